Source: an optimization exercise on an open RTL-to-GDS flow (aim: small area, a short achievable clock period and few clock cycles). Production flows keep margins and buffers that such runs may drop.
At most, simulation tests tie the RTL to the original design; equivalence was not proved.
The runs stand in the order in which they began. Some may have run side by side, so a run need not build on the results above it, and the first need not be the original design.
Not every run is shown, and edits may drop behaviour that the tests do not exercise.
No functional check of the RTL was part of runs 3, 4, 7, 10, 14, 15 and 22.

==> flow/design.v <==
module huffman(clk, reset, gray_valid, gray_data, CNT_valid, CNT1, CNT2, CNT3, CNT4, CNT5, CNT6,code_valid, HC1, HC2, HC3, HC4, HC5, HC6, M1, M2, M3, M4, M5, M6);
input clk;
input reset;
input gray_valid;
input [7:0] gray_data;
output reg CNT_valid;
output reg [7:0] CNT1, CNT2, CNT3, CNT4, CNT5, CNT6;
output reg code_valid;
output reg [7:0] HC1, HC2, HC3, HC4, HC5, HC6;
output reg [7:0] M1, M2, M3, M4, M5, M6;
reg			sort_index;
reg	[2:0]	comb_cnt;
reg	[2:0]	sort_cnt;
reg	[6:0]	num_cnt;
reg	[6:0]	A1_cnt;
reg	[6:0]	A2_cnt;
reg	[6:0]	A3_cnt;
reg	[6:0]	A4_cnt;
reg	[6:0]	A5_cnt;
reg	[6:0]	A6_cnt;
reg	[7:0]	Queue		[0:5];
reg	[5:0]	Member		[0:5];
reg	[7:0]	HC_Queue	[0:5];
reg	[7:0]	M_Queue		[0:5];
reg	[2:0]	current_state;
reg	[2:0]	next_state;
integer i;
parameter	IDLE	=	3'd0;
parameter	READ	=	3'd1;
parameter	SORT 	=	3'd2;
parameter	COMB 	=	3'd3;
parameter	SPLIT 	=	3'd4;
parameter	FINISH 	=	3'd5;
always @(posedge clk or posedge reset)
	begin
		if(reset)
			begin
				current_state <= IDLE;
			end
		else
			begin
				current_state <= next_state;
			end
	end
always @(*)
	begin
		case(current_state)
				IDLE:	next_state = (gray_valid) ? READ : IDLE;
				READ:	next_state = (num_cnt == 7'd100) ? SORT : READ;
				SORT:	next_state = (sort_cnt == 3'd6) ? COMB : SORT;
				COMB:	next_state = (comb_cnt == 3'd4) ? SPLIT : COMB;
				SPLIT:	next_state = FINISH;
				FINISH:	next_state = FINISH;
		default:
			begin
				next_state = IDLE;
			end
		endcase
	end
always @(posedge clk or posedge reset)
	begin
		if(reset)
			begin
				num_cnt <= 7'd0;
			end
		else
			begin
				case(current_state)
					IDLE:
						begin
							num_cnt <= (gray_valid) ? 7'd1 : 7'd0;
						end
					READ:
						begin
							num_cnt <= (num_cnt == 7'd100) ? num_cnt : num_cnt + 7'd1;
						end
				default:
					begin
						num_cnt <= num_cnt;
					end
				endcase
			end
	end
always @(posedge clk or posedge reset)
	begin
		if(reset)
			begin
				A1_cnt <= 7'd0;
				A2_cnt <= 7'd0;
				A3_cnt <= 7'd0;
				A4_cnt <= 7'd0;
				A5_cnt <= 7'd0;
				A6_cnt <= 7'd0;
			end
		else
			begin
				case(current_state)
					IDLE:
						begin
							A1_cnt <= ( (gray_data == 8'd1) && (gray_valid) )  ? 7'd1 : 7'd0;
							A2_cnt <= ( (gray_data == 8'd2) && (gray_valid) )  ? 7'd1 : 7'd0;
							A3_cnt <= ( (gray_data == 8'd3) && (gray_valid) )  ? 7'd1 : 7'd0;
							A4_cnt <= ( (gray_data == 8'd4) && (gray_valid) )  ? 7'd1 : 7'd0;
							A5_cnt <= ( (gray_data == 8'd5) && (gray_valid) )  ? 7'd1 : 7'd0;
							A6_cnt <= ( (gray_data == 8'd6) && (gray_valid) )  ? 7'd1 : 7'd0;
						end
					READ:
						if(num_cnt != 7'd100)
						begin
							A1_cnt <= (gray_data == 8'd1) ? A1_cnt + 7'd1 : A1_cnt;
							A2_cnt <= (gray_data == 8'd2) ?	A2_cnt + 7'd1 : A2_cnt;
							A3_cnt <= (gray_data == 8'd3) ?	A3_cnt + 7'd1 : A3_cnt;
							A4_cnt <= (gray_data == 8'd4) ?	A4_cnt + 7'd1 : A4_cnt;
							A5_cnt <= (gray_data == 8'd5) ?	A5_cnt + 7'd1 : A5_cnt;
							A6_cnt <= (gray_data == 8'd6) ?	A6_cnt + 7'd1 : A6_cnt;
						end
				default:
					begin
						A1_cnt <= A1_cnt;
						A2_cnt <= A2_cnt;
						A3_cnt <= A3_cnt;
						A4_cnt <= A4_cnt;
						A5_cnt <= A5_cnt;
						A6_cnt <= A6_cnt;
					end
				endcase
			end
	end
always @(posedge clk or posedge reset)
	begin
		if(reset)
			begin
				CNT1 <= 8'd0;
				CNT2 <= 8'd0;
				CNT3 <= 8'd0;
				CNT4 <= 8'd0;
				CNT5 <= 8'd0;
				CNT6 <= 8'd0;
			end
		else if((current_state == READ) && (num_cnt == 7'd100))
			begin
				CNT1 <= {1'b0, A1_cnt};
				CNT2 <= {1'b0, A2_cnt};
				CNT3 <= {1'b0, A3_cnt};
				CNT4 <= {1'b0, A4_cnt};
				CNT5 <= {1'b0, A5_cnt};
				CNT6 <= {1'b0, A6_cnt};
			end
	end
always@(posedge clk or posedge reset)
	begin
        if(reset)
        	begin
        		sort_index <= 1'd0;
        		sort_cnt <= 3'd0;
        		comb_cnt <= 3'd0;
        	end
        else
        	begin
        		case(current_state)
        			SORT:
        				begin
        					sort_index <= ~sort_index;
        					sort_cnt <= sort_cnt + 3'd1;
        				end
        			COMB:
        				begin
        					comb_cnt <= comb_cnt + 3'd1;
        				end
        		default:
        			begin
        				sort_index <= 1'd0;
        				sort_cnt <= 3'd0;
        				comb_cnt <= 3'd0;
        			end
        		endcase
        	end
     end
wire	[7:0]	new_node	=	Queue[0] + Queue[1];
wire	[5:0]	new_member	=	Member[0] | Member[1];
always @(posedge clk or posedge reset)
	begin
		if(reset)
			begin
				for(i=0 ; i<6 ; i=i+1)
					begin
						Queue[i] <= 8'd0;
						Member[i] <= 6'd0;
					end
			end
		else
			begin
				case(current_state)
					READ:
						begin
							Member[0] <= 6'b100000;
							Member[1] <= 6'b010000;
							Member[2] <= 6'b001000;
							Member[3] <= 6'b000100;
							Member[4] <= 6'b000010;
							Member[5] <= 6'b000001;
						end
					SORT:
						begin
							if( sort_cnt == 3'd0 )
								begin
									Queue[0] <= CNT6;
									Queue[1] <= CNT5;
									Queue[2] <= CNT4;
									Queue[3] <= CNT3;
									Queue[4] <= CNT2;
									Queue[5] <= CNT1;
								end
							else if( sort_index == 1'd1 )
								begin
    								for(i=0 ; i<6 ; i=i+2)
    									begin
    										if(Queue[i] > Queue[i+1])
    											begin
    												Queue[i] <= Queue[i+1];
    												Queue[i+1] <= Queue[i];
    												Member[i] <= Member[i+1];
    												Member[i+1] <= Member[i];
    											end
    									end
								end
							else
								begin
    								for(i=1 ; i<4 ; i=i+2)
    									begin
    										if(Queue[i] > Queue[i+1])
    											begin
    												Queue[i] <= Queue[i+1];
    												Queue[i+1] <= Queue[i];
    												Member[i] <= Member[i+1];
    												Member[i+1] <= Member[i];
    											end
    									end
 								end
						end
					COMB:
						begin
							for(i=0 ; i<4 ; i=i+1)
								begin
									if(Queue[i+2] < new_node)
										begin
											Queue[i] <= Queue[i+2];
											Member[i] <= Member[i+2];
										end
									else if( (i == 0) || (Queue[i+1] < new_node) )
										begin
											Queue[i] <= new_node;
											Member[i] <= new_member;
										end
									else
										begin
											Queue[i] <= Queue[i+1];
											Member[i] <= Member[i+1];
										end
								end
							Queue[4] <= (Queue[5] < new_node) ? new_node : Queue[5];
							Member[4] <= (Queue[5] < new_node) ? new_member : Member[5];
							Queue[5] <= 8'hff;
							Member[5] <= 6'd0;
						end
				default:
					begin
						for(i=0 ; i<6 ; i=i+1)
							begin
								Queue[i] <= Queue[i];
								Member[i] <= Member[i];
							end
					end
				endcase
			end
	end
always @(posedge clk or posedge reset)
	begin
		if(reset)
			begin
				for(i=0 ; i<6 ; i=i+1)
					begin
						HC_Queue[i] <= 8'd0;
						M_Queue[i] <= 8'd0;
					end
			end
		else
			begin
				case(current_state)
					READ:
						begin
							for(i=0 ; i<6 ; i=i+1)
								begin
									HC_Queue[i] <= 8'd0;
									M_Queue[i] <= 8'd0;
								end
						end
					COMB:
						begin
							for(i=0 ; i<6 ; i=i+1)
								begin
									if(Member[0][i])
										begin
											HC_Queue[i] <= HC_Queue[i] | (M_Queue[i] + 8'd1);
											M_Queue[i] <= {M_Queue[i][6:0], 1'b1};
										end
									else if(Member[1][i])
										begin
											M_Queue[i] <= {M_Queue[i][6:0], 1'b1};
										end
								end
						end
				default:
					begin
						for(i=0 ; i<6 ; i=i+1)
							begin
								HC_Queue[i] <= HC_Queue[i];
								M_Queue[i] <= M_Queue[i];
							end
					end
				endcase
			end
	end
always @(posedge clk or posedge reset)
	begin
		if(reset)
			begin
				HC1 <= 8'd0;	M1 <= 8'd0;
				HC2 <= 8'd0;	M2 <= 8'd0;
				HC3 <= 8'd0;	M3 <= 8'd0;
				HC4 <= 8'd0;	M4 <= 8'd0;
				HC5 <= 8'd0;	M5 <= 8'd0;
				HC6 <= 8'd0;	M6 <= 8'd0;
			end
		else if(current_state == SPLIT)
			begin
				HC1 <= HC_Queue[0];	M1 <= M_Queue[0];
				HC2 <= HC_Queue[1];	M2 <= M_Queue[1];
				HC3 <= HC_Queue[2];	M3 <= M_Queue[2];
				HC4 <= HC_Queue[3];	M4 <= M_Queue[3];
				HC5 <= HC_Queue[4];	M5 <= M_Queue[4];
				HC6 <= HC_Queue[5];	M6 <= M_Queue[5];
			end
	end
always @(posedge clk or posedge reset)
	begin
		if(reset)
			begin
				CNT_valid <= 1'd0;
				code_valid <= 1'd0;
			end
		else
			begin
				CNT_valid <= (current_state == READ) && (num_cnt == 7'd100);
				code_valid <= (current_state == SPLIT);
			end
	end
endmodule
==> flow/run.sh <==
#!/bin/bash
# synth_recipe.tcl (not shown) runs the flow's synth.tcl, then flattens the netlist and writes it again
# the make line also repeats each setting of config.mk as NAME=value (left out here)
make -C /OpenROAD-flow-scripts/flow DESIGN_CONFIG=/design/flow/config.mk WORK_HOME=/design/flow/orfs CLKGATE_MAP_FILE= SYNTH_SCRIPT=/design/flow/synth_recipe.tcl finish
==> flow/config.mk <==
export PLATFORM = sky130hd
export DESIGN_NAME = huffman
export DESIGN_NICKNAME = huffman
export VERILOG_FILES = /design/flow/design.v
export SDC_FILE = /design/flow/constraint.sdc
export NUM_CORES = 4
export LEC_CHECK = 0
export CAP_MARGIN = 20
export CORE_MARGIN = 2
export CORE_UTILIZATION = 40
export SLEW_MARGIN = 20
==> flow/constraint.sdc <==
create_clock -name core_clock -period 5.0 [get_ports {clk}]
set_input_delay 1.0000 -clock core_clock [delete_from_list [all_inputs] [get_ports {clk}]]
set_output_delay 1.0000 -clock core_clock [all_outputs]
set_load 0.01 [all_outputs]
==> flow_summary_export.csv, run 1 <==
group,metric,value,unit
synth,synth_ff_type,"dfrtp_1",
synth,ys_types,84,
drt,drt_pass1_iterations,7,
synth,async_reset_ff_frac,1.00,
floorplan,die_w,230,µm
synth,ys_ff_latch,379,
global_routing,grtUsageTotal,0.217,
sta,finalCritPeriodShare,0.912,
floorplan,initial_core_util,0.406,
synth,ys_seq_area_frac,0.464,
drt,vias,15900,
cts,cts_buffers,42,
setup_path,worstSetupPathType,"reg -> reg",
cts,cts_resized,0,
drt,avgRoutedWirePerCell,20.3,µm
sta,fin_tns_setup,0,ps
sta,max_slew_margin,0.407,
cells_and_area,layout_commonest_cell,"dfrtp_1",
synth,synth_cells,1996,
floorplan,coreArea,50300,µm²
drt,ant_nets,0,
cells_and_area,fillers,4652,
global_routing,grt_max_degree,96,
setup_path,rr_worst_depth,15,
setup_path,r2r_start,"Queue[1][2]",
synth,netlist_area,20400,µm²
cts,insertion_delay,580,ps
cells_and_area,final_cell_mix,"378 x dfrtp_1, 194 x nor2_1, 154 x nand2_1, 150 x clkdlybuf4s50_1, 146 x mux2_2",
sta,rsz0062_at_grt,"false",
place,dpl.hpwl,39400,µm
sta,setup_viol,0,
job,drv_cap,0,
cells_and_area,seq_area,9490,µm²
min_path,min-delay-path-class,"reg -> reg",
cells_and_area,antennaDiodeCount,0,
place,port_buffers,150,
floorplan,dieArea,52900,µm²
setup_path,worstReg2RegEnd,"Queue[2][6]",
setup_path,reg2reg_setup_slack,440,ps
synth,yosysWarnings,5,
cts,clkSinkCount,379,
cts,cts_tree,"built",
drt,via_per_inst,5.63,
cells_and_area,drive_above_1_share,0.143,
cts,clkTransAtPathRegs,60,ps
global_routing,grt_pass1_vias,16100,
cts,cts-root-buf,"clkbuf_16",
sta,min_period,4560,ps
setup_path,critPathCaptureType,"flop",
cells_and_area,areaGrowthSynthToFinish,18.6,%
sta,fmax,0.219,GHz
synth,synth_edf_count,0,
place,dp_slack,643,ps
global_routing,grt_pass1_wl,92400,µm
global_routing,grt-ovfl-total,0,
cts,hold_buffers,0,
place,place_congestion,0.905,
min_path,min_from,"HC_Queue[2][5]",
drt,drtIter0Drc,1218,
global_routing,antenna_found_initial,0,
sta,fin_skew,35.4,ps
setup_path,cp_max_fo,11,
cts,htreeDepth,2,
drt,drc_errors,0,
sta,fin_ws,439,ps
setup_path,required,5450,ps
cells_and_area,multi_input_area,10200,µm²
min_path,hold_path_end,"HC_Queue[2][5]",
setup_path,worstPathArrival,5010,ps
floorplan,die_h,230,µm
min_path,worstHoldPathCells,2,
drt,wl,57400,µm
outcome,status,"timing/DRC/antenna clean",
cells_and_area,nets,2225,
sta,worst_pin_slew,889,ps
sta,hold_violations,0,
cts,post_cts_buffers,0,
floorplan,io_pins,157,
floorplan,fp-row-count,82,
cts,clk_path_buf_depth,3,
synth,syn_area_per_cell,10.2,µm²
sta,slew_violations,0,
setup_path,crit_path_start_kind,"flop",
[worst max-delay path, cell delays in order (launching register included)]
cell	delay (ps)
dfrtp_1	400
inv_1	100
ha_1	370
nor3_1	270
o21a_1	300
nor3_1	110
o31ai_1	250
xnor2_1	330
inv_1	220
ha_1	400
o21ai_0	160
nor4_2	70
buf_4	160
nor2_2	670
nor2_2	310
a221oi_2	310
[Yosys cell counts (all sizes together) (11+ instances only)]
master | n | area, µm²
dfrtp | 379 | 9480
nor2 | 201 | 767
nand2 | 156 | 593
mux2 | 146 | 1640
a21oi | 130 | 651
mux2i | 115 | 1150
o21ai | 113 | 569
ha | 86 | 1080
inv | 81 | 304
clkbuf | 79 | 297
nand3 | 52 | 260
a22o | 46 | 403
xor2 | 43 | 377
buf | 36 | 205
o211ai | 34 | 255
xnor2 | 28 | 245
nand4 | 27 | 169
a211oi | 21 | 168
o221ai | 21 | 184
a31oi | 17 | 121
o21a | 16 | 121
nor2b | 12 | 75.1
nor3 | 12 | 60.1
and2 | 11 | 68.8
or2 | 11 | 68.8
[metal layers]
| layer | GRT usage | part of all wire | vias to the layer above |
|---|---|---|---|
| met2 | 0.339 | 0.45 | 503 |
| met1 | 0.309 | 0.46 | 7911 |
| met4 | 0.0704 | 0.028 | 0 |
| met3 | 0.0327 | 0.054 | 101 |
| met5 | 0 | 0 | - |
| li1 | - | - | 7424 |
[metrics by stage]
stage,util,area (µm²),std cells,hold WS [ps]
after floorplan,-,20400,2001,456
after global placement,0.452,22700,2754,471
after detailed placement,0.452,22700,2754,480
after CTS,0.481,24200,2829,495
after global routing,0.482,24200,2830,512
final,0.482,24200,2830,492
[worst max-delay path by stage]
stage,to,startpoint,depth (start not counted)
2_1_floorplan,A1_cnt[0],reset,1
3_3_place_gp,Queue[2][0],Queue[1][3],14
3_5_place_dp,Queue[2][6],Queue[1][2],15
4_1_cts,Queue[2][6],Queue[1][2],15
5_1_grt,Queue[2][6],Queue[1][3],15
6_report,Queue[2][6],Queue[1][2],15
[cell families after synthesis]
| kind of cell | Yosys count | share of synthesized area |
|---|---|---|
| AND/OR/NAND/NOR | 518 | 0.113 |
| AO/OA/AOI/OAI | 482 | 0.161 |
| flip-flops | 379 | 0.464 |
| multiplexers | 261 | 0.137 |
| buffers and inverters | 197 | 0.0396 |
| adder cells (fa/ha/maj) | 87 | 0.0537 |
| XOR/XNOR | 71 | 0.0305 |
| other | 1 | 0.000184 |
[state kept, by name, indices dropped and copies added, names as in the netlist, 8 cells and up]
name,flops
HC6,8
Member,36
M6,8
HC3,8
M5,8
M3,8
HC2,8
HC5,8
M1,8
HC4,8
Queue,48
HC1,8
M4,8
M2,8
HC_Queue,48
M_Queue,48
[layout make-up]
| class | count | share of cell area |
|---|---|---|
| clock buffers | 64 | 0.0514 |
| clock inverters | 11 | 0.00879 |
| multi-input cells | 1425 | 0.421 |
| repair buffers | 197 | 0.0792 |
| flip-flops and latches | 379 | 0.392 |
| well taps | 672 | 0.0347 |
| inverters | 82 | 0.0129 |
Testbench counts, summed over its fixed seeds: cycles 45,600.
Power of run 1 is not shown: the default activity estimate is doubtful for this run.
==> run 2, diff against run 1 <==
==> flow/design.v (replaced) <==
module huffman(clk, reset, gray_valid, gray_data, CNT_valid, CNT1, CNT2, CNT3, CNT4, CNT5, CNT6,code_valid, HC1, HC2, HC3, HC4, HC5, HC6, M1, M2, M3, M4, M5, M6);
input clk;
input reset;
input gray_valid;
input [7:0] gray_data;
output reg CNT_valid;
output [7:0] CNT1, CNT2, CNT3, CNT4, CNT5, CNT6;
output reg code_valid;
output [7:0] HC1, HC2, HC3, HC4, HC5, HC6;
output [7:0] M1, M2, M3, M4, M5, M6;
integer i;
reg [3:0] st;
wire sorting = (st == 4'd2) | (st == 4'd3) | (st == 4'd4);
wire merging = (st == 4'd5) | (st == 4'd6) | (st == 4'd7) | (st == 4'd8) | (st == 4'd9);
always @(posedge clk or posedge reset)
	if (reset) begin
		st <= 4'd0;
		CNT_valid <= 1'b0;
		code_valid <= 1'b0;
	end else begin
		CNT_valid <= (st == 4'd1) & ~gray_valid;
		code_valid <= (st == 4'd9);
		case (st)
			4'd0:	st <= gray_valid ? 4'd1 : 4'd0;
			4'd1:	st <= gray_valid ? 4'd1 : 4'd2;
			4'd10:	st <= 4'd10;
			default: st <= st + 4'd1;
		endcase
	end
reg [6:0] Q [0:5];
reg [5:0] Mem [0:5];
assign CNT6 = {1'b0, Q[0]};
assign CNT5 = {1'b0, Q[1]};
assign CNT4 = {1'b0, Q[2]};
assign CNT3 = {1'b0, Q[3]};
assign CNT2 = {1'b0, Q[4]};
assign CNT1 = {1'b0, Q[5]};
reg [6:0] ev [0:5];
reg [5:0] evm [0:5];
reg [6:0] od [0:5];
reg [5:0] odm [0:5];
always @(*) begin
	for (i = 0; i < 6; i = i + 2) begin
		if (Q[i] > Q[i+1]) begin
			ev[i] = Q[i+1]; ev[i+1] = Q[i];
			evm[i] = Mem[i+1]; evm[i+1] = Mem[i];
		end else begin
			ev[i] = Q[i]; ev[i+1] = Q[i+1];
			evm[i] = Mem[i]; evm[i+1] = Mem[i+1];
		end
	end
	od[0] = ev[0]; odm[0] = evm[0];
	od[5] = ev[5]; odm[5] = evm[5];
	for (i = 1; i < 5; i = i + 2) begin
		if (ev[i] > ev[i+1]) begin
			od[i] = ev[i+1]; od[i+1] = ev[i];
			odm[i] = evm[i+1]; odm[i+1] = evm[i];
		end else begin
			od[i] = ev[i]; od[i+1] = ev[i+1];
			odm[i] = evm[i]; odm[i+1] = evm[i+1];
		end
	end
end
wire [6:0] sum = Q[0] + Q[1];
wire [5:0] smem = Mem[0] | Mem[1];
reg [5:0] lt;
reg [6:0] mg [0:5];
reg [5:0] mgm [0:5];
always @(*) begin
	lt = 6'd0;
	for (i = 2; i < 6; i = i + 1)
		lt[i] = Q[i] < sum;
	for (i = 0; i < 4; i = i + 1) begin
		if (lt[i+2]) begin
			mg[i] = Q[i+2]; mgm[i] = Mem[i+2];
		end else if ((i == 0) || lt[i+1]) begin
			mg[i] = sum; mgm[i] = smem;
		end else begin
			mg[i] = Q[i+1]; mgm[i] = Mem[i+1];
		end
	end
	mg[4] = lt[5] ? sum : Q[5];
	mgm[4] = lt[5] ? smem : Mem[5];
	mg[5] = 7'h7f;
	mgm[5] = 6'd0;
end
always @(posedge clk or posedge reset)
	if (reset) begin
		for (i = 0; i < 6; i = i + 1) begin
			Q[i] <= 7'd0;
			Mem[i] <= 6'b100000 >> i;
		end
	end else if (sorting) begin
		for (i = 0; i < 6; i = i + 1) begin
			Q[i] <= od[i];
			Mem[i] <= odm[i];
		end
	end else if (merging) begin
		for (i = 0; i < 6; i = i + 1) begin
			Q[i] <= mg[i];
			Mem[i] <= mgm[i];
		end
	end else if (gray_valid) begin
		for (i = 0; i < 6; i = i + 1)
			if (gray_data[2:0] == 3'd6 - i)
				Q[i] <= Q[i] + 7'd1;
	end
reg [4:0] T [0:5];
reg [4:0] H [0:5];
always @(posedge clk or posedge reset)
	if (reset) begin
		for (i = 0; i < 6; i = i + 1) begin
			T[i] <= 5'd0;
			H[i] <= 5'd0;
		end
	end else if (merging) begin
		for (i = 0; i < 6; i = i + 1)
			if (Mem[0][i] | Mem[1][i]) begin
				T[i] <= {T[i][3:0], 1'b1};
				if (Mem[0][i])
					H[i] <= H[i] | (T[i] ^ {T[i][3:0], 1'b1});
			end
	end
assign HC1 = {3'b0, H[0]};	assign M1 = {3'b0, T[0]};
assign HC2 = {3'b0, H[1]};	assign M2 = {3'b0, T[1]};
assign HC3 = {3'b0, H[2]};	assign M3 = {3'b0, T[2]};
assign HC4 = {3'b0, H[3]};	assign M4 = {3'b0, T[3]};
assign HC5 = {3'b0, H[4]};	assign M5 = {3'b0, T[4]};
assign HC6 = {3'b0, H[5]};	assign M6 = {3'b0, T[5]};
endmodule
==> run 2 against run 1 <==
  * Clock skew is 18 ps lower
  * Final cell count shrank 37%
  * Sequential cell count shrank 235
  * Non-clock buffer count fell by 27
  * Maximum frequency increased by 0.82%
  * Setup slack gained 37 ps
  * Critical endpoint is now Q[3][4]
  * Global-route usage grew 2.2 points
  * Cell area down 45%
  * Hold slack worse by 17 ps
==> flow_summary_export.csv, run 2 <==
group,metric,value,unit
cells_and_area,largest_register_ffs,42,
cells_and_area,drive_above_1_share,0.123,
synth,synth_top_area_cell,"dfrtp_1",
cts,clk_path_buf_depth,2,
floorplan,dieArea,29300,µm²
sta,rsz0062_at_grt,"false",
synth,yosys-top-cells-count,"138 x dfrtp_1, 112 x nand2_1, 103 x a21oi_1",
cells_and_area,areaGrowthSynthToFinish,20.2,%
drt,wl,34400,µm
sta,fmax,0.221,GHz
cts,cts_resized,0,
global_routing,grt-ovfl-total,0,
place,dpl.hpwl,24100,µm
sta,max_slew_margin,0.253,
cts,hold_buffers,0,
place,port_buffers,109,
cells_and_area,nets,1483,
setup_path,crit_buf_inv,2,
sta,fin_tns_setup,0,ps
setup_path,cp_max_fo,13,
floorplan,fp-row-count,61,
cts,htreeDepth,4,
synth,ys_top_cells_by_area,"dfrtp_1 31%, ha_1 8.0%, mux2i_1 6.1%",
cells_and_area,top_regs,"Q: 42 flops, Mem: 36 flops",
floorplan,initial_core_util,0.404,
sta,hold_ws,475,ps
place,place_congestion,0.883,
sta,finalCritPeriodShare,0.905,
setup_path,path_common_cell,"a21oi_1",
synth,synth_ff_type,"dfrtp_1",
cts,cts_tree,"built",
setup_path,crit_path_start_kind,"flop",
sta,slew_violations,0,
synth,yosysWarnings,11,
synth,ys_types,73,
place,place_inst,1759,
synth,netlist.area_leader.share,0.309,
cts,cts_buffers,17,
drt,avgRoutedWirePerCell,19.2,µm
sta,min_period,4520,ps
cells_and_area,fillers,2656,
setup_path,worstPathArrival,4850,ps
setup_path,crit_slowest_cell,"dfrtp_1",
global_routing,grt_pass1_vias,10100,
drt,vias,10300,
global_routing,grtUsageTotal,0.239,
cells_and_area,regMostFlops,"Q",
setup_path,path_cells,"inv_1 -> ha_1 -> nor2b_1 -> o21ai_1 -> a21oi_1 -> o31ai_2 -> buf_4 -> mux2i_1 -> ha_1 -> nor2b_1 -> o21ai_0 -> a21oi_1 -> or2_2 -> a21oi_1 -> a221oi_1 -> o21ai_0 -> a21boi_0",
outcome,status,"timing/DRC/antenna clean",
setup_path,worstSetupPathType,"reg -> reg",
global_routing,antenna_found_initial,0,
cells_and_area,fin_cells,1791,
synth,synth_edf_count,0,
min_path,min-delay-path-class,"reg -> reg",
drt,ant_nets,0,
sta,fin_skew,17.2,ps
floorplan,die_h,171,µm
floorplan,io_pins,157,
sta,hold_violations,0,
synth,async_reset_ff_frac,1.00,
floorplan,die_w,171,µm
setup_path,required,5320,ps
synth,synth_cells,1287,
floorplan,coreArea,27600,µm²
synth,syn_area_per_cell,8.68,µm²
cells_and_area,final_cell_mix,"138 x dfrtp_1, 112 x nand2_1, 109 x clkdlybuf4s50_1, 102 x a21oi_1, 95 x nor2_1",
synth,ys_seq_area_frac,0.323,
cts,insertion_delay,440,ps
cts,clkTransAtPathRegs,80,ps
global_routing,grt_pass1_wl,55000,µm
drt,drc_errors,0,
synth,yosysMostFrequentCell,"dfrtp_1",
setup_path,critPathCaptureType,"flop",
cts,clkSinkCount,144,
cts,cts-root-buf,"clkbuf_16",
synth,netlist_area,11200,µm²
cells_and_area,antennaDiodeCount,0,
cells_and_area,layout_commonest_cell,"dfrtp_1",
drt,drt_pass1_iterations,5,
synth,ys_ff_latch,144,
drt,drtIter0Drc,919,
global_routing,grt_max_degree,113,
setup_path,cpLargestDelayFamily,"compound AO/OA/AOI/OAI gates",
sta,worst_pin_slew,1100,ps
job,drv_cap,0,
cts,post_cts_buffers,0,
drt,via_per_inst,5.76,
sta,setup_viol,0,
setup_path,cpPeakStageDelay,530,ps
-- run 2: cell types whose count changed after synthesis, moves of 31 or more --
cell	change
buf_4	+36
a22o_1	-40
o21bai_1	+35
inv_1	-31
dfrtp_1	-241
mux2i_1	-47
xor2_1	-34
mux2_2	-106
nand2_1	-43
nor2_1	-102
-- run 2: worst paths after layout --
| check | start | end | slack (ps) | cells after the start |
|---|---|---|---|---|
| min reg2reg | H[2][3] | H[2][3] | 480 | 1 |
| max in group asynchronous | reset | Mem[2][3] | 3040 | 3 |
| min | H[2][3] | H[2][3] | 480 | 1 |
| max reg2reg | Q[5][1] | Q[3][4] | 480 | 17 |
| max | Q[5][1] | Q[3][4] | 480 | 17 |
| min in group asynchronous | reset | H[4][3] | 1130 | 2 |
-- run 2: metal layers --
metal | share of wire | track usage | up-vias | routed length [µm]
met4 | 0.029 | 0.0932 | 0 | 995
met2 | 0.46 | 0.382 | 413 | 15800
li1 | - | - | 4852 | -
met3 | 0.065 | 0.0354 | 75 | 2240
met1 | 0.45 | 0.325 | 4980 | 15400
met5 | 0 | 0 | - | 0
-- run 2: stage by stage --
step	utilization	setup slack, ps	area [µm²]
finish	0.486	476	13400
global route	0.486	152	13400
CTS	0.486	548	13400
detailed placement	0.463	645	12800
global placement	0.463	688	12800
floorplan	-	144	11300
-- run 2: layout make-up --
cell class,instances,area (µm²),share of cell area
repair buffers,170,1590,0.118
multi-input cells,1017,6940,0.517
well taps,378,473,0.0352
clock buffers,17,425,0.0317
flip-flops and latches,144,3610,0.269
clock inverters,15,195,0.0145
inverters,50,195,0.0145
-- run 2: logic make-up (layout without fill, tap and decap cells) --
group	count (synthesis)	in the layout	synth area share
fa+ha+maj	73	73	0.0824
buf+inv	167	252	0.0736
mux	108	108	0.101
flops	144	144	0.323
xor+xnor	53	53	0.0416
compound gates	408	408	0.242
other cells	1	42	0.000336
simple gates	333	333	0.135
-- run 2: worst register-to-register path: stages (launching register included) --
cell	delay, ps
dfrtp_1	530
inv_1	110
ha_1	310
nor2b_1	130
o21ai_1	250
a21oi_1	160
o31ai_2	220
buf_4	300
mux2i_1	310
ha_1	290
nor2b_1	140
o21ai_0	180
a21oi_1	150
or2_2	360
a21oi_1	350
a221oi_1	150
o21ai_0	180
a21boi_0	290
Testbench counts for the RTL of run 2, summed over its fixed seeds: cycles 43,600.
Power of run 2 is not shown: the default activity estimate is doubtful for this run.
==> run 3, diff against run 2 <==
==> flow/design.v (replaced) <==
module huffman(clk, reset, gray_valid, gray_data, CNT_valid, CNT1, CNT2, CNT3, CNT4, CNT5, CNT6,code_valid, HC1, HC2, HC3, HC4, HC5, HC6, M1, M2, M3, M4, M5, M6);
input clk;
input reset;
input gray_valid;
input [7:0] gray_data;
output reg CNT_valid;
output [7:0] CNT1, CNT2, CNT3, CNT4, CNT5, CNT6;
output reg code_valid;
output [7:0] HC1, HC2, HC3, HC4, HC5, HC6;
output [7:0] M1, M2, M3, M4, M5, M6;
integer i;
reg [3:0] st;
wire sort_ev = (st == 4'd2) | (st == 4'd4) | (st == 4'd6);
wire sort_od = (st == 4'd3) | (st == 4'd5) | (st == 4'd7);
wire sort_last = (st == 4'd7);
wire merging = (st >= 4'd8) & (st <= 4'd12);
always @(posedge clk or posedge reset)
	if (reset) begin
		st <= 4'd0;
		CNT_valid <= 1'b0;
		code_valid <= 1'b0;
	end else begin
		CNT_valid <= (st == 4'd1) & ~gray_valid;
		code_valid <= (st == 4'd12);
		case (st)
			4'd0:	st <= gray_valid ? 4'd1 : 4'd0;
			4'd1:	st <= gray_valid ? 4'd1 : 4'd2;
			4'd13:	st <= 4'd13;
			default: st <= st + 4'd1;
		endcase
	end
reg [6:0] Q [0:5];
assign CNT6 = {1'b0, Q[0]};
assign CNT5 = {1'b0, Q[1]};
assign CNT4 = {1'b0, Q[2]};
assign CNT3 = {1'b0, Q[3]};
assign CNT2 = {1'b0, Q[4]};
assign CNT1 = {1'b0, Q[5]};
wire [2:0] ef = {Q[4] > Q[5], Q[2] > Q[3], Q[0] > Q[1]};
wire [1:0] of = {Q[3] > Q[4], Q[1] > Q[2]};
wire [6:0] S = Q[0];
wire [5:2] lt = {Q[5] < S, Q[4] < S, Q[3] < S, Q[2] < S};
wire [2:0] ins = {2'b00, lt[2]} + {2'b00, lt[3]} + {2'b00, lt[4]} + {2'b00, lt[5]};
wire [6:0] addA = Q[0] + Q[2];
wire [6:0] addB = sort_last ? (Q[0] + Q[1]) : (Q[2] + Q[3]);
always @(posedge clk or posedge reset)
	if (reset) begin
		for (i = 0; i < 6; i = i + 1)
			Q[i] <= 7'd0;
	end else if (sort_ev) begin
		for (i = 0; i < 6; i = i + 2)
			if (ef[i/2]) begin
				Q[i] <= Q[i+1];
				Q[i+1] <= Q[i];
			end
	end else if (sort_od) begin
		for (i = 1; i < 5; i = i + 2)
			if (of[i/2]) begin
				Q[i] <= Q[i+1];
				Q[i+1] <= Q[i];
			end
		if (sort_last)
			Q[0] <= of[0] ? addA : addB;
	end else if (merging) begin
		Q[0] <= lt[3] ? addB : addA;
		Q[2] <= lt[4] ? Q[4] : (lt[3] ? S : Q[3]);
		Q[3] <= lt[5] ? Q[5] : (lt[4] ? S : Q[4]);
		Q[4] <= lt[5] ? S : Q[5];
		Q[5] <= 7'h7f;
	end else if (gray_valid) begin
		for (i = 0; i < 6; i = i + 1)
			if (gray_data[2:0] == 3'd6 - i)
				Q[i] <= Q[i] + 7'd1;
	end
reg [2:0] P [0:5];
reg [4:0] T [0:5];
reg [4:0] H [0:5];
reg [2:0] np;
always @(posedge clk or posedge reset)
	if (reset) begin
		for (i = 0; i < 6; i = i + 1) begin
			P[i] <= 3'd5 - i;
			T[i] <= 5'd0;
			H[i] <= 5'd0;
		end
	end else begin
		for (i = 0; i < 6; i = i + 1) begin
			np = P[i];
			if (sort_ev) begin
				np[0] = P[i][0] ^ ef[P[i][2:1]];
			end else if (sort_od) begin
				case (P[i])
					3'd1: if (of[0]) np = 3'd2;
					3'd2: if (of[0]) np = 3'd1;
					3'd3: if (of[1]) np = 3'd4;
					3'd4: if (of[1]) np = 3'd3;
					default: ;
				endcase
			end else if (merging) begin
				if (P[i] <= 3'd1) begin
					np = ins;
					T[i] <= {T[i][3:0], 1'b1};
					if (P[i] == 3'd0)
						H[i] <= H[i] | (T[i] ^ {T[i][3:0], 1'b1});
				end else if (lt[P[i]])
					np = P[i] - 3'd2;
				else
					np = P[i] - 3'd1;
			end
			P[i] <= np;
		end
	end
assign HC1 = {3'b0, H[0]};	assign M1 = {3'b0, T[0]};
assign HC2 = {3'b0, H[1]};	assign M2 = {3'b0, T[1]};
assign HC3 = {3'b0, H[2]};	assign M3 = {3'b0, T[2]};
assign HC4 = {3'b0, H[3]};	assign M4 = {3'b0, T[3]};
assign HC5 = {3'b0, H[4]};	assign M5 = {3'b0, T[4]};
assign HC6 = {3'b0, H[5]};	assign M6 = {3'b0, T[5]};
endmodule
--- a/flow/config.mk
+++ b/flow/config.mk
@@ -7,2 +7,3 @@
 export LEC_CHECK = 0
+export ABC_CLOCK_PERIOD_IN_PS = 2000
 export CAP_MARGIN = 20
@@ -10,2 +11,3 @@
 export CORE_UTILIZATION = 40
+export SETUP_SLACK_MARGIN = 2.8
 export SLEW_MARGIN = 20
==> run 3 against run 2 <==
  * Final cell count increased by 18%
  * Critical path depth decreased by 4
  * Sequential cell count is 18 lower
  * Highest routed layer unchanged
==> flow_summary_export.csv, run 3 <==
group,metric,value,unit
outcome,status,"timing/DRC/antenna clean",
synth,synth_ff_type,"dfrtp_1",
cells_and_area,regMostFlops,"Q",
synth,synth_top_area_cell,"dfrtp_1",
global_routing,antenna_found_initial,0,
global_routing,grt_pass1_wl,68800,µm
synth,yosysWarnings,5,
drt,ant_nets,0,
floorplan,die_w,177,µm
synth,ys_ff_latch,126,
cells_and_area,areaGrowthSynthToFinish,44.4,%
cts,htreeDepth,4,
setup_path,critPathCaptureType,"flop",
cells_and_area,layout_commonest_cell,"buf_4",
setup_path,worstPathArrival,3530,ps
floorplan,die_h,177,µm
sta,fin_tns_setup,0,ps
sta,max_slew_margin,0.406,
synth,synth_cells,1401,
min_path,worstHoldPathCells,1,
setup_path,path_common_cell,"inv_2",
global_routing,grt-ovfl-total,0,
drt,wl,45700,µm
cells_and_area,nets,1864,
setup_path,worstReg2RegEnd,"P[1][0]",
place,port_buffers,109,
synth,ys_seq_area_frac,0.263,
setup_path,required,5320,ps
setup_path,worstSetupPathType,"reg -> reg",
setup_path,path_cells,"clkinv_4 -> buf_4 -> ha_1 -> and4_1 -> a21oi_2 -> inv_2 -> fa_1 -> inv_2 -> ha_4 -> a32oi_2 -> o21ai_1 -> o41a_1 -> a31o_1",
drt,drtIter0Drc,1358,
drt,drc_errors,0,
sta,setup_viol,0,
drt,avgRoutedWirePerCell,21.6,µm
sta,rsz0062_at_grt,"true",
drt,via_per_inst,6.02,
synth,synth_edf_count,0,
floorplan,io_pins,157,
setup_path,cp_max_fo,5,
cells_and_area,top_regs,"Q: 42 flops, H: 30 flops, T: 30 flops",
setup_path,crit_path_start_kind,"flop",
floorplan,coreArea,29600,µm²
global_routing,grt_pass1_vias,12200,
synth,ys_top_cells_by_area,"dfrtp_1 25%, ha_1 14%, mux2i_1 4.2%",
setup_path,cpPeakStageDelay,570,ps
job,drv_cap,0,
global_routing,grt_max_degree,59,
synth,netlist.area_leader.share,0.247,
cts,clkTransAtPathRegs,70,ps
cells_and_area,fin_area,17400,µm²
sta,fmax,0.311,GHz
setup_path,reg2reg_setup_slack,1790,ps
cells_and_area,final_cell_mix,"155 x buf_4, 107 x ha_1, 89 x nand2_1, 86 x buf_6, 69 x inv_1",
cts,clkSinkCount,126,
sta,fin_skew,17.0,ps
synth,yosys-top-cells-count,"138 x ha_1, 119 x dfrtp_1, 104 x nand2_1",
setup_path,crit_slowest_cell,"fa_1",
synth,netlist_area,12000,µm²
cts,insertion_delay,440,ps
global_routing,grtUsageTotal,0.281,
cts,cts-root-buf,"clkbuf_16",
min_path,min_from,"H[4][2]",
drt,vias,12700,
setup_path,r2r_start,"Q[0][4]",
sta,slew_violations,0,
cts,cts_tree,"built",
floorplan,fp-row-count,63,
synth,async_reset_ff_frac,1.00,
min_path,min-delay-path-class,"reg -> reg",
place,place_congestion,0.908,
drt,drt_pass1_iterations,7,
cts,cts_buffers,17,
synth,ys_types,92,
setup_path,rr_worst_depth,13,
sta,hold_violations,0,
floorplan,dieArea,31500,µm²
cells_and_area,largest_register_ffs,42,
synth,yosysMostFrequentCell,"ha_1",
floorplan,initial_core_util,0.406,
cells_and_area,drive_above_1_share,0.358,
synth,syn_area_per_cell,8.59,µm²
sta,min_period,3210,ps
place,dpl-instance-area,13500,µm²
cts,clk_path_buf_depth,2,
place,dpl.hpwl,27200,µm
min_path,hold_path_end,"H[4][2]",
sta,worst_pin_slew,887,ps
sta,finalCritPeriodShare,0.643,
-- run 3: cell count changes after synthesis, sizes merged, moves of 20 or more --
cell	delta
a211oi	-20
a21oi	-22
ha	+67
inv	+42
nor2	-25
o21ai	+30
-- run 3: cell type report --
| type | instances | area [µm²] |
|---|---|---|
| Multi-Input combinational cell | 1110 | 9280 |
| Fill cell | 2579 | 12300 |
| Clock buffer | 20 | 447 |
| Tap cell | 390 | 488 |
| Timing Repair Buffer | 363 | 3450 |
| Sequential cell | 126 | 3230 |
| Antenna cell | 2 | 5.00 |
| Inverter | 92 | 394 |
| Timing Repair inverter | 1 | 5.00 |
| Clock inverter | 12 | 88.8 |
-- run 3: cells by family after synthesis --
group,Yosys count,synth area share
AND/OR/NAND/NOR,370,0.155
AO/OA/AOI/OAI,428,0.246
XOR/XNOR,45,0.0327
flip-flops,126,0.263
adder cells (fa/ha/maj),142,0.150
other,1,0.000312
multiplexers,82,0.0714
buffers and inverters,207,0.0819
-- run 3: metal layers --
layer	up-vias	wire length (µm)	GRT usage
met5	-	0	0
met4	0	1610	0.120
met3	123	4050	0.0636
met2	680	20900	0.442
met1	6194	19200	0.371
li1	5745	-	-
-- run 3: worst max-delay path by stage --
| stage | from | end | slack [ps] | cells after the start |
|---|---|---|---|---|
| 2_1_floorplan | Q[0][2] | P[1][0] | 1610 | 15 |
| 3_3_place_gp | Q[0][2] | P[1][0] | 1240 | 13 |
| 3_5_place_dp | Q[0][2] | P[1][0] | 1190 | 13 |
| 4_1_cts | Q[0][2] | P[1][0] | 1890 | 13 |
| 5_1_grt | Q[0][4] | P[1][0] | 1750 | 13 |
| 6_report | Q[0][4] | P[1][0] | 1790 | 13 |
-- run 3: critical path: cells and delay by family (launching register included) --
family                   cells  cell delay [ps]
flip-flops                   1              390
AO/OA/AOI/OAI                5             1000
adder cells (fa/ha/maj)      3             1100
buffers and inverters        4              390
AND/OR/NAND/NOR              1              190
-- run 3: metrics by stage --
stage	instances	utilization	setup WS, ps	hold WS, ps
floorplan	1442	-	1610	513
detailed placement	1850	0.454	1190	461
global placement	1850	0.454	1240	458
CTS	2065	0.554	1890	473
global route	2114	0.586	1750	483
finish	2116	0.586	1790	466
-- run 3: repair_timing --
action                     CTS  global route
setup buffers              178            47
setup endpoints to repair  175           146
gates cloned                 5             2
gates resized for setup    484           173
hold buffers                 0             0
pin swaps                   43            77
Power of run 3 is not shown: default switching activity piles up to over one toggle a cycle in this logic, so the estimate is an artifact.
==> run 4, diff against run 3 <==
--- a/flow/config.mk
+++ b/flow/config.mk
@@ -7,3 +7,2 @@
 export LEC_CHECK = 0
-export ABC_CLOCK_PERIOD_IN_PS = 2000
 export CAP_MARGIN = 20
@@ -11,3 +10,2 @@
 export CORE_UTILIZATION = 40
-export SETUP_SLACK_MARGIN = 2.8
 export SLEW_MARGIN = 20
==> run 4 against run 3 <==
  * Still clean
  * Synthesized area did not move
  * Count of clock-buffer cells in the layout decreased by 1
  * Sequential cell count is the same
  * Cell area shrank 19%
  * Maximum frequency is 20% lower
==> flow_summary_export.csv, run 4 <==
group,metric,value,unit
cts,cts_buffers,17,
synth,yosysWarnings,5,
synth,synth_top_family_by_area,"compound AO/OA/AOI/OAI gates",
synth,yosysMostFrequentCell,"ha_1",
global_routing,grt_max_degree,70,
cells_and_area,fillers,2914,
min_path,min-delay-path-class,"reg -> reg",
floorplan,dieArea,31500,µm²
job,drv_cap,0,
sta,fmax,0.249,GHz
sta,hold_violations,0,
cells_and_area,drive_above_1_share,0.0921,
cells_and_area,seq_area,3160,µm²
drt,drtIter0Drc,1035,
synth,netlist.area_leader.share,0.247,
cts,post_cts_buffers,0,
cells_and_area,final_cell_mix,"138 x ha_1, 119 x dfrtp_1, 109 x clkdlybuf4s50_1, 104 x nand2_1",
place,dpl.hpwl,27100,µm
outcome,status,"timing/DRC/antenna clean",
setup_path,worstSetupPathType,"reg -> reg",
sta,hold_ws,472,ps
sta,worst_pin_slew,1050,ps
setup_path,crit_path_start_kind,"flop",
floorplan,initial_core_util,0.406,
setup_path,path_cells,"inv_1 -> ha_1 -> a21oi_1 -> a21oi_1 -> nor3_4 -> inv_1 -> fa_1 -> inv_1 -> ha_1 -> a32oi_1 -> o21ai_0 -> o41a_1 -> a31o_1",
cells_and_area,utilization,0.473,
global_routing,grt-ovfl-total,0,
cells_and_area,largest_register_ffs,42,
synth,synth_edf_count,0,
sta,fin_skew,14.1,ps
cells_and_area,areaGrowthSynthToFinish,16.5,%
drt,drt_pass1_iterations,6,
setup_path,cpLargestDelayFamily,"adder cells",
synth,syn_area_per_cell,8.59,µm²
floorplan,fp-row-count,63,
synth,synth_top_area_cell,"dfrtp_1",
synth,ys_types,92,
synth,ys_seq_area_frac,0.263,
synth,synth_cells,1401,
setup_path,cpPeakStageDelay,560,ps
setup_path,crit_buf_inv,3,
synth,synth-xor-area-share,0.0327,
floorplan,coreArea,29600,µm²
synth,async_reset_ff_frac,1.00,
cts,hold_buffers,0,
drt,via_per_inst,5.95,
floorplan,die_w,177,µm
synth,ys_ff_latch,126,
cells_and_area,layout_commonest_cell,"ha_1",
synth,netlist_area,12000,µm²
setup_path,crit_slowest_cell,"fa_1",
synth,synth-simple-area-share,0.155,
setup_path,cp_max_fo,9,
cells_and_area,regMostFlops,"Q",
sta,rsz0062_at_grt,"false",
cts,clk_path_buf_depth,2,
drt,wl,38400,µm
cts,clkTransAtPathRegs,70,ps
cts,clkSinkCount,126,
drt,ant_nets,0,
floorplan,io_pins,157,
synth,muxShareOfSynthArea,0.0714,
sta,min_period,4010,ps
synth,synth_ff_type,"dfrtp_1",
global_routing,grt_pass1_wl,60000,µm
cts,insertion_delay,440,ps
synth,ys_top_cells_by_area,"dfrtp_1 25%, ha_1 14%, mux2i_1 4.2%",
drt,vias,11200,
sta,fin_tns_setup,0,ps
cells_and_area,top_regs,"Q: 42 flops, H: 30 flops, T: 30 flops",
synth,synth_compound_area_frac,0.246,
cts,cts_tree,"built",
sta,slew_violations,0,
cts,cts_resized,0,
synth,yosys-top-cells-count,"138 x ha_1, 119 x dfrtp_1, 104 x nand2_1",
cells_and_area,nets,1639,
drt,avgRoutedWirePerCell,20.3,µm
setup_path,worstPathArrival,4350,ps
setup_path,path_common_cell,"inv_1",
cells_and_area,multi_input_area,8070,µm²
place,port_buffers,109,
sta,finalCritPeriodShare,0.802,
cts,htreeDepth,4,
sta,setup_viol,0,
cts,cts-root-buf,"clkbuf_16",
place,place_congestion,0.894,
setup_path,required,5330,ps
setup_path,critPathCaptureType,"flop",
sta,max_slew_margin,0.299,
global_routing,antenna_found_initial,0,
global_routing,grtUsageTotal,0.245,
synth,synth_adder_area_share,0.150,
global_routing,grt_pass1_vias,10600,
floorplan,die_h,177,µm
cells_and_area,antennaDiodeCount,0,
drt,drc_errors,0,
## run 4: cell counts after synthesis
Identical to the previous run, type by type.
## run 4: cells by family after synthesis
kind of cell | count (synthesis)
AO/OA/AOI/OAI | 428
other | 1
AND/OR/NAND/NOR | 370
flip-flops | 126
multiplexers | 82
XOR/XNOR | 45
buffers and inverters | 207
adder cells (fa/ha/maj) | 142
## run 4: stage by stage
step	instance area (µm²)	setup WS, ps	cells
floorplan	12200	656	1442
CTS	14000	1060	1889
finish	14000	988	1889
detailed placement	13400	1050	1857
global route	14000	773	1889
global placement	13400	1140	1857
## run 4: final timing paths
path | cells after the start | to | slack [ps] | from
setup reg to reg | 13 | P[1][0] | 990 | Q[0][2]
setup / recovery | 13 | P[1][0] | 990 | Q[0][2]
min in group asynchronous | 2 | H[2][4] | 1050 | reset
hold reg to reg | 1 | H[2][2] | 470 | H[2][2]
max in group asynchronous | 3 | H[5][0] | 3000 | reset
hold / removal | 1 | H[2][2] | 470 | H[2][2]
## run 4: layout make-up
type	instances	share of cell area
timing repair buffer	140	0.0944
sequential	126	0.226
inverter	92	0.0250
multi-input combinational	1109	0.576
clock buffer	19	0.0323
tap	390	0.0348
clock inverter	13	0.0124
## run 4: metal layers
metal | routed length (µm) | global-route usage | vias up | part of all wire
met5 | 0 | 0 | - | 0
met4 | 1210 | 0.0997 | 0 | 0.032
met3 | 3080 | 0.0388 | 80 | 0.080
met2 | 17100 | 0.380 | 485 | 0.45
met1 | 17000 | 0.341 | 5417 | 0.44
li1 | - | - | 5261 | -
Power of run 4 is not shown: the default activity estimate is doubtful for this run.
==> run 5, diff against run 4 <==
==> flow/design.v (replaced) <==
module huffman(clk, reset, gray_valid, gray_data, CNT_valid, CNT1, CNT2, CNT3, CNT4, CNT5, CNT6,code_valid, HC1, HC2, HC3, HC4, HC5, HC6, M1, M2, M3, M4, M5, M6);
input clk;
input reset;
input gray_valid;
input [7:0] gray_data;
output reg CNT_valid;
output [7:0] CNT1, CNT2, CNT3, CNT4, CNT5, CNT6;
output reg code_valid;
output [7:0] HC1, HC2, HC3, HC4, HC5, HC6;
output [7:0] M1, M2, M3, M4, M5, M6;
integer i;
function lt7;
	input [6:0] a, b;
	integer k;
	reg c;
	begin
		c = 1'b0;
		for (k = 0; k < 7; k = k + 1)
			c = (~a[k] & b[k]) | (~(a[k] & ~b[k]) & c);
		lt7 = c;
	end
endfunction
reg [3:0] st;
reg srt, slast, mrg;
wire [3:0] st_n = (st == 4'd0) ? {3'd0, gray_valid} :
		(st == 4'd1) ? (gray_valid ? 4'd1 : 4'd2) :
		(st == 4'd12) ? 4'd12 : st + 4'd1;
always @(posedge clk or posedge reset)
	if (reset) begin
		st <= 4'd0;
		srt <= 1'b0;
		slast <= 1'b0;
		mrg <= 1'b0;
		CNT_valid <= 1'b0;
		code_valid <= 1'b0;
	end else begin
		st <= st_n;
		srt <= (st_n >= 4'd2) & (st_n <= 4'd6);
		slast <= (st_n == 4'd6);
		mrg <= (st_n >= 4'd7) & (st_n <= 4'd11);
		CNT_valid <= (st == 4'd1) & ~gray_valid;
		code_valid <= (st == 4'd11);
	end
reg [6:0] Q [0:5];
assign CNT1 = {1'b0, Q[5]};
assign CNT2 = {1'b0, Q[0]};
assign CNT3 = {1'b0, Q[1]};
assign CNT4 = {1'b0, Q[2]};
assign CNT5 = {1'b0, Q[3]};
assign CNT6 = {1'b0, Q[4]};
wire [5:1] unsorted = {1'b0, st == 4'd2, st <= 4'd3, st <= 4'd4, st <= 4'd5};
wire [7:0] lt;
assign lt[0] = 1'b1;
assign lt[6] = 1'b0;
assign lt[7] = 1'b0;
genvar g;
generate
	for (g = 1; g < 6; g = g + 1) begin : cmp
		assign lt[g] = (srt & unsorted[g]) | lt7(Q[g], Q[0]);
	end
endgenerate
wire [6:0] R1 = slast ? Q[1] : Q[2];
wire [6:0] R2 = slast ? Q[2] : Q[3];
wire [6:0] addA = Q[0] + R1;
wire [6:0] addB = R1 + R2;
wire sumB = slast ? lt[2] : lt[3];
wire [6:0] S = (addA & {7{~sumB}}) | (addB & {7{sumB}});
wire [5:0] inc;
assign inc[0] = gray_valid & (gray_data[2:0] == 3'd2);
assign inc[1] = gray_valid & (gray_data[2:0] == 3'd3);
assign inc[2] = gray_valid & (gray_data[2:0] == 3'd4);
assign inc[3] = gray_valid & (gray_data[2:0] == 3'd5);
assign inc[4] = gray_valid & (gray_data[2:0] == 3'd6);
assign inc[5] = gray_valid & (gray_data[2:0] == 3'd1);
always @(posedge clk or posedge reset)
	if (reset) begin
		for (i = 0; i < 6; i = i + 1)
			Q[i] <= 7'd0;
	end else if (srt) begin
		Q[0] <= slast ? S : (lt[1] ? Q[1] : Q[0]);
		for (i = 1; i < 6; i = i + 1)
			Q[i] <= lt[i+1] ? Q[(i+1)%6] : (lt[i] ? Q[0] : Q[i]);
	end else if (mrg) begin
		Q[0] <= S;
		for (i = 2; i < 6; i = i + 1)
			Q[i] <= lt[i+2] ? Q[(i+2)%6] : (lt[i+1] ? Q[0] : ((i == 5) ? 7'h7f : Q[(i+1)%6]));
	end else begin
		for (i = 0; i < 6; i = i + 1)
			Q[i] <= Q[i] + {6'd0, inc[i]};
	end
wire [2:0] ins_s = {lt[4], lt[2] & ~lt[4], (lt[1] & ~lt[2]) | (lt[3] & ~lt[4]) | lt[5]};
wire [2:0] ins_m = {lt[5], lt[3] & ~lt[5], (lt[2] & ~lt[3]) | (lt[4] & ~lt[5])};
reg [2:0] nv [0:7];
always @(*) begin
	if (mrg) begin
		nv[0] = ins_m;
		nv[1] = ins_m;
		for (i = 2; i < 6; i = i + 1)
			nv[i] = lt[i] ? i - 2 : i - 1;
	end else begin
		nv[0] = ins_s;
		for (i = 1; i < 6; i = i + 1)
			nv[i] = lt[i] ? i - 1 : i;
	end
	nv[6] = 3'd0;
	nv[7] = 3'd0;
end
reg [2:0] P [0:5];
reg [4:0] T [0:5];
reg [4:0] H [0:5];
always @(posedge clk or posedge reset)
	if (reset) begin
		P[0] <= 3'd5;
		for (i = 1; i < 6; i = i + 1)
			P[i] <= i - 1;
		for (i = 0; i < 6; i = i + 1) begin
			T[i] <= 5'd0;
			H[i] <= 5'd0;
		end
	end else begin
		for (i = 0; i < 6; i = i + 1) begin
			if (srt | mrg)
				P[i] <= nv[P[i]];
			if (mrg & (P[i] <= 3'd1)) begin
				T[i] <= {T[i][3:0], 1'b1};
				if (P[i] == 3'd0)
					H[i] <= H[i] | ({T[i][3:0], 1'b1} & ~T[i]);
			end
		end
	end
assign HC1 = {3'b0, H[0]};	assign M1 = {3'b0, T[0][4:1], 1'b1};
assign HC2 = {3'b0, H[1]};	assign M2 = {3'b0, T[1][4:1], 1'b1};
assign HC3 = {3'b0, H[2]};	assign M3 = {3'b0, T[2][4:1], 1'b1};
assign HC4 = {3'b0, H[3]};	assign M4 = {3'b0, T[3][4:1], 1'b1};
assign HC5 = {3'b0, H[4]};	assign M5 = {3'b0, T[4][4:1], 1'b1};
assign HC6 = {3'b0, H[5]};	assign M6 = {3'b0, T[5][4:1], 1'b1};
endmodule
==> run 5 against run 4 <==
  * Still clean on timing, DRC and antenna
  * Synthesized cell count down 20%
  * Setup slack better by 250 ps
  * Core utilization is 0.30 points higher
  * Non-clock buffer count fell by 20
  * Global-route usage decreased by 2.7 points
  * Synthesized area is 22% lower
  * First-iteration DRC count shrank 21%
  * Register-to-register slack improved by 250 ps
  * Final cell count decreased by 21%
  * Clock skew decreased by 6.7 ps
  * Critical path type unchanged
  * Critical endpoint is now P[4][0]
  * Largest cell class unchanged
==> flow_summary_export.csv, run 5 <==
group,metric,value,unit
outcome,status,"timing/DRC/antenna clean",
synth,synth-simple-area-share,0.164,
sta,setup_viol,0,
sta,fin_skew,7.44,ps
setup_path,cpPeakStageDelay,750,ps
floorplan,coreArea,22800,µm²
synth,muxShareOfSynthArea,0.0425,
cells_and_area,antennaDiodeCount,0,
sta,fmax,0.266,GHz
floorplan,die_w,157,µm
sta,slew_violations,0,
synth,yosysWarnings,6,
sta,fin_tns_setup,0,ps
synth,synth_compound_area_frac,0.242,
cells_and_area,final_cell_mix,"121 x dfrtp_1, 106 x nand2_1, 103 x clkdlybuf4s50_1, 90 x o21ai_0, 86 x a21oi_1",
cts,htreeDepth,4,
floorplan,fp-row-count,55,
synth,synth-xor-area-share,0.0291,
synth,netlist_area,9330,µm²
setup_path,required,5350,ps
place,port_buffers,103,
floorplan,dieArea,24600,µm²
drt,ant_nets,0,
job,drv_cap,0,
global_routing,antenna_found_initial,0,
setup_path,crit_slowest_cell,"dfrtp_1",
global_routing,grt-ovfl-total,0,
place,dpl.hpwl,18500,µm
drt,via_per_inst,5.52,
synth,yosysMostFrequentCell,"dfrtp_1",
place,place_congestion,0.865,
setup_path,worstSetupPathType,"reg -> reg",
synth,synth_ff_type,"dfrtp_1",
cts,post_cts_buffers,0,
cts,clkSinkCount,129,
drt,drc_errors,0,
synth,ys_top_cells_by_area,"dfrtp_1 33%, buf_4 6.0%, o21ai_0 4.8%",
cts,cts-root-buf,"clkbuf_16",
cts,cts_resized,0,
min_path,min-delay-path-class,"reg -> reg",
setup_path,path_cells,"clkinv_1 -> o22ai_1 -> a22oi_1 -> a22oi_2 -> o21a_1 -> a21oi_2 -> ha_1 -> nor4bb_1 -> a2111o_1 -> o21a_1 -> a41oi_1 -> o21ai_1",
synth,async_reset_ff_frac,1.00,
cells_and_area,top_regs,"Q: 42 flops, H: 30 flops, T: 30 flops",
global_routing,grt_max_degree,82,
cts,cts_tree,"built",
cts,clk_path_buf_depth,2,
synth,ys_seq_area_frac,0.347,
cts,clkTransAtPathRegs,60,ps
floorplan,initial_core_util,0.410,
synth,synth_top_area_cell,"dfrtp_1",
synth,ys_ff_latch,129,
synth,synth_adder_area_share,0.0591,
cells_and_area,regMostFlops,"Q",
cells_and_area,layout_commonest_cell,"dfrtp_1",
drt,vias,8247,
setup_path,critPathCaptureType,"flop",
synth,synth_top_family_by_area,"compound AO/OA/AOI/OAI gates",
setup_path,worstPathArrival,4110,ps
synth,netlist.area_leader.share,0.327,
global_routing,grt_pass1_wl,42300,µm
sta,worst_pin_slew,1090,ps
sta,hold_violations,0,
floorplan,die_h,157,µm
sta,rsz0062_at_grt,"false",
synth,synth_edf_count,0,
cts,hold_buffers,0,
setup_path,crit_path_start_kind,"flop",
setup_path,path_common_cell,"o21a_1",
sta,finalCritPeriodShare,0.753,
drt,drtIter0Drc,820,
cells_and_area,largest_register_ffs,42,
synth,yosys-top-cells-count,"122 x dfrtp_1, 106 x nand2_1, 90 x o21ai_0",
synth,syn_area_per_cell,8.35,µm²
cells_and_area,nets,1215,
cts,cts_buffers,17,
drt,wl,26400,µm
sta,max_slew_margin,0.273,
sta,min_period,3770,ps
synth,ys_types,82,
drt,drt_pass1_iterations,5,
synth,synth_cells,1118,
drt,avgRoutedWirePerCell,17.7,µm
cells_and_area,drive_above_1_share,0.103,
floorplan,io_pins,157,
cells_and_area,areaGrowthSynthToFinish,16.2,%
global_routing,grtUsageTotal,0.218,
global_routing,grt_pass1_vias,7586,
setup_path,reg2reg_setup_slack,1230,ps
cts,insertion_delay,430,ps
setup_path,cp_max_fo,12,
## run 5: area by class of cell
type	count	area (µm²)
multi-input cells	830	5210
well taps	313	392
inverters	69	267
repair buffers	120	1160
flip-flops and latches	129	3240
clock buffers	18	439
clock inverters	14	143
fillers	2243	11900
## run 5: cell families after synthesis
kind of cell | after synthesis
and+or+nand+nor | 329
buffers and inverters | 205
other | 2
xor gates and xnor gates | 31
DFF | 129
muxes | 38
AOI/OAI and AO/OA | 340
adders and majority gates | 44
## run 5: path summary, 6_finish.rpt
kind | startpoint | endpoint | cells after the start
hold / removal | H[3][0] | H[3][0] | 1
hold reg to reg | H[3][0] | H[3][0] | 1
setup reg to reg | Q[0][4] | P[4][0] | 12
setup / recovery | Q[0][4] | P[4][0] | 12
min in group asynchronous | reset | T[5][4] | 2
max in group asynchronous | reset | H[5][0] | 3
## run 5: routing by layer
metal | up-vias | routed length, µm | GRT usage
li1 | 3971 | - | -
met1 | 3925 | 11600 | 0.292
met2 | 304 | 12600 | 0.361
met3 | 47 | 1670 | 0.0393
met4 | 0 | 572 | 0.0642
met5 | - | 0 | 0
## run 5: per-stage QoR
stage,setup WS (ps),instance area (µm²),util,hold slack [ps],cells
detailed placement,1370,10300,0.450,448,1461
global route,993,10800,0.476,475,1493
floorplan,571,9510,-,456,1164
global placement,1400,10300,0.450,438,1461
CTS,1350,10800,0.476,462,1493
finish,1230,10800,0.476,455,1493
## run 5: worst max-delay path, delay by kind of cell (launching register included)
family	cells	cell delay, ps
AOI/OAI and AO/OA	9	1800
DFF	1	750
buffers and inverters	1	530
adders and majority gates	1	440
and+or+nand+nor	1	160
Testbench counts for the RTL of run 5, summed over its fixed seeds: cycles 44,400.
Power of run 5 is not shown: the default activity estimate is doubtful for this run.
==> run 6, diff against run 5 <==
--- a/flow/config.mk
+++ b/flow/config.mk
@@ -10,2 +10,3 @@
 export CORE_UTILIZATION = 40
+export SETUP_SLACK_MARGIN = 2.0
 export SLEW_MARGIN = 20
==> run 6 against run 5 <==
  * Die area unchanged
  * Routed wire length up 1.9%
  * Hold slack better by 3.9 ps
  * Non-clock buffer count up 20
  * Count of clock-buffer cells in the layout unchanged
  * Sequential share of layout area down 0.78 points
  * Synthesized area unchanged
  * First-iteration DRC count down 23%
  * Clock skew up 3.8 ps
  * Critical path type unchanged
==> flow_summary_export.csv, run 6 <==
group,metric,value,unit
cells_and_area,antennaDiodeCount,0,
global_routing,grt-ovfl-total,0,
sta,fin_tns_setup,0,ps
drt,vias,8368,
min_path,min-delay-path-class,"reg -> reg",
synth,netlist.area_leader.share,0.327,
cts,insertion_delay,430,ps
sta,slew_violations,0,
global_routing,grt_max_degree,103,
cells_and_area,areaGrowthSynthToFinish,20.2,%
synth,ys_ff_latch,129,
floorplan,dieArea,24600,µm²
drt,avgRoutedWirePerCell,17.8,µm
sta,fmax,0.341,GHz
setup_path,cp-endpoint,"Q[2][3]",
setup_path,reg2reg_setup_slack,2060,ps
drt,ant_nets,0,
min_path,worstHoldPathCells,2,
synth,ys_types,82,
cts,cts_buffers,17,
cells_and_area,regMostFlops,"Q",
synth,ys_top_cells_by_area,"dfrtp_1 33%, buf_4 6.0%, o21ai_0 4.8%",
cts,hold_buffers,0,
sta,hold_violations,0,
setup_path,r2r_start,"Q[0][3]",
sta,setup_viol,0,
setup_path,rr_worst_depth,10,
sta,min_period,2940,ps
floorplan,die_h,157,µm
synth,synth_top_area_cell,"dfrtp_1",
cells_and_area,layout_commonest_cell,"dfrtp_1",
floorplan,io_pins,157,
cts,clk_path_buf_depth,2,
global_routing,grt_pass1_wl,43000,µm
setup_path,critPathCaptureType,"flop",
drt,drt_pass1_iterations,6,
floorplan,coreArea,22800,µm²
drt,via_per_inst,5.53,
floorplan,die_w,157,µm
setup_path,worstSetupPathType,"reg -> reg",
cts,cts_tree,"built",
synth,netlist_area,9330,µm²
cells_and_area,nets,1235,
synth,synth_edf_count,0,
global_routing,antenna_found_initial,0,
setup_path,required,5290,ps
cts,clkSinkCount,129,
setup_path,worstReg2RegEnd,"Q[2][3]",
cells_and_area,utilization,0.492,
synth,async_reset_ff_frac,1.00,
floorplan,initial_core_util,0.410,
cells_and_area,final_cell_mix,"110 x dfrtp_1, 106 x nand2_1, 103 x clkdlybuf4s50_1, 88 x o21ai_0, 85 x a21oi_1",
cts,clkTransAtPathRegs,60,ps
synth,yosysWarnings,6,
place,place_congestion,0.870,
drt,drc_errors,0,
place,dpl.hpwl,18200,µm
cells_and_area,fillers,2174,
sta,worst_pin_slew,1020,ps
drt,wl,26900,µm
cts,cts-root-buf,"clkbuf_16",
synth,syn_area_per_cell,8.35,µm²
synth,synth_ff_type,"dfrtp_1",
synth,ys_seq_area_frac,0.347,
floorplan,fp-row-count,55,
sta,max_slew_margin,0.314,
sta,rsz0062_at_grt,"true",
outcome,status,"timing/DRC/antenna clean",
synth,yosysMostFrequentCell,"dfrtp_1",
sta,finalCritPeriodShare,0.587,
sta,fin_skew,11.2,ps
cells_and_area,drive_above_1_share,0.145,
synth,yosys-top-cells-count,"122 x dfrtp_1, 106 x nand2_1, 90 x o21ai_0",
setup_path,crit_path_start_kind,"flop",
place,port_buffers,103,
setup_path,cp_max_fo,10,
cells_and_area,largest_register_ffs,42,
global_routing,grt_pass1_vias,7859,
cts,htreeDepth,4,
synth,synth_cells,1118,
setup_path,worstPathArrival,3220,ps
job,drv_cap,0,
setup_path,worstSetupStartpoint,"Q[0][3]",
global_routing,grtUsageTotal,0.223,
drt,drtIter0Drc,634,
cells_and_area,top_regs,"Q: 42 flops, H: 30 flops, T: 30 flops",
run 6: timing repair:
item | 4_1_cts | 5_1_grt
endpoints found under the setup margin | 38 | 19
pin swaps | 5 | 7
hold endpoints to repair | 0 | 0
setup buffers | 12 | 14
gates resized for setup | 19 | 21
run 6: layout make-up:
cell class                 count  area (µm²)  share of cell area
timing repair buffer         140        1330               0.119
clock buffer                  18         429              0.0383
sequential                   129        3260               0.291
inverter                      69         270              0.0241
multi-input combinational    830        5350               0.477
tap                          313         392              0.0349
clock inverter                14         181              0.0162
run 6: kinds of logic (layout without fill, tap and decap cells):
group                      count (synthesis)  after routing  synth area share
AOI/OAI and AO/OA                        340            340             0.242
and+or+nand+nor                          329            329             0.165
buffers and inverters                    205            241             0.115
DFF                                      129            129             0.347
adders and majority gates                 44             44            0.0591
muxes                                     38             38            0.0425
xor gates and xnor gates                  31             31            0.0291
other                                      2             48          0.000805
run 6: per-stage QoR:
| stage | hold WS (ps) | cell area, µm² | cells | setup WS [ps] |
|---|---|---|---|---|
| after floorplan | 456 | 9580 | 1164 | 1990 |
| after global placement | 439 | 10300 | 1455 | 1230 |
| after detailed placement | 448 | 10300 | 1455 | 1170 |
| after CTS | 462 | 11000 | 1499 | 2010 |
| after global routing | 477 | 11200 | 1513 | 1930 |
| final | 459 | 11200 | 1513 | 2060 |
run 6: how the worst min path moves through the flow:
stage	from	endpoint	slack, ps
floorplan	T[0][4]	H[0][4]	460
global placement	H[3][0]	H[3][0]	440
detailed placement	H[2][3]	H[2][3]	450
CTS	H[2][3]	H[2][3]	460
global route	H[2][4]	H[2][4]	480
finish	H[2][3]	H[2][3]	460
run 6: metal layers:
metal | global-route usage | up-vias | routed length [µm]
met3 | 0.0501 | 58 | 1880
met2 | 0.349 | 315 | 12400
met5 | 0 | - | 0
met4 | 0.0725 | 0 | 602
li1 | - | 3996 | -
met1 | 0.306 | 3999 | 12100
run 6: worst max-delay path, cell delays in order, from the launching register on:
cell and delay, ps:
dfrtp_4 500, inv_2 180, maj3_2 350, maj3_2 340, o21ai_4 240, buf_4 220
mux2_2 340, mux2i_1 200, nor2_1 80, a221oi_1 220, o21ai_0 140
Power of run 6 is not shown: the default activity estimate is doubtful for this run.
==> run 7, diff against run 6 <==
--- a/flow/design.v
+++ b/flow/design.v
@@ -13,9 +13,13 @@
 	input [6:0] a, b;
-	integer k;
-	reg c;
+	reg [6:0] l, g;
+	reg l10, g10, l32, g32, l54, g54, l30, g30, l64, g64;
 	begin
-		c = 1'b0;
-		for (k = 0; k < 7; k = k + 1)
-			c = (~a[k] & b[k]) | (~(a[k] & ~b[k]) & c);
-		lt7 = c;
+		l = ~a & b;
+		g = a & ~b;
+		l10 = l[1] | (~g[1] & l[0]);	g10 = g[1] | (~l[1] & g[0]);
+		l32 = l[3] | (~g[3] & l[2]);	g32 = g[3] | (~l[3] & g[2]);
+		l54 = l[5] | (~g[5] & l[4]);	g54 = g[5] | (~l[5] & g[4]);
+		l30 = l32 | (~g32 & l10);	g30 = g32 | (~l32 & g10);
+		l64 = l[6] | (~g[6] & l54);	g64 = g[6] | (~l[6] & g54);
+		lt7 = l64 | (~g64 & l30);
 	end
@@ -74,2 +78,21 @@
 assign inc[5] = gray_valid & (gray_data[2:0] == 3'd1);
+reg [6:0] Qn [0:5];
+reg [6:0] Qc [0:5];
+reg selB, selC, selD;
+always @(*) begin
+	for (i = 0; i < 6; i = i + 1)
+		Qc[i] = Q[i] + {6'd0, inc[i]};
+	selB = srt & ~slast & lt[1];
+	selD = slast | mrg;
+	Qn[0] = (Qc[0] & {7{~(selB | selD)}}) | (Q[1] & {7{selB}}) | (S & {7{selD}});
+	for (i = 1; i < 5; i = i + 1) begin
+		selB = (srt & lt[i+1]) | (mrg & (i > 1) & ~lt[i+2] & ~lt[i+1]);
+		selC = mrg & (i > 1) & lt[i+2];
+		selD = (srt & ~lt[i+1] & lt[i]) | (mrg & (i > 1) & ~lt[i+2] & lt[i+1]);
+		Qn[i] = (Qc[i] & {7{~(selB | selC | selD)}}) | (Q[(i+1)%6] & {7{selB}})
+			| (Q[(i+2)%6] & {7{selC}}) | (Q[0] & {7{selD}});
+	end
+	selD = srt & lt[5];
+	Qn[5] = (Qc[5] & {7{~(selD | mrg)}}) | (Q[0] & {7{selD}}) | {7{mrg}};
+end
 always @(posedge clk or posedge reset)
@@ -78,13 +101,5 @@
 			Q[i] <= 7'd0;
-	end else if (srt) begin
-		Q[0] <= slast ? S : (lt[1] ? Q[1] : Q[0]);
-		for (i = 1; i < 6; i = i + 1)
-			Q[i] <= lt[i+1] ? Q[(i+1)%6] : (lt[i] ? Q[0] : Q[i]);
-	end else if (mrg) begin
-		Q[0] <= S;
-		for (i = 2; i < 6; i = i + 1)
-			Q[i] <= lt[i+2] ? Q[(i+2)%6] : (lt[i+1] ? Q[0] : ((i == 5) ? 7'h7f : Q[(i+1)%6]));
 	end else begin
 		for (i = 0; i < 6; i = i + 1)
-			Q[i] <= Q[i] + {6'd0, inc[i]};
+			Q[i] <= Qn[i];
 	end
--- a/flow/config.mk
+++ b/flow/config.mk
@@ -10,3 +10,3 @@
 export CORE_UTILIZATION = 40
-export SETUP_SLACK_MARGIN = 2.0
+export SETUP_SLACK_MARGIN = 2.5
 export SLEW_MARGIN = 20
==> run 7 against run 6 <==
  * Still clean on timing, DRC and antenna
  * Global-route usage fell by 1.0 points
  * Sequential cell count did not move
  * Sequential share of layout area fell by 1.4 points
  * Critical path depth rose by 5
  * Count of clock-buffer cells in the layout did not move
  * Core utilization rose by 5.5 points
  * First-iteration DRC count rose by 19%
  * Synthesized cell count fell by 12%
  * Final cell count fell by 5.3%
  * Setup slack got worse by 39 ps
  * Critical path type unchanged
  * Critical endpoint is now P[5][0]
  * Highest routed layer unchanged
==> flow_summary_export.csv, run 7 <==
group,metric,value,unit
outcome,status,"timing/DRC/antenna clean",
cts,cts_tree,"built",
synth,ys_ff_latch,129,
floorplan,die_w,152,µm
cts,hold_buffers,0,
sta,setup_viol,0,
global_routing,grt-ovfl-total,0,
sta,hold_violations,0,
sta,finalCritPeriodShare,0.595,
floorplan,io_pins,157,
drt,drtIter0Drc,754,
global_routing,grt_pass1_wl,40300,µm
sta,slew_violations,0,
cts,clk_path_buf_depth,2,
cts,insertion_delay,420,ps
cts,clkTransAtPathRegs,60,ps
drt,via_per_inst,5.59,
sta,max_slew_margin,0.397,
synth,yosysMostFrequentCell,"dfrtp_1",
setup_path,critPathCaptureType,"flop",
synth,async_reset_ff_frac,1.00,
sta,min_period,2970,ps
cells_and_area,top_regs,"Q: 42 flops, H: 30 flops, T: 30 flops",
cells_and_area,fillers,1972,
drt,vias,8005,
place,place_congestion,0.842,
synth,syn_area_per_cell,8.93,µm²
cts,clkSinkCount,129,
setup_path,crit_path_start_kind,"flop",
cells_and_area,final_cell_mix,"86 x clkdlybuf4s50_1, 78 x dfrtp_1, 78 x buf_4, 65 x inv_1, 64 x nand2_1",
setup_path,cp_max_fo,5,
synth,netlist.area_leader.share,0.346,
global_routing,grtUsageTotal,0.213,
cells_and_area,drive_above_1_share,0.302,
cells_and_area,multi_input_area,5350,µm²
floorplan,coreArea,21800,µm²
setup_path,worstSetupPathType,"reg -> reg",
cts,cts-root-buf,"clkbuf_16",
synth,yosys-top-cells-count,"122 x dfrtp_1, 86 x o21ai_0, 78 x inv_1",
cells_and_area,regMostFlops,"Q",
synth,ys_types,80,
job,drv_cap,0,
drt,ant_nets,0,
cts,cts_buffers,17,
global_routing,grt_max_degree,62,
sta,fin_skew,12.5,ps
floorplan,fp-row-count,54,
global_routing,antenna_found_initial,0,
place,port_buffers,103,
setup_path,required,5310,ps
floorplan,dieArea,23200,µm²
sta,worst_pin_slew,902,ps
synth,synth_cells,987,
synth,netlist_area,8810,µm²
cells_and_area,areaGrowthSynthToFinish,35.2,%
min_path,min-delay-path-class,"reg -> reg",
sta,fin_tns_setup,0,ps
cells_and_area,largest_register_ffs,42,
synth,synth_edf_count,0,
drt,wl,26400,µm
drt,drt_pass1_iterations,7,
setup_path,worstPathArrival,3280,ps
cells_and_area,nets,1193,
drt,avgRoutedWirePerCell,18.4,µm
cts,htreeDepth,4,
place,dpl-instance-area,9800,µm²
cells_and_area,fin_area,11900,µm²
floorplan,die_h,152,µm
cells_and_area,layout_commonest_cell,"clkdlybuf4s50_1",
synth,ys_seq_area_frac,0.367,
sta,fmax,0.336,GHz
sta,rsz0062_at_grt,"true",
floorplan,initial_core_util,0.405,
synth,yosysWarnings,8,
synth,ys_top_cells_by_area,"dfrtp_1 35%, buf_4 6.2%, ha_1 5.7%",
drt,drc_errors,0,
global_routing,grt_pass1_vias,7477,
cells_and_area,seq_area,3300,µm²
place,dpl.hpwl,17000,µm
cells_and_area,antennaDiodeCount,0,
synth,synth_top_area_cell,"dfrtp_1",
synth,synth_ff_type,"dfrtp_1",
run 7: cell count changes in the layout (fill, tap and decap cells not counted), moves of 11 or more:
cell | before | now
buf_4 | 34 | 78
a21oi_1 | 85 | 32
dfrtp_2 | 8 | 42
nor2_1 | 82 | 34
nand2_1 | 106 | 64
nand2b_1 | 30 | 15
a222oi_1 | 3 | 14
buf_6 | 1 | 15
nand3_1 | 35 | 24
clkdlybuf4s50_1 | 103 | 86
o21ai_0 | 88 | 55
dfrtp_1 | 110 | 78
nor3_1 | 28 | 11
o21ai_1 | 4 | 27
run 7: metal layers:
layer / share of wire / GRT usage / wire, µm
met5: 0 / 0 / 0
met2: 0.49 / 0.349 / 12800
met4: 0.022 / 0.0705 / 569
met1: 0.44 / 0.286 / 11500
met3: 0.056 / 0.0404 / 1470
run 7: timing repair:
item                                    in CTS  in global routing
buffers inserted                            50                 42
gates cloned                                 1                  3
endpoints found under the setup margin     130                 76
pin swaps                                   31                 61
gates resized for setup                    109                110
run 7: final cells by class:
type,count,share of cell area
clock buffer,18,0.0369
clock inverter,14,0.0170
inverter,80,0.0272
multi-input combinational,706,0.449
sequential,129,0.277
tap,280,0.0294
timing repair buffer,205,0.163
timing repair inverter,1,0.000420
run 7: path summary, 6_finish.rpt:
| check | slack, ps | end | depth (start not counted) | start |
|---|---|---|---|---|
| setup / recovery | 2030 | P[5][0] | 15 | Q[0][1] |
| hold / removal | 460 | H[2][0] | 1 | H[2][0] |
| setup reg to reg | 2030 | P[5][0] | 15 | Q[0][1] |
| hold reg to reg | 460 | H[2][0] | 1 | H[2][0] |
| max in group asynchronous | 2910 | Q[1][6] | 3 | reset |
| min in group asynchronous | 1110 | H[1][2] | 2 | reset |
run 7: stage by stage:
stage / util / instances / hold slack [ps] / setup slack (ps)
2_1_floorplan: - / 1033 / 472 / 2220
4_1_cts: 0.512 / 1388 / 464 / 2080
6_report: 0.548 / 1433 / 461 / 2030
3_3_place_gp: 0.450 / 1305 / 442 / 1530
3_5_place_dp: 0.450 / 1305 / 450 / 1470
5_1_grt: 0.548 / 1433 / 476 / 1950
run 7: cell families after synthesis:
logic type / Yosys count / share of synthesized area
multiplexers: 27 / 0.0325
AO/OA/AOI/OAI: 314 / 0.245
buffers and inverters: 198 / 0.117
flip-flops: 129 / 0.367
adder cells (fa/ha/maj): 52 / 0.0730
other: 2 / 0.000852
AND/OR/NAND/NOR: 223 / 0.123
XOR/XNOR: 42 / 0.0417
run 7: critical path: stages, from the launching register on:
cell and delay, ps:
dfrtp_2 420, buf_6 110, nand3b_1 70, a22o_1 200
maj3_2 310, maj3_2 350, o21ai_4 170, buf_4 140
buf_6 100, buf_6 90, ha_4 210, inv_6 80
nand3_1 70, o311ai_0 120, o311ai_1 160, o32ai_1 250
Power of run 7 is not shown: the default activity estimate is doubtful for this run.
==> run 8, diff against run 7 <==
--- a/flow/design.v
+++ b/flow/design.v
@@ -27,2 +27,3 @@
 reg [3:0] st;
+reg mv;
 reg srt, slast, mrg;
@@ -30,3 +31,3 @@
 		(st == 4'd1) ? (gray_valid ? 4'd1 : 4'd2) :
-		(st == 4'd12) ? 4'd12 : st + 4'd1;
+		(st == 4'd12) ? 4'd12 : (mv ? st + 4'd1 : st);
 always @(posedge clk or posedge reset)
@@ -34,2 +35,3 @@
 		st <= 4'd0;
+		mv <= 1'b0;
 		srt <= 1'b0;
@@ -41,2 +43,3 @@
 		st <= st_n;
+		mv <= (srt | mrg) & ~mv;
 		srt <= (st_n >= 4'd2) & (st_n <= 4'd6);
@@ -45,3 +48,3 @@
 		CNT_valid <= (st == 4'd1) & ~gray_valid;
-		code_valid <= (st == 4'd11);
+		code_valid <= (st == 4'd11) & mv;
 	end
@@ -55,6 +58,3 @@
 wire [5:1] unsorted = {1'b0, st == 4'd2, st <= 4'd3, st <= 4'd4, st <= 4'd5};
-wire [7:0] lt;
-assign lt[0] = 1'b1;
-assign lt[6] = 1'b0;
-assign lt[7] = 1'b0;
+wire [5:1] lt_c;
 genvar g;
@@ -62,5 +62,12 @@
 	for (g = 1; g < 6; g = g + 1) begin : cmp
-		assign lt[g] = (srt & unsorted[g]) | lt7(Q[g], Q[0]);
+		assign lt_c[g] = (srt & unsorted[g]) | lt7(Q[g], Q[0]);
 	end
 endgenerate
+reg [5:1] lt_r;
+always @(posedge clk or posedge reset)
+	if (reset)
+		lt_r <= 5'd0;
+	else
+		lt_r <= lt_c;
+wire [7:0] lt = {2'b00, lt_r, 1'b1};
 wire [6:0] R1 = slast ? Q[1] : Q[2];
@@ -84,9 +91,9 @@
 		Qc[i] = Q[i] + {6'd0, inc[i]};
-	selB = srt & ~slast & lt[1];
-	selD = slast | mrg;
+	selB = mv & srt & ~slast & lt[1];
+	selD = mv & (slast | mrg);
 	Qn[0] = (Qc[0] & {7{~(selB | selD)}}) | (Q[1] & {7{selB}}) | (S & {7{selD}});
 	for (i = 1; i < 5; i = i + 1) begin
-		selB = (srt & lt[i+1]) | (mrg & (i > 1) & ~lt[i+2] & ~lt[i+1]);
-		selC = mrg & (i > 1) & lt[i+2];
-		selD = (srt & ~lt[i+1] & lt[i]) | (mrg & (i > 1) & ~lt[i+2] & lt[i+1]);
+		selB = mv & ((srt & lt[i+1]) | (mrg & (i > 1) & ~lt[i+2] & ~lt[i+1]));
+		selC = mv & mrg & (i > 1) & lt[i+2];
+		selD = mv & ((srt & ~lt[i+1] & lt[i]) | (mrg & (i > 1) & ~lt[i+2] & lt[i+1]));
 		Qn[i] = (Qc[i] & {7{~(selB | selC | selD)}}) | (Q[(i+1)%6] & {7{selB}})
@@ -94,4 +101,4 @@
 	end
-	selD = srt & lt[5];
-	Qn[5] = (Qc[5] & {7{~(selD | mrg)}}) | (Q[0] & {7{selD}}) | {7{mrg}};
+	selD = mv & srt & lt[5];
+	Qn[5] = (Qc[5] & {7{~(selD | (mv & mrg))}}) | (Q[0] & {7{selD}}) | {7{mv & mrg}};
 end
@@ -136,5 +143,5 @@
 		for (i = 0; i < 6; i = i + 1) begin
-			if (srt | mrg)
+			if (mv)
 				P[i] <= nv[P[i]];
-			if (mrg & (P[i] <= 3'd1)) begin
+			if (mv & mrg & (P[i] <= 3'd1)) begin
 				T[i] <= {T[i][3:0], 1'b1};
--- a/flow/config.mk
+++ b/flow/config.mk
@@ -10,3 +10,3 @@
 export CORE_UTILIZATION = 40
-export SETUP_SLACK_MARGIN = 2.5
+export SETUP_SLACK_MARGIN = 3.0
 export SLEW_MARGIN = 20
==> run 8 against run 7 <==
  * Still clean
  * Register-to-register slack better by 690 ps
  * Clock skew is 4.9 ps higher
  * First-iteration DRC count decreased by 2.9%
  * Sequential share of layout area up 1.6 points
  * Routed wire length fell by 4.2%
  * Via count shrank 0.55%
  * Die area is 0.57% higher
  * Setup slack better by 690 ps
  * Final cell count grew 2.0%
  * Global-route usage increased by 0.17 points
  * Critical path depth decreased by 5
  * Sequential cell count grew 6
  * Largest cell class unchanged
  * Highest routed layer unchanged
==> flow_summary_export.csv, run 8 <==
group,metric,value,unit
outcome,status,"timing/DRC/antenna clean",
floorplan,coreArea,21800,µm²
cells_and_area,nets,1217,
place,dpl.hpwl,15800,µm
cts,htreeDepth,4,
synth,ys_types,68,
cts,clkSinkCount,135,
global_routing,grt_max_degree,136,
setup_path,cp_max_fo,6,
global_routing,grt.met1_usage,0.281,
setup_path,crit_slowest_cell,"dfrtp_4",
drt,wl,25300,µm
synth,synth_top_area_cell,"dfrtp_1",
synth,synth_edf_count,0,
global_routing,grt_util_met3,0.0346,
synth,synth_compound_area_frac,0.216,
synth,syn_area_per_cell,8.73,µm²
global_routing,grt_pass1_wl,40900,µm
synth,synth_adder_area_share,0.0769,
setup_path,worstSetupPathType,"reg -> reg",
setup_path,rr_worst_depth,10,
min_path,min-delay-path-class,"reg -> reg",
min_path,min_from,"H[0][0]",
floorplan,io_pins,157,
global_routing,globalRoute.busiestLayer,"met2",
place,port_buffers,103,
drt,drc_errors,0,
cts,cts_buffers,17,
sta,worst_pin_slew,775,ps
floorplan,die_h,153,µm
cells_and_area,top_regs,"Q: 42 flops, H: 30 flops, T: 30 flops",
drt,via_per_inst,5.45,
synth,synth-xor-area-share,0.0435,
cells_and_area,final_cell_mix,"100 x buf_4, 98 x o21ai_0, 89 x nand2_1, 83 x dfrtp_1, 68 x buf_2",
synth,async_reset_ff_frac,1.00,
sta,hold_violations,0,
sta,setup_viol,0,
setup_path,path_cells,"buf_8 -> buf_4 -> mux2_4 -> ha_1 -> o21ai_0 -> a21oi_2 -> o22ai_1 -> xnor2_1 -> nand2b_1 -> o211ai_1",
sta,rsz0062_at_grt,"true",
sta,slew_violations,0,
synth,synth_ff_type,"dfrtp_1",
cells_and_area,layout_commonest_cell,"buf_4",
place,place_congestion,0.830,
cells_and_area,drive_above_1_share,0.405,
cts,insertion_delay,430,ps
setup_path,required,5300,ps
synth,yosysWarnings,8,
synth,netlist.area_leader.share,0.361,
synth,muxShareOfSynthArea,0.0230,
drt,drtIter0Drc,732,
setup_path,worstPathArrival,2580,ps
cts,cts-root-buf,"clkbuf_16",
setup_path,r2r_start,"slast",
synth,ys_ff_latch,135,
cells_and_area,areaGrowthSynthToFinish,32.9,%
floorplan,initial_core_util,0.407,
global_routing,antenna_found_initial,0,
cts,clk_path_buf_depth,2,
min_path,worstHoldPathCells,1,
drt,ant_nets,0,
cts,clkTransAtPathRegs,60,ps
setup_path,reg2reg_setup_slack,2720,ps
global_routing,grtUsageTotal,0.215,
sta,fin_tns_setup,0,ps
synth,netlist_area,8860,µm²
setup_path,critPathCaptureType,"flop",
synth,synth_top_family_by_area,"compound AO/OA/AOI/OAI gates",
global_routing,grt-ovfl-total,0,
job,drv_cap,0,
setup_path,crit_path_start_kind,"flop",
sta,fin_skew,17.4,ps
synth,ys_top_cells_by_area,"dfrtp_1 36%, o21ai_0 6.8%, buf_4 6.1%",
drt,drt_pass1_iterations,7,
global_routing,gr-usage-met2,0.363,
drt,vias,7961,
cells_and_area,antennaDiodeCount,0,
setup_path,cpLargestDelayFamily,"flip-flops",
sta,finalCritPeriodShare,0.456,
setup_path,worstReg2RegEnd,"Q[0][6]",
drt,avgRoutedWirePerCell,17.3,µm
cells_and_area,regMostFlops,"Q",
synth,ys_seq_area_frac,0.382,
synth,yosysMostFrequentCell,"dfrtp_1",
floorplan,dieArea,23400,µm²
cells_and_area,fillers,2001,
setup_path,crit_buf_inv,2,
cts,cts_tree,"built",
sta,min_period,2280,ps
floorplan,die_w,153,µm
global_routing,grt_pass1_vias,7713,
sta,max_slew_margin,0.479,
synth,synth_cells,1015,
setup_path,cpPeakStageDelay,550,ps
sta,fmax,0.438,GHz
floorplan,fp-row-count,54,
synth,yosys-top-cells-count,"128 x dfrtp_1, 120 x o21ai_0, 93 x nand2_1",
synth,synth-simple-area-share,0.140,
cells_and_area,largest_register_ffs,42,
min_path,hold_path_end,"H[0][0]",
-- run 8: cells by family after synthesis --
| kind of cell | count (synthesis) |
|---|---|
| muxes | 19 |
| buffers and inverters | 203 |
| xor gates and xnor gates | 44 |
| and+or+nand+nor | 264 |
| other | 2 |
| AOI/OAI and AO/OA | 292 |
| DFF | 135 |
| adders and majority gates | 56 |
-- run 8: how the worst max path moves through the flow --
stage / startpoint / to / slack [ps] / cells past startpoint
floorplan: reset / CNT_valid / 2330 / 1
global placement: gray_valid / Q[1][4] / 1680 / 11
detailed placement: gray_valid / Q[1][4] / 1630 / 11
CTS: slast / Q[0][6] / 2690 / 10
global route: slast / Q[0][6] / 2610 / 10
finish: slast / Q[0][6] / 2720 / 10
-- run 8: repair_timing --
action                                  CTS  global route
buffers inserted                         97            16
resized for setup                       564            61
hold buffers                              0             0
pin swaps                                44            36
endpoints found under the setup margin  223           103
-- run 8: layout make-up --
type | count | area (µm²) | share of cell area
Sequential cell | 135 | 3450 | 0.293
Inverter | 74 | 298 | 0.0253
Clock inverter | 15 | 144 | 0.0122
Multi-Input combinational cell | 723 | 5430 | 0.461
Tap cell | 280 | 350 | 0.0297
Timing Repair Buffer | 218 | 1680 | 0.143
Clock buffer | 17 | 425 | 0.0361
-- run 8: metal layers --
layer	up-vias	part of all wire
li1	3756	-
met1	3909	0.43
met2	245	0.49
met3	51	0.047
met4	0	0.030
met5	-	0
-- run 8: stage by stage --
| step | hold slack (ps) | utilization | setup WS, ps | cell area [µm²] | instances |
|---|---|---|---|---|---|
| finish | 447 | 0.542 | 2720 | 11800 | 1462 |
| global route | 478 | 0.542 | 2610 | 11800 | 1462 |
| CTS | 452 | 0.523 | 2690 | 11400 | 1446 |
| detailed placement | 442 | 0.460 | 1630 | 10000 | 1317 |
| global placement | 441 | 0.460 | 1680 | 10000 | 1317 |
| floorplan | 484 | - | 2330 | 9400 | 1061 |
Testbench counts for the RTL of run 8, summed over its fixed seeds: cycles 48,400.
Power of run 8 is not shown: the default activity estimate is doubtful for this run.
==> run 9, diff against run 8 <==
--- a/flow/config.mk
+++ b/flow/config.mk
@@ -10,3 +10,3 @@
 export CORE_UTILIZATION = 40
-export SETUP_SLACK_MARGIN = 3.0
+export SETUP_SLACK_MARGIN = 3.5
 export SLEW_MARGIN = 20
==> run 9 against run 8 <==
  * Critical path depth is 1 higher
  * Die area stayed put
  * Sequential share of layout area is 4.8 points lower
  * Cell area is 20% higher
  * Synthesized cell count stayed put
  * Routed wire length is 17% higher
==> flow_summary_export.csv, run 9 <==
group,metric,value,unit
outcome,status,"timing/DRC/antenna clean",
floorplan,die_h,153,µm
setup_path,worstSetupPathType,"reg -> reg",
floorplan,initial_core_util,0.407,
cells_and_area,multi_input_area,6370,µm²
floorplan,coreArea,21800,µm²
place,port_buffers,103,
global_routing,grt_pass1_wl,44400,µm
floorplan,io_pins,157,
synth,netlist_area,8860,µm²
cells_and_area,areaGrowthSynthToFinish,59.1,%
min_path,min_from,"H[4][0]",
cells_and_area,nets,1332,
synth,synth_ff_type,"dfrtp_1",
cells_and_area,fillers,1694,
sta,fin_skew,11.8,ps
drt,avgRoutedWirePerCell,18.7,µm
setup_path,required,5350,ps
job,drv_cap,0,
sta,worst_pin_slew,747,ps
floorplan,fp-row-count,54,
sta,finalCritPeriodShare,0.444,
cells_and_area,regMostFlops,"Q",
cells_and_area,final_cell_mix,"151 x buf_4, 83 x dfrtp_1, 82 x buf_6, 80 x nand2_1, 77 x o21ai_1",
synth,ys_ff_latch,135,
cts,cts_tree,"built",
cts,insertion_delay,430,ps
setup_path,cp_max_fo,10,
cells_and_area,utilization,0.648,
setup_path,r2r_start,"slast",
drt,vias,8632,
synth,synth_cells,1015,
drt,drt_pass1_iterations,13,
cts,hold_buffers,0,
synth,netlist.area_leader.share,0.361,
cts,clkTransAtPathRegs,70,ps
place,dpl.hpwl,15900,µm
synth,ys_top_cells_by_area,"dfrtp_1 36%, o21ai_0 6.8%, buf_4 6.1%",
cells_and_area,top_regs,"Q: 42 flops, H: 30 flops, T: 30 flops",
synth,ys_seq_area_frac,0.382,
setup_path,worstReg2RegEnd,"Q[0][6]",
synth,yosysWarnings,8,
cells_and_area,largest_register_ffs,42,
drt,ant_nets,0,
cells_and_area,antennaDiodeCount,0,
synth,synth_top_area_cell,"dfrtp_1",
place,place_congestion,0.832,
drt,via_per_inst,5.47,
sta,slew_violations,0,
synth,yosys-top-cells-count,"128 x dfrtp_1, 120 x o21ai_0, 93 x nand2_1",
global_routing,grtUsageTotal,0.237,
sta,rsz0062_at_grt,"true",
synth,ys_types,68,
setup_path,worstPathArrival,2560,ps
sta,max_slew_margin,0.502,
drt,drc_errors,0,
sta,fin_tns_setup,0,ps
cells_and_area,layout_commonest_cell,"buf_4",
cells_and_area,drive_above_1_share,0.524,
setup_path,rr_worst_depth,11,
global_routing,antenna_found_initial,0,
sta,setup_viol,0,
synth,async_reset_ff_frac,1.00,
cts,cts-root-buf,"clkbuf_16",
global_routing,grt_max_degree,69,
cts,htreeDepth,4,
synth,syn_area_per_cell,8.73,µm²
synth,yosysMostFrequentCell,"dfrtp_1",
floorplan,dieArea,23400,µm²
min_path,min-delay-path-class,"reg -> reg",
drt,drtIter0Drc,772,
floorplan,die_w,153,µm
sta,min_period,2220,ps
setup_path,critPathCaptureType,"flop",
global_routing,grt_pass1_vias,8263,
cts,clkSinkCount,135,
synth,synth_edf_count,0,
drt,wl,29500,µm
sta,hold_violations,0,
cts,cts_buffers,17,
place,place_inst,1319,
setup_path,cp-endpoint,"Q[0][6]",
global_routing,grt-ovfl-total,0,
setup_path,worstSetupStartpoint,"slast",
setup_path,reg2reg_setup_slack,2780,ps
cts,clk_path_buf_depth,2,
cells_and_area,fin_cells,1577,
setup_path,crit_path_start_kind,"flop",
sta,fmax,0.451,GHz
cells_and_area,seq_area,3450,µm²
-- run 9: cell types whose count changed in the layout (fill, tap and decap cells not counted), moves of 9 or more --
| cell | change |
|---|---|
| nand2_1 | -9 |
| buf_12 | +13 |
| buf_6 | +41 |
| o21ai_1 | +55 |
| o21ai_0 | -70 |
| a31o_4 | +18 |
| buf_4 | +51 |
| o21ai_2 | +15 |
| nor3_4 | +13 |
| a31o_2 | -18 |
-- run 9: cells by family after synthesis --
| logic type | share of synthesized area |
|---|---|
| xor gates and xnor gates | 0.0435 |
| AOI/OAI and AO/OA | 0.216 |
| buffers and inverters | 0.118 |
| DFF | 0.382 |
| other | 0.000847 |
| adders and majority gates | 0.0769 |
| muxes | 0.0230 |
| and+or+nand+nor | 0.140 |
-- run 9: cell type report --
cell class,instances,share of cell area
inverter,74,0.0212
multi-input combinational,729,0.452
timing repair buffer,327,0.215
sequential,135,0.245
clock inverter,15,0.0125
tap,280,0.0248
clock buffer,17,0.0302
-- run 9: how the worst min path moves through the flow --
stage,endpoint,slack [ps],cells past startpoint
after floorplan,T[1][1],490,2
after global placement,H[2][0],440,1
after detailed placement,H[2][0],450,1
after CTS,H[2][0],450,1
after global routing,H[1][0],480,1
final,H[4][0],450,1
-- run 9: worst max-delay path: stages (launching register included) --
cell and delay, ps:
dfrtp_1 410, buf_12 160, mux2_4 230, ha_4 140, inv_2 40, fa_2 380
nor2b_4 170, nor3_4 60, o21bai_1 160, a21oi_2 80, xor2_1 140, o211ai_1 160
-- run 9: timing repair --
item                                    in CTS  in global routing
gates cloned                                11                  3
endpoints found under the setup margin     364                270
pin swaps                                  156                110
gates resized for setup                    728                130
setup buffers                              160                 52
-- run 9: per-stage QoR --
step / hold WS (ps) / setup slack, ps / cell area, µm²
after floorplan: 486 / 2330 / 9700
after global placement: 440 / 1640 / 10200
after detailed placement: 446 / 1610 / 10200
after CTS: 453 / 2760 / 13100
final: 452 / 2780 / 14100
after global routing: 483 / 2610 / 14100
-- run 9: layer usage --
layer,vias to the layer above,global-route usage,wire (µm)
met5,-,0,0
met4,0,0.0877,809
met3,66,0.0403,1530
met2,321,0.410,15200
met1,4223,0.296,12000
li1,4022,-,-
Power of run 9 is not shown: the default activity estimate is doubtful for this run.
==> run 10, diff against run 9 <==
--- a/flow/design.v
+++ b/flow/design.v
@@ -72,8 +72,5 @@
 wire [7:0] lt = {2'b00, lt_r, 1'b1};
-wire [6:0] R1 = slast ? Q[1] : Q[2];
-wire [6:0] R2 = slast ? Q[2] : Q[3];
-wire [6:0] addA = Q[0] + R1;
-wire [6:0] addB = R1 + R2;
-wire sumB = slast ? lt[2] : lt[3];
-wire [6:0] S = (addA & {7{~sumB}}) | (addB & {7{sumB}});
+wire [6:0] addA = Q[0] + Q[1];
+wire [6:0] addB = Q[1] + Q[2];
+wire [6:0] S = (addA & {7{~lt[2]}}) | (addB & {7{lt[2]}});
 wire [5:0] inc;
@@ -85,2 +82,4 @@
 assign inc[5] = gray_valid & (gray_data[2:0] == 3'd1);
+wire sm = mv & srt & ~slast;
+wire mm = mv & (slast | mrg);
 reg [6:0] Qn [0:5];
@@ -91,9 +90,8 @@
 		Qc[i] = Q[i] + {6'd0, inc[i]};
-	selB = mv & srt & ~slast & lt[1];
-	selD = mv & (slast | mrg);
-	Qn[0] = (Qc[0] & {7{~(selB | selD)}}) | (Q[1] & {7{selB}}) | (S & {7{selD}});
+	selB = sm & lt[1];
+	Qn[0] = (Qc[0] & {7{~(selB | mm)}}) | (Q[1] & {7{selB}}) | (S & {7{mm}});
 	for (i = 1; i < 5; i = i + 1) begin
-		selB = mv & ((srt & lt[i+1]) | (mrg & (i > 1) & ~lt[i+2] & ~lt[i+1]));
-		selC = mv & mrg & (i > 1) & lt[i+2];
-		selD = mv & ((srt & ~lt[i+1] & lt[i]) | (mrg & (i > 1) & ~lt[i+2] & lt[i+1]));
+		selB = (sm & lt[i+1]) | (mm & ~lt[i+2] & ~lt[i+1]);
+		selC = mm & lt[i+2];
+		selD = (sm & ~lt[i+1] & lt[i]) | (mm & ~lt[i+2] & lt[i+1]);
 		Qn[i] = (Qc[i] & {7{~(selB | selC | selD)}}) | (Q[(i+1)%6] & {7{selB}})
@@ -101,4 +99,4 @@
 	end
-	selD = mv & srt & lt[5];
-	Qn[5] = (Qc[5] & {7{~(selD | (mv & mrg))}}) | (Q[0] & {7{selD}}) | {7{mv & mrg}};
+	selD = sm & lt[5];
+	Qn[5] = (Qc[5] & {7{~(selD | mm)}}) | (Q[0] & {7{selD}}) | {7{mm}};
 end
@@ -112,13 +110,16 @@
 	end
-wire [2:0] ins_s = {lt[4], lt[2] & ~lt[4], (lt[1] & ~lt[2]) | (lt[3] & ~lt[4]) | lt[5]};
-wire [2:0] ins_m = {lt[5], lt[3] & ~lt[5], (lt[2] & ~lt[3]) | (lt[4] & ~lt[5])};
+wire [2:0] ins = {lt[4], lt[2] & ~lt[4], (lt[1] & ~lt[2]) | (lt[3] & ~lt[4]) | lt[5]};
+function [2:0] place;
+	input [2:0] m;
+	place = (m == 3'd0) ? 3'd0 : (m == 3'd1) ? 3'd5 : m - 3'd1;
+endfunction
 reg [2:0] nv [0:7];
 always @(*) begin
-	if (mrg) begin
-		nv[0] = ins_m;
-		nv[1] = ins_m;
-		for (i = 2; i < 6; i = i + 1)
-			nv[i] = lt[i] ? i - 2 : i - 1;
+	if (mm) begin
+		nv[0] = place(ins);
+		for (i = 1; i < 5; i = i + 1)
+			nv[i] = lt[i] ? place(i - 1) : place(i);
+		nv[5] = slast ? (lt[5] ? place(4) : place(5)) : place(ins);
 	end else begin
-		nv[0] = ins_s;
+		nv[0] = ins;
 		for (i = 1; i < 6; i = i + 1)
@@ -145,3 +146,3 @@
 				P[i] <= nv[P[i]];
-			if (mv & mrg & (P[i] <= 3'd1)) begin
+			if (mv & mrg & ((P[i] == 3'd0) | (P[i] == 3'd5))) begin
 				T[i] <= {T[i][3:0], 1'b1};
--- a/flow/config.mk
+++ b/flow/config.mk
@@ -9,4 +9,4 @@
 export CORE_MARGIN = 2
-export CORE_UTILIZATION = 40
-export SETUP_SLACK_MARGIN = 3.5
+export CORE_UTILIZATION = 60
+export SETUP_SLACK_MARGIN = 3.0
 export SLEW_MARGIN = 20
==> run 10 against run 9 <==
  * Clock skew down 2.2 ps
  * Critical path depth down 2
  * Via count down 3.3%
  * Global-route usage up 8.6 points
  * Hold slack worse by 0.79 ps
  * Maximum frequency up 0.11%
  * Critical endpoint unchanged
==> flow_summary_export.csv, run 10 <==
group,metric,value,unit
cts,clk_path_buf_depth,2,
floorplan,io_pins,157,
cells_and_area,antennaDiodeCount,0,
cells_and_area,final_cell_mix,"90 x buf_4, 82 x dfrtp_1, 77 x buf_2, 74 x inv_1, 49 x nand2_1",
synth,ys_top_cells_by_area,"dfrtp_1 36%, ha_1 7.0%, buf_4 6.2%",
synth,ys_ff_latch,135,
synth,yosysWarnings,8,
cells_and_area,fillers,943,
cells_and_area,top_regs,"Q: 42 flops, H: 30 flops, T: 30 flops",
global_routing,antenna_found_initial,0,
cells_and_area,largest_register_ffs,42,
synth,ys_seq_area_frac,0.378,
setup_path,worstPathArrival,2560,ps
synth,synth_top_area_cell,"dfrtp_1",
cts,cts_tree,"built",
floorplan,die_h,126,µm
synth,netlist_area,8950,µm²
global_routing,grt-ovfl-total,0,
cells_and_area,nets,1197,
drt,ant_nets,0,
sta,slew_violations,0,
min_path,min-delay-path-class,"reg -> reg",
setup_path,crit_path_start_kind,"flop",
global_routing,grt_pass1_wl,40800,µm
synth,yosysMostFrequentCell,"dfrtp_1",
cts,clkTransAtPathRegs,60,ps
drt,vias,8346,
drt,avgRoutedWirePerCell,20.6,µm
cts,cts_buffers,17,
setup_path,required,5340,ps
cells_and_area,multi_input_area,5520,µm²
drt,via_per_inst,6.27,
synth,synth_cells,972,
place,place_congestion,0.849,
floorplan,fp-row-count,44,
drt,wl,27400,µm
synth,synth_ff_type,"dfrtp_1",
synth,ys_types,69,
cells_and_area,layout_commonest_cell,"buf_4",
sta,rsz0062_at_grt,"true",
setup_path,worstSetupPathType,"reg -> reg",
sta,fin_tns_setup,0,ps
cells_and_area,areaGrowthSynthToFinish,31.4,%
sta,min_period,2220,ps
floorplan,die_w,126,µm
cts,clkSinkCount,135,
sta,finalCritPeriodShare,0.443,
cts,hold_buffers,0,
floorplan,dieArea,15900,µm²
global_routing,grtUsageTotal,0.322,
outcome,status,"timing/DRC/antenna clean",
drt,drc_errors,0,
cells_and_area,seq_area,3450,µm²
setup_path,cp_max_fo,9,
synth,synth_edf_count,0,
cells_and_area,regMostFlops,"Q",
floorplan,coreArea,14500,µm²
sta,fmax,0.451,GHz
drt,drt_pass1_iterations,8,
sta,fin_skew,9.57,ps
cells_and_area,drive_above_1_share,0.421,
cts,htreeDepth,4,
cts,insertion_delay,440,ps
synth,async_reset_ff_frac,1.00,
place,port_buffers,103,
sta,hold_violations,0,
place,dpl.hpwl,14700,µm
global_routing,grt_max_degree,136,
job,drv_cap,0,
synth,yosys-top-cells-count,"128 x dfrtp_1, 83 x inv_1, 74 x buf_4",
global_routing,grt_pass1_vias,7831,
setup_path,critPathCaptureType,"flop",
synth,netlist.area_leader.share,0.358,
synth,syn_area_per_cell,9.21,µm²
sta,setup_viol,0,
drt,drtIter0Drc,1104,
floorplan,initial_core_util,0.616,
cts,cts-root-buf,"clkbuf_16",
sta,max_slew_margin,0.497,
sta,worst_pin_slew,754,ps
-- run 10: cell types whose count changed after synthesis, moves of 13 or more --
cell      before  now
a22oi_1       23    3
a222oi_1      14   28
o41ai_1        0   15
a21oi_1       30   57
a22o_1         1   16
o21ai_0      120   49
ha_1          35   50
o221ai_1       2   15
nand2_1       93   55
-- run 10: cell type report --
cell class,count,area share
multi-input combinational,678,0.469
clock buffer,21,0.0392
inverter,86,0.0295
clock inverter,11,0.0105
tap,184,0.0196
timing repair buffer,215,0.138
timing repair inverter,1,0.000426
sequential,135,0.293
-- run 10: worst paths after layout --
kind | from | end | slack (ps) | cells after the start
worst max-delay path | Q[0][5] | Q[0][6] | 2780 | 9
worst min-delay path | H[4][3] | H[4][3] | 450 | 2
worst max register to register | Q[0][5] | Q[0][6] | 2780 | 9
worst min register to register | H[4][3] | H[4][3] | 450 | 2
max in group asynchronous | reset | Q[5][6] | 3260 | 3
min in group asynchronous | reset | Q[0][0] | 1110 | 3
-- run 10: timing repair --
item / in CTS / in global routing
gates resized for setup: 543 / 119
gates cloned: 2 / 0
pin swaps: 35 / 43
buffers inserted: 94 / 11
setup endpoints to repair: 177 / 90
-- run 10: logic make-up (layout without fill, tap and decap cells) --
logic type / Yosys count / count (layout) / synth area share
mux: 18 / 18 / 0.0222
buf+inv: 205 / 334 / 0.118
other cells: 2 / 48 / 0.000839
fa+ha+maj: 61 / 61 / 0.0855
compound gates: 280 / 280 / 0.222
xor+xnor: 39 / 39 / 0.0382
flops: 135 / 135 / 0.378
simple gates: 232 / 232 / 0.135
-- run 10: worst max-delay path: stages, from the launching register on --
cell      delay (ps)
dfrtp_2          440
buf_4            180
clkinv_2         170
ha_4             350
inv_1             80
a21oi_2          190
o31ai_4          110
xor2_1           170
or3_1            330
o211ai_1         100
-- run 10: through the flow --
step                instance area, µm²  utilization  cells  setup slack, ps  hold slack, ps
detailed placement                9920        0.682   1192             1820             447
global placement                  9920        0.682   1192             1870             441
CTS                              11200        0.767   1320             2870             456
floorplan                         9340            -   1018             2330             452
global route                     11800        0.809   1331             2720             472
finish                           11800        0.809   1331             2780             451
-- run 10: routing by layer --
layer | track usage | routed length (µm)
met5 | 0 | 0
met1 | 0.394 | 10400
met4 | 0.179 | 1410
met3 | 0.0599 | 2000
met2 | 0.538 | 13600
Power of run 10 is not shown: the default activity estimate is doubtful for this run.
==> run 11, diff against run 10 <==
--- a/flow/design.v
+++ b/flow/design.v
@@ -29,2 +29,3 @@
 reg srt, slast, mrg;
+wire img_end = (st == 4'd1) & ~gray_valid;
 wire [3:0] st_n = (st == 4'd0) ? {3'd0, gray_valid} :
@@ -43,3 +44,3 @@
 		st <= st_n;
-		mv <= (srt | mrg) & ~mv;
+		mv <= img_end | ((srt | mrg) & (~mv | (st_n == 4'd11)));
 		srt <= (st_n >= 4'd2) & (st_n <= 4'd6);
@@ -47,3 +48,3 @@
 		mrg <= (st_n >= 4'd7) & (st_n <= 4'd11);
-		CNT_valid <= (st == 4'd1) & ~gray_valid;
+		CNT_valid <= img_end;
 		code_valid <= (st == 4'd11) & mv;
@@ -57,3 +58,3 @@
 assign CNT6 = {1'b0, Q[4]};
-wire [5:1] unsorted = {1'b0, st == 4'd2, st <= 4'd3, st <= 4'd4, st <= 4'd5};
+wire [5:1] unsorted = {1'b0, st <= 4'd2, st <= 4'd3, st <= 4'd4, st <= 4'd5};
 wire [5:1] lt_c;
@@ -62,3 +63,3 @@
 	for (g = 1; g < 6; g = g + 1) begin : cmp
-		assign lt_c[g] = (srt & unsorted[g]) | lt7(Q[g], Q[0]);
+		assign lt_c[g] = unsorted[g] | lt7(Q[g], Q[0]);
 	end
--- a/flow/config.mk
+++ b/flow/config.mk
@@ -9,3 +9,3 @@
 export CORE_MARGIN = 2
-export CORE_UTILIZATION = 60
+export CORE_UTILIZATION = 40
 export SETUP_SLACK_MARGIN = 3.0
==> run 11 against run 10 <==
  * Non-clock buffer count up 22
  * Critical endpoint is now P[3][0]
  * Maximum frequency is 6.2% higher
  * Sequential cell count unchanged
  * Highest routed layer unchanged
  * Final cell count rose by 8.7%
  * Routed wire length is 1.8% lower
  * Still clean
==> flow_summary_export.csv, run 11 <==
group,metric,value,unit
setup_path,cp_max_fo,6,
setup_path,crit_slowest_cell,"dfrtp_2",
cts,insertion_delay,430,ps
synth,yosysWarnings,8,
sta,fin_tns_setup,0,ps
sta,fin_skew,20.6,ps
drt,drt_pass1_iterations,8,
cts,hold_buffers,0,
global_routing,grtUsageTotal,0.225,
cells_and_area,layout_commonest_cell,"buf_4",
sta,min_period,2090,ps
synth,netlist_area,8950,µm²
global_routing,grt_max_degree,64,
global_routing,grt-ovfl-total,0,
global_routing,grt_pass1_vias,7596,
synth,yosysMostFrequentCell,"dfrtp_1",
sta,worst_pin_slew,985,ps
setup_path,crit_buf_inv,2,
cts,htreeDepth,4,
place,port_buffers,103,
cts,clkSinkCount,135,
synth,synth_ff_type,"dfrtp_1",
drt,vias,8059,
synth,ys_seq_area_frac,0.378,
floorplan,dieArea,23600,µm²
synth,ys_ff_latch,135,
synth,synth_edf_count,0,
job,drv_cap,0,
cells_and_area,regMostFlops,"Q",
place,place_inst,1283,
cells_and_area,antennaDiodeCount,0,
drt,wl,26900,µm
synth,netlist.area_leader.share,0.358,
sta,max_slew_margin,0.338,
setup_path,cpLargestDelayFamily,"compound AO/OA/AOI/OAI gates",
place,dpl.hpwl,16300,µm
setup_path,worstSetupPathType,"reg -> reg",
drt,via_per_inst,5.57,
sta,rsz0062_at_grt,"true",
synth,syn_area_per_cell,9.25,µm²
cts,clk_path_buf_depth,2,
floorplan,die_w,154,µm
sta,slew_violations,0,
cells_and_area,nets,1215,
drt,ant_nets,0,
setup_path,required,5320,ps
cells_and_area,top_regs,"Q: 42 flops, H: 30 flops, T: 30 flops",
synth,yosys-top-cells-count,"128 x dfrtp_1, 87 x inv_1, 73 x buf_4",
setup_path,cpPeakStageDelay,410,ps
cells_and_area,final_cell_mix,"117 x buf_4, 79 x dfrtp_1, 78 x inv_1, 61 x buf_2, 48 x conb_1",
drt,drtIter0Drc,762,
cts,cts_tree,"built",
floorplan,coreArea,21900,µm²
floorplan,io_pins,157,
outcome,status,"timing/DRC/antenna clean",
synth,async_reset_ff_frac,1.00,
setup_path,critPathCaptureType,"flop",
sta,hold_violations,0,
global_routing,grt_pass1_wl,42700,µm
place,dpl-instance-area,10000,µm²
place,place_congestion,0.862,
synth,synth_cells,967,
cells_and_area,areaGrowthSynthToFinish,36.0,%
cells_and_area,fin_cells,1447,
drt,avgRoutedWirePerCell,18.6,µm
setup_path,worstPathArrival,2410,ps
cells_and_area,largest_register_ffs,42,
global_routing,antenna_found_initial,0,
min_path,min-delay-path-class,"reg -> reg",
cts,clkTransAtPathRegs,70,ps
sta,fmax,0.479,GHz
sta,finalCritPeriodShare,0.417,
cts,cts-root-buf,"clkbuf_16",
cells_and_area,fin_area,12200,µm²
synth,synth_top_area_cell,"dfrtp_1",
synth,ys_types,74,
sta,setup_viol,0,
cells_and_area,drive_above_1_share,0.434,
cts,cts_buffers,17,
floorplan,fp-row-count,54,
setup_path,path_cells,"and2b_2 -> nor3_4 -> inv_2 -> ha_4 -> nand2_2 -> a22oi_2 -> o31ai_4 -> buf_12 -> o221ai_2 -> a22o_1",
drt,drc_errors,0,
synth,ys_top_cells_by_area,"dfrtp_1 36%, ha_1 6.7%, buf_4 6.1%",
setup_path,crit_path_start_kind,"flop",
floorplan,die_h,154,µm
floorplan,initial_core_util,0.409,
-- run 11: cell types whose count changed after synthesis, sizes merged, moves of 4 or more --
cell	previous run	this run
nand3b	9	5
a22oi	3	7
o221ai	15	11
or3	14	9
nor2b	17	8
nand3	21	25
inv	84	89
and3b	5	1
nor2	45	40
maj3	9	5
o21ai	57	65
-- run 11: worst paths after layout --
kind | startpoint | to | slack (ps) | depth (start not counted)
max | lt_r[4] | P[3][0] | 2910 | 10
min | H[0][4] | H[0][4] | 450 | 2
max reg2reg | lt_r[4] | P[3][0] | 2910 | 10
min reg2reg | H[0][4] | H[0][4] | 450 | 2
max in group asynchronous | reset | Q[0][1] | 3200 | 3
min in group asynchronous | reset | code_valid | 970 | 2
-- run 11: metrics by stage --
stage | utilization | hold slack, ps | setup slack (ps)
finish | 0.556 | 453 | 2910
detailed placement | 0.457 | 448 | 1700
global route | 0.556 | 481 | 2800
CTS | 0.530 | 459 | 2880
floorplan | - | 453 | 2330
global placement | 0.457 | 445 | 1730
-- run 11: kinds of logic after synthesis --
logic type                 count (synthesis)  synth area share
AOI/OAI and AO/OA                        295             0.236
and+or+nand+nor                          207             0.119
adders and majority gates                 55            0.0775
buffers and inverters                    210             0.121
other                                      2          0.000839
DFF                                      135             0.378
muxes                                     23            0.0285
xor gates and xnor gates                  40            0.0391
-- run 11: per-layer routing --
layer	GRT usage	vias up	share of wire
li1	-	3788	-
met1	0.309	3944	0.43
met2	0.371	303	0.49
met3	0.0443	24	0.067
met4	0.0481	0	0.012
met5	0	-	0
-- run 11: tightest hold or removal path: cells and delay by family (launching register included) --
| kind | cells | cell delay [ps] |
|---|---|---|
| flip-flops | 1 | 330 |
| AO/OA/AOI/OAI | 1 | 40 |
| buffers and inverters | 1 | 40 |
-- run 11: final cells by class --
class | instances | area, µm²
Tap cell | 280 | 350
Clock buffer | 18 | 439
Clock inverter | 14 | 158
Timing Repair inverter | 2 | 17.5
Multi-Input combinational cell | 669 | 5420
Timing Repair Buffer | 237 | 1940
Fill cell | 1968 | 9720
Sequential cell | 135 | 3450
Inverter | 92 | 392
-- run 11: repair_timing --
item	CTS	global route
pin swaps	46	52
endpoints found under the hold margin	0	0
setup buffers	108	20
resized for setup	589	87
endpoints found under the setup margin	294	191
gates cloned	2	2
Testbench counts for the RTL of run 11, summed over its fixed seeds: cycles 47,600.
Power of run 11 is not shown: the default activity estimate is doubtful for this run.
==> run 12, diff against run 11 <==
--- a/flow/config.mk
+++ b/flow/config.mk
@@ -9,3 +9,4 @@
 export CORE_MARGIN = 2
-export CORE_UTILIZATION = 40
+export CORE_UTILIZATION = 55
+export CTS_CLUSTER_SIZE = 30
 export SETUP_SLACK_MARGIN = 3.0
==> run 12 against run 11 <==
  * Die area fell by 27%
  * Core utilization increased by 20 points
  * Cell area decreased by 1.1%
  * Synthesized cell count unchanged
  * Count of clock-buffer cells in the layout up 2
  * Via count increased by 5.2%
  * Critical path type unchanged
  * Highest routed layer unchanged
==> flow_summary_export.csv, run 12 <==
group,metric,value,unit
drt,top_layer_used,"met4",
sta,setup_viol,0,
setup_path,crit_path_start_kind,"flop",
sta,rsz0062_at_grt,"true",
cts,insertion_delay,430,ps
synth,netlist.area_leader.share,0.358,
floorplan,die_w,132,µm
floorplan,coreArea,15900,µm²
setup_path,critPathCaptureType,"flop",
sta,slew_violations,0,
sta,fin_skew,12.8,ps
job,drv_cap,0,
setup_path,required,5310,ps
setup_path,worstPathArrival,2510,ps
sta,worst_pin_slew,807,ps
synth,async_reset_ff_frac,1.00,
place,dpl.hpwl,16200,µm
outcome,status,"timing/DRC/antenna clean",
cts,cts_tree,"built",
cells_and_area,regMostFlops,"Q",
synth,yosys-top-cells-count,"128 x dfrtp_1, 87 x inv_1, 73 x buf_4",
global_routing,grt-ovfl-total,0,
floorplan,io_pins,157,
drt,ant_nets,0,
cells_and_area,largest_register_ffs,42,
floorplan,initial_core_util,0.563,
floorplan,dieArea,17300,µm²
cts,clkTransAtPathRegs,60,ps
cts,cts_buffers,17,
global_routing,grt_pass1_wl,43700,µm
global_routing,antenna_found_initial,0,
sta,fmax,0.456,GHz
drt,drt_pass1_iterations,9,
setup_path,cp_max_fo,7,
cells_and_area,areaGrowthSynthToFinish,34.4,%
min_path,min-delay-path-class,"reg -> reg",
synth,yosysMostFrequentCell,"dfrtp_1",
drt,avgRoutedWirePerCell,20.3,µm
drt,drtIter0Drc,1052,
sta,fin_tns_setup,0,ps
cells_and_area,drive_above_1_share,0.427,
drt,via_per_inst,6.10,
cells_and_area,nets,1222,
global_routing,grt_max_degree,136,
drt,wl,28200,µm
cts,cts-root-buf,"clkbuf_16",
synth,ys_seq_area_frac,0.378,
synth,synth_edf_count,0,
floorplan,die_h,132,µm
cells_and_area,top_regs,"Q: 42 flops, H: 30 flops, T: 30 flops",
synth,synth_top_area_cell,"dfrtp_1",
synth,synth_cells,967,
cts,htreeDepth,4,
synth,synth_ff_type,"dfrtp_1",
sta,hold_violations,0,
cells_and_area,antennaDiodeCount,0,
drt,dr_wl_met3,1920,µm
cts,clkSinkCount,135,
synth,ys_types,74,
drt,met1_length,10700,µm
cells_and_area,fillers,1120,
sta,min_period,2190,ps
synth,ys_ff_latch,135,
cells_and_area,final_cell_mix,"122 x buf_4, 80 x dfrtp_1, 79 x inv_1, 71 x buf_2",
synth,syn_area_per_cell,9.25,µm²
global_routing,grt_pass1_vias,8253,
setup_path,worstSetupPathType,"reg -> reg",
synth,ys_top_cells_by_area,"dfrtp_1 36%, ha_1 6.7%, buf_4 6.1%",
cts,clk_path_buf_depth,2,
drt,vias,8480,
drt,wl_met2,14200,µm
sta,finalCritPeriodShare,0.438,
global_routing,grtUsageTotal,0.313,
drt,drc_errors,0,
sta,max_slew_margin,0.462,
synth,yosysWarnings,8,
floorplan,fp-row-count,46,
cells_and_area,layout_commonest_cell,"buf_4",
place,place_congestion,0.868,
place,port_buffers,103,
synth,netlist_area,8950,µm²
[run 12: cell counts after synthesis]
Identical to the previous run, type by type.
[run 12: logic make-up (layout without fill, tap and decap cells)]
logic type                 Yosys count  count (layout)  synth area share
muxes                               23              23            0.0285
other                                2              48          0.000839
xor gates and xnor gates            40              40            0.0391
buffers and inverters              210             370             0.121
AOI/OAI and AO/OA                  295             296             0.236
DFF                                135             135             0.378
adders and majority gates           55              55            0.0775
and+or+nand+nor                    207             207             0.119
[run 12: what timing repair did]
item | 4_1_cts | 5_1_grt
buffers inserted | 108 | 29
hold endpoints to repair | 0 | 0
hold buffers | 0 | 0
endpoints found under the setup margin | 176 | 93
resized for setup | 555 | 88
cloned | 2 | 1
pin swaps | 45 | 58
[run 12: area by class of cell]
| type | count | area [µm²] | area share |
|---|---|---|---|
| repair inverters | 2 | 17.5 | 0.00146 |
| repair buffers | 244 | 1920 | 0.159 |
| multi-input cells | 669 | 5360 | 0.445 |
| flip-flops and latches | 135 | 3450 | 0.287 |
| clock inverters | 12 | 166 | 0.0138 |
| inverters | 92 | 395 | 0.0329 |
| well taps | 216 | 270 | 0.0225 |
| clock buffers | 20 | 457 | 0.0380 |
[run 12: final timing paths]
kind	startpoint	to	slack [ps]	depth (start not counted)
setup / recovery	lt_r[4]	P[5][1]	2810	11
hold / removal	H[5][0]	H[5][0]	450	1
setup reg to reg	lt_r[4]	P[5][1]	2810	11
hold reg to reg	H[5][0]	H[5][0]	450	1
max in group asynchronous	reset	Q[1][5]	3220	3
min in group asynchronous	reset	H[5][4]	1080	3
[run 12: per-stage QoR]
step	util	setup WS (ps)	cell area [µm²]	std cells	hold slack, ps
finish	0.757	2810	12000	1390	454
floorplan	-	2330	9340	1013	453
detailed placement	0.625	1720	9930	1218	452
global route	0.757	2590	12000	1390	470
CTS	0.718	2830	11400	1360	462
global placement	0.625	1760	9930	1218	442
[run 12: worst max-delay path: stages, from the launching register on]
cell	delay [ps]
dfrtp_2	400
clkinvlp_4	240
nand2_2	240
ha_4	190
nor2_2	50
nor2_1	100
nor2_2	70
o211ai_1	250
buf_4	220
buf_4	120
o21ai_2	40
a22o_1	170
[run 12: routing by layer]
layer | vias to the layer above | track usage
met5 | - | 0
met4 | 0 | 0.153
li1 | 3794 | -
met1 | 4102 | 0.379
met2 | 464 | 0.540
met3 | 120 | 0.0532
Power of run 12 is not shown: the default activity estimate is doubtful for this run.
==> run 13, diff against run 12 <==
--- a/flow/config.mk
+++ b/flow/config.mk
@@ -9,5 +9,4 @@
 export CORE_MARGIN = 2
-export CORE_UTILIZATION = 55
-export CTS_CLUSTER_SIZE = 30
-export SETUP_SLACK_MARGIN = 3.0
+export CORE_UTILIZATION = 40
+export SETUP_SLACK_MARGIN = 2.6
 export SLEW_MARGIN = 20
==> run 13 against run 12 <==
  * Still clean
  * Final cell count is 1.2% lower
  * Via count decreased by 9.8%
  * Synthesized cell count unchanged
  * Register-to-register slack worse by 140 ps
  * Maximum frequency shrank 7.2%
  * First-iteration DRC count shrank 30%
  * Critical path depth down 10
  * Setup slack got worse by 170 ps
  * Synthesized area unchanged
  * Critical endpoint is now CNT5[5]
  * Highest routed layer unchanged
==> flow_summary_export.csv, run 13 <==
group,metric,value,unit
synth,async_reset_ff_frac,1.00,
synth,synth_adder_area_share,0.0775,
synth,synth_compound_area_frac,0.236,
sta,slew_violations,0,
floorplan,initial_core_util,0.409,
setup_path,rr_worst_depth,6,
synth,muxShareOfSynthArea,0.0285,
synth,netlist.area_leader.share,0.358,
synth,netlist_area,8950,µm²
floorplan,coreArea,21900,µm²
synth,synth_ff_type,"dfrtp_1",
floorplan,die_h,154,µm
synth,synth_top_area_cell,"dfrtp_1",
synth,ys_seq_area_frac,0.378,
drt,via_per_inst,5.57,
setup_path,cpPeakStageDelay,550,ps
cells_and_area,largest_register_ffs,42,
synth,synth_cells,967,
sta,hold_violations,0,
drt,drc_errors,0,
setup_path,cp_max_fo,2,
cts,insertion_delay,430,ps
cells_and_area,fin_area,11100,µm²
cts,clkTransAtPathRegs,60,ps
drt,avgRoutedWirePerCell,17.9,µm
global_routing,grt_pass1_vias,7282,
synth,synth_edf_count,0,
cells_and_area,top_regs,"Q: 42 flops, H: 30 flops, T: 30 flops",
place,dpl.hpwl,16000,µm
global_routing,grt-ovfl-total,0,
floorplan,fp-row-count,54,
job,drv_cap,0,
synth,synth-simple-area-share,0.119,
synth,yosysMostFrequentCell,"dfrtp_1",
drt,wl,24600,µm
synth,yosys-top-cells-count,"128 x dfrtp_1, 87 x inv_1, 73 x buf_4",
min_path,min_from,"H[2][2]",
cells_and_area,final_cell_mix,"85 x inv_1, 83 x dfrtp_1, 79 x clkdlybuf4s50_1, 61 x buf_4, 56 x a21oi_1",
setup_path,reg2reg_setup_slack,2670,ps
floorplan,io_pins,157,
place,place_congestion,0.876,
synth,syn_area_per_cell,9.25,µm²
cts,clk_path_buf_depth,2,
global_routing,antenna_found_initial,0,
cts,cts_buffers,17,
cells_and_area,nets,1142,
synth,ys_top_cells_by_area,"dfrtp_1 36%, ha_1 6.7%, buf_4 6.1%",
cells_and_area,drive_above_1_share,0.217,
cells_and_area,layout_commonest_cell,"inv_1",
setup_path,required,4000,ps
min_path,min-delay-path-class,"reg -> reg",
min_path,hold_path_end,"H[2][2]",
cells_and_area,regMostFlops,"Q",
sta,fin_ws,2640,ps
cts,hold_buffers,0,
sta,worst_pin_slew,863,ps
cells_and_area,fillers,2099,
sta,finalCritPeriodShare,0.472,
synth,yosysWarnings,8,
floorplan,dieArea,23600,µm²
sta,fin_skew,9.96,ps
setup_path,worstSetupPathType,"reg -> out",
cts,cts-root-buf,"clkbuf_16",
sta,min_period,2360,ps
sta,setup_viol,0,
place,dp_slack,1710,ps
global_routing,grtUsageTotal,0.207,
synth,synth_top_family_by_area,"compound AO/OA/AOI/OAI gates",
place,port_buffers,103,
outcome,status,"timing/DRC/antenna clean",
cts,htreeDepth,4,
cts,clkSinkCount,135,
cts,cts_tree,"built",
synth,ys_ff_latch,135,
sta,fmax,0.424,GHz
setup_path,critPathCaptureType,"primary output",
cells_and_area,areaGrowthSynthToFinish,24.0,%
setup_path,path_cells,"clkdlybuf4s50_1",
global_routing,grt_pass1_wl,39500,µm
synth,ys_types,74,
setup_path,cpLargestDelayFamily,"buffers and inverters",
setup_path,r2r_start,"mv",
sta,rsz0062_at_grt,"false",
synth,synth-xor-area-share,0.0391,
setup_path,crit_buf_inv,1,
drt,drtIter0Drc,736,
setup_path,crit_slowest_cell,"clkdlybuf4s50_1",
floorplan,die_w,154,µm
sta,hold_ws,458,ps
sta,fin_tns_setup,0,ps
global_routing,grt_max_degree,136,
setup_path,worstReg2RegEnd,"Q[1][1]",
setup_path,worstPathArrival,1360,ps
drt,ant_nets,0,
drt,vias,7652,
place,dpl-instance-area,9820,µm²
setup_path,crit_path_start_kind,"flop",
sta,max_slew_margin,0.419,
drt,drt_pass1_iterations,8,
min_path,worstHoldPathCells,2,
run 13: cell types whose count changed in the layout (fill, tap and decap cells not counted), sizes merged:
cell / change
dlymetal6s2s: +8
inv: +2
o21ai: -1
dlygate4sd2: +15
diode: +1
clkbuf: -1
buf: -179
clkinvlp: -5
clkinv: +2
clkdlybuf4s50: +78
run 13: stage by stage:
step,utilization,std cells
after floorplan,-,1013
after global placement,0.449,1283
after detailed placement,0.449,1283
after CTS,0.499,1363
after global routing,0.507,1373
final,0.507,1374
run 13: worst max path at each step:
stage | from | to | slack (ps) | depth (start not counted)
5_1_grt | lt_r[4] | P[4][1] | 2570 | 11
3_5_place_dp | gray_valid | Q[0][6] | 1710 | 10
3_3_place_gp | gray_valid | Q[0][6] | 1740 | 10
2_1_floorplan | reset | CNT_valid | 2330 | 1
4_1_cts | Q[0][3] | CNT2[3] | 2410 | 1
6_report | Q[3][5] | CNT5[5] | 2640 | 1
run 13: repair_timing:
item                                   4_1_cts  5_1_grt
setup endpoints to repair                   97       45
endpoints found under the hold margin        0        0
buffers inserted                            49       10
pin swaps                                    6       10
gates resized for setup                     80       31
run 13: metal layers:
metal | up-vias | GRT usage | share of wire
li1 | 3611 | - | -
met1 | 3699 | 0.283 | 0.43
met2 | 309 | 0.331 | 0.48
met3 | 33 | 0.0403 | 0.066
met4 | 0 | 0.0682 | 0.019
met5 | - | 0 | 0
run 13: logic make-up (layout without fill, tap and decap cells):
group | after synthesis | after routing
compound gates | 295 | 295
xor+xnor | 40 | 40
fa+ha+maj | 55 | 55
buf+inv | 210 | 290
flops | 135 | 135
mux | 23 | 23
other cells | 2 | 49
simple gates | 207 | 207
run 13: final cells by class:
type | count | area (µm²) | share of cell area
Multi-Input combinational cell | 668 | 4800 | 0.433
Sequential cell | 135 | 3450 | 0.310
Tap cell | 280 | 350 | 0.0316
Clock inverter | 13 | 173 | 0.0156
Antenna cell | 1 | 2.50 | 0.000225
Inverter | 92 | 358 | 0.0322
Clock buffer | 18 | 429 | 0.0387
Timing Repair Buffer | 167 | 1540 | 0.138
Power of run 13 is not shown: the default activity estimate is doubtful for this run.
==> run 14, diff against run 13 <==
--- a/flow/design.v
+++ b/flow/design.v
@@ -123,3 +123,3 @@
 		nv[5] = slast ? (lt[5] ? place(4) : place(5)) : place(ins);
-	end else begin
+	end else if (sm) begin
 		nv[0] = ins;
@@ -127,5 +127,8 @@
 			nv[i] = lt[i] ? i - 1 : i;
+	end else begin
+		for (i = 0; i < 6; i = i + 1)
+			nv[i] = i;
 	end
-	nv[6] = 3'd0;
-	nv[7] = 3'd0;
+	nv[6] = 3'd6;
+	nv[7] = 3'd7;
 end
@@ -134,2 +137,3 @@
 reg [4:0] H [0:5];
+reg lo, hi;
 always @(posedge clk or posedge reset)
@@ -145,9 +149,7 @@
 		for (i = 0; i < 6; i = i + 1) begin
-			if (mv)
-				P[i] <= nv[P[i]];
-			if (mv & mrg & ((P[i] == 3'd0) | (P[i] == 3'd5))) begin
-				T[i] <= {T[i][3:0], 1'b1};
-				if (P[i] == 3'd0)
-					H[i] <= H[i] | ({T[i][3:0], 1'b1} & ~T[i]);
-			end
+			P[i] <= nv[P[i]];
+			lo = mv & mrg & (P[i] == 3'd0);
+			hi = mv & mrg & (P[i] == 3'd5);
+			T[i] <= T[i] | ({5{lo | hi}} & {T[i][3:0], 1'b1});
+			H[i] <= H[i] | ({5{lo}} & {T[i][3:0], 1'b1} & ~T[i]);
 		end
==> flow/flow/run.sh (new file) <==
#!/bin/bash
# Own flow: the standard synthesis and layout (standard.sh), with the
# port buffers made of the smallest plain buffer cell. The make output goes
# to layout.log here.
set -euo pipefail
bash standard.sh BUFFER_PORTS_ARGS="-buffer_cell sky130_fd_sc_hd__buf_1" finish > "$PWD/layout.log" 2>&1
==> flow/standard.sh (new file) <==
#!/bin/bash
# synth_recipe.tcl (not shown) runs the flow's synth.tcl, then flattens the netlist and writes it again
# the make line also repeats each setting of config.mk as NAME=value (left out here)
make -C /OpenROAD-flow-scripts/flow DESIGN_CONFIG=/design/flow/config.mk WORK_HOME=/design/flow/orfs CLKGATE_MAP_FILE= SYNTH_SCRIPT=/design/flow/synth_recipe.tcl "${@:-finish}"
--- a/flow/config.mk
+++ b/flow/config.mk
@@ -10,3 +10,3 @@
 export CORE_UTILIZATION = 40
-export SETUP_SLACK_MARGIN = 2.6
+export SETUP_SLACK_MARGIN = 3.0
 export SLEW_MARGIN = 20
removed: flow/run.sh
==> run 14 against run 13 <==
  * Setup slack improved by 11 ps
  * Critical path type is now reg -> reg
  * Sequential cell count unchanged
  * Via count increased by 9.8%
  * Still clean on timing, DRC and antenna
  * Critical endpoint is now P[1][0]
==> flow_summary_export.csv, run 14 <==
group,metric,value,unit
cells_and_area,drive_above_1_share,0.340,
cells_and_area,fillers,2016,
drt,drc_errors,0,
cells_and_area,top_regs,"Q: 42 flops, H: 30 flops, T: 30 flops",
drt,dr_wl_met3,1800,µm
floorplan,dieArea,23800,µm²
place,place_congestion,0.828,
place,port_buffers,103,
synth,async_reset_ff_frac,1.00,
min_path,min-delay-path-class,"reg -> reg",
synth,synth_ff_type,"dfrtp_1",
setup_path,crit_slowest_cell,"dfrtp_2",
global_routing,grt-ovfl-total,0,
drt,drt_pass1_iterations,9,
synth,netlist.area_leader.share,0.354,
setup_path,critPathCaptureType,"flop",
sta,slew_violations,0,
cts,clkSinkCount,135,
sta,hold_violations,0,
drt,top_layer_used,"met4",
floorplan,io_pins,157,
job,drv_cap,0,
sta,fin_skew,13.5,ps
drt,vias,8402,
global_routing,grt_pass1_wl,42400,µm
setup_path,cp_max_fo,5,
setup_path,required,5310,ps
setup_path,path_cells,"and2b_2 -> nor3_4 -> inv_1 -> ha_2 -> nor2b_4 -> or3_4 -> a21oi_4 -> buf_12 -> o221ai_2 -> o22a_1",
cells_and_area,largest_register_ffs,42,
global_routing,grt_pass1_vias,7773,
cells_and_area,regMostFlops,"Q",
synth,ys_seq_area_frac,0.375,
setup_path,reg2reg_setup_slack,2650,ps
sta,rsz0062_at_grt,"true",
place,dpl.hpwl,16500,µm
cts,clkTransAtPathRegs,60,ps
global_routing,antenna_found_initial,0,
floorplan,die_h,154,µm
synth,syn_area_per_cell,8.86,µm²
cts,cts_buffers,17,
global_routing,grtUsageTotal,0.226,
synth,synth_cells,1021,
synth,yosysWarnings,8,
sta,min_period,2350,ps
drt,drtIter0Drc,711,
drt,wl,27800,µm
min_path,min_from,"H[4][0]",
setup_path,cpPeakStageDelay,400,ps
sta,setup_viol,0,
setup_path,worstSetupPathType,"reg -> reg",
drt,met1_length,11800,µm
cts,insertion_delay,440,ps
synth,ys_top_cells_by_area,"dfrtp_1 35%, buf_4 6.3%, ha_1 5.8%",
floorplan,die_w,154,µm
cts,cts_tree,"built",
sta,finalCritPeriodShare,0.470,
cells_and_area,layout_commonest_cell,"buf_4",
cts,cts-root-buf,"clkbuf_16",
min_path,hold_path_end,"H[4][0]",
cells_and_area,areaGrowthSynthToFinish,31.5,%
drt,wl_met2,13100,µm
drt,via_per_inst,5.63,
cells_and_area,final_cell_mix,"112 x buf_4, 106 x nand2_1, 76 x dfrtp_1, 72 x inv_1, 53 x nor2_1",
synth,ys_ff_latch,135,
floorplan,fp-row-count,55,
setup_path,r2r_start,"lt_r[3]",
cells_and_area,antennaDiodeCount,0,
outcome,status,"timing/DRC/antenna clean",
global_routing,grt_max_degree,90,
synth,synth_edf_count,0,
sta,fin_tns_setup,0,ps
synth,synth_top_area_cell,"dfrtp_1",
cts,hold_buffers,0,
floorplan,coreArea,22400,µm²
cts,clk_path_buf_depth,2,
synth,yosysMostFrequentCell,"dfrtp_1",
drt,ant_nets,0,
setup_path,rr_worst_depth,10,
setup_path,worstReg2RegEnd,"P[1][0]",
min_path,worstHoldPathCells,1,
synth,yosys-top-cells-count,"128 x dfrtp_1, 113 x nand2_1, 78 x inv_1",
cts,htreeDepth,4,
drt,avgRoutedWirePerCell,18.6,µm
floorplan,initial_core_util,0.403,
synth,netlist_area,9040,µm²
sta,worst_pin_slew,780,ps
cells_and_area,nets,1250,
setup_path,crit_path_start_kind,"flop",
sta,fmax,0.426,GHz
sta,max_slew_margin,0.480,
setup_path,worstPathArrival,2660,ps
synth,ys_types,73,
==> run 14: cells by family after synthesis <==
family	count (synthesis)	synth area share
other	2	0.000830
AOI/OAI and AO/OA	272	0.228
adders and majority gates	52	0.0718
and+or+nand+nor	307	0.160
DFF	135	0.375
buffers and inverters	204	0.118
muxes	4	0.00457
xor gates and xnor gates	45	0.0436
==> run 14: area by class of cell <==
class                           count  area (µm²)  share of cell area
Tap cell                          285         357              0.0300
Timing Repair Buffer              234        1720               0.145
Clock buffer                       17         425              0.0358
Clock inverter                     15         178              0.0149
Multi-Input combinational cell    728        5440               0.457
Sequential cell                   135        3460               0.291
Inverter                           79         315              0.0265
==> run 14: worst max-delay path: cells and delay by family, from the launching register on <==
family	cells	cell delay [ps]
simple gates	4	930
compound gates	3	500
flops	1	400
buf+inv	2	220
fa+ha+maj	1	180
==> run 14: worst max path at each step <==
stage	from	to	cells past startpoint	slack [ps]
after detailed placement	lt_r[2]	P[4][0]	9	2050
after global routing	lt_r[3]	P[1][0]	10	2600
after floorplan	reset	CNT_valid	1	2330
after CTS	lt_r[3]	P[1][0]	10	2760
after global placement	lt_r[2]	P[4][0]	9	2050
final	lt_r[3]	P[1][0]	10	2650
==> run 14: per-stage QoR <==
| stage | worst slack [ps] | instance area (µm²) | cells | utilization | hold slack, ps |
|---|---|---|---|---|---|
| 4_1_cts | 2760 | 11400 | 1470 | 0.507 | 458 |
| 2_1_floorplan | 2330 | 9420 | 1067 | - | 441 |
| 6_report | 2650 | 11900 | 1493 | 0.530 | 453 |
| 5_1_grt | 2600 | 11900 | 1493 | 0.530 | 468 |
| 3_5_place_dp | 2050 | 9430 | 1334 | 0.420 | 444 |
| 3_3_place_gp | 2050 | 9430 | 1334 | 0.420 | 439 |
==> run 14: repair_timing <==
item                       4_1_cts  5_1_grt
pin swaps                       48       33
gates resized for setup        177       96
setup buffers                  104       22
setup endpoints to repair      116      112
==> run 14: layer usage <==
metal	vias up	GRT usage
met5	-	0
met4	0	0.111
met3	79	0.0437
met2	355	0.362
met1	4083	0.295
li1	3885	-
Power of run 14 is not shown: the default activity estimate is doubtful for this run.
==> run 15, diff against run 14 <==
--- a/flow/config.mk
+++ b/flow/config.mk
@@ -10,3 +10,3 @@
 export CORE_UTILIZATION = 40
-export SETUP_SLACK_MARGIN = 3.0
+export SETUP_SLACK_MARGIN = 2.8
 export SLEW_MARGIN = 20
==> run 15 against run 14 <==
  * Non-clock buffer count decreased by 88
  * Critical endpoint unchanged
  * Synthesized area is the same
  * Routed wire length decreased by 8.7%
  * Clock skew down 4.1 ps
  * Cell area decreased by 11%
  * Register-to-register slack better by 50 ps
  * Sequential cell count unchanged
  * Critical path depth is 1 lower
  * Hold slack better by 5.7 ps
  * Die area unchanged
  * Count of clock-buffer cells in the layout unchanged
  * Critical path type unchanged
  * Largest cell class unchanged
==> flow_summary_export.csv, run 15 <==
group,metric,value,unit
cells_and_area,largest_register_ffs,42,
cts,insertion_delay,430,ps
setup_path,worstReg2RegEnd,"P[1][0]",
synth,netlist.area_leader.share,0.354,
sta,min_period,2300,ps
setup_path,reg2reg_setup_slack,2700,ps
drt,drc_errors,0,
sta,rsz0062_at_grt,"true",
place,place_congestion,0.833,
global_routing,antenna_found_initial,0,
cts,cts-root-buf,"clkbuf_16",
drt,wl,25400,µm
floorplan,die_h,154,µm
synth,synth_ff_type,"dfrtp_1",
floorplan,dieArea,23800,µm²
drt,ant_nets,0,
floorplan,io_pins,157,
cells_and_area,drive_above_1_share,0.183,
sta,fin_tns_setup,0,ps
synth,yosysWarnings,8,
cts,htreeDepth,4,
sta,worst_pin_slew,756,ps
setup_path,path_cells,"buf_4 -> nand2b_1 -> ha_2 -> nor2b_4 -> or3_4 -> a21oi_4 -> buf_12 -> o221ai_4 -> o22a_1",
setup_path,worstSetupStartpoint,"lt_r[4]",
cts,cts_buffers,17,
place,dp_slack,1910,ps
place,dpl.hpwl,16400,µm
synth,muxShareOfSynthArea,0.00457,
setup_path,required,5310,ps
synth,synth_top_area_cell,"dfrtp_1",
sta,hold_ws,459,ps
sta,finalCritPeriodShare,0.459,
setup_path,worstPathArrival,2610,ps
synth,synth_top_family_by_area,"compound AO/OA/AOI/OAI gates",
place,place_inst,1334,
sta,max_slew_margin,0.492,
sta,fin_skew,9.40,ps
setup_path,cp_max_fo,11,
synth,yosysMostFrequentCell,"dfrtp_1",
synth,yosys-top-cells-count,"128 x dfrtp_1, 113 x nand2_1, 78 x inv_1",
synth,synth-simple-area-share,0.160,
synth,ys_seq_area_frac,0.375,
min_path,min-delay-path-class,"reg -> reg",
job,drv_cap,0,
setup_path,cp_num_cells,9,
cells_and_area,top_regs,"Q: 42 flops, H: 30 flops, T: 30 flops",
cells_and_area,fin_cells,1405,
synth,synth_compound_area_frac,0.228,
global_routing,grt_max_degree,136,
floorplan,fp-row-count,55,
cells_and_area,nets,1162,
drt,drtIter0Drc,646,
setup_path,rr_worst_depth,9,
sta,fin_ws,2700,ps
synth,netlist_area,9040,µm²
synth,ys_types,73,
setup_path,worstSetupPathType,"reg -> reg",
setup_path,crit_path_start_kind,"flop",
sta,hold_violations,0,
setup_path,crit_buf_inv,2,
global_routing,grt_pass1_vias,7323,
global_routing,grtUsageTotal,0.210,
outcome,status,"timing/DRC/antenna clean",
sta,setup_viol,0,
synth,ys_ff_latch,135,
synth,async_reset_ff_frac,1.00,
setup_path,cpPeakStageDelay,410,ps
global_routing,grt-ovfl-total,0,
sta,fmax,0.436,GHz
synth,synth_cells,1021,
cells_and_area,antennaDiodeCount,0,
synth,synth-xor-area-share,0.0436,
sta,slew_violations,0,
setup_path,crit_slowest_cell,"dfrtp_2",
cts,cts_tree,"built",
cells_and_area,areaGrowthSynthToFinish,16.5,%
drt,vias,7802,
cts,clkTransAtPathRegs,70,ps
cts,hold_buffers,0,
cells_and_area,regMostFlops,"Q",
drt,drt_pass1_iterations,8,
floorplan,die_w,154,µm
synth,syn_area_per_cell,8.86,µm²
synth,ys_top_cells_by_area,"dfrtp_1 35%, buf_4 6.3%, ha_1 5.8%",
synth,synth_edf_count,0,
setup_path,cpLargestDelayFamily,"simple AND/OR/NAND/NOR gates",
setup_path,r2r_start,"lt_r[4]",
cts,clkSinkCount,135,
synth,synth_adder_area_share,0.0718,
cts,clk_path_buf_depth,2,
cells_and_area,final_cell_mix,"111 x nand2_1, 103 x dfrtp_1, 98 x buf_1, 72 x inv_1, 56 x nor2_1",
setup_path,cp-endpoint,"P[1][0]",
place,port_buffers,103,
floorplan,coreArea,22400,µm²
drt,avgRoutedWirePerCell,18.1,µm
drt,via_per_inst,5.55,
floorplan,initial_core_util,0.403,
global_routing,grt_pass1_wl,39600,µm
setup_path,critPathCaptureType,"flop",
cells_and_area,layout_commonest_cell,"nand2_1",
==> run 15: changes by cell type in the layout (fill, tap and decap cells not counted), moves of 5 or more <==
| cell | delta |
|---|---|
| nand3_1 | +7 |
| buf_1 | +48 |
| dfrtp_1 | +27 |
| ha_1 | +10 |
| nand2_1 | +5 |
| buf_2 | -5 |
| nand3_2 | -7 |
| buf_6 | -36 |
| buf_4 | -73 |
| clkbuf_2 | -18 |
| dfrtp_2 | -27 |
| ha_4 | -11 |
==> run 15: repair_timing <==
| item | 4_1_cts | 5_1_grt |
|---|---|---|
| hold endpoints to repair | 0 | 0 |
| pin swaps | 11 | 17 |
| buffers inserted | 32 | 7 |
| endpoints found under the setup margin | 60 | 50 |
| gates resized for setup | 55 | 46 |
==> run 15: worst min-delay path by stage <==
stage	depth (start not counted)	startpoint	slack, ps	end
global placement	2	H[2][4]	440	H[2][4]
finish	2	H[1][4]	460	H[1][4]
global route	2	H[0][4]	470	H[0][4]
floorplan	2	T[4][4]	440	T[4][4]
CTS	2	H[1][4]	460	H[1][4]
detailed placement	2	H[1][4]	450	H[1][4]
==> run 15: kinds of logic (layout without fill, tap and decap cells) <==
group / after synthesis / count (layout)
other: 2 / 48
buffers and inverters: 204 / 257
DFF: 135 / 135
AOI/OAI and AO/OA: 272 / 272
and+or+nand+nor: 307 / 307
adders and majority gates: 52 / 52
xor gates and xnor gates: 45 / 45
muxes: 4 / 4
==> run 15: tightest hold or removal path, cell delays in order, from the launching register on <==
cell and delay (ps):
dfrtp_1 340, inv_1 40, o41ai_1 50
==> run 15: stage by stage <==
step	instance area (µm²)	utilization
final	10500	0.470
after floorplan	9340	-
after CTS	10300	0.460
after global routing	10500	0.470
after detailed placement	9350	0.417
after global placement	9350	0.417
==> run 15: cell type report <==
type / instances / area [µm²]
multi-input cells: 728 / 5120
fillers: 2176 / 11900
repair buffers: 146 / 761
clock inverters: 15 / 130
well taps: 285 / 357
inverters: 79 / 315
flip-flops and latches: 135 / 3430
clock buffers: 17 / 425
==> run 15: per-layer routing <==
metal | global-route usage | routed length (µm)
met5 | 0 | 0
met4 | 0.0767 | 678
met3 | 0.0429 | 1710
met2 | 0.345 | 12100
met1 | 0.276 | 10900
Power of run 15 is not shown: the default activity estimate is doubtful for this run.
==> run 16, diff against run 15 <==
--- a/flow/design.v
+++ b/flow/design.v
@@ -123,3 +123,3 @@
 		nv[5] = slast ? (lt[5] ? place(4) : place(5)) : place(ins);
-	end else if (sm) begin
+	end else begin
 		nv[0] = ins;
@@ -127,8 +127,5 @@
 			nv[i] = lt[i] ? i - 1 : i;
-	end else begin
-		for (i = 0; i < 6; i = i + 1)
-			nv[i] = i;
 	end
-	nv[6] = 3'd6;
-	nv[7] = 3'd7;
+	nv[6] = 3'd0;
+	nv[7] = 3'd0;
 end
@@ -137,3 +134,2 @@
 reg [4:0] H [0:5];
-reg lo, hi;
 always @(posedge clk or posedge reset)
@@ -149,7 +145,9 @@
 		for (i = 0; i < 6; i = i + 1) begin
-			P[i] <= nv[P[i]];
-			lo = mv & mrg & (P[i] == 3'd0);
-			hi = mv & mrg & (P[i] == 3'd5);
-			T[i] <= T[i] | ({5{lo | hi}} & {T[i][3:0], 1'b1});
-			H[i] <= H[i] | ({5{lo}} & {T[i][3:0], 1'b1} & ~T[i]);
+			if (mv)
+				P[i] <= nv[P[i]];
+			if (mv & mrg & ((P[i] == 3'd0) | (P[i] == 3'd5))) begin
+				T[i] <= {T[i][3:0], 1'b1};
+				if (P[i] == 3'd0)
+					H[i] <= H[i] | ({T[i][3:0], 1'b1} & ~T[i]);
+			end
 		end
--- a/flow/config.mk
+++ b/flow/config.mk
@@ -10,3 +10,3 @@
 export CORE_UTILIZATION = 40
-export SETUP_SLACK_MARGIN = 2.8
+export SETUP_SLACK_MARGIN = 3.0
 export SLEW_MARGIN = 20
==> run 16 against run 15 <==
  * Still clean on timing, DRC and antenna
  * Setup slack gained 190 ps
  * Count of clock-buffer cells in the layout rose by 1
  * Synthesized cell count fell by 5.3%
  * Synthesized area down 1.1%
  * First-iteration DRC count rose by 22%
  * Maximum frequency grew 9.1%
  * Hold slack hardly changed
  * Non-clock buffer count rose by 86
  * Global-route usage up 1.0 points
  * Clock skew increased by 5.4 ps
  * Routed wire length rose by 6.6%
  * Final cell count rose by 2.6%
  * Critical endpoint is now Q[0][6]
==> flow_summary_export.csv, run 16 <==
group,metric,value,unit
outcome,status,"timing/DRC/antenna clean",
setup_path,r2r_start,"Q[0][2]",
setup_path,reg2reg_setup_slack,2900,ps
sta,hold_violations,0,
floorplan,initial_core_util,0.409,
setup_path,crit_slowest_cell,"dfrtp_1",
setup_path,worstPathArrival,2390,ps
floorplan,dieArea,23600,µm²
drt,drtIter0Drc,785,
setup_path,rr_worst_depth,10,
synth,synth_top_family_by_area,"compound AO/OA/AOI/OAI gates",
place,place_congestion,0.817,
synth,synth-xor-area-share,0.0391,
synth,ys_ff_latch,135,
drt,drt_pass1_iterations,8,
synth,ys_top_cells_by_area,"dfrtp_1 36%, ha_1 6.7%, buf_4 6.1%",
setup_path,cp-endpoint,"Q[0][6]",
cts,cts_buffers,17,
cells_and_area,layout_commonest_cell,"buf_4",
sta,setup_viol,0,
cells_and_area,largest_register_ffs,42,
sta,max_slew_margin,0.481,
cts,clkSinkCount,135,
sta,fmax,0.475,GHz
cts,clkTransAtPathRegs,70,ps
synth,syn_area_per_cell,9.25,µm²
setup_path,cpLargestDelayFamily,"compound AO/OA/AOI/OAI gates",
synth,synth_top_area_cell,"dfrtp_1",
job,drv_cap,0,
global_routing,grt_pass1_vias,7610,
drt,wl_met2,13400,µm
synth,synth_ff_type,"dfrtp_1",
cts,htreeDepth,4,
floorplan,coreArea,21900,µm²
place,port_buffers,103,
cts,cts_tree,"built",
global_routing,grtUsageTotal,0.220,
synth,synth_cells,967,
cells_and_area,final_cell_mix,"108 x buf_4, 81 x dfrtp_1, 79 x inv_1, 65 x buf_1",
sta,finalCritPeriodShare,0.421,
synth,yosys-top-cells-count,"128 x dfrtp_1, 87 x inv_1, 73 x buf_4",
drt,met1_length,11300,µm
drt,drc_errors,0,
drt,avgRoutedWirePerCell,18.8,µm
synth,synth_edf_count,0,
synth,netlist.area_leader.share,0.358,
setup_path,worstReg2RegEnd,"Q[0][6]",
sta,worst_pin_slew,779,ps
drt,wl,27000,µm
floorplan,die_w,154,µm
setup_path,crit_buf_inv,3,
drt,top_layer_used,"met4",
setup_path,cp_num_cells,10,
cts,hold_buffers,0,
global_routing,grt_pass1_wl,41600,µm
sta,slew_violations,0,
setup_path,cpPeakStageDelay,370,ps
setup_path,path_common_cell,"buf_12",
cells_and_area,seq_area,3450,µm²
synth,ys_types,74,
sta,min_period,2100,ps
cells_and_area,antennaDiodeCount,0,
synth,netlist_area,8950,µm²
synth,synth_compound_area_frac,0.236,
setup_path,worstSetupStartpoint,"Q[0][2]",
synth,muxShareOfSynthArea,0.0285,
cells_and_area,fillers,1971,
drt,vias,8131,
sta,rsz0062_at_grt,"true",
min_path,min-delay-path-class,"reg -> reg",
cells_and_area,regMostFlops,"Q",
global_routing,grt_max_degree,136,
drt,via_per_inst,5.64,
cells_and_area,utilization,0.545,
synth,async_reset_ff_frac,1.00,
cells_and_area,top_regs,"Q: 42 flops, H: 30 flops, T: 30 flops",
sta,fin_skew,14.8,ps
drt,ant_nets,0,
synth,synth-simple-area-share,0.119,
floorplan,die_h,154,µm
cts,clk_path_buf_depth,2,
setup_path,path_cells,"buf_12 -> buf_12 -> clkinvlp_4 -> ha_4 -> o21bai_4 -> a21oi_4 -> nor2_2 -> mux2_4 -> o21ai_2 -> o211ai_1",
cells_and_area,nets,1210,
cells_and_area,drive_above_1_share,0.361,
cells_and_area,areaGrowthSynthToFinish,33.3,%
cts,insertion_delay,420,ps
synth,yosysMostFrequentCell,"dfrtp_1",
setup_path,required,5290,ps
sta,fin_tns_setup,0,ps
setup_path,cp_max_fo,5,
floorplan,fp-row-count,54,
setup_path,crit_path_start_kind,"flop",
synth,ys_seq_area_frac,0.378,
cts,cts-root-buf,"clkbuf_16",
place,dpl.hpwl,15700,µm
global_routing,grt-ovfl-total,0,
setup_path,critPathCaptureType,"flop",
global_routing,antenna_found_initial,0,
setup_path,worstSetupPathType,"reg -> reg",
synth,synth_adder_area_share,0.0775,
cells_and_area,multi_input_area,5360,µm²
floorplan,io_pins,157,
synth,yosysWarnings,8,
drt,dr_wl_met3,1650,µm
run 16: kinds of logic after synthesis:
kind of cell | after synthesis
other cells | 2
buf+inv | 210
mux | 23
xor+xnor | 40
fa+ha+maj | 55
compound gates | 295
flops | 135
simple gates | 207
run 16: area by class of cell:
type / count / area share
clock buffers: 18 / 0.0368
clock inverters: 14 / 0.0157
inverters: 92 / 0.0324
multi-input cells: 669 / 0.449
flip-flops and latches: 135 / 0.289
well taps: 280 / 0.0294
repair buffers: 232 / 0.146
repair inverters: 2 / 0.00147
run 16: timing repair:
action / 4_1_cts / 5_1_grt
pin swaps: 40 / 46
gates cloned: 2 / 1
setup endpoints to repair: 120 / 106
gates resized for setup: 161 / 119
setup buffers: 102 / 22
endpoints found under the hold margin: 0 / 0
run 16: worst min-delay path by stage:
stage                  from      end  slack, ps  cells after the start
CTS                 H[2][2]  H[2][2]        460                      2
finish              H[2][2]  H[2][2]        460                      2
detailed placement  H[2][4]  H[2][4]        450                      2
floorplan           T[2][4]  H[2][4]        450                      1
global placement    H[2][2]  H[2][2]        440                      2
global route        H[1][3]  H[1][3]        480                      1
run 16: metrics by stage:
stage / worst slack (ps) / hold slack (ps) / area, µm² / std cells
after floorplan: 2330 / 453 / 9340 / 1013
after global placement: 2100 / 442 / 9380 / 1283
after detailed placement: 2080 / 446 / 9380 / 1283
after CTS: 2890 / 462 / 11300 / 1419
after global routing: 2860 / 477 / 11900 / 1442
final: 2900 / 459 / 11900 / 1442
run 16: worst reg2reg max path, stage by stage (launching register included):
cell	delay [ps]
dfrtp_1	370
buf_12	120
buf_12	120
clkinvlp_4	140
ha_4	270
o21bai_4	190
a21oi_4	90
nor2_2	130
mux2_4	310
o21ai_2	130
o211ai_1	120
run 16: metal layers:
layer	vias to the layer above	global-route usage
met5	-	0
met4	0	0.0699
met3	49	0.0355
met2	350	0.372
met1	3978	0.291
li1	3754	-
Testbench counts for the RTL of run 16, summed over its fixed seeds: cycles 47,600.
Power of run 16 is not shown: the default activity estimate is doubtful for this run.
==> run 17, diff against run 16 <==
--- a/flow/design.v
+++ b/flow/design.v
@@ -90,3 +90,3 @@
 	for (i = 0; i < 6; i = i + 1)
-		Qc[i] = Q[i] + {6'd0, inc[i]};
+		Qc[i] = inc[i] ? Q[i] + 7'd1 : Q[i];
 	selB = sm & lt[1];
==> run 17 against run 16 <==
  * Critical path depth is the same
  * Sequential share of layout area grew 0.81 points
  * Core utilization shrank 2.8 points
  * Synthesized area grew 2.1%
  * Die area grew 2.0%
==> flow_summary_export.csv, run 17 <==
group,metric,value,unit
setup_path,critPathCaptureType,"flop",
synth,yosysMostFrequentCell,"dfrtp_1",
synth,synth_edf_count,0,
min_path,min-delay-path-class,"reg -> reg",
setup_path,path_cells,"nor2b_4 -> nor3_4 -> inv_2 -> ha_4 -> nor2_4 -> o21bai_4 -> o31ai_4 -> nand2b_1 -> a31oi_1 -> mux2_4",
sta,fmax,0.465,GHz
sta,rsz0062_at_grt,"true",
cells_and_area,drive_above_1_share,0.305,
synth,ys_top_cells_by_area,"dfrtp_1 35%, buf_4 5.9%, ha_1 5.8%",
cts,clk_path_buf_depth,2,
synth,synth_top_area_cell,"dfrtp_1",
synth,synth_cells,1032,
place,port_buffers,103,
job,drv_cap,0,
global_routing,grt-ovfl-total,0,
sta,hold_violations,0,
drt,via_per_inst,5.53,
floorplan,die_h,155,µm
setup_path,rr_worst_depth,10,
global_routing,antenna_found_initial,0,
sta,max_slew_margin,0.485,
synth,yosysWarnings,8,
synth,ys_ff_latch,135,
synth,netlist_area,9140,µm²
cts,htreeDepth,4,
cts,cts_buffers,17,
drt,drc_errors,0,
sta,worst_pin_slew,772,ps
min_path,min_from,"H[1][0]",
synth,async_reset_ff_frac,1.00,
setup_path,worstPathArrival,2530,ps
cts,clkTransAtPathRegs,70,ps
cts,cts_tree,"built",
global_routing,grt_pass1_vias,7613,
sta,finalCritPeriodShare,0.430,
floorplan,dieArea,24100,µm²
synth,ys_types,74,
global_routing,grtUsageTotal,0.217,
cells_and_area,largest_register_ffs,42,
cts,clkSinkCount,135,
global_routing,grt_pass1_wl,41500,µm
setup_path,worstSetupPathType,"reg -> reg",
global_routing,grt_max_degree,136,
drt,avgRoutedWirePerCell,18.0,µm
sta,fin_tns_setup,0,ps
floorplan,io_pins,157,
cells_and_area,regMostFlops,"Q",
cells_and_area,nets,1246,
floorplan,initial_core_util,0.406,
setup_path,reg2reg_setup_slack,2850,ps
setup_path,cp_max_fo,5,
cells_and_area,antennaDiodeCount,0,
sta,fin_ws,2850,ps
setup_path,required,5380,ps
outcome,status,"timing/DRC/antenna clean",
setup_path,r2r_start,"lt_r[3]",
cells_and_area,final_cell_mix,"109 x buf_4, 88 x nand2_1, 77 x dfrtp_1, 67 x inv_1, 59 x buf_1",
place,dpl.hpwl,16100,µm
drt,vias,8232,
synth,yosys-top-cells-count,"128 x dfrtp_1, 88 x nand2_1, 72 x buf_4",
place,dp_slack,1980,ps
floorplan,fp-row-count,55,
floorplan,die_w,155,µm
cts,insertion_delay,430,ps
setup_path,worstReg2RegEnd,"P[4][1]",
floorplan,coreArea,22500,µm²
sta,setup_viol,0,
drt,drtIter0Drc,764,
synth,syn_area_per_cell,8.85,µm²
min_path,hold_path_end,"H[1][0]",
setup_path,crit_slowest_cell,"dfrtp_2",
setup_path,cpPeakStageDelay,440,ps
drt,drt_pass1_iterations,8,
sta,fin_skew,14.1,ps
drt,ant_nets,0,
synth,ys_seq_area_frac,0.371,
cells_and_area,top_regs,"Q: 42 flops, H: 30 flops, T: 30 flops",
sta,slew_violations,0,
cts,cts-root-buf,"clkbuf_16",
setup_path,crit_path_start_kind,"flop",
synth,synth_ff_type,"dfrtp_1",
cells_and_area,layout_commonest_cell,"buf_4",
place,place_congestion,0.841,
min_path,worstHoldPathCells,2,
synth,netlist.area_leader.share,0.351,
sta,hold_ws,458,ps
drt,wl,26800,µm
cells_and_area,areaGrowthSynthToFinish,27.3,%
sta,min_period,2150,ps
==> run 17: changes by cell type after synthesis, moves of 9 or more <==
| cell | before | now |
|---|---|---|
| a21oi_1 | 59 | 44 |
| a22o_1 | 18 | 0 |
| a31o_1 | 0 | 9 |
| clkbuf_1 | 35 | 47 |
| inv_1 | 87 | 70 |
| nand2_1 | 52 | 88 |
| nand3_1 | 25 | 10 |
| nand4_1 | 1 | 10 |
| nor2_1 | 40 | 58 |
| nor2b_1 | 8 | 22 |
| o21ai_1 | 4 | 37 |
| o21bai_1 | 4 | 14 |
==> run 17: stage by stage <==
stage	utilization	cell area, µm²	cells
floorplan	-	9410	1078
global placement	0.417	9390	1342
detailed placement	0.417	9390	1342
CTS	0.495	11100	1461
global route	0.517	11600	1489
finish	0.517	11600	1489
==> run 17: cell families after synthesis <==
logic type,count (synthesis),share of synthesized area
AND/OR/NAND/NOR,274,0.149
buffers and inverters,204,0.115
other,2,0.000822
adder cells (fa/ha/maj),50,0.0690
AO/OA/AOI/OAI,299,0.225
XOR/XNOR,45,0.0431
flip-flops,135,0.371
multiplexers,23,0.0274
==> run 17: per-layer routing <==
metal | vias up | global-route usage | part of all wire
met2 | 324 | 0.354 | 0.49
met1 | 3963 | 0.291 | 0.43
met4 | 0 | 0.0772 | 0.023
met5 | - | 0 | 0
li1 | 3897 | - | -
met3 | 48 | 0.0362 | 0.058
==> run 17: layout make-up <==
| cell class | count | area (µm²) |
|---|---|---|
| Clock buffer | 17 | 425 |
| Clock inverter | 15 | 215 |
| Fill cell | 2077 | 10900 |
| Inverter | 76 | 300 |
| Multi-Input combinational cell | 740 | 5320 |
| Sequential cell | 135 | 3460 |
| Tap cell | 285 | 357 |
| Timing Repair Buffer | 221 | 1560 |
==> run 17: timing repair <==
action,CTS,global route
setup buffers,84,28
setup endpoints to repair,132,88
hold buffers,0,0
gates resized for setup,141,86
cloned,3,0
pin swaps,17,41
==> run 17: how the worst max path moves through the flow <==
stage | to | slack, ps | cells after the start | start
after floorplan | CNT_valid | 2330 | 1 | reset
after global placement | P[3][0] | 1990 | 7 | slast
after detailed placement | P[1][0] | 1980 | 7 | slast
after CTS | CNT2[0] | 2910 | 1 | Q[0][0]
after global routing | P[4][1] | 2770 | 10 | lt_r[3]
final | P[4][1] | 2850 | 10 | lt_r[3]
==> run 17: worst max-delay path: cells and delay by family, from the launching register on <==
family                   cells  cell delay, ps
AO/OA/AOI/OAI                3             620
adder cells (fa/ha/maj)      1             170
buffers and inverters        1              80
flip-flops                   1             440
multiplexers                 1             170
AND/OR/NAND/NOR              4             600
Testbench counts for the RTL of run 17, summed over its fixed seeds: cycles 47,600.
Power of run 17 is not shown: the default activity estimate is doubtful for this run.
==> run 18, diff against run 17 <==
--- a/flow/design.v
+++ b/flow/design.v
@@ -90,3 +90,3 @@
 	for (i = 0; i < 6; i = i + 1)
-		Qc[i] = inc[i] ? Q[i] + 7'd1 : Q[i];
+		Qc[i] = Q[i] + {6'd0, inc[i]};
 	selB = sm & lt[1];
--- a/flow/config.mk
+++ b/flow/config.mk
@@ -10,3 +10,3 @@
 export CORE_UTILIZATION = 40
-export SETUP_SLACK_MARGIN = 3.0
+export SETUP_SLACK_MARGIN = 2.8
 export SLEW_MARGIN = 20
==> run 18 against run 17 <==
  * Via count down 8.9%
  * Core utilization down 4.2 points
  * Clock skew up 3.4 ps
  * Count of clock-buffer cells in the layout up 1
  * Die area down 2.0%
  * Critical path type is now reg -> out
  * Final cell count down 9.3%
  * Critical path depth down 9
  * Largest cell class unchanged
  * Hold slack worse by 0.77 ps
  * Register-to-register slack better by 40 ps
  * Maximum frequency down 0.38%
  * Synthesized area down 2.0%
==> flow_summary_export.csv, run 18 <==
group,metric,value,unit
drt,ant_nets,0,
global_routing,grt_pass1_vias,6928,
global_routing,grt-ovfl-total,0,
cells_and_area,largest_register_ffs,42,
setup_path,crit_buf_inv,1,
setup_path,cpPeakStageDelay,530,ps
job,drv_cap,0,
setup_path,path_cells,"buf_1",
floorplan,die_h,154,µm
cts,cts_tree,"built",
global_routing,grt_pass1_wl,37800,µm
cells_and_area,areaGrowthSynthToFinish,16.2,%
sta,rsz0062_at_grt,"true",
setup_path,cp_max_fo,7,
synth,async_reset_ff_frac,1.00,
place,place_congestion,0.852,
drt,vias,7502,
setup_path,critPathCaptureType,"primary output",
synth,yosys-top-cells-count,"128 x dfrtp_1, 87 x inv_1, 73 x buf_4",
sta,worst_pin_slew,957,ps
sta,finalCritPeriodShare,0.432,
cts,clkTransAtPathRegs,60,ps
setup_path,worstSetupPathType,"reg -> out",
synth,yosysWarnings,8,
sta,fin_skew,17.6,ps
setup_path,worstPathArrival,1160,ps
synth,ys_seq_area_frac,0.378,
synth,synth_ff_type,"dfrtp_1",
drt,wl_met2,10900,µm
floorplan,fp-row-count,54,
cells_and_area,drive_above_1_share,0.197,
global_routing,grt_max_degree,136,
cells_and_area,top_regs,"Q: 42 flops, H: 30 flops, T: 30 flops",
drt,met1_length,10900,µm
floorplan,coreArea,21900,µm²
floorplan,initial_core_util,0.409,
sta,hold_ws,458,ps
synth,synth_top_area_cell,"dfrtp_1",
drt,top_layer_used,"met4",
cts,clk_path_buf_depth,2,
sta,fmax,0.463,GHz
synth,netlist.area_leader.share,0.358,
drt,drt_pass1_iterations,7,
sta,slew_violations,0,
cells_and_area,regMostFlops,"Q",
cts,clkSinkCount,135,
floorplan,io_pins,157,
drt,drc_errors,0,
place,port_buffers,103,
outcome,status,"timing/DRC/antenna clean",
sta,max_slew_margin,0.356,
cells_and_area,nets,1120,
floorplan,dieArea,23600,µm²
synth,syn_area_per_cell,9.25,µm²
cts,insertion_delay,420,ps
cells_and_area,antennaDiodeCount,0,
global_routing,grtUsageTotal,0.195,
synth,synth_cells,967,
place,dpl.hpwl,15900,µm
sta,setup_viol,0,
cells_and_area,final_cell_mix,"108 x dfrtp_1, 98 x buf_1, 81 x inv_1, 56 x a21oi_1, 51 x o21ai_0",
synth,ys_types,74,
cts,cts-root-buf,"clkbuf_16",
cells_and_area,fillers,2136,
drt,avgRoutedWirePerCell,17.3,µm
cts,htreeDepth,4,
sta,fin_ws,2840,ps
setup_path,crit_slowest_cell,"dfrtp_1",
synth,yosysMostFrequentCell,"dfrtp_1",
cts,cts_buffers,17,
cts,hold_buffers,0,
sta,fin_tns_setup,0,ps
global_routing,antenna_found_initial,0,
min_path,min-delay-path-class,"reg -> reg",
synth,ys_top_cells_by_area,"dfrtp_1 36%, ha_1 6.7%, buf_4 6.1%",
drt,drtIter0Drc,599,
cells_and_area,layout_commonest_cell,"dfrtp_1",
synth,ys_ff_latch,135,
drt,via_per_inst,5.56,
setup_path,cpLargestDelayFamily,"flip-flops",
floorplan,die_w,154,µm
synth,synth_edf_count,0,
drt,dr_wl_met3,1230,µm
sta,hold_violations,0,
synth,netlist_area,8950,µm²
setup_path,crit_path_start_kind,"flop",
sta,min_period,2160,ps
place,dp_slack,2100,ps
drt,wl,23400,µm
setup_path,required,4000,ps
==> run 18: cell types whose count changed after synthesis, sizes merged, moves of 8 or more <==
cell | previous run | this run
nor2 | 58 | 40
a31o | 22 | 14
o21bai | 14 | 4
nand2 | 88 | 52
nand4 | 10 | 1
nand3 | 10 | 25
o21ai | 84 | 65
nor2b | 22 | 8
a22o | 0 | 18
a21oi | 45 | 60
inv | 75 | 89
clkbuf | 47 | 35
==> run 18: kinds of logic after synthesis <==
family	after synthesis	synth area share
AOI/OAI and AO/OA	295	0.236
xor gates and xnor gates	40	0.0391
adders and majority gates	55	0.0775
buffers and inverters	210	0.121
DFF	135	0.378
muxes	23	0.0285
other	2	0.000839
and+or+nand+nor	207	0.119
==> run 18: worst paths after layout <==
check	startpoint	to	slack, ps	cells past startpoint
worst max-delay path	Q[4][5]	CNT6[5]	2840	1
worst min-delay path	H[2][4]	H[2][4]	460	2
worst max register to register	lt_r[2]	P[5][1]	2890	11
worst min register to register	H[2][4]	H[2][4]	460	2
max in group asynchronous	reset	lt_r[5]	3590	3
min in group asynchronous	reset	H[5][3]	780	3
==> run 18: routing by layer <==
| layer | vias to the layer above | track usage |
|---|---|---|
| met1 | 3638 | 0.278 |
| met5 | - | 0 |
| li1 | 3587 | - |
| met4 | 0 | 0.0476 |
| met3 | 24 | 0.0355 |
| met2 | 253 | 0.310 |
==> run 18: metrics by stage <==
step                      utilization  area, µm²  cells
after floorplan                     -       9220   1013
after global placement          0.423       9260   1282
after detailed placement        0.423       9260   1282
after CTS                       0.462      10100   1331
after global routing            0.475      10400   1350
final                           0.475      10400   1350
==> run 18: final cells by class <==
class                      instances  area (µm²)  area share
clock buffer                      18         439      0.0422
clock inverter                    12         178      0.0171
inverter                          92         365      0.0351
multi-input combinational        668        4910       0.472
sequential                       135        3410       0.328
tap                              280         350      0.0337
timing repair buffer             145         742      0.0714
==> run 18: repair_timing <==
| action | 4_1_cts | 5_1_grt |
|---|---|---|
| resized for setup | 38 | 42 |
| pin swaps | 5 | 12 |
| buffers inserted | 19 | 19 |
| setup endpoints to repair | 66 | 55 |
Testbench counts for the RTL of run 18, summed over its fixed seeds: cycles 47,600.
Power of run 18 is not shown: the default activity estimate is doubtful for this run.
==> run 19, diff against run 18 <==
--- a/flow/design.v
+++ b/flow/design.v
@@ -90,3 +90,3 @@
 	for (i = 0; i < 6; i = i + 1)
-		Qc[i] = Q[i] + {6'd0, inc[i]};
+		Qc[i] = inc[i] ? Q[i] + 7'd1 : Q[i];
 	selB = sm & lt[1];
==> run 19 against run 18 <==
  * Final cell count is 3.6% higher
  * Synthesized area rose by 2.1%
  * Setup slack got worse by 6.7 ps
  * Core utilization shrank 1.4 points
  * Highest routed layer unchanged
  * Clock skew decreased by 1.8 ps
  * Still clean on timing, DRC and antenna
  * Cell area decreased by 0.22%
  * Global-route usage increased by 0.25 points
  * Maximum frequency down 0.31%
  * Hold slack got worse by 4.5 ps
  * Die area grew 2.0%
  * Register-to-register slack about the same
  * Routed wire length grew 2.5%
==> flow_summary_export.csv, run 19 <==
group,metric,value,unit
outcome,status,"timing/DRC/antenna clean",
cells_and_area,drive_above_1_share,0.142,
cts,insertion_delay,430,ps
synth,synth_edf_count,0,
place,place_congestion,0.824,
cells_and_area,antennaDiodeCount,0,
sta,fin_skew,15.8,ps
drt,via_per_inst,5.49,
min_path,min-delay-path-class,"reg -> reg",
setup_path,worstPathArrival,1160,ps
cts,cts-root-buf,"clkbuf_16",
cts,clk_path_buf_depth,2,
drt,drc_errors,0,
synth,synth_ff_type,"dfrtp_1",
place,dpl.hpwl,16200,µm
setup_path,cpLargestDelayFamily,"flip-flops",
global_routing,grt_pass1_wl,38200,µm
cts,clkSinkCount,135,
setup_path,cpPeakStageDelay,460,ps
setup_path,reg2reg_setup_slack,2890,ps
synth,netlist.area_leader.share,0.351,
synth,ys_top_cells_by_area,"dfrtp_1 35%, buf_4 5.9%, ha_1 5.8%",
drt,wl,24000,µm
cts,hold_buffers,0,
floorplan,coreArea,22500,µm²
floorplan,io_pins,157,
min_path,hold_path_end,"H[4][0]",
synth,ys_ff_latch,135,
setup_path,path_cells,"buf_4 -> buf_1",
cells_and_area,fillers,2222,
cells_and_area,areaGrowthSynthToFinish,13.6,%
sta,hold_violations,0,
drt,vias,7674,
synth,ys_types,74,
cells_and_area,largest_register_ffs,42,
global_routing,grt_max_degree,116,
cts,htreeDepth,4,
floorplan,die_h,155,µm
setup_path,worstReg2RegEnd,"Q[0][4]",
drt,drtIter0Drc,640,
synth,netlist_area,9140,µm²
min_path,worstHoldPathCells,1,
setup_path,crit_path_start_kind,"flop",
sta,setup_viol,0,
floorplan,dieArea,24100,µm²
drt,ant_nets,0,
global_routing,grt_pass1_vias,6998,
setup_path,rr_worst_depth,8,
cts,cts_buffers,17,
cells_and_area,layout_commonest_cell,"dfrtp_1",
place,dp_slack,2110,ps
global_routing,grtUsageTotal,0.198,
global_routing,antenna_found_initial,0,
sta,max_slew_margin,0.345,
setup_path,crit_slowest_cell,"dfrtp_2",
cts,clkTransAtPathRegs,70,ps
sta,finalCritPeriodShare,0.433,
sta,hold_ws,453,ps
sta,min_period,2160,ps
cells_and_area,nets,1156,
floorplan,die_w,155,µm
synth,syn_area_per_cell,8.85,µm²
setup_path,critPathCaptureType,"primary output",
sta,fin_ws,2840,ps
setup_path,r2r_start,"Q[2][0]",
synth,synth_cells,1032,
synth,yosysWarnings,8,
cts,cts_tree,"built",
job,drv_cap,0,
synth,async_reset_ff_frac,1.00,
sta,fmax,0.462,GHz
setup_path,required,4000,ps
min_path,min_from,"H[4][0]",
setup_path,worstSetupPathType,"reg -> out",
floorplan,initial_core_util,0.406,
cells_and_area,final_cell_mix,"108 x dfrtp_1, 100 x buf_1, 87 x nand2_1, 69 x inv_1, 57 x nor2_1",
place,port_buffers,103,
drt,drt_pass1_iterations,6,
cells_and_area,top_regs,"Q: 42 flops, H: 30 flops, T: 30 flops",
sta,worst_pin_slew,975,ps
synth,yosysMostFrequentCell,"dfrtp_1",
synth,ys_seq_area_frac,0.371,
setup_path,crit_buf_inv,2,
sta,fin_tns_setup,0,ps
cells_and_area,regMostFlops,"Q",
synth,yosys-top-cells-count,"128 x dfrtp_1, 88 x nand2_1, 72 x buf_4",
setup_path,cp_max_fo,7,
synth,synth_top_area_cell,"dfrtp_1",
drt,avgRoutedWirePerCell,17.1,µm
sta,rsz0062_at_grt,"true",
floorplan,fp-row-count,55,
global_routing,grt-ovfl-total,0,
sta,slew_violations,0,
run 19: logic make-up (layout without fill, tap and decap cells):
logic type,after synthesis,count (layout),share of synthesized area
XOR/XNOR,45,45,0.0431
adder cells (fa/ha/maj),50,50,0.0690
flip-flops,135,135,0.371
AND/OR/NAND/NOR,274,274,0.149
multiplexers,23,23,0.0274
buffers and inverters,204,240,0.115
other,2,48,0.000822
AO/OA/AOI/OAI,299,299,0.225
run 19: worst reg2reg max path, stage by stage, from the launching register on:
cell and delay (ps):
dfrtp_2 440, ha_1 240, inv_1 70, fa_1 430, nor2b_2 170, nor3_1 80
o21ai_0 170, o22ai_1 90, a221o_1 310
run 19: how the worst max path moves through the flow:
| stage | cells after the start | to | start | slack (ps) |
|---|---|---|---|---|
| 2_1_floorplan | 1 | CNT_valid | reset | 2330 |
| 6_report | 2 | CNT3[1] | Q[1][1] | 2840 |
| 5_1_grt | 9 | Q[0][6] | Q[0][0] | 2760 |
| 4_1_cts | 10 | P[4][1] | lt_r[3] | 2780 |
| 3_3_place_gp | 4 | T[5][3] | mv | 2160 |
| 3_5_place_dp | 8 | P[4][1] | lt_r[2] | 2110 |
run 19: layer usage:
metal / GRT usage / vias up / wire length, µm / part of all wire
met5: 0 / - / 0 / 0
met2: 0.322 / 223 / 11600 / 0.49
met3: 0.0401 / 21 / 1140 / 0.048
met4: 0.0472 / 0 / 191 / 0.0080
met1: 0.271 / 3721 / 11000 / 0.46
li1: - / 3709 / - / -
run 19: cell type report:
cell class	instances	area, µm²	area share
clock buffers	18	429	0.0414
clock inverters	14	186	0.0180
inverters	76	294	0.0283
multi-input cells	739	5060	0.488
flip-flops and latches	135	3420	0.330
well taps	285	357	0.0344
repair buffers	132	624	0.0602
run 19: what timing repair did:
| action | in CTS | in global routing |
|---|---|---|
| gates resized for setup | 37 | 32 |
| setup endpoints to repair | 107 | 35 |
| pin swaps | 3 | 8 |
| hold endpoints to repair | 0 | 0 |
| buffers inserted | 14 | 10 |
run 19: through the flow:
step / instances / util / area [µm²]
after floorplan: 1078 / - / 9320
after global placement: 1343 / 0.415 / 9340
after detailed placement: 1343 / 0.415 / 9340
after CTS: 1389 / 0.452 / 10200
after global routing: 1399 / 0.461 / 10400
final: 1399 / 0.461 / 10400
Testbench counts for the RTL of run 19, summed over its fixed seeds: cycles 47,600.
Power of run 19 is not shown: the default activity estimate is doubtful for this run.
==> run 20, diff against run 19 <==
--- a/flow/config.mk
+++ b/flow/config.mk
@@ -10,3 +10,3 @@
 export CORE_UTILIZATION = 40
-export SETUP_SLACK_MARGIN = 2.8
+export SETUP_SLACK_MARGIN = 2.6
 export SLEW_MARGIN = 20
==> run 20 against run 19 <==
  * Via count fell by 0.85%
  * Register-to-register slack worse by 240 ps
  * Count of clock-buffer cells in the layout shrank 1
==> flow_summary_export.csv, run 20 <==
group,metric,value,unit
cells_and_area,layout_commonest_cell,"dfrtp_1",
synth,ys_seq_area_frac,0.371,
setup_path,worstSetupPathType,"reg -> reg",
floorplan,dieArea,24100,µm²
cells_and_area,regMostFlops,"Q",
drt,ant_nets,0,
setup_path,crit_slowest_cell,"dfrtp_4",
setup_path,crit_path_start_kind,"flop",
sta,fmax,0.426,GHz
sta,slew_violations,0,
cts,clkSinkCount,135,
synth,yosysWarnings,8,
global_routing,grt-ovfl-total,0,
floorplan,initial_core_util,0.406,
place,place_congestion,0.840,
outcome,status,"timing/DRC/antenna clean",
sta,rsz0062_at_grt,"true",
cells_and_area,fin_cells,1375,
global_routing,grt_pass1_wl,38200,µm
drt,via_per_inst,5.53,
cts,insertion_delay,430,ps
drt,drt_pass1_iterations,6,
floorplan,io_pins,157,
sta,hold_violations,0,
sta,max_slew_margin,0.383,
synth,synth_ff_type,"dfrtp_1",
global_routing,antenna_found_initial,0,
global_routing,grt_pass1_vias,7028,
sta,fin_skew,17.5,ps
setup_path,worstPathArrival,2700,ps
synth,synth-xor-area-share,0.0431,
cts,htreeDepth,4,
place,place_inst,1343,
drt,drtIter0Drc,578,
synth,synth_compound_area_frac,0.225,
drt,drc_errors,0,
cts,clkTransAtPathRegs,60,ps
place,dpl.hpwl,16400,µm
cells_and_area,top_regs,"Q: 42 flops, H: 30 flops, T: 30 flops",
cells_and_area,final_cell_mix,"119 x dfrtp_1, 102 x buf_1, 87 x nand2_1, 69 x inv_1, 58 x nor2_1",
drt,avgRoutedWirePerCell,17.0,µm
setup_path,cpPeakStageDelay,590,ps
place,port_buffers,103,
sta,setup_viol,0,
synth,synth_cells,1032,
drt,vias,7609,
global_routing,grtUsageTotal,0.197,
cts,cts-root-buf,"clkbuf_16",
synth,ys_ff_latch,135,
floorplan,fp-row-count,55,
synth,synth_edf_count,0,
cells_and_area,areaGrowthSynthToFinish,9.55,%
floorplan,coreArea,22500,µm²
cells_and_area,drive_above_1_share,0.100,
cells_and_area,antennaDiodeCount,0,
synth,syn_area_per_cell,8.85,µm²
sta,worst_pin_slew,917,ps
synth,async_reset_ff_frac,1.00,
synth,synth_top_family_by_area,"compound AO/OA/AOI/OAI gates",
setup_path,path_cells,"nor2b_1 -> nor3_2 -> inv_2 -> ha_1 -> nor2_1 -> o21bai_2 -> mux2i_4 -> nor2_1 -> a31oi_1 -> mux2_2",
cts,cts_buffers,17,
synth,synth_top_area_cell,"dfrtp_1",
cts,post_cts_buffers,0,
cts,cts_tree,"built",
synth,netlist_area,9140,µm²
floorplan,die_h,155,µm
drt,wl,23300,µm
sta,min_period,2350,ps
setup_path,critPathCaptureType,"flop",
synth,ys_types,74,
job,drv_cap,0,
setup_path,cp_max_fo,17,
setup_path,required,5350,ps
synth,netlist.area_leader.share,0.351,
global_routing,grt_max_degree,122,
synth,ys_top_cells_by_area,"dfrtp_1 35%, buf_4 5.9%, ha_1 5.8%",
sta,finalCritPeriodShare,0.470,
synth,synth-simple-area-share,0.149,
cells_and_area,largest_register_ffs,42,
cells_and_area,nets,1132,
synth,yosys-top-cells-count,"128 x dfrtp_1, 88 x nand2_1, 72 x buf_4",
synth,synth_adder_area_share,0.0690,
synth,muxShareOfSynthArea,0.0274,
synth,yosysMostFrequentCell,"dfrtp_1",
setup_path,path_common_cell,"nor2_1",
min_path,min-delay-path-class,"reg -> reg",
sta,fin_tns_setup,0,ps
floorplan,die_w,155,µm
cts,clk_path_buf_depth,2,
==> run 20: cell counts after synthesis <==
No cell type changed its count.
==> run 20: layout make-up <==
cell class / instances / area (µm²)
fill: 2269 / 12500
multi-input combinational: 739 / 4950
sequential: 135 / 3410
timing repair buffer: 108 / 438
clock buffer: 17 / 425
tap: 285 / 357
inverter: 76 / 292
clock inverter: 15 / 136
==> run 20: worst paths after layout <==
kind                            startpoint        end  slack, ps  cells after the start
worst max-delay path               lt_r[1]    P[5][1]       2650                     10
worst min-delay path               H[4][0]    H[4][0]        460                      1
worst max register to register     lt_r[1]    P[5][1]       2650                     10
worst min register to register     H[4][0]    H[4][0]        460                      1
min in group asynchronous            reset  CNT_valid        550                      2
max in group asynchronous            reset    Q[0][0]       3450                      3
==> run 20: metal layers <==
metal  share of wire  track usage  routed length, µm
met1            0.45        0.273              10600
met2            0.48        0.318              11100
met3           0.059       0.0368               1380
met4           0.012       0.0511                277
met5               0            0                  0
==> run 20: critical path, delay by kind of cell (launching register included) <==
kind                     cells  cell delay [ps]
AO/OA/AOI/OAI                2              290
adder cells (fa/ha/maj)      1              210
flip-flops                   1              590
AND/OR/NAND/NOR              4              640
multiplexers                 2              490
buffers and inverters        1               70
==> run 20: metrics by stage <==
stage	setup slack, ps	instance area (µm²)	util	hold slack (ps)
6_report	2650	10000	0.445	458
5_1_grt	2530	10000	0.445	480
4_1_cts	2600	9950	0.442	459
3_5_place_dp	2040	9340	0.415	445
3_3_place_gp	2070	9340	0.415	442
2_1_floorplan	2330	9310	-	453
==> run 20: kinds of logic (layout without fill, tap and decap cells) <==
| logic type | after synthesis | after routing |
|---|---|---|
| buffers and inverters | 204 | 216 |
| multiplexers | 23 | 23 |
| flip-flops | 135 | 135 |
| adder cells (fa/ha/maj) | 50 | 50 |
| other | 2 | 48 |
| AND/OR/NAND/NOR | 274 | 274 |
| AO/OA/AOI/OAI | 299 | 299 |
| XOR/XNOR | 45 | 45 |
==> run 20: timing repair <==
action | in CTS | in global routing
hold buffers | 0 | 0
resized for setup | 14 | 15
endpoints found under the setup margin | 72 | 38
pin swaps | 2 | 0
Power of run 20 is not shown: the default activity estimate is doubtful for this run.
==> run 21, diff against run 20 <==
--- a/flow/config.mk
+++ b/flow/config.mk
@@ -10,3 +10,3 @@
 export CORE_UTILIZATION = 40
-export SETUP_SLACK_MARGIN = 2.6
+export SETUP_SLACK_MARGIN = 2.4
 export SLEW_MARGIN = 20
==> run 21 against run 20 <==
  * Non-clock buffer count unchanged
  * Register-to-register slack lost 100 ps
  * Via count is 0.34% lower
  * Highest routed layer unchanged
  * Clock skew fell by 3.1 ps
  * Sequential share of layout area about the same
  * Still clean
  * Die area did not move
  * Setup slack lost 100 ps
  * Synthesized area did not move
  * Final cell count unchanged
  * Global-route usage down 0.65 points
  * Maximum frequency is 4.2% lower
  * Critical path depth fell by 1
==> flow_summary_export.csv, run 21 <==
group,metric,value,unit
synth,ys_types,74,
global_routing,grt-ovfl-total,0,
synth,synth_top_family_by_area,"compound AO/OA/AOI/OAI gates",
sta,fin_skew,14.3,ps
place,dpl.hpwl,16300,µm
cells_and_area,final_cell_mix,"123 x dfrtp_1, 103 x buf_1, 87 x nand2_1, 69 x inv_1, 58 x nor2_1",
cells_and_area,layout_commonest_cell,"dfrtp_1",
sta,fin_ws,2550,ps
synth,netlist.area_leader.share,0.351,
cells_and_area,nets,1132,
synth,ys_ff_latch,135,
cts,cts_tree,"built",
cts,clk_path_buf_depth,2,
floorplan,io_pins,157,
setup_path,cpPeakStageDelay,560,ps
drt,drc_errors,0,
sta,fmax,0.408,GHz
cells_and_area,seq_area,3390,µm²
synth,syn_area_per_cell,8.85,µm²
synth,synth_edf_count,0,
global_routing,grtUsageTotal,0.191,
floorplan,coreArea,22500,µm²
synth,synth_adder_area_share,0.0690,
synth,synth_cells,1032,
cells_and_area,areaGrowthSynthToFinish,9.12,%
setup_path,path_cells,"nor2b_1 -> nor3_2 -> inv_2 -> ha_1 -> nor2_1 -> o21bai_1 -> o31ai_1 -> a21oi_1 -> a21oi_1",
cts,cts_buffers,17,
cts,clkTransAtPathRegs,70,ps
synth,synth_compound_area_frac,0.225,
setup_path,critPathCaptureType,"flop",
sta,setup_viol,0,
drt,ant_nets,0,
floorplan,dieArea,24100,µm²
setup_path,path_common_cell,"a21oi_1",
synth,yosys-top-cells-count,"128 x dfrtp_1, 88 x nand2_1, 72 x buf_4",
setup_path,worstPathArrival,2800,ps
sta,hold_violations,0,
min_path,min-delay-path-class,"reg -> reg",
sta,max_slew_margin,0.337,
drt,avgRoutedWirePerCell,16.9,µm
cells_and_area,regMostFlops,"Q",
synth,synth_top_area_cell,"dfrtp_1",
floorplan,die_w,155,µm
synth,synth-xor-area-share,0.0431,
sta,finalCritPeriodShare,0.491,
cells_and_area,drive_above_1_share,0.0890,
setup_path,cpLargestDelayFamily,"compound AO/OA/AOI/OAI gates",
cells_and_area,multi_input_area,4910,µm²
global_routing,grt_max_degree,112,
global_routing,grt_pass1_wl,36900,µm
cells_and_area,fillers,2208,
sta,worst_pin_slew,986,ps
synth,yosysWarnings,8,
cts,insertion_delay,420,ps
setup_path,worstSetupPathType,"reg -> reg",
sta,rsz0062_at_grt,"true",
sta,fin_tns_setup,0,ps
drt,wl,23200,µm
floorplan,initial_core_util,0.406,
floorplan,fp-row-count,55,
synth,synth_ff_type,"dfrtp_1",
outcome,status,"timing/DRC/antenna clean",
place,port_buffers,103,
synth,async_reset_ff_frac,1.00,
place,dp_slack,2040,ps
cts,cts-root-buf,"clkbuf_16",
floorplan,die_h,155,µm
cts,clkSinkCount,135,
drt,vias,7583,
synth,netlist_area,9140,µm²
sta,min_period,2450,ps
synth,ys_top_cells_by_area,"dfrtp_1 35%, buf_4 5.9%, ha_1 5.8%",
place,place_congestion,0.846,
global_routing,grt_pass1_vias,6889,
setup_path,required,5350,ps
drt,drt_pass1_iterations,7,
cells_and_area,top_regs,"Q: 42 flops, H: 30 flops, T: 30 flops",
cts,hold_buffers,0,
cts,htreeDepth,4,
synth,synth-simple-area-share,0.149,
job,drv_cap,0,
setup_path,cp_max_fo,17,
cells_and_area,antennaDiodeCount,0,
synth,ys_seq_area_frac,0.371,
setup_path,crit_path_start_kind,"flop",
synth,yosysMostFrequentCell,"dfrtp_1",
sta,slew_violations,0,
setup_path,crit_buf_inv,1,
drt,via_per_inst,5.51,
cells_and_area,largest_register_ffs,42,
drt,drtIter0Drc,635,
synth,muxShareOfSynthArea,0.0274,
setup_path,crit_slowest_cell,"o31ai_1",
global_routing,antenna_found_initial,0,
-- run 21: logic make-up after synthesis --
family | Yosys count
xor gates and xnor gates | 45
adders and majority gates | 50
DFF | 135
AOI/OAI and AO/OA | 299
and+or+nand+nor | 274
muxes | 23
other | 2
buffers and inverters | 204
-- run 21: tightest hold or removal path, delay by kind of cell, from the launching register on --
kind                   cells  cell delay (ps)
buffers and inverters      1               40
flip-flops                 1              340
AO/OA/AOI/OAI              1               50
-- run 21: what timing repair did --
action / 4_1_cts / 5_1_grt
endpoints found under the setup margin: 36 / 14
cloned: 0 / 0
setup buffers: 0 / 0
resized for setup: 8 / 5
-- run 21: cell type report --
type | instances | area share
multi-input combinational | 739 | 0.493
sequential | 135 | 0.340
timing repair buffer | 108 | 0.0438
clock buffer | 19 | 0.0434
tap | 285 | 0.0358
inverter | 76 | 0.0292
clock inverter | 13 | 0.0148
-- run 21: worst paths after layout --
check,start,end,slack [ps],cells after the start
setup / recovery,lt_r[1],P[3][1],2550,9
setup reg to reg,lt_r[1],P[3][1],2550,9
hold reg to reg,H[4][3],H[4][3],460,2
max in group asynchronous,reset,H[1][1],3330,3
hold / removal,H[4][3],H[4][3],460,2
min in group asynchronous,reset,Q[1][6],630,2
-- run 21: layer usage --
metal  vias up  global-route usage  part of all wire
met4         0              0.0591             0.017
met2       236               0.309              0.48
met1      3652               0.259              0.46
met3        25              0.0348             0.047
met5         -                   0                 0
li1       3670                   -                 -
-- run 21: metrics by stage --
step	utilization	std cells	cell area (µm²)	hold slack (ps)
after floorplan	-	1078	9310	453
after global placement	0.415	1343	9340	439
after detailed placement	0.415	1343	9340	446
after CTS	0.442	1375	9950	461
after global routing	0.443	1375	9970	486
final	0.443	1375	9970	461
Power of run 21 is not shown: the default activity estimate is doubtful for this run.
==> run 22, diff against run 21 <==
--- a/flow/design.v
+++ b/flow/design.v
@@ -73,5 +73,3 @@
 wire [7:0] lt = {2'b00, lt_r, 1'b1};
-wire [6:0] addA = Q[0] + Q[1];
-wire [6:0] addB = Q[1] + Q[2];
-wire [6:0] S = (addA & {7{~lt[2]}}) | (addB & {7{lt[2]}});
+wire [6:0] S = Q[1] + (lt[2] ? Q[2] : Q[0]);
 wire [5:0] inc;
--- a/flow/config.mk
+++ b/flow/config.mk
@@ -10,3 +10,3 @@
 export CORE_UTILIZATION = 40
-export SETUP_SLACK_MARGIN = 2.4
+export SETUP_SLACK_MARGIN = 2.8
 export SLEW_MARGIN = 20
==> run 22 against run 21 <==
  * Still clean on timing, DRC and antenna
  * Routed wire length is 2.0% higher
  * Via count hardly changed
  * Die area is 5.2% lower
  * Critical path depth is 2 higher
  * Count of clock-buffer cells in the layout is 1 lower
  * First-iteration DRC count is 9.9% higher
  * Clock skew is 1.5 ps lower
  * Maximum frequency is 10% higher
  * Cell area is 1.9% higher
  * Sequential cell count stayed put
  * Sequential share of layout area is 0.49 points lower
  * Non-clock buffer count is 45 higher
  * Largest cell class unchanged
  * Highest routed layer unchanged
==> flow_summary_export.csv, run 22 <==
group,metric,value,unit
sta,setup_viol,0,
synth,synth_top_area_cell,"dfrtp_1",
sta,hold_ws,455,ps
drt,drc_errors,0,
cts,insertion_delay,430,ps
job,drv_cap,0,
floorplan,die_h,151,µm
cells_and_area,top_regs,"Q: 42 flops, H: 30 flops, T: 30 flops",
setup_path,worstPathArrival,2490,ps
cells_and_area,areaGrowthSynthToFinish,17.4,%
setup_path,path_cells,"buf_12 -> mux2_4 -> ha_4 -> inv_2 -> fa_2 -> nand2b_4 -> a21oi_4 -> o32a_1 -> a31oi_1 -> o21ai_1 -> o221ai_1",
setup_path,cp_max_fo,4,
global_routing,grt_max_degree,95,
setup_path,critPathCaptureType,"flop",
cts,clkTransAtPathRegs,60,ps
cts,clk_path_buf_depth,2,
floorplan,dieArea,22800,µm²
synth,syn_area_per_cell,8.92,µm²
floorplan,io_pins,157,
synth,netlist_area,8650,µm²
drt,wl,23700,µm
floorplan,fp-row-count,53,
sta,rsz0062_at_grt,"true",
synth,ys_seq_area_frac,0.392,
drt,avgRoutedWirePerCell,17.5,µm
global_routing,grt-ovfl-total,0,
synth,async_reset_ff_frac,1.00,
global_routing,antenna_found_initial,0,
cts,clkSinkCount,135,
cells_and_area,layout_commonest_cell,"dfrtp_1",
cells_and_area,fillers,2028,
drt,drt_pass1_iterations,8,
setup_path,crit_slowest_cell,"dfrtp_2",
cells_and_area,drive_above_1_share,0.185,
drt,vias,7588,
global_routing,grtUsageTotal,0.203,
cts,cts_tree,"built",
drt,via_per_inst,5.59,
drt,drtIter0Drc,698,
synth,synth_cells,970,
floorplan,coreArea,21200,µm²
place,port_buffers,103,
cells_and_area,utilization,0.480,
place,place_inst,1285,
sta,worst_pin_slew,943,ps
cells_and_area,regMostFlops,"Q",
cells_and_area,nets,1105,
sta,max_slew_margin,0.366,
sta,min_period,2220,ps
setup_path,cpPeakStageDelay,430,ps
cts,cts_buffers,17,
global_routing,grt_pass1_vias,6829,
cells_and_area,final_cell_mix,"112 x dfrtp_1, 101 x buf_1, 80 x o21ai_0, 75 x inv_1, 67 x nand2_1",
floorplan,initial_core_util,0.409,
min_path,min-delay-path-class,"reg -> reg",
setup_path,required,5260,ps
synth,synth_ff_type,"dfrtp_1",
outcome,status,"timing/DRC/antenna clean",
floorplan,die_w,151,µm
sta,finalCritPeriodShare,0.445,
sta,fmax,0.450,GHz
sta,fin_skew,12.8,ps
sta,slew_violations,0,
synth,ys_ff_latch,135,
cells_and_area,antennaDiodeCount,0,
synth,synth_edf_count,0,
global_routing,grt_pass1_wl,36300,µm
synth,ys_types,70,
cells_and_area,fin_cells,1358,
place,place_congestion,0.808,
cts,htreeDepth,4,
synth,yosysWarnings,8,
synth,yosys-top-cells-count,"128 x dfrtp_1, 92 x o21ai_0, 79 x inv_1",
cts,cts-root-buf,"clkbuf_16",
cells_and_area,largest_register_ffs,42,
drt,ant_nets,0,
synth,netlist.area_leader.share,0.370,
sta,hold_violations,0,
setup_path,crit_path_start_kind,"flop",
synth,yosysMostFrequentCell,"dfrtp_1",
place,dpl.hpwl,15800,µm
synth,ys_top_cells_by_area,"dfrtp_1 37%, buf_4 6.3%, o21ai_0 5.3%",
sta,fin_tns_setup,0,ps
setup_path,worstSetupPathType,"reg -> reg",
==> run 22: cell types whose count changed after synthesis, moves of 10 or more <==
cell | before | now
ha_1 | 42 | 22
nand2_1 | 88 | 70
nor2b_1 | 22 | 12
o21bai_1 | 14 | 2
o21ai_1 | 37 | 5
clkbuf_1 | 47 | 37
o21ai_0 | 46 | 92
==> run 22: worst max-delay path, delay by kind of cell, from the launching register on <==
| kind | cells | cell delay, ps |
|---|---|---|
| multiplexers | 1 | 200 |
| adder cells (fa/ha/maj) | 2 | 460 |
| AO/OA/AOI/OAI | 5 | 650 |
| AND/OR/NAND/NOR | 1 | 160 |
| flip-flops | 1 | 430 |
| buffers and inverters | 2 | 170 |
==> run 22: path summary, 6_finish.rpt <==
path	from	endpoint	slack, ps	depth (start not counted)
setup / recovery	lt_r[2]	Q[0][6]	2780	11
hold / removal	H[5][0]	H[5][0]	460	1
setup reg to reg	lt_r[2]	Q[0][6]	2780	11
hold reg to reg	H[5][0]	H[5][0]	460	1
max in group asynchronous	reset	P[4][0]	3570	3
min in group asynchronous	reset	Q[0][4]	590	2
==> run 22: metal layers <==
metal | GRT usage | share of wire
met1 | 0.270 | 0.44
met2 | 0.338 | 0.49
met3 | 0.0334 | 0.055
met4 | 0.0682 | 0.016
met5 | 0 | 0
==> run 22: timing repair <==
action / CTS / global route
gates cloned: 0 / 1
hold buffers: 0 / 0
pin swaps: 5 / 14
setup buffers: 19 / 21
setup endpoints to repair: 73 / 44
resized for setup: 42 / 47
==> run 22: metrics by stage <==
stage / cell area [µm²] / worst slack [ps]
finish: 10200 / 2780
global route: 10200 / 2670
CTS: 9800 / 2770
detailed placement: 8950 / 1970
global placement: 8950 / 2000
floorplan: 8910 / 2330
==> run 22: cell families (layout without fill, tap and decap cells) <==
logic type                 Yosys count  count (layout)  share of synthesized area
other                                2              48                   0.000868
DFF                                135             135                      0.392
xor gates and xnor gates            38              38                     0.0385
AOI/OAI and AO/OA                  293             293                      0.229
buffers and inverters              199             266                      0.120
muxes                               26              26                     0.0327
and+or+nand+nor                    249             249                      0.147
adders and majority gates           28              28                     0.0399
==> run 22: final cells by class <==
| cell class | count | area [µm²] | share of cell area |
|---|---|---|---|
| Inverter | 82 | 322 | 0.0317 |
| Timing Repair Buffer | 153 | 872 | 0.0859 |
| Tap cell | 275 | 344 | 0.0339 |
| Sequential cell | 135 | 3410 | 0.336 |
| Clock buffer | 18 | 439 | 0.0432 |
| Clock inverter | 13 | 121 | 0.0120 |
| Multi-Input combinational cell | 682 | 4650 | 0.458 |
Power of run 22 is not shown: the default activity estimate is doubtful for this run.
==> run 23, diff against run 22 <==
--- a/flow/design.v
+++ b/flow/design.v
@@ -73,3 +73,5 @@
 wire [7:0] lt = {2'b00, lt_r, 1'b1};
-wire [6:0] S = Q[1] + (lt[2] ? Q[2] : Q[0]);
+wire [6:0] addA = Q[0] + Q[1];
+wire [6:0] addB = Q[1] + Q[2];
+wire [6:0] S = (addA & {7{~lt[2]}}) | (addB & {7{lt[2]}});
 wire [5:0] inc;
--- a/flow/config.mk
+++ b/flow/config.mk
@@ -10,2 +10,3 @@
 export CORE_UTILIZATION = 40
+export CTS_BUF_LIST = sky130_fd_sc_hd__clkbuf_4 sky130_fd_sc_hd__clkbuf_8
 export SETUP_SLACK_MARGIN = 2.8
==> run 23 against run 22 <==
  * First-iteration DRC count decreased by 1.9%
  * Final cell count increased by 3.8%
  * Synthesized cell count increased by 6.4%
  * Routed wire length increased by 1.4%
  * Via count increased by 1.6%
  * Core utilization decreased by 2.3 points
  * Critical endpoint is now CNT3[1]
  * Largest cell class unchanged
==> flow_summary_export.csv, run 23 <==
group,metric,value,unit
floorplan,dieArea,24100,µm²
synth,ys_seq_area_frac,0.371,
synth,synth_edf_count,0,
cells_and_area,top_regs,"Q: 42 flops, H: 30 flops, T: 30 flops",
global_routing,grtUsageTotal,0.198,
drt,ant_nets,0,
synth,yosys-top-cells-count,"128 x dfrtp_1, 88 x nand2_1, 72 x buf_4",
cts,clk_path_buf_depth,2,
synth,synth_adder_area_share,0.0690,
sta,finalCritPeriodShare,0.441,
drt,avgRoutedWirePerCell,17.1,µm
sta,fin_skew,18.4,ps
sta,min_period,2200,ps
sta,fin_tns_setup,0,ps
sta,rsz0062_at_grt,"true",
setup_path,worstReg2RegEnd,"P[5][0]",
cells_and_area,fillers,2241,
synth,netlist_area,9140,µm²
synth,syn_area_per_cell,8.85,µm²
setup_path,crit_buf_inv,2,
setup_path,cpPeakStageDelay,470,ps
synth,synth_cells,1032,
setup_path,required,4000,ps
global_routing,grt_pass1_wl,38100,µm
min_path,hold_path_end,"H[4][0]",
global_routing,grt_max_degree,116,
synth,yosysMostFrequentCell,"dfrtp_1",
sta,fmax,0.454,GHz
synth,muxShareOfSynthArea,0.0274,
setup_path,r2r_start,"mrg",
setup_path,worstSetupPathType,"reg -> out",
cts,insertion_delay,460,ps
floorplan,initial_core_util,0.406,
cells_and_area,regMostFlops,"Q",
synth,synth-simple-area-share,0.149,
floorplan,die_w,155,µm
drt,via_per_inst,5.47,
global_routing,antenna_found_initial,0,
cells_and_area,nets,1166,
cts,clkTransAtPathRegs,90,ps
cells_and_area,layout_commonest_cell,"buf_1",
cts,cts_tree,"built",
cts,cts_buffers,17,
cells_and_area,drive_above_1_share,0.169,
sta,worst_pin_slew,756,ps
job,drv_cap,0,
floorplan,coreArea,22500,µm²
min_path,min-delay-path-class,"reg -> reg",
place,place_congestion,0.824,
cts,htreeDepth,4,
drt,drc_errors,0,
cells_and_area,antennaDiodeCount,0,
min_path,min_from,"H[4][0]",
setup_path,crit_path_start_kind,"flop",
global_routing,grt-ovfl-total,0,
setup_path,path_cells,"buf_4 -> buf_1",
cells_and_area,areaGrowthSynthToFinish,12.6,%
drt,wl,24100,µm
synth,ys_ff_latch,135,
cells_and_area,final_cell_mix,"99 x buf_1, 92 x dfrtp_1, 87 x nand2_1, 69 x inv_1, 57 x nor2_1",
synth,synth_top_area_cell,"dfrtp_1",
global_routing,grt_pass1_vias,6952,
synth,synth_compound_area_frac,0.225,
sta,slew_violations,0,
sta,max_slew_margin,0.495,
synth,ys_types,74,
place,dpl.hpwl,16200,µm
cells_and_area,largest_register_ffs,42,
setup_path,reg2reg_setup_slack,2880,ps
synth,netlist.area_leader.share,0.351,
synth,yosysWarnings,8,
setup_path,cp_max_fo,8,
place,port_buffers,103,
setup_path,cpLargestDelayFamily,"flip-flops",
synth,ys_top_cells_by_area,"dfrtp_1 35%, buf_4 5.9%, ha_1 5.8%",
setup_path,rr_worst_depth,6,
drt,drtIter0Drc,685,
synth,synth_ff_type,"dfrtp_1",
outcome,status,"timing/DRC/antenna clean",
sta,hold_violations,0,
drt,vias,7711,
floorplan,die_h,155,µm
setup_path,worstPathArrival,1200,ps
synth,synth-xor-area-share,0.0431,
drt,drt_pass1_iterations,6,
sta,setup_viol,0,
setup_path,critPathCaptureType,"primary output",
cts,hold_buffers,0,
min_path,worstHoldPathCells,1,
cts,cts-root-buf,"clkbuf_8",
setup_path,crit_slowest_cell,"dfrtp_2",
synth,async_reset_ff_frac,1.00,
synth,synth_top_family_by_area,"compound AO/OA/AOI/OAI gates",
cts,clkSinkCount,135,
floorplan,io_pins,157,
floorplan,fp-row-count,55,
[run 23: cell types whose count changed after synthesis, moves of 9 or more]
| cell | change |
|---|---|
| o21ai_0 | -46 |
| inv_1 | -9 |
| nand2_1 | +18 |
| o21bai_1 | +12 |
| a31o_1 | +9 |
| clkbuf_1 | +10 |
| a22o_1 | -9 |
| nor2b_1 | +10 |
| o21ai_1 | +32 |
| ha_1 | +20 |
[run 23: logic make-up (layout without fill, tap and decap cells)]
kind of cell / Yosys count / count (layout)
other: 2 / 48
XOR/XNOR: 45 / 45
flip-flops: 135 / 135
AND/OR/NAND/NOR: 274 / 274
adder cells (fa/ha/maj): 50 / 50
buffers and inverters: 204 / 250
multiplexers: 23 / 23
AO/OA/AOI/OAI: 299 / 299
[run 23: worst max path at each step]
stage	depth (start not counted)	from	slack, ps	endpoint
2_1_floorplan	1	reset	2330	CNT_valid
3_3_place_gp	4	mv	2160	T[5][3]
3_5_place_dp	8	lt_r[2]	2110	P[4][1]
4_1_cts	10	lt_r[3]	2700	P[4][1]
5_1_grt	2	Q[1][1]	2740	CNT3[1]
6_report	2	Q[1][1]	2800	CNT3[1]
[run 23: final cells by class]
cell class / instances / area [µm²] / area share
repair buffers: 142 / 697 / 0.0678
multi-input cells: 739 / 5070 / 0.493
flip-flops and latches: 135 / 3440 / 0.334
clock inverters: 14 / 186 / 0.0181
well taps: 285 / 357 / 0.0347
clock buffers: 18 / 241 / 0.0235
inverters: 76 / 294 / 0.0286
[run 23: timing repair]
item                                    4_1_cts  5_1_grt
buffers inserted                             14       20
cloned                                        0        0
hold endpoints to repair                      0        0
gates resized for setup                      38       50
pin swaps                                     2       10
endpoints found under the setup margin      113       53
[run 23: routing by layer]
metal  vias to the layer above  part of all wire  global-route usage
met1                      3715              0.45               0.273
met3                        20             0.053              0.0373
met2                       242              0.48               0.320
met4                         0             0.012              0.0503
li1                       3734                 -                   -
met5                         -                 0                   0
[run 23: stage by stage]
step                      instance area [µm²]   util  instances  hold WS (ps)  setup slack, ps
after floorplan                          9320      -       1078           453             2330
after global placement                   9340  0.415       1343           444             2160
after detailed placement                 9340  0.415       1343           443             2110
after CTS                                9980  0.443       1389           464             2700
after global routing                    10300  0.457       1409           494             2740
final                                   10300  0.457       1409           459             2800
Testbench counts for the RTL of run 23, summed over its fixed seeds: cycles 47,600.
Power of run 23 is not shown: the default activity estimate is doubtful for this run.
==> run 24, diff against run 23 <==
--- a/flow/config.mk
+++ b/flow/config.mk
@@ -9,4 +9,3 @@
 export CORE_MARGIN = 2
-export CORE_UTILIZATION = 40
-export CTS_BUF_LIST = sky130_fd_sc_hd__clkbuf_4 sky130_fd_sc_hd__clkbuf_8
+export CORE_UTILIZATION = 60
 export SETUP_SLACK_MARGIN = 2.8
==> run 24 against run 23 <==
  * Via count up 0.92%
  * First-iteration DRC count up 8.6%
  * Synthesized cell count did not move
  * Clock skew down 7.9 ps
  * Synthesized area stayed put
  * Core utilization up 23 points
  * Final cell count fell by 6.7%
  * Still clean
  * Global-route usage up 8.7 points
  * Count of clock-buffer cells in the layout rose by 1
==> flow_summary_export.csv, run 24 <==
group,metric,value,unit
cells_and_area,layout_commonest_cell,"dfrtp_1",
cells_and_area,regMostFlops,"Q",
synth,synth_ff_type,"dfrtp_1",
synth,ys_seq_area_frac,0.371,
cts,cts_tree,"built",
floorplan,initial_core_util,0.608,
global_routing,antenna_found_initial,0,
sta,fin_tns_setup,0,ps
sta,fin_skew,10.5,ps
cts,cts-root-buf,"clkbuf_16",
global_routing,grt-ovfl-total,0,
synth,syn_area_per_cell,8.85,µm²
synth,async_reset_ff_frac,1.00,
sta,fin_ws,2800,ps
cells_and_area,largest_register_ffs,42,
place,place_congestion,0.850,
synth,yosysMostFrequentCell,"dfrtp_1",
sta,worst_pin_slew,867,ps
synth,netlist.area_leader.share,0.351,
sta,hold_violations,0,
global_routing,grt_pass1_wl,37100,µm
drt,vias,7782,
place,dpl.hpwl,15400,µm
cells_and_area,drive_above_1_share,0.151,
synth,netlist_area,9140,µm²
cells_and_area,top_regs,"Q: 42 flops, H: 30 flops, T: 30 flops",
setup_path,worstPathArrival,2560,ps
cells_and_area,final_cell_mix,"110 x dfrtp_1, 100 x buf_1, 87 x nand2_1, 69 x inv_1, 57 x nor2_1",
synth,yosys-top-cells-count,"128 x dfrtp_1, 88 x nand2_1, 72 x buf_4",
cts,hold_buffers,0,
synth,synth_top_area_cell,"dfrtp_1",
cts,clkSinkCount,135,
global_routing,grtUsageTotal,0.284,
place,port_buffers,103,
sta,min_period,2200,ps
sta,slew_violations,0,
cells_and_area,antennaDiodeCount,0,
floorplan,die_h,127,µm
floorplan,die_w,127,µm
sta,hold_ws,458,ps
cts,htreeDepth,4,
cells_and_area,areaGrowthSynthToFinish,13.0,%
setup_path,cp_max_fo,4,
drt,avgRoutedWirePerCell,17.4,µm
setup_path,critPathCaptureType,"flop",
synth,synth_edf_count,0,
sta,finalCritPeriodShare,0.439,
floorplan,coreArea,15000,µm²
setup_path,worstSetupPathType,"reg -> reg",
cells_and_area,fillers,1263,
floorplan,io_pins,157,
setup_path,crit_path_start_kind,"flop",
floorplan,dieArea,16200,µm²
synth,synth_cells,1032,
global_routing,grt_max_degree,136,
outcome,status,"timing/DRC/antenna clean",
drt,via_per_inst,5.92,
drt,wl,22900,µm
synth,ys_types,74,
drt,drt_pass1_iterations,9,
setup_path,required,5370,ps
drt,drc_errors,0,
min_path,min-delay-path-class,"reg -> reg",
cts,insertion_delay,420,ps
cells_and_area,nets,1169,
sta,setup_viol,0,
cells_and_area,utilization,0.687,
job,drv_cap,0,
global_routing,grt_pass1_vias,7216,
drt,ant_nets,0,
sta,max_slew_margin,0.417,
sta,fmax,0.455,GHz
cts,clk_path_buf_depth,2,
floorplan,fp-row-count,45,
synth,yosysWarnings,8,
cts,cts_buffers,17,
sta,rsz0062_at_grt,"true",
drt,drtIter0Drc,744,
synth,ys_ff_latch,135,
cts,clkTransAtPathRegs,60,ps
place,dp_slack,2150,ps
synth,ys_top_cells_by_area,"dfrtp_1 35%, buf_4 5.9%, ha_1 5.8%",
run 24: cell count changes in the layout (fill, tap and decap cells not counted), sizes merged:
| cell | change |
|---|---|
| buf | +2 |
| bufbuf | +1 |
| bufinv | -2 |
| clkbuf | +1 |
| clkinv | +3 |
| inv | -2 |
run 24: per-stage QoR:
stage	cells	cell area [µm²]
2_1_floorplan	1078	9320
3_3_place_gp	1246	9220
3_5_place_dp	1246	9220
4_1_cts	1289	10000
5_1_grt	1315	10300
6_report	1315	10300
run 24: critical path: stages, from the launching register on:
cell,delay (ps)
dfrtp_2,430
nor2b_4,150
nor3_4,240
inv_2,70
ha_1,230
nor2_2,170
o21bai_4,100
o31ai_2,180
buf_4,160
nand2b_1,50
a31oi_1,180
mux2_2,170
run 24: path summary, 6_finish.rpt:
check | startpoint | slack (ps) | endpoint | depth (start not counted)
min reg2reg | H[0][4] | 460 | H[0][4] | 2
max | lt_r[3] | 2800 | P[4][1] | 11
max in group asynchronous | reset | 3550 | lt_r[5] | 3
min | H[0][4] | 460 | H[0][4] | 2
min in group asynchronous | reset | 720 | Q[1][5] | 3
max reg2reg | lt_r[3] | 2800 | P[4][1] | 11
run 24: kinds of logic (layout without fill, tap and decap cells):
family,count (synthesis),after routing,synth area share
buf+inv,204,253,0.115
xor+xnor,45,45,0.0431
simple gates,274,274,0.149
other cells,2,48,0.000822
compound gates,299,299,0.225
fa+ha+maj,50,50,0.0690
flops,135,135,0.371
mux,23,23,0.0274
run 24: area by class of cell:
class | count | area [µm²] | share of cell area
Tap cell | 188 | 235 | 0.0228
Clock inverter | 13 | 135 | 0.0131
Timing Repair Buffer | 145 | 768 | 0.0744
Inverter | 76 | 294 | 0.0285
Clock buffer | 19 | 453 | 0.0439
Multi-Input combinational cell | 739 | 5020 | 0.486
Sequential cell | 135 | 3420 | 0.331
run 24: repair_timing:
item                                    4_1_cts  5_1_grt
gates cloned                                  1        0
setup buffers                                10       26
gates resized for setup                      43       24
endpoints found under the setup margin       85       40
pin swaps                                     3        4
endpoints found under the hold margin         0        0
run 24: layer usage:
layer / vias up / part of all wire / wire [µm] / track usage
met5: - / 0 / 0 / 0
met4: 0 / 0.019 / 430 / 0.0892
met3: 32 / 0.057 / 1310 / 0.0444
met2: 280 / 0.50 / 11400 / 0.480
met1: 3728 / 0.43 / 9760 / 0.379
li1: 3742 / - / - / -
Power of run 24 is not shown: the default activity estimate is doubtful for this run.
==> run 25, diff against run 24 <==
--- a/flow/config.mk
+++ b/flow/config.mk
@@ -9,4 +9,4 @@
 export CORE_MARGIN = 2
-export CORE_UTILIZATION = 60
-export SETUP_SLACK_MARGIN = 2.8
+export CORE_UTILIZATION = 40
+export SETUP_SLACK_MARGIN = 2.7
 export SLEW_MARGIN = 20
==> run 25 against run 24 <==
  * Core utilization shrank 23 points
  * Critical path type is now reg -> out
  * Highest routed layer unchanged
  * Clock skew is 6.3 ps higher
  * Synthesized cell count stayed put
  * Hold slack gained 3.9 ps
==> flow_summary_export.csv, run 25 <==
group,metric,value,unit
cells_and_area,top_regs,"Q: 42 flops, H: 30 flops, T: 30 flops",
place,dpl.hpwl,16300,µm
synth,yosysMostFrequentCell,"dfrtp_1",
synth,synth_cells,1032,
setup_path,worstSetupPathType,"reg -> out",
synth,ys_types,74,
synth,ys_seq_area_frac,0.371,
sta,worst_pin_slew,916,ps
global_routing,grt_pass1_wl,37400,µm
sta,fmax,0.450,GHz
cells_and_area,seq_area,3420,µm²
cells_and_area,final_cell_mix,"113 x dfrtp_1, 102 x buf_1, 87 x nand2_1, 69 x inv_1, 58 x nor2_1",
setup_path,worstPathArrival,1220,ps
sta,hold_violations,0,
cells_and_area,regMostFlops,"Q",
sta,min_period,2220,ps
cts,cts_tree,"built",
floorplan,io_pins,157,
cells_and_area,largest_register_ffs,42,
setup_path,cpPeakStageDelay,510,ps
setup_path,crit_slowest_cell,"dfrtp_4",
synth,ys_ff_latch,135,
synth,synth_top_area_cell,"dfrtp_1",
cells_and_area,antennaDiodeCount,0,
floorplan,initial_core_util,0.406,
setup_path,crit_path_start_kind,"flop",
cells_and_area,areaGrowthSynthToFinish,12.5,%
sta,slew_violations,0,
synth,synth_edf_count,0,
place,port_buffers,103,
place,place_congestion,0.831,
sta,fin_tns_setup,0,ps
cells_and_area,fillers,2181,
drt,avgRoutedWirePerCell,16.8,µm
cells_and_area,utilization,0.457,
outcome,status,"timing/DRC/antenna clean",
cts,htreeDepth,4,
floorplan,die_h,155,µm
global_routing,grt_max_degree,119,
setup_path,cp-endpoint,"CNT2[0]",
sta,setup_viol,0,
sta,finalCritPeriodShare,0.444,
synth,synth_compound_area_frac,0.225,
synth,netlist_area,9140,µm²
synth,synth-xor-area-share,0.0431,
sta,rsz0062_at_grt,"false",
floorplan,die_w,155,µm
cts,clkTransAtPathRegs,70,ps
global_routing,grtUsageTotal,0.193,
cts,cts-root-buf,"clkbuf_16",
setup_path,critPathCaptureType,"primary output",
cts,clk_path_buf_depth,2,
cts,insertion_delay,430,ps
setup_path,required,4000,ps
synth,synth_top_family_by_area,"compound AO/OA/AOI/OAI gates",
synth,netlist.area_leader.share,0.351,
setup_path,path_cells,"buf_12 -> buf_1",
setup_path,r2r_start,"lt_r[1]",
floorplan,fp-row-count,55,
sta,fin_skew,16.8,ps
cells_and_area,drive_above_1_share,0.128,
drt,drc_errors,0,
synth,async_reset_ff_frac,1.00,
cells_and_area,nets,1155,
cts,hold_buffers,0,
synth,ys_top_cells_by_area,"dfrtp_1 35%, buf_4 5.9%, ha_1 5.8%",
cts,clkSinkCount,135,
sta,max_slew_margin,0.384,
drt,ant_nets,0,
setup_path,reg2reg_setup_slack,2840,ps
min_path,min-delay-path-class,"reg -> reg",
global_routing,antenna_found_initial,0,
synth,synth_adder_area_share,0.0690,
cts,cts_buffers,17,
floorplan,coreArea,22500,µm²
drt,vias,7634,
cells_and_area,fin_area,10300,µm²
setup_path,worstSetupStartpoint,"Q[0][0]",
setup_path,worstReg2RegEnd,"P[4][1]",
synth,synth-simple-area-share,0.149,
synth,muxShareOfSynthArea,0.0274,
setup_path,cp_max_fo,13,
cells_and_area,layout_commonest_cell,"dfrtp_1",
synth,synth_ff_type,"dfrtp_1",
place,dpl-instance-area,9340,µm²
synth,yosysWarnings,8,
global_routing,grt-ovfl-total,0,
job,drv_cap,0,
synth,syn_area_per_cell,8.85,µm²
setup_path,rr_worst_depth,10,
drt,drt_pass1_iterations,6,
synth,yosys-top-cells-count,"128 x dfrtp_1, 88 x nand2_1, 72 x buf_4",
drt,drtIter0Drc,638,
floorplan,dieArea,24100,µm²
cells_and_area,multi_input_area,4960,µm²
global_routing,grt_pass1_vias,6956,
drt,wl,23400,µm
drt,via_per_inst,5.46,
==> run 25: layout make-up <==
type                            instances  area share
Clock buffer                           18      0.0427
Clock inverter                         14      0.0180
Inverter                               76      0.0286
Multi-Input combinational cell        739       0.483
Sequential cell                       135       0.333
Tap cell                              285      0.0347
Timing Repair Buffer                  131      0.0606
==> run 25: timing repair <==
item	CTS	global route
resized for setup	21	21
setup buffers	2	21
endpoints found under the setup margin	84	48
pin swaps	2	2
==> run 25: kinds of logic after synthesis <==
| family | count (synthesis) |
|---|---|
| other cells | 2 |
| buf+inv | 204 |
| simple gates | 274 |
| xor+xnor | 45 |
| mux | 23 |
| fa+ha+maj | 50 |
| flops | 135 |
| compound gates | 299 |
==> run 25: metrics by stage <==
step	hold slack (ps)	setup slack, ps	cells
2_1_floorplan	453	2330	1078
3_5_place_dp	449	2150	1343
6_report	462	2780	1398
5_1_grt	478	2680	1398
3_3_place_gp	440	2130	1343
4_1_cts	466	2670	1377
==> run 25: critical path: cells and delay by family (launching register included) <==
kind	cells	cell delay [ps]
buffers and inverters	2	280
DFF	1	510
==> run 25: worst min-delay path by stage <==
stage / startpoint / to / slack, ps / cells after the start
CTS: H[5][0] / H[5][0] / 470 / 1
global route: H[4][2] / H[4][2] / 480 / 1
finish: H[1][0] / H[1][0] / 460 / 2
detailed placement: H[5][0] / H[5][0] / 450 / 1
global placement: H[5][0] / H[5][0] / 440 / 1
floorplan: T[0][4] / H[0][4] / 450 / 1
==> run 25: metal layers <==
layer,up-vias,track usage,share of wire
li1,3714,-,-
met1,3679,0.262,0.46
met2,225,0.313,0.47
met3,16,0.0376,0.052
met4,0,0.0556,0.012
met5,-,0,0
Power of run 25 is not shown: the default activity estimate is doubtful for this run.
==> run 26, diff against run 25 <==
--- a/flow/config.mk
+++ b/flow/config.mk
@@ -10,3 +10,3 @@
 export CORE_UTILIZATION = 40
-export SETUP_SLACK_MARGIN = 2.7
+export SETUP_SLACK_MARGIN = 2.9
 export SLEW_MARGIN = 20
==> run 26 against run 25 <==
  * Core utilization up 2.4 points
  * Final cell count up 3.3%
  * Non-clock buffer count up 45
  * Die area unchanged
  * Sequential share of layout area down 1.3 points
  * Setup slack better by 68 ps
  * Cell area up 5.2%
  * Sequential cell count unchanged
  * Synthesized area unchanged
  * Hold slack worse by 7.9 ps
  * Largest cell class unchanged
==> flow_summary_export.csv, run 26 <==
group,metric,value,unit
cts,clk_path_buf_depth,2,
synth,yosys-top-cells-count,"128 x dfrtp_1, 88 x nand2_1, 72 x buf_4",
place,place_congestion,0.843,
cts,hold_buffers,0,
drt,vias,8018,
cells_and_area,utilization,0.480,
cells_and_area,top_regs,"Q: 42 flops, H: 30 flops, T: 30 flops",
floorplan,coreArea,22500,µm²
floorplan,dieArea,24100,µm²
synth,yosysWarnings,8,
synth,netlist_area,9140,µm²
floorplan,initial_core_util,0.406,
floorplan,fp-row-count,55,
setup_path,reg2reg_setup_slack,2920,ps
place,port_buffers,103,
global_routing,grt_pass1_wl,39300,µm
place,dpl.hpwl,16200,µm
setup_path,crit_path_start_kind,"flop",
place,dp_slack,1920,ps
synth,synth_cells,1032,
cells_and_area,nets,1201,
setup_path,rr_worst_depth,7,
setup_path,cp_max_fo,7,
floorplan,die_w,155,µm
global_routing,grt-ovfl-total,0,
synth,ys_types,74,
synth,async_reset_ff_frac,1.00,
sta,fin_ws,2850,ps
global_routing,antenna_found_initial,0,
synth,synth_edf_count,0,
sta,max_slew_margin,0.366,
sta,worst_pin_slew,943,ps
setup_path,path_common_cell,"buf_6",
synth,ys_seq_area_frac,0.371,
setup_path,path_cells,"buf_6 -> buf_6",
cells_and_area,drive_above_1_share,0.228,
cts,cts-root-buf,"clkbuf_16",
cells_and_area,areaGrowthSynthToFinish,18.4,%
cells_and_area,final_cell_mix,"92 x buf_1, 87 x nand2_1, 77 x dfrtp_1, 69 x buf_4, 68 x inv_1",
drt,drc_errors,0,
outcome,status,"timing/DRC/antenna clean",
cells_and_area,regMostFlops,"Q",
setup_path,worstPathArrival,1150,ps
sta,setup_viol,0,
sta,rsz0062_at_grt,"true",
cells_and_area,fillers,2174,
cells_and_area,largest_register_ffs,42,
sta,fin_skew,12.4,ps
synth,yosysMostFrequentCell,"dfrtp_1",
sta,min_period,2150,ps
cts,clkTransAtPathRegs,70,ps
setup_path,crit_slowest_cell,"dfrtp_2",
cts,cts_tree,"built",
drt,ant_nets,0,
setup_path,worstSetupPathType,"reg -> out",
sta,hold_violations,0,
setup_path,critPathCaptureType,"primary output",
sta,slew_violations,0,
drt,avgRoutedWirePerCell,17.5,µm
cts,htreeDepth,4,
drt,via_per_inst,5.55,
synth,netlist.area_leader.share,0.351,
synth,synth_top_area_cell,"dfrtp_1",
floorplan,io_pins,157,
synth,syn_area_per_cell,8.85,µm²
sta,fin_tns_setup,0,ps
global_routing,grt_max_degree,125,
job,drv_cap,0,
sta,finalCritPeriodShare,0.431,
cts,clkSinkCount,135,
synth,ys_top_cells_by_area,"dfrtp_1 35%, buf_4 5.9%, ha_1 5.8%",
cells_and_area,antennaDiodeCount,0,
global_routing,grt_pass1_vias,7221,
cts,cts_buffers,17,
setup_path,required,4000,ps
setup_path,cp-endpoint,"CNT3[1]",
cts,insertion_delay,430,ps
drt,drtIter0Drc,725,
setup_path,worstSetupStartpoint,"Q[1][1]",
global_routing,grtUsageTotal,0.205,
floorplan,die_h,155,µm
drt,wl,25300,µm
setup_path,worstReg2RegEnd,"Q[0][4]",
sta,fmax,0.464,GHz
drt,drt_pass1_iterations,6,
synth,synth_ff_type,"dfrtp_1",
setup_path,r2r_start,"Q[0][2]",
cells_and_area,layout_commonest_cell,"buf_1",
synth,ys_ff_latch,135,
setup_path,cpPeakStageDelay,470,ps
min_path,min-delay-path-class,"reg -> reg",
-- run 26: worst min-delay path by stage --
stage               endpoint    start  depth (start not counted)  slack, ps
CTS                  H[5][0]  H[5][0]                          1        460
global placement     H[4][0]  H[4][0]                          1        440
detailed placement   H[5][0]  H[5][0]                          1        440
finish               H[4][0]  H[4][0]                          1        450
floorplan            H[0][4]  T[0][4]                          1        450
global route         H[0][0]  H[0][0]                          2        490
-- run 26: layout make-up --
class	instances	area [µm²]	share of cell area
Clock inverter	15	136	0.0126
Tap cell	285	357	0.0330
Clock buffer	17	425	0.0393
Inverter	76	298	0.0275
Sequential cell	135	3460	0.320
Multi-Input combinational cell	740	5160	0.477
Timing Repair Buffer	176	983	0.0910
-- run 26: metrics by stage --
stage                     instance area (µm²)  hold WS, ps  std cells
after floorplan                          9350          453       1078
after global placement                   9350          439       1342
after detailed placement                 9350          443       1342
after CTS                               10400          458       1416
after global routing                    10800          487       1444
final                                   10800          454       1444
-- run 26: worst max-delay path, delay by kind of cell, from the launching register on --
family | cells | cell delay [ps]
DFF | 1 | 470
buffers and inverters | 2 | 250
-- run 26: cells by family after synthesis --
family                     Yosys count  synth area share
DFF                                135             0.371
AOI/OAI and AO/OA                  299             0.225
and+or+nand+nor                    274             0.149
adders and majority gates           50            0.0690
muxes                               23            0.0274
buffers and inverters              204             0.115
other                                2          0.000822
xor gates and xnor gates            45            0.0431
-- run 26: timing repair --
| action | 4_1_cts | 5_1_grt |
|---|---|---|
| cloned | 1 | 0 |
| hold endpoints to repair | 0 | 0 |
| gates resized for setup | 77 | 55 |
| endpoints found under the setup margin | 114 | 61 |
| pin swaps | 8 | 16 |
| buffers inserted | 41 | 28 |
-- run 26: per-layer routing --
layer,share of wire,up-vias,global-route usage
met4,0.025,0,0.0701
met2,0.48,266,0.330
li1,-,3811,-
met1,0.45,3896,0.276
met5,0,-,0
met3,0.053,45,0.0407
Power of run 26 is not shown: the default activity estimate is doubtful for this run.

==> afterwards: timing with drivers on the ports <==
The results above use ideal ports. As a check the final layouts listed here were re-extracted and re-timed, cells and wires unchanged.
Step 1 sets driving cells, clkbuf_16 on the clock port and buf_2 on the other inputs (assumed; they add their load-dependent delay and slew).
Step 2 also shifts input and output timing later by t, the mid clock arrival at the registers, as if the neighbouring blocks saw the same clock.
Three values: ideal, step 1, step 2; two values: the first two.
run	t (ns)	setup slack, ns	worst data-port slew with drivers (ns)	cell pins on the clock port's net
run 1	0.615	0.439 / 0.439 / 0.439	0.04	1
run 2	0.482	0.476 / 0.476 / 0.476	0.03	1
run 3	0.484	1.787 / 1.787 / 1.787	0.03	1
run 4	0.480	0.988 / 0.988 / 0.988	0.03	1
run 5	0.472	1.234 / 1.234 / 1.234	0.03	1
run 6	0.477	2.064 / 2.064 / 1.842	0.03	1
run 7	0.461	2.026 / 2.026 / 1.999	0.03	1
run 8	0.472	2.718 / 2.718 / 2.412	0.05	1
run 9	0.471	2.781 / 2.781 / 2.396	0.06	1
run 10	0.479	2.783 / 2.783 / 2.532	0.04	1
run 11	0.468	2.913 / 2.882 / 2.478	0.06	1
run 12	0.467	2.808 / 2.808 / 2.425	0.07	1
run 13	0.467	2.639 / 2.593 / 2.248	0.03	1
run 14	0.469	2.651 / 2.651 / 2.386	0.06	1
run 15	0.469	2.704 / 2.704 / 2.403	0.03	1
run 16	0.461	2.897 / 2.857 / 2.465	0.07	1
run 17	0.469	2.850 / 2.850 / 2.562	0.05	1
run 18	0.457	2.842 / 2.798 / 2.461	0.04	1
run 19	0.461	2.835 / 2.794 / 2.477	0.03	1
run 20	0.466	2.652 / 2.652 / 2.402	0.03	1
run 21	0.459	2.547 / 2.547 / 2.220	0.03	1
run 22	0.463	2.776 / 2.776 / 2.450	0.03	1
run 23	0.493	2.797 / 2.756 / 2.483	0.03	1
run 24	0.464	2.804 / 2.792 / 2.465	0.03	1
run 25	0.461	2.778 / 2.735 / 2.389	0.03	1
run 26	0.473	2.846 / 2.799 / 2.484	0.03	1
After both steps setup and hold are still met in every run listed. For run 11, which loses most, drivers alone change the setup slack by -0.031 ns; drivers and shift together by -0.435 ns.
